Source: an optimization exercise on an open RTL-to-GDS flow (aim: small area). Production flows keep margins and buffers that such runs may drop.
At most, simulation tests tie the RTL to the original design; equivalence was not proved.
Runs are listed by start time; runs that overlapped did not see each other's results, and the first one shown may already differ from the original design.
Not every run is shown, and edits may drop behaviour that the tests do not exercise.
No functional check of the RTL was part of run 2.
In runs 10 and 12 to 16 the design's own scripts or RTL, not TritonCTS, make the clock network.
The flow treats the clock pin as an ideal source. Dropping or thinning the clock tree relies on that and would not hold on a real chip.
No activity file was given, so power comes from the tool's default toggle rates.

**flow/run.sh**
```bash
#!/bin/bash
# synth_recipe.tcl (not shown) runs the flow's synth.tcl, then flattens the netlist and writes it again
# the make line also repeats each setting of config.mk as NAME=value (left out here)
make -C /OpenROAD-flow-scripts/flow DESIGN_CONFIG=/design/flow/config.mk WORK_HOME=/design/flow/orfs CLKGATE_MAP_FILE= SYNTH_SCRIPT=/design/flow/synth_recipe.tcl finish
```
**flow/constraint.sdc**
```tcl
create_clock -name core_clock -period 60.0 [get_ports {clk}]
set_input_delay 12.0000 -clock core_clock [delete_from_list [all_inputs] [get_ports {clk}]]
set_output_delay 12.0000 -clock core_clock [all_outputs]
set_load 0.01 [all_outputs]
```
**flow/design.v**
```verilog
module sign_reg(key_value, is_op, is_clr, is_eq, is_dig, digit);
	input      [3:0] key_value;
	output           is_op, is_clr, is_eq, is_dig;
	output reg [3:0] digit;
assign is_op  = (key_value[1:0] == 2'b11);
assign is_clr = (key_value == 4'd12);
assign is_eq  = (key_value == 4'd14);
assign is_dig = ~is_op & ~is_clr & ~is_eq;
always @(*) begin
	case (key_value)
		4'd0:  digit = 4'd7;
		4'd1:  digit = 4'd8;
		4'd2:  digit = 4'd9;
		4'd4:  digit = 4'd4;
		4'd5:  digit = 4'd5;
		4'd6:  digit = 4'd6;
		4'd8:  digit = 4'd1;
		4'd9:  digit = 4'd2;
		4'd10: digit = 4'd3;
		default: digit = 4'd0;
	endcase
end
endmodule
module number_reg(bcd, bin);
	input  [11:0] bcd;
	output [9:0]  bin;
assign bin = bcd[11:8] * 7'd100 + bcd[7:4] * 4'd10 + bcd[3:0];
endmodule
module processor(d, o);
	input  [23:0] d;
	output [23:0] o;
	genvar k;
generate
	for (k = 0; k < 5; k = k + 1) begin : g
		assign o[4*k +: 4] = (d[4*k +: 4] >= 4'd5) ? d[4*k +: 4] + 4'd3 : d[4*k +: 4];
	end
endgenerate
assign o[23:20] = d[23:20];
endmodule
module drive_tube(c, sym, ar, op, dsp, nd, seg);
	input         c, sym, ar;
	input  [1:0]  op;
	input  [23:0] dsp;
	input  [11:0] nd;
	output reg [47:0] seg;
	wire   [23:0] v = c ? dsp : {12'd0, nd};
	reg    [5:0]  lit;
	integer       k;
function [7:0] digit_seg;
	input [3:0] d;
	case (d)
		4'd0: digit_seg = 8'h3f;
		4'd1: digit_seg = 8'h06;
		4'd2: digit_seg = 8'h5b;
		4'd3: digit_seg = 8'h4f;
		4'd4: digit_seg = 8'h66;
		4'd5: digit_seg = 8'h6d;
		4'd6: digit_seg = 8'h7d;
		4'd7: digit_seg = 8'h07;
		4'd8: digit_seg = 8'h7f;
		4'd9: digit_seg = 8'h6f;
		default: digit_seg = 8'h00;
	endcase
endfunction
always @(*) begin
	lit[5] = |v[23:20];
	for (k = 4; k >= 1; k = k - 1)
		lit[k] = lit[k+1] | (|v[4*k +: 4]);
	lit[0] = 1'b1;
	seg = 48'd0;
	if (sym) begin
		if (!ar) seg[7:0] = 8'h3f;
		else case (op)
			2'd0: seg[7:0] = 8'h70;
			2'd1: seg[7:0] = 8'h40;
			2'd2: seg[7:0] = 8'h76;
			default: seg[7:0] = 8'h49;
		endcase
	end
	else
		for (k = 0; k < 6; k = k + 1)
			if (lit[k]) seg[8*k +: 8] = digit_seg(v[4*k +: 4]);
end
endmodule
module calc_core(clk, rst, key_valid, key_value, ready, seg);
	input         clk;
	input         rst;
	input         key_valid;
	input  [3:0]  key_value;
	output        ready;
	output [47:0] seg;
	reg    [11:0] nd;     
	reg    [19:0] r;      
	reg    [23:0] dsp;    
	reg    [9:0]  acc;    
	reg           c;      
	reg           sym;    
	reg           ar;     
	reg    [1:0]  op;     
	reg           busy;
	reg           ph;     
	reg           ld;     
	reg    [4:0]  cnt;
	wire          is_op, is_clr, is_eq, is_dig;
	wire   [3:0]  dv;
	wire   [9:0]  nb;
assign ready = ~busy;
wire take = key_valid & ~busy;
sign_reg   u_key (.key_value(key_value), .is_op(is_op), .is_clr(is_clr),
                  .is_eq(is_eq), .is_dig(is_dig), .digit(dv));
number_reg u_nb  (.bcd(nd), .bin(nb));
wire        div  = ~ld & (op == 2'd3);
wire        mul  = ~ld & (op == 2'd2);
wire        sub  = ~ld & (op == 2'd1);
wire        rbit = (r[0] ^ sub) & ~ld;
wire [10:0] a_in = div ? {acc, r[19]} : {1'b0, acc};
wire [10:0] b_in = div ? ~{1'b0, nb} :
                   mul ? (r[0] ? {1'b0, nb} : 11'd0) : {10'd0, rbit};
wire [11:0] sum  = {1'b0, a_in} + {1'b0, b_in} + {11'd0, div};
wire        q    = sum[11];
wire [23:0] dd;
processor u_dd (.d(dsp), .o(dd));
always @(posedge clk) begin
	if (rst) begin
		nd   <= 12'd0;
		r    <= 20'd0;
		c    <= 1'b0;
		sym  <= 1'b0;
		ar   <= 1'b0;
		busy <= 1'b0;
	end
	else if (busy) begin
		cnt <= cnt + 5'd1;
		if (!ph) begin
			if (div) begin
				acc <= q ? sum[9:0] : a_in[9:0];
				r   <= {r[18:0], q};
			end
			else begin
				acc <= sum[10:1];
				r   <= {sum[0] ^ sub, r[19:1]};
			end
			if (cnt == 5'd19) begin
				cnt <= 5'd0;
				if (ld) busy <= 1'b0;
				else    ph   <= 1'b1;
			end
		end
		else begin
			dsp <= {dd[22:0], r[19]};
			r   <= {r[18:0], r[19]};
			if (cnt == 5'd19) busy <= 1'b0;
		end
	end
	else if (take) begin
		if (is_dig) begin
			nd  <= {nd[7:0], dv};
			sym <= 1'b0;
		end
		if (is_op) begin
			ar  <= 1'b1;
			op  <= key_value[3:2];
			sym <= 1'b1;
			nd  <= 12'd0;
			acc <= nb;
			ld  <= 1'b1;
			cnt <= 5'd0;
			ph  <= 1'b0;
			if (!c) busy <= 1'b1;
		end
		if (is_clr) begin
			ar  <= 1'b0;
			c   <= 1'b0;
			r   <= 20'd0;
			nd  <= 12'd0;
			sym <= 1'b1;
		end
		if (is_eq) begin
			sym  <= 1'b0;
			c    <= 1'b1;
			ld   <= 1'b0;
			cnt  <= 5'd0;
			ph   <= ~ar;
			busy <= 1'b1;
			dsp  <= 24'd0;
			acc  <= op[1] ? 10'd0 : nb;
		end
	end
end
drive_tube u_tube (.c(c), .sym(sym), .ar(ar), .op(op), .dsp(dsp), .nd(nd), .seg(seg));
endmodule
```
**flow/config.mk**
```make
export PLATFORM = sky130hd
export DESIGN_NAME = calc_core
export DESIGN_NICKNAME = calc_core
export VERILOG_FILES = /design/flow/design.v
export SDC_FILE = /design/flow/constraint.sdc
export NUM_CORES = 4
export LEC_CHECK = 0
export CAP_MARGIN = 20
export CORE_MARGIN = 2
export CORE_UTILIZATION = 40
export PLACE_DENSITY = 0.6
export SLEW_MARGIN = 20
```
==> results of run 1 <==
## power by group
group	internal, W	switching (W)	leakage [nW]
logic	0.0000122	0.0000148	2.51
clock network	0.0000294	0.0000260	0.147
registers	0.0000583	0.00000160	0.693
## placed cells by master (no fill, tap or decap), types with 4 or more instances in the layout
cell type,n
nand3_1,11
edfxtp_1,43
mux2i_1,27
clkbuf_16,9
or3_1,4
and2_1,6
nor2b_1,11
a31oi_1,12
fa_1,7
a21oi_1,79
inv_1,56
o21ai_0,36
clkdlybuf4s50_1,49
ha_1,78
conb_1,6
nor3_1,13
o21a_1,5
mux2_1,10
nand2b_1,14
xor2_1,8
mux2_2,4
nor2_1,82
buf_4,7
o21ai_1,17
o211ai_1,5
xnor2_1,21
a21o_1,8
a22oi_1,28
and3_1,5
dfxtp_1,35
a211oi_1,7
inv_6,5
mux2_4,9
nand2_1,88
## metal layers
metal / global-route usage [%] / up-vias
met4: 5.61 / 0
met3: 2.41 / 15
met1: 23.6 / 2720
li1: - / 3000
met2: 27.4 / 66
met5: 0 / -
## worst min path at each step
stage	startpoint	endpoint	slack [ns]
final	nd[3]	nd[7]	0.50
after global routing	nd[3]	nd[7]	0.54
after floorplan	nd[3]	nd[7]	0.46
after global placement	nd[3]	nd[7]	0.49
after detailed placement	nd[3]	nd[7]	0.49
after CTS	nd[3]	nd[7]	0.50
## kinds of logic (layout without fill, tap and decap cells)
group / count (synthesis) / after routing
other: 1 / 6
AO/OA/AOI/OAI: 232 / 232
buffers and inverters: 100 / 129
flip-flops: 79 / 79
multiplexers: 54 / 54
adder cells (fa/ha/maj): 85 / 85
XOR/XNOR: 29 / 29
AND/OR/NAND/NOR: 253 / 253
## per-stage QoR
stage	setup WS, ns	utilization [%]	hold slack (ns)
4_1_cts	44.53	46.1	0.501
3_5_place_dp	44.91	44.4	0.491
3_3_place_gp	45.06	44.4	0.491
2_1_floorplan	45.69	-	0.459
6_report	44.53	46.1	0.501
5_1_grt	44.27	46.1	0.540
## worst max-delay path: cells and delay by family, from the launching register on
kind | cells | cell delay [ns]
mux | 1 | 0.45
simple gates | 1 | 0.28
buf+inv | 2 | 0.91
flops | 1 | 0.66
fa+ha+maj | 1 | 0.26
compound gates | 4 | 0.55
## state kept, by name (all words and copies together), names as in the netlist
name / flops
acc: 10
op: 2
nd: 12
c: 1
ar: 1
cnt: 5
sym: 1
ld: 1
ph: 1
dsp: 24
r: 20
busy: 1
## cell type report
type,instances,area [sq um],share of cell area (%)
flip-flops and latches,79,2010,25.3
clock inverters,7,71.3,0.895
multi-input cells,659,4620,58.0
well taps,225,282,3.53
inverters,57,214,2.68
clock buffers,9,225,2.83
repair buffers,56,543,6.81
==> flow_metrics.py, run 1 <==
metrics = {
    "run_status": {
        "status": "timing/DRC/antenna clean",
    },
    "critical_path": {
        "timing.rr.end": "acc[8]",
        "critical_path.max_fanout": 33,
        "critPathCaptureType": "primary output",
        "rr_startpoint": "nd[7]",
        "delay_of_the_slowest_cell_on_the_worst_path_ns": 0.66,
        "reg2reg_path_depth": 17,
        "crit_slowest_cell": "dfxtp_2",
        "ff2ff_setup_slack_ns": 54.87,
        "timing.critical_path.cells": "buf_4 -> mux2i_1 -> ha_1 -> o21ai_1 -> nor3_1 -> a31o_1 -> o21bai_2 -> a21oi_1 -> clkdlybuf4s50_1",
        "critPathCapture": "seg[11]",
        "timing_worst_setup_path_type": "reg -> out",
        "timing.critical_path.arrival_ns": 3.47,
        "cp_data_required_time_ns": 48.00,
        "critPathLaunch": "c",
        "critPathLaunchType": "register",
    },
    "synth": {
        "ys_warn_count": 3,
        "post_synth_fa_ha_maj_area_fraction_pct": 15.8,
        "synth_edf_count": 43,
        "synthDistinctLibCells": 69,
        "yosys-mux-area-fraction_pct": 8.88,
        "synth_compound_gate_area_share_pct": 20.2,
        "combinational_family_with_the_most_area_after_synthesis": "compound AO/OA/AOI/OAI gates",
        "post_synth.cell_area_avg_sq_um": 8.47,
        "yosysTopAreaCellShare_pct": 18.3,
        "synth_xor_area_share_pct": 3.60,
        "synthCells": 833,
        "synth-simple-area-share_pct": 16.6,
        "most_repeated_cell_in_the_gate_level_netlist_after_synthesis": "nand2_1",
        "syn-cell-area_sq_um": 7060,
        "seq_area_frac_synth_pct": 28.5,
        "yosys_register_bits": 79,
        "async_flop_share_pct": 0,
        "dominantRegCellSynth": "edfxtp_1",
        "synth.cells.most_frequent": "nand2_1 (88), nor2_1 (82), a21oi_1 (80)",
        "netlist_top_cells_area": "edfxtp_1 (18%), ha_1 (14%), dfxtp_1 (10%), a21oi_1 (5.7%), nand2_1 (4.7%)",
        "synth_top_cell_by_area": "edfxtp_1",
    },
    "placement": {
        "dp_hpwl_um": 11600,
        "placement.io_buffers": 49,
        "placedCellCount": 1076,
        "routabilityCongestion": 0.839,
        "post_dp_cell_area_sq_um": 7670,
    },
    "cells_and_area": {
        "antenna_cells": 0,
        "fillCellCount": 1715,
        "design_area_sq_um": 7970,
        "final_layout_size_suffix_gt1_share_pct": 6.46,
        "final_cells": 1092,
        "number_of_nets_at_the_end_of_the_flow": 954,
        "area_growth_pct": 12.9,
    },
    "timing": {
        "finalCritPeriodShare_pct": 25.8,
        "clock-skew-final_ns": 0.0106,
        "max_slew_margin_pct": 37.4,
        "grt_setup_unrepaired": "false",
        "setup-tns-final_ns": 0,
        "final-hold-violation-count": 0,
        "timing.final.setup_violations": 0,
        "finalMaxSlewViolations": 0,
        "max_slew.worst_pin.slew_ns": 0.939,
        "fmax_mhz": 64.7,
        "layout_min_cycle_time_ns": 15.47,
    },
    "route": {
        "wl_per_cell_um": 14.3,
        "detail_route.wirelength_um": 15600,
        "met3WireLength_um": 382,
        "drc": 0,
        "route.layer.met1.wl_um": 7770,
        "dr_wl_met2_um": 7200,
        "drt.antenna.violating_nets": 0,
        "detail_route.vias_per_cell": 5.31,
        "highest_layer": "met4",
        "num_vias": 5801,
        "drt_pass1_iterations": 4,
        "initialDrtViolationCount": 281,
    },
    "cts": {
        "cts_num_sinks": 79,
        "cts_tree": "yes",
        "clock_path_buffers": 2,
        "clock_tree.htree_level_count": 3,
        "cts-hold-fix-buffers": 0,
        "cts_root_buffer": "clkbuf_16",
        "cts_inserted_buffers": 9,
        "post_cts_buffers": 0,
        "path_clk_slew_ns": 0.06,
        "clock_latency_ns": 0.35,
        "number_of_gates_given_a_new_drive_strength_after_cts": 0,
    },
    "power_and_ir_drop": {
        "post-layout-total-power_w": 0.000142,
        "power_density_relative_to_cell_area_nw_per_um2": 17.9,
        "p_leak_nw": 3.35,
        "vdd_drop_max_mv": 0.0151,
    },
    "floorplan": {
        "dieHeight_um": 137,
        "dieArea_sq_um": 18700,
        "start_util_pct": 40.8,
        "num_rows": 48,
        "design.core.area_sq_um": 17300,
        "die_w_um": 137,
        "io_pins": 56,
    },
    "worst_hold_path": {
        "hp-class": "reg -> reg",
        "worst_hold_path.num_cells": 2,
    },
    "global_routing": {
        "grt-ovfl-total": 0,
        "vias_in_the_first_global_route": 5343,
        "grt_first_pass_wirelength_um": 25600,
        "grt_antenna_before_repair": 0,
        "track_usage_pct": 17.0,
        "grt_start_max_net_pins": 35,
    },
    "flow_run": {
        "drv_cap": 0,
    },
}
==> run 2, diff against run 1 <==
==> flow/design.v (replaced) <==
module sign_reg(key_value, is_op, is_clr, is_eq, is_dig, digit);
	input      [3:0] key_value;
	output           is_op, is_clr, is_eq, is_dig;
	output reg [3:0] digit;
assign is_op  = (key_value[1:0] == 2'b11);
assign is_clr = (key_value == 4'd12);
assign is_eq  = (key_value == 4'd14);
assign is_dig = ~is_op & ~is_clr & ~is_eq;
always @(*) begin
	case (key_value)
		4'd0:  digit = 4'd7;
		4'd1:  digit = 4'd8;
		4'd2:  digit = 4'd9;
		4'd4:  digit = 4'd4;
		4'd5:  digit = 4'd5;
		4'd6:  digit = 4'd6;
		4'd8:  digit = 4'd1;
		4'd9:  digit = 4'd2;
		4'd10: digit = 4'd3;
		default: digit = 4'd0;
	endcase
end
endmodule
module number_reg(bcd, bin);
	input  [11:0] bcd;
	output [9:0]  bin;
assign bin = bcd[11:8] * 7'd100 + bcd[7:4] * 4'd10 + bcd[3:0];
endmodule
module processor(d, cin, o);
	input  [23:0] d;
	input         cin;
	output [23:0] o;
	wire   [6:0]  cy;
function [4:0] step;       
	input [3:0] x;
	input       ci;
	case (x)
		4'd0: step = {1'b0, 3'd0, ci};
		4'd1: step = {1'b0, 3'd1, ci};
		4'd2: step = {1'b0, 3'd2, ci};
		4'd3: step = {1'b0, 3'd3, ci};
		4'd4: step = {1'b0, 3'd4, ci};
		4'd5: step = {1'b1, 3'd0, ci};
		4'd6: step = {1'b1, 3'd1, ci};
		4'd7: step = {1'b1, 3'd2, ci};
		4'd8: step = {1'b1, 3'd3, ci};
		4'd9: step = {1'b1, 3'd4, ci};
		default: step = ci ? 5'b00001 : 5'b01010;
	endcase
endfunction
assign cy[0] = cin;
genvar k;
generate
	for (k = 0; k < 5; k = k + 1) begin : g
		assign {cy[k+1], o[4*k +: 4]} = step(d[4*k +: 4], cy[k]);
	end
endgenerate
assign o[23:20] = (d[23:20] == 4'ha) ? (cy[5] ? 4'd1 : 4'ha) : {d[22:20], cy[5]};
endmodule
module drive_tube(dsp, seg);
	input  [23:0] dsp;
	output [47:0] seg;
	wire [111:0] t0 = {16'hf37c, 16'h5371, 16'h5145, 16'h836d, 16'h43fb, 16'h439f, 16'h83ed};
	wire [111:0] t1 = {16'h037c, 16'h0371, 16'h0145, 16'h036d, 16'h03fb, 16'h039f, 16'h03ed};
	genvar k, j;
generate
	for (j = 0; j < 7; j = j + 1) begin : s0
		assign seg[j] = t0[16*j + dsp[3:0]];
	end
	for (k = 1; k < 6; k = k + 1) begin : g
		for (j = 0; j < 7; j = j + 1) begin : s
			assign seg[8*k + j] = t1[16*j + dsp[4*k +: 4]];
		end
	end
	for (k = 0; k < 6; k = k + 1) begin : dp
		assign seg[8*k + 7] = 1'b0;
	end
endgenerate
endmodule
module calc_core(clk, rst, key_valid, key_value, ready, seg);
	input         clk;
	input         rst;
	input         key_valid;
	input  [3:0]  key_value;
	output        ready;
	output [47:0] seg;
	reg    [11:0] nd;     
	reg    [19:0] r;      
	reg    [23:0] dsp;    
	reg    [9:0]  acc;    
	reg           c;      
	reg           ar;     
	reg    [1:0]  op;     
	reg           busy;
	reg           ph;     
	reg           ld;     
	reg    [4:0]  cnt;
	wire          is_op, is_clr, is_eq, is_dig;
	wire   [3:0]  dv;
	wire   [9:0]  nb;
localparam [23:0] ZERO = 24'haaaaa0;    
assign ready = ~busy;
wire take = key_valid & ~busy;
sign_reg   u_key (.key_value(key_value), .is_op(is_op), .is_clr(is_clr),
                  .is_eq(is_eq), .is_dig(is_dig), .digit(dv));
number_reg u_nb  (.bcd(nd), .bin(nb));
wire        div  = ~ld & (op == 2'd3);
wire        mul  = ~ld & (op == 2'd2);
wire        sub  = ~ld & (op == 2'd1);
wire        rbit = (r[0] ^ sub) & ~ld;
wire [10:0] a_in = div ? {acc, r[19]} : {1'b0, acc};
wire [10:0] b_in = div ? ~{1'b0, nb} :
                   mul ? (r[0] ? {1'b0, nb} : 11'd0) : {10'd0, rbit};
wire [11:0] sum  = {1'b0, a_in} + {1'b0, b_in} + {11'd0, div};
wire        q    = sum[11];
wire [23:0] dd;
processor u_dd (.d(dsp), .cin(r[19]), .o(dd));
wire [11:0] nn  = {nd[7:0], dv};
wire        l2  = |nn[11:8];
wire        l1  = l2 | (|nn[7:4]);
wire [11:0] nds = {l2 ? nn[11:8] : 4'ha, l1 ? nn[7:4] : 4'ha, nn[3:0]};
always @(posedge clk) begin
	if (rst) begin
		nd   <= 12'd0;
		r    <= 20'd0;
		dsp  <= ZERO;
		c    <= 1'b0;
		ar   <= 1'b0;
		busy <= 1'b0;
	end
	else if (busy) begin
		cnt <= cnt + 5'd1;
		if (!ph) begin
			if (div) begin
				acc <= q ? sum[9:0] : a_in[9:0];
				r   <= {r[18:0], q};
			end
			else begin
				acc <= sum[10:1];
				r   <= {sum[0] ^ sub, r[19:1]};
			end
			if (cnt == 5'd19) begin
				cnt <= 5'd0;
				if (ld) busy <= 1'b0;
				else    ph   <= 1'b1;
			end
		end
		else begin
			dsp <= dd;
			r   <= {r[18:0], r[19]};
			if (cnt == 5'd19) busy <= 1'b0;
		end
	end
	else if (take) begin
		if (is_dig) begin
			nd <= nn;
			if (!c) dsp <= {12'haaa, nds};
			else if (dsp[3:2] == 2'b11) begin
				dsp  <= ZERO;
				busy <= 1'b1;
				ph   <= 1'b1;
				cnt  <= 5'd0;
			end
		end
		if (is_op) begin
			ar  <= 1'b1;
			op  <= key_value[3:2];
			nd  <= 12'd0;
			dsp <= {20'haaaaa, 2'b11, key_value[3:2]};
			acc <= nb;
			ld  <= 1'b1;
			cnt <= 5'd0;
			ph  <= 1'b0;
			if (!c) busy <= 1'b1;
		end
		if (is_clr) begin
			ar  <= 1'b0;
			c   <= 1'b0;
			r   <= 20'd0;
			nd  <= 12'd0;
			dsp <= ZERO;
		end
		if (is_eq) begin
			c    <= 1'b1;
			ld   <= 1'b0;
			cnt  <= 5'd0;
			ph   <= ~ar;
			busy <= 1'b1;
			dsp  <= ZERO;
			acc  <= op[1] ? 10'd0 : nb;
		end
	end
end
drive_tube u_tube (.dsp(dsp), .seg(seg));
endmodule
==> flow/flow/run.sh (new file) <==
#!/bin/bash
# Standard layout, logged.
bash standard.sh > standard.log 2>&1
==> flow/standard.sh (new file) <==
#!/bin/bash
# synth_recipe.tcl (not shown) runs the flow's synth.tcl, then flattens the netlist and writes it again
# the make line also repeats each setting of config.mk as NAME=value (left out here)
make -C /OpenROAD-flow-scripts/flow DESIGN_CONFIG=/design/flow/config.mk WORK_HOME=/design/flow/orfs CLKGATE_MAP_FILE= SYNTH_SCRIPT=/design/flow/synth_recipe.tcl "${@:-finish}"
removed: flow/run.sh
==> run 2 against run 1 <==
Net effect: flip-flop and latch count down 1; critical path type is now in -> reg; combinational power is about 50% higher; sequential power is essentially flat; first-iteration DRC count rose by 68%; die area shrank 0.71%; via count increased by 7.9%; critical endpoint is now dsp[19]; area after synthesis is 0.73% lower; sequential share of layout area down 3.1 points; cell count is 5.2% higher; still clean on timing, DRC and antenna; wire length rose by 6.2%.
==> flow_metrics.py, run 2 <==
metrics = {
    "run_status": {
        "status": "timing/DRC/antenna clean",
    },
    "floorplan": {
        "start_util_pct": 40.6,
        "die_w_um": 136,
        "io_pins": 56,
        "design.core.area_sq_um": 17200,
        "dieArea_sq_um": 18600,
        "dieHeight_um": 136,
        "num_rows": 48,
    },
    "cts": {
        "cts_root_buffer": "clkbuf_16",
        "number_of_gates_given_a_new_drive_strength_after_cts": 0,
        "cts_num_sinks": 78,
        "cts_tree": "yes",
        "cts_inserted_buffers": 9,
        "post_cts_buffers": 0,
        "path_clk_slew_ns": 0.06,
        "clock_path_buffers": 2,
        "clock_latency_ns": 0.35,
        "clock_tree.htree_level_count": 3,
        "cts-hold-fix-buffers": 0,
    },
    "synth": {
        "synthCells": 903,
        "ys_warn_count": 3,
        "most_repeated_cell_in_the_gate_level_netlist_after_synthesis": "a21oi_1",
        "synth_edf_count": 19,
        "synthDistinctLibCells": 69,
        "seq_area_frac_synth_pct": 25.0,
        "synth.cells.most_frequent": "a21oi_1 (90), ha_1 (84), nor2_1 (84)",
        "async_flop_share_pct": 0,
        "synth_top_cell_by_area": "dfxtp_1",
        "netlist_top_cells_area": "dfxtp_1 (17%), ha_1 (15%), edfxtp_1 (8.1%), a21oi_1 (6.4%), o21ai_0 (5.6%)",
        "post_synth.cell_area_avg_sq_um": 7.76,
        "dominantRegCellSynth": "dfxtp_1",
        "yosysTopAreaCellShare_pct": 16.9,
        "syn-cell-area_sq_um": 7000,
        "yosys_register_bits": 78,
    },
    "route": {
        "initialDrtViolationCount": 473,
        "drt.antenna.violating_nets": 0,
        "detail_route.wirelength_um": 16500,
        "drc": 0,
        "wl_per_cell_um": 14.4,
        "detail_route.vias_per_cell": 5.45,
        "drt_pass1_iterations": 7,
        "num_vias": 6258,
    },
    "timing": {
        "layout_min_cycle_time_ns": 14.28,
        "fmax_mhz": 70.0,
        "finalCritPeriodShare_pct": 23.8,
        "grt_setup_unrepaired": "false",
        "clock-skew-final_ns": 0.00901,
        "setup-tns-final_ns": 0,
        "max_slew_margin_pct": 35.3,
        "timing.final.setup_violations": 0,
        "finalHoldWorstSlack_ns": 0.505,
        "finalMaxSlewViolations": 0,
        "final-hold-violation-count": 0,
        "max_slew.worst_pin.slew_ns": 0.963,
    },
    "critical_path": {
        "critical_path.max_fanout": 18,
        "timing.critical_path.cells": "clkdlybuf4s50_1 -> ha_1 -> nor3b_1 -> a21boi_0 -> o21a_1 -> o21ai_0 -> a221o_1",
        "worst-path-buf-inv": 1,
        "timing_worst_setup_path_type": "in -> reg",
        "critPathTopFamily": "compound AO/OA/AOI/OAI gates",
        "cp_data_required_time_ns": 60.23,
        "crit_slowest_cell": "ha_1",
        "critPathLaunchType": "primary input",
        "timing.critical_path.arrival_ns": 14.51,
        "delay_of_the_slowest_cell_on_the_worst_path_ns": 0.53,
        "critPathCaptureType": "register",
    },
    "power_and_ir_drop": {
        "p_leak_nw": 3.23,
        "power_density_relative_to_cell_area_nw_per_um2": 19.7,
        "vdd_drop_max_mv": 0.0128,
        "post-layout-total-power_w": 0.000155,
    },
    "cells_and_area": {
        "flip_flop_count_of_the_largest_register_after_layout": 24,
        "max_flop_register": "dsp",
        "number_of_nets_at_the_end_of_the_flow": 1017,
        "area_growth_pct": 12.7,
        "multiInputGateArea_sq_um": 4780,
        "layout.area.seq_sq_um": 1750,
        "final_layout_size_suffix_gt1_share_pct": 3.90,
        "antenna_cells": 0,
        "mostFrequentLayoutCell": "a21oi_1",
        "layout_common_cells": "a21oi_1 (90), nor2_1 (84), ha_1 (84), nand2_1 (80), o21ai_0 (79)",
        "final_util_pct": 45.8,
        "largestRegisters": "dsp x24, r x20, nd x12",
        "fillCellCount": 1738,
    },
    "global_routing": {
        "track_usage_pct": 18.2,
        "grt_first_pass_wirelength_um": 27800,
        "grt-ovfl-total": 0,
        "grt_antenna_before_repair": 0,
        "vias_in_the_first_global_route": 5778,
        "grt_start_max_net_pins": 64,
    },
    "flow_run": {
        "drv_cap": 0,
    },
    "placement": {
        "placement.io_buffers": 49,
        "dp_hpwl_um": 11600,
        "routabilityCongestion": 0.812,
    },
    "worst_hold_path": {
        "hp-class": "reg -> reg",
    },
}
-- run 2: cell types whose count changed in the layout (fill, tap and decap cells not counted), sizes merged, moves of 11 or more --
cell / change
mux2i: -14
o22ai: +19
edfxtp: -24
o21ai: +28
dfxtp: +23
a22oi: -11
nand2b: +12
mux2: -20
-- run 2: worst paths after layout --
kind / from / endpoint / slack (ns) / depth (start not counted)
worst max-delay path: key_value[1] / dsp[19] / 45.72 / 7
worst min-delay path: r[15] / r[15] / 0.51 / 2
worst max register to register: nd[5] / acc[5] / 54.17 / 18
worst min register to register: r[15] / r[15] / 0.51 / 2
-- run 2: per-layer routing --
metal / wire [um] / GRT usage, % / vias up
met3: 540 / 1.79 / 16
met2: 7230 / 28.3 / 109
met5: 0 / 0 / -
met1: 8560 / 26.2 / 2891
li1: - / - / 3242
met4: 218 / 6.08 / 0
-- run 2: final cells by class --
| type | instances | area share [%] |
|---|---|---|
| Inverter | 62 | 2.95 |
| Clock inverter | 5 | 0.507 |
| Clock buffer | 11 | 3.22 |
| Multi-Input combinational cell | 710 | 60.6 |
| Sequential cell | 78 | 22.2 |
| Tap cell | 225 | 3.57 |
| Timing Repair Buffer | 58 | 7.01 |
-- run 2: kinds of logic (layout without fill, tap and decap cells) --
kind of cell	after synthesis	count (layout)	synth area share, %
xor+xnor	24	24	3.00
buf+inv	120	136	7.04
simple gates	264	264	17.6
fa+ha+maj	91	91	17.0
other cells	1	6	0.0535
mux	20	20	2.91
flops	78	78	25.0
compound gates	305	305	27.3
-- run 2: metrics by stage --
step,instances,worst slack [ns],cell area [sq um]
after floorplan,908,46.27,7020
after global placement,1133,45.46,7600
after detailed placement,1133,45.37,7600
after CTS,1149,45.73,7890
after global routing,1149,45.47,7890
final,1149,45.72,7890
-- run 2: power by group --
part	switching, W	internal, W	total (W)
clock network	0.0000235	0.0000309	0.0000544
registers	0.00000449	0.0000558	0.0000602
logic	0.0000211	0.0000193	0.0000405
-- run 2: tightest hold or removal path, cell delays in order (launching register included) --
cell,delay [ns]
dfxtp_1,0.34
a21oi_1,0.06
nor2_1,0.07
==> run 3, diff against run 2 <==
==> flow/design.v (replaced) <==
module sign_reg(key_value, is_op, is_clr, is_eq, is_dig, dcode);
	input      [3:0] key_value;
	output           is_op, is_clr, is_eq, is_dig;
	output reg [3:0] dcode;
assign is_op  = (key_value[1:0] == 2'b11);
assign is_clr = (key_value == 4'd12);
assign is_eq  = (key_value == 4'd14);
assign is_dig = ~is_op & ~is_clr & ~is_eq;
always @(*) begin
	case (key_value)
		4'd0:  dcode = 4'd7;
		4'd1:  dcode = 4'd8;
		4'd2:  dcode = 4'd9;
		4'd4:  dcode = 4'd4;
		4'd5:  dcode = 4'd5;
		4'd6:  dcode = 4'd6;
		4'd8:  dcode = 4'd1;
		4'd9:  dcode = 4'd2;
		4'd10: dcode = 4'd3;
		default: dcode = 4'ha;
	endcase
end
endmodule
module number_reg(nd, dcode, nn, nb);
	input  [11:0] nd;
	input  [3:0]  dcode;
	output [11:0] nn;
	output [9:0]  nb;
function [3:0] val;
	input [3:0] x;
	val = (x == 4'ha) ? 4'd0 : x;
endfunction
	wire   [3:0]  o1 = nd[7:4];
	wire   [3:0]  o0 = nd[3:0];
	wire   [3:0]  n2 = (o1 == 4'd0 || o1 == 4'ha) ? 4'd0 : o1;
	wire   [3:0]  n1 = (o0 == 4'ha && n2 == 4'd0) ? 4'd0 : o0;
assign nn = {n2, n1, dcode};
assign nb = val(nd[11:8]) * 7'd100 + val(nd[7:4]) * 4'd10 + val(nd[3:0]);
endmodule
module processor(d, cin, o);
	input  [23:0] d;
	input         cin;
	output [23:0] o;
	wire   [5:0]  cy;
function [3:0] val;
	input [3:0] x;
	val = (x == 4'ha) ? 4'd0 : x;
endfunction
function [4:0] step;       
	input [3:0] x;
	input       ci;
	reg   [3:0] e;
	begin
		e = (val(x) >= 4'd5) ? val(x) + 4'd3 : val(x);
		if (x == 4'd0)
			step = {1'b0, 3'd0, ci};
		else if ({e[2:0], ci} == 4'd0)
			step = {e[3], 4'ha};
		else
			step = {e[3], e[2:0], ci};
	end
endfunction
assign cy[0] = cin;
genvar k;
generate
	for (k = 0; k < 5; k = k + 1) begin : g
		assign {cy[k+1], o[4*k +: 4]} = step(d[4*k +: 4], cy[k]);
	end
endgenerate
assign o[23:20] = (d[23:20] == 4'd5 && !cy[5]) ? 4'hb : {d[22:20], cy[5]};
endmodule
module drive_tube(dsp, seg);
	input  [23:0] dsp;
	output [47:0] seg;
	wire [111:0] t0 = {16'hf37c, 16'h5770, 16'h5544, 16'h876c, 16'h47fa, 16'h479e, 16'h87ec};
	wire [111:0] t1 = {16'h037c, 16'h0770, 16'h0544, 16'h076c, 16'h07fa, 16'h079e, 16'h07ec};
	genvar k, j;
generate
	for (j = 0; j < 7; j = j + 1) begin : s0
		assign seg[j] = t0[16*j + dsp[3:0]];
	end
	for (k = 1; k < 6; k = k + 1) begin : g
		for (j = 0; j < 7; j = j + 1) begin : s
			assign seg[8*k + j] = t1[16*j + dsp[4*k +: 4]];
		end
	end
	for (k = 0; k < 6; k = k + 1) begin : dp
		assign seg[8*k + 7] = 1'b0;
	end
endgenerate
endmodule
module calc_core(clk, rst, key_valid, key_value, ready, seg);
	input         clk;
	input         rst;
	input         key_valid;
	input  [3:0]  key_value;
	output        ready;
	output [47:0] seg;
	reg    [11:0] nd;     
	reg    [19:0] r;      
	reg    [23:0] dsp;    
	reg           c;      
	reg           ar;     
	reg    [1:0]  op;     
	reg           busy;
	reg           ph;     
	reg    [4:0]  cnt;
	wire          is_op, is_clr, is_eq, is_dig;
	wire   [3:0]  dcode;
	wire   [9:0]  nb;
	wire   [11:0] nn;
	wire   [3:0]  symc = {2'b11, op};
	wire   [23:0] dd;
assign ready = ~busy;
wire take = key_valid & ~busy;
sign_reg   u_key (.key_value(key_value), .is_op(is_op), .is_clr(is_clr),
                  .is_eq(is_eq), .is_dig(is_dig), .dcode(dcode));
number_reg u_num (.nd(nd), .dcode(dcode), .nn(nn), .nb(nb));
wire [9:0]  acc  = dsp[23:14];
wire        div  = c & (op == 2'd3);
wire        mul  = c & (op == 2'd2);
wire        sub  = c & (op == 2'd1);
wire        rbit = (r[0] ^ sub) & c;
wire        addn = mul ? r[0] : (cnt == 5'd0);
wire [10:0] a_in = div ? {acc, r[19]} : {1'b0, acc};
wire [10:0] b_in = div ? ~{1'b0, nb} : (addn ? {1'b0, nb} : 11'd0);
wire [11:0] sum  = {1'b0, a_in} + {1'b0, b_in} + {11'd0, div | (~mul & rbit)};
wire        q    = sum[11];
wire        last = (cnt == 5'd19);
processor  u_dd  (.d(dsp), .cin(r[19]), .o(dd));
drive_tube u_seg (.dsp(dsp), .seg(seg));
wire [23:0] ZERO = {20'd0, 4'ha};
always @(posedge clk) begin
	if (rst) begin
		nd   <= {8'd0, 4'ha};
		r    <= 20'd0;
		dsp  <= ZERO;
		c    <= 1'b0;
		ar   <= 1'b0;
		busy <= 1'b0;
	end
	else if (busy) begin
		cnt <= cnt + 5'd1;
		if (!ph) begin
			if (div) begin
				dsp[23:14] <= q ? sum[9:0] : a_in[9:0];
				r          <= {r[18:0], q};
			end
			else begin
				dsp[23:14] <= sum[10:1];
				r          <= {sum[0] ^ sub, r[19:1]};
			end
			if (last) begin
				cnt <= 5'd0;
				if (c) begin
					ph  <= 1'b1;
					dsp <= ZERO;
				end
				else begin
					busy <= 1'b0;
					dsp  <= {20'd0, symc};
					nd   <= {8'd0, 4'ha};
				end
			end
		end
		else begin
			dsp <= dd;
			r   <= {r[18:0], r[19]};
			if (last) busy <= 1'b0;
		end
	end
	else if (take) begin
		cnt <= 5'd0;
		if (is_dig) begin
			nd <= nn;
			if (!c) dsp <= {12'd0, nn};
			else if (dsp[3:2] == 2'b11) begin
				dsp  <= ZERO;
				busy <= 1'b1;
				ph   <= 1'b1;
			end
		end
		if (is_op) begin
			ar  <= 1'b1;
			op  <= key_value[3:2];
			dsp <= {20'd0, 2'b11, key_value[3:2]};
			ph  <= 1'b0;
			if (c) nd <= {8'd0, 4'ha};
			else begin
				busy <= 1'b1;
				dsp  <= 24'd0;
			end
		end
		if (is_clr) begin
			ar  <= 1'b0;
			c   <= 1'b0;
			r   <= 20'd0;
			nd  <= {8'd0, 4'ha};
			dsp <= ZERO;
		end
		if (is_eq) begin
			c    <= 1'b1;
			ph   <= ~ar;
			busy <= 1'b1;
			dsp  <= ZERO;
		end
	end
end
endmodule
==> flow/flow/run.sh (replaced) <==
#!/bin/bash
# The standard layout (standard.sh), with area-oriented synthesis and
# buffering: no adder-cell extraction, an area-oriented ABC script (run
# through flow/synth.tcl, which is synth_recipe.tcl with the ABC script
# swapped), one-site port buffers and mid-size clock buffers.
F=$(pwd)/flow
export MY_ABC_SCRIPT=$F/area.abc
bash standard.sh ADDER_MAP_FILE= SYNTH_SCRIPT=$F/synth.tcl \
	"BUFFER_PORTS_ARGS=-buffer_cell sky130_fd_sc_hd__buf_1" \
	"CTS_BUF_LIST=sky130_fd_sc_hd__clkbuf_8" \
	finish > standard.log 2>&1
==> flow/flow/area.abc (new file) <==
strash
&get -n
&fraig -x
&put
scorr
dc2
dretime
strash
&get -n
&dch -f
&nf -R 1000
&put
strash
&get -n
&dch -f
&nf -R 1000
&put
==> flow/flow/synth.tcl (new file) <==
proc synth {args} { yosys synth -nofsm -noshare {*}$args }
proc abc {args} {
  set i [lsearch -exact $args -script]
  if { $i >= 0 && [info exists ::env(MY_ABC_SCRIPT)] } { lset args [expr {$i + 1}] $::env(MY_ABC_SCRIPT) }
  yosys abc {*}$args
}
source $::env(SCRIPTS_DIR)/synth.tcl
# left out here: clear keep_hierarchy, flatten, clean up, hide names made inside functions, write 1_2_yosys.v
==> run 3 against run 2 <==
Net effect: clock skew is 0.00077 ns lower; setup slack got worse by 0.12 ns; area after synthesis shrank 27%; critical path type unchanged; still clean on timing, DRC and antenna; utilization about the same; register-to-register slack lost 1.0 ns; sequential share of layout area increased by 2.6 points.
==> flow_metrics.py, run 3 <==
metrics = {
    "run_status": {
        "status": "timing/DRC/antenna clean",
    },
    "power_and_ir_drop": {
        "power.share.combinational_pct": 29.7,
        "p_leak_nw": 2.07,
        "sw_share_pct": 36.4,
        "seqPwrFrac_pct": 40.4,
        "internal_power_w": 0.0000830,
        "power_density_relative_to_cell_area_nw_per_um2": 22.8,
        "p_sw_w": 0.0000474,
        "vdd_drop_max_mv": 0.0124,
        "p_clk_share_pct": 30.0,
    },
    "timing": {
        "finalHoldWorstSlack_ns": 0.481,
        "clock-skew-final_ns": 0.00824,
        "finalCritPeriodShare_pct": 24.0,
        "final-hold-violation-count": 0,
        "layout_min_cycle_time_ns": 14.40,
        "max_slew.worst_pin.slew_ns": 0.912,
        "finalMaxSlewViolations": 0,
        "setup-tns-final_ns": 0,
        "worst_slack_ns": 45.60,
        "max_slew_margin_pct": 38.7,
        "timing.final.setup_violations": 0,
        "fmax_mhz": 69.5,
        "grt_setup_unrepaired": "false",
    },
    "worst_hold_path": {
        "worst_hold_path.num_cells": 1,
        "hold_start": "ar",
        "worstHoldEndpoint": "ar",
        "hp-class": "reg -> reg",
    },
    "cells_and_area": {
        "flip_flop_count_of_the_largest_register_after_layout": 24,
        "antenna_cells": 0,
        "largestRegisters": "dsp x24, r x20, nd x12",
        "final_layout_size_suffix_gt1_share_pct": 2.76,
        "final_cells": 1004,
        "layout_common_cells": "nor2_1 (166), a21oi_1 (96), nand2_1 (88), o21ai_0 (81), dfxtp_1 (59)",
        "area_growth_pct": 12.2,
        "mostFrequentLayoutCell": "nor2_1",
        "number_of_nets_at_the_end_of_the_flow": 834,
        "max_flop_register": "dsp",
    },
    "floorplan": {
        "num_rows": 41,
        "start_util_pct": 40.8,
        "io_pins": 56,
        "die_w_um": 117,
        "design.core.area_sq_um": 12500,
        "dieHeight_um": 117,
        "dieArea_sq_um": 13700,
    },
    "global_routing": {
        "grt_antenna_before_repair": 0,
        "vias_in_the_first_global_route": 4817,
        "grt_start_max_net_pins": 51,
        "grt_first_pass_wirelength_um": 22300,
        "track_usage_pct": 19.8,
        "grt-ovfl-total": 0,
    },
    "critical_path": {
        "delay_of_the_slowest_cell_on_the_worst_path_ns": 0.58,
        "worst-path-buf-inv": 1,
        "timing.critical_path.depth": 9,
        "cp_data_required_time_ns": 60.19,
        "timing.rr.end": "dsp[23]",
        "timing.critical_path.cells": "buf_1 -> nand2_1 -> nor3_1 -> nor2_1 -> o21ai_0 -> o22ai_2 -> or2_0 -> a2111oi_0 -> a211oi_1",
        "reg2reg_path_depth": 21,
        "crit_slowest_cell": "or2_0",
        "critPathTopFamily": "simple AND/OR/NAND/NOR gates",
        "critPathLaunchType": "primary input",
        "critPathCaptureType": "register",
        "timing_worst_setup_path_type": "in -> reg",
        "critical_path.max_fanout": 15,
        "ff2ff_setup_slack_ns": 53.16,
        "rr_startpoint": "c",
        "timing.critical_path.arrival_ns": 14.59,
    },
    "route": {
        "drt.antenna.violating_nets": 0,
        "num_vias": 5517,
        "wl_per_cell_um": 13.3,
        "drc": 0,
        "detail_route.wirelength_um": 13400,
        "initialDrtViolationCount": 361,
        "detail_route.vias_per_cell": 5.50,
        "drt_pass1_iterations": 5,
    },
    "cts": {
        "clock_latency_ns": 0.34,
        "post_cts_buffers": 0,
        "cts_tree": "yes",
        "cts_root_buffer": "clkbuf_8",
        "cts-hold-fix-buffers": 0,
        "clock_path_buffers": 2,
        "number_of_gates_given_a_new_drive_strength_after_cts": 0,
        "path_clk_slew_ns": 0.08,
        "cts_num_sinks": 67,
        "clock_tree.htree_level_count": 3,
        "cts_inserted_buffers": 9,
    },
    "synth": {
        "post_synth.cell_area_avg_sq_um": 6.69,
        "ys_warn_count": 4,
        "dominantRegCellSynth": "dfxtp_1",
        "syn-cell-area_sq_um": 5110,
        "seq_area_frac_synth_pct": 27.8,
        "yosysTopAreaCellShare_pct": 23.1,
        "synth.cells.most_frequent": "nor2_1 (167), a21oi_1 (96), nand2_1 (88)",
        "most_repeated_cell_in_the_gate_level_netlist_after_synthesis": "nor2_1",
        "synth_edf_count": 8,
        "synthDistinctLibCells": 38,
        "yosys_register_bits": 67,
        "synth_top_cell_by_area": "dfxtp_1",
        "netlist_top_cells_area": "dfxtp_1 (23%), nor2_1 (12%), a21oi_1 (9.4%), o21ai_0 (7.9%), nand2_1 (6.5%)",
        "async_flop_share_pct": 0,
        "synthCells": 763,
    },
    "placement": {
        "placedCellCount": 988,
        "place_ws_ns": 45.04,
        "routabilityCongestion": 0.873,
        "placement.io_buffers": 49,
        "dp_hpwl_um": 9580,
    },
    "flow_run": {
        "drv_cap": 0,
    },
}
-- run 3: cell count changes after synthesis, moves of 14 or more --
cell / before / now
ha_1: 84 / 0
nor2_1: 84 / 167
inv_1: 61 / 0
clkbuf_1: 41 / 0
xnor2_1: 15 / 37
o22ai_1: 21 / 7
-- run 3: routing by layer --
metal	up-vias	track usage, %	share of wire [%]
li1	2868	-	-
met5	-	0	0
met1	2523	26.1	47
met3	15	2.57	3.5
met4	0	4.63	1.0
met2	111	34.6	48
-- run 3: how the worst max path moves through the flow --
stage          slack, ns     end         start
2_1_floorplan      46.06  dsp[2]  key_value[0]
3_3_place_gp       45.16  dsp[2]  key_value[0]
3_5_place_dp       45.04  dsp[2]  key_value[0]
4_1_cts            45.39  dsp[2]  key_value[0]
5_1_grt            45.39  dsp[2]  key_value[2]
6_report           45.60  dsp[2]  key_value[2]
-- run 3: final cells by class --
class | instances | area [sq um]
Tap cell | 172 | 215
Clock inverter | 6 | 65.1
Multi-Input combinational cell | 683 | 3620
Sequential cell | 67 | 1420
Clock buffer | 10 | 138
Timing Repair Buffer | 54 | 223
Fill cell | 1312 | 6790
Inverter | 12 | 45.0
-- run 3: power groups by stage --
stage / combinational (W) / clock [W] / sequential [W]
after floorplan: 0.0000298 / 0 / 0.0000524
after global placement: 0.0000378 / 0 / 0.0000534
after detailed placement: 0.0000385 / 0 / 0.0000536
after CTS: 0.0000386 / 0.0000405 / 0.0000526
after global routing: 0.0000440 / 0.0000419 / 0.0000534
final: 0.0000387 / 0.0000391 / 0.0000526
-- run 3: through the flow --
| stage | area [sq um] | util [%] | total power, W |
|---|---|---|---|
| 6_report | 5730 | 45.8 | 0.000130 |
| 4_1_cts | 5720 | 45.7 | 0.000132 |
| 3_5_place_dp | 5520 | 44.1 | 0.0000921 |
| 2_1_floorplan | 5120 | - | 0.0000822 |
| 5_1_grt | 5730 | 45.8 | 0.000139 |
| 3_3_place_gp | 5520 | 44.1 | 0.0000913 |
-- run 3: kinds of logic after synthesis --
group,Yosys count,synth area share (%)
AND/OR/NAND/NOR,353,29.8
AO/OA/AOI/OAI,267,30.5
flip-flops,67,27.8
XOR/XNOR,46,7.89
buffers and inverters,18,1.76
adder cells (fa/ha/maj),6,1.18
multiplexers,5,0.980
other,1,0.0734
-- run 3: worst register-to-register path: stages (launching register included) --
cell and delay, ns:
dfxtp_1 0.53, and3_1 0.52, a21oi_1 0.74, a21oi_1 0.22
maj3_1 0.44, maj3_1 0.40, maj3_1 0.39, maj3_1 0.38
maj3_1 0.41, o21a_1 0.20, a21oi_1 0.19, nor2_1 0.07
a21oi_1 0.19, a21oi_1 0.14, o21ai_0 0.27, a21oi_1 0.15
nor2b_1 0.30, nor2_1 0.63, clkinv_1 0.16, o221ai_1 0.21
a222oi_1 0.13, nor2_1 0.12
==> run 4, diff against run 3 <==
--- a/flow/flow/run.sh
+++ b/flow/flow/run.sh
@@ -7,5 +7,5 @@
 export MY_ABC_SCRIPT=$F/area.abc
 bash standard.sh ADDER_MAP_FILE= SYNTH_SCRIPT=$F/synth.tcl \
 	"BUFFER_PORTS_ARGS=-buffer_cell sky130_fd_sc_hd__buf_1" \
-	"CTS_BUF_LIST=sky130_fd_sc_hd__clkbuf_8" \
+	"CTS_BUF_LIST=sky130_fd_sc_hd__clkbuf_8" CTS_CLUSTER_SIZE=30 CTS_CLUSTER_DIAMETER=200 \
 	finish > standard.log 2>&1
==> run 4 against run 3 <==
Net effect: critical path depth is the same; total power is the same; critical path type unchanged; still clean on timing, DRC and antenna; synthesized cell count is the same; largest cell class unchanged.
==> flow_metrics.py, run 4 <==
metrics = {
    "synth": {
        "synth_top_cell_by_area": "dfxtp_1",
        "synth_compound_gate_area_share_pct": 30.5,
        "post_synth.cell_area_avg_sq_um": 6.69,
        "yosys-mux-area-fraction_pct": 0.980,
        "synthCells": 763,
        "synth_xor_area_share_pct": 7.89,
        "post_synth_fa_ha_maj_area_fraction_pct": 1.18,
        "async_flop_share_pct": 0,
        "most_repeated_cell_in_the_gate_level_netlist_after_synthesis": "nor2_1",
        "syn-cell-area_sq_um": 5110,
        "synth_edf_count": 8,
        "yosys_register_bits": 67,
        "synth.cells.most_frequent": "nor2_1 (167), a21oi_1 (96), nand2_1 (88)",
        "ys_warn_count": 4,
        "synthDistinctLibCells": 38,
        "combinational_family_with_the_most_area_after_synthesis": "compound AO/OA/AOI/OAI gates",
        "yosysTopAreaCellShare_pct": 23.1,
        "synth-simple-area-share_pct": 29.8,
        "seq_area_frac_synth_pct": 27.8,
        "dominantRegCellSynth": "dfxtp_1",
        "netlist_top_cells_area": "dfxtp_1 (23%), nor2_1 (12%), a21oi_1 (9.4%), o21ai_0 (7.9%), nand2_1 (6.5%)",
    },
    "timing": {
        "final-hold-violation-count": 0,
        "grt_setup_unrepaired": "false",
        "finalMaxSlewViolations": 0,
        "timing.final.setup_violations": 0,
        "setup-tns-final_ns": 0,
        "fmax_mhz": 69.5,
        "max_slew_margin_pct": 38.7,
        "layout_min_cycle_time_ns": 14.40,
        "worst_slack_ns": 45.60,
        "max_slew.worst_pin.slew_ns": 0.912,
        "clock-skew-final_ns": 0.00824,
        "finalCritPeriodShare_pct": 24.0,
    },
    "placement": {
        "routabilityCongestion": 0.873,
        "dp_hpwl_um": 9580,
        "post_dp_cell_area_sq_um": 5520,
        "placedCellCount": 988,
        "placement.io_buffers": 49,
        "place_ws_ns": 45.04,
    },
    "cells_and_area": {
        "fillCellCount": 1312,
        "final_layout_size_suffix_gt1_share_pct": 2.76,
        "number_of_nets_at_the_end_of_the_flow": 834,
        "multiInputGateArea_sq_um": 3620,
        "design_area_sq_um": 5730,
        "largestRegisters": "dsp x24, r x20, nd x12",
        "layout_common_cells": "nor2_1 (166), a21oi_1 (96), nand2_1 (88), o21ai_0 (81), dfxtp_1 (59)",
        "final_cells": 1004,
        "flip_flop_count_of_the_largest_register_after_layout": 24,
        "antenna_cells": 0,
        "layout.area.seq_sq_um": 1420,
        "max_flop_register": "dsp",
        "mostFrequentLayoutCell": "nor2_1",
        "area_growth_pct": 12.2,
    },
    "critical_path": {
        "reg2reg_path_depth": 21,
        "timing_worst_setup_path_type": "in -> reg",
        "critPathLaunchType": "primary input",
        "timing.critical_path.arrival_ns": 14.59,
        "critical_path.max_fanout": 15,
        "rr_startpoint": "c",
        "timing.rr.end": "dsp[23]",
        "critPathCaptureType": "register",
        "cp_data_required_time_ns": 60.19,
        "ff2ff_setup_slack_ns": 53.16,
    },
    "cts": {
        "clock_tree.htree_level_count": 3,
        "cts_tree": "yes",
        "cts_root_buffer": "clkbuf_8",
        "cts_inserted_buffers": 9,
        "cts_num_sinks": 67,
        "cts-hold-fix-buffers": 0,
        "path_clk_slew_ns": 0.08,
        "post_cts_buffers": 0,
        "clock_latency_ns": 0.34,
        "number_of_gates_given_a_new_drive_strength_after_cts": 0,
        "clock_path_buffers": 2,
    },
    "route": {
        "num_vias": 5517,
        "wl_per_cell_um": 13.3,
        "detail_route.wirelength_um": 13400,
        "initialDrtViolationCount": 361,
        "drc": 0,
        "detail_route.vias_per_cell": 5.50,
        "drt_pass1_iterations": 5,
        "drt.antenna.violating_nets": 0,
    },
    "floorplan": {
        "io_pins": 56,
        "dieHeight_um": 117,
        "die_w_um": 117,
        "design.core.area_sq_um": 12500,
        "num_rows": 41,
        "dieArea_sq_um": 13700,
        "start_util_pct": 40.8,
    },
    "power_and_ir_drop": {
        "power_density_relative_to_cell_area_nw_per_um2": 22.8,
        "p_leak_nw": 2.07,
        "post-layout-total-power_w": 0.000130,
        "vdd_drop_max_mv": 0.0124,
    },
    "worst_hold_path": {
        "hold_start": "ar",
        "hp-class": "reg -> reg",
        "worst_hold_path.num_cells": 1,
        "worstHoldEndpoint": "ar",
    },
    "flow_run": {
        "drv_cap": 0,
    },
    "global_routing": {
        "grt_first_pass_wirelength_um": 22300,
        "track_usage_pct": 19.8,
        "grt_start_max_net_pins": 51,
        "grt_antenna_before_repair": 0,
        "vias_in_the_first_global_route": 4817,
        "grt-ovfl-total": 0,
    },
    "run_status": {
        "status": "timing/DRC/antenna clean",
    },
}
-- run 4: critical path, cell delays in order --
cell and delay (ns):
buf_1 0.29, nand2_1 0.13, nor3_1 0.39, nor2_1 0.09
o21ai_0 0.20, o22ai_2 0.33, or2_0 0.58, a2111oi_0 0.47
a211oi_1 0.09
-- run 4: cells by family after synthesis --
kind of cell               count (synthesis)
muxes                                      5
and+or+nand+nor                          353
adders and majority gates                  6
other                                      1
buffers and inverters                     18
xor gates and xnor gates                  46
DFF                                       67
AOI/OAI and AO/OA                        267
-- run 4: through the flow --
step	utilization, %	hold slack, ns
2_1_floorplan	-	0.426
3_3_place_gp	44.1	0.455
3_5_place_dp	44.1	0.467
4_1_cts	45.7	0.486
5_1_grt	45.8	0.510
6_report	45.8	0.481
-- run 4: where the power goes --
group	leakage, nW	switching (W)	internal [W]
clock	0.108	0.0000187	0.0000204
combinational	1.41	0.0000239	0.0000148
sequential	0.556	0.00000491	0.0000477
-- run 4: worst max path at each step --
stage	startpoint	endpoint	slack, ns	cells after the start
2_1_floorplan	key_value[0]	dsp[2]	46.06	7
3_3_place_gp	key_value[0]	dsp[2]	45.16	8
3_5_place_dp	key_value[0]	dsp[2]	45.04	8
4_1_cts	key_value[0]	dsp[2]	45.39	8
5_1_grt	key_value[2]	dsp[2]	45.39	9
6_report	key_value[2]	dsp[2]	45.60	9
-- run 4: final cells by class --
cell class	instances	area share, %
multi-input cells	683	63.2
flip-flops and latches	67	24.8
repair buffers	54	3.89
well taps	172	3.76
clock buffers	10	2.40
clock inverters	6	1.14
inverters	12	0.786
-- run 4: layer usage --
metal  vias up  share of wire [%]  global-route usage, %  wire (um)
met5         -                  0                      0          0
met4         0                1.0                   4.63        137
met3        15                3.5                   2.57        467
met2       111                 48                   34.6       6430
met1      2523                 47                   26.1       6360
li1       2868                  -                      -          -
==> run 5, diff against run 4 <==
==> flow/design.v (replaced) <==
module sign_reg(key_value, is_op, is_clr, is_eq, is_dig, dcode);
	input  [3:0] key_value;
	output       is_op, is_clr, is_eq, is_dig;
	output [3:0] dcode;
	wire   [63:0] dt = {4'd10, 4'd10, 4'd10, 4'd10, 4'd10, 4'd3, 4'd2, 4'd1, 4'd10, 4'd6, 4'd5, 4'd4, 4'd10, 4'd9, 4'd8, 4'd7};
assign is_op  = (key_value[1:0] == 2'b11);
assign is_clr = (key_value == 4'd12);
assign is_eq  = (key_value == 4'd14);
assign is_dig = ~is_op & ~is_clr & ~is_eq;
assign dcode  = dt[4*key_value +: 4];
endmodule
module number_reg(nd, dcode, nn, nb);
	input  [11:0] nd;
	input  [3:0]  dcode;
	output [11:0] nn;
	output [9:0]  nb;
	wire   [63:0] vt = {4'bx, 4'bx, 4'bx, 4'bx, 4'bx, 4'd0, 4'd9, 4'd8, 4'd7, 4'd6, 4'd5, 4'd4, 4'd3, 4'd2, 4'd1, 4'd0};
	wire   [3:0]  a = vt[4*nd[11:8] +: 4];
	wire   [3:0]  b = vt[4*nd[7:4] +: 4];
	wire   [3:0]  c = vt[4*nd[3:0] +: 4];
	wire   [3:0]  n2 = (b == 4'd0) ? 4'd0 : nd[7:4];
	wire   [3:0]  n1 = (c == 4'd0 && n2 == 4'd0) ? 4'd0 : nd[3:0];
assign nn = {n2, n1, dcode};
assign nb = a * 7'd100 + b * 4'd10 + c;
endmodule
module processor(d, cin, o);
	input  [23:0] d;
	input         cin;
	output [23:0] o;
	wire   [5:0]  cy;
function [4:0] step;
	input [4:0] i;
	case (i)
		5'd0: step = 5'd0;
		5'd1: step = 5'd1;
		5'd2: step = 5'd2;
		5'd3: step = 5'd3;
		5'd4: step = 5'd4;
		5'd5: step = 5'd5;
		5'd6: step = 5'd6;
		5'd7: step = 5'd7;
		5'd8: step = 5'd8;
		5'd9: step = 5'd9;
		5'd10: step = 5'd26;
		5'd11: step = 5'd17;
		5'd12: step = 5'd18;
		5'd13: step = 5'd19;
		5'd14: step = 5'd20;
		5'd15: step = 5'd21;
		5'd16: step = 5'd22;
		5'd17: step = 5'd23;
		5'd18: step = 5'd24;
		5'd19: step = 5'd25;
		5'd20: step = 5'd10;
		5'd21: step = 5'd1;
		default: step = 5'bx;
	endcase
endfunction
function [3:0] step5;
	input [4:0] i;
	case (i)
		5'd0: step5 = 4'd0;
		5'd1: step5 = 4'd1;
		5'd2: step5 = 4'd2;
		5'd3: step5 = 4'd3;
		5'd4: step5 = 4'd4;
		5'd5: step5 = 4'd5;
		5'd6: step5 = 4'd6;
		5'd7: step5 = 4'd7;
		5'd8: step5 = 4'd8;
		5'd9: step5 = 4'd9;
		5'd10: step5 = 4'd11;
		5'd20: step5 = 4'd10;
		5'd21: step5 = 4'd1;
		default: step5 = 4'bx;
	endcase
endfunction
assign cy[0] = cin;
genvar k;
generate
	for (k = 0; k < 5; k = k + 1) begin : g
		assign {cy[k+1], o[4*k +: 4]} = step({d[4*k +: 4], cy[k]});
	end
endgenerate
assign o[23:20] = step5({d[23:20], cy[5]});
endmodule
module drive_tube(dsp, seg);
	input  [23:0] dsp;
	output [47:0] seg;
	wire [111:0] d0_t = {16'b1111x01101111100, 16'b0101x11101110000, 16'b0101x10101000100, 16'b1000x11101101100, 16'b0100x11111111010, 16'b0100x11110011110, 16'b1000x11111101100};
	wire [111:0] d1_t = {16'bxxxx001101111100, 16'bxxxx011101110000, 16'bxxxx010101000100, 16'bxxxx011101101100, 16'bxxxx011111111010, 16'bxxxx011110011110, 16'bxxxx011111101100};
	genvar k, j;
generate
	for (j = 0; j < 7; j = j + 1) begin : s0
		assign seg[j] = d0_t[16*j + dsp[3:0]];
	end
	for (k = 1; k < 6; k = k + 1) begin : g
		for (j = 0; j < 7; j = j + 1) begin : s
			assign seg[8*k + j] = d1_t[16*j + dsp[4*k +: 4]];
		end
	end
	for (k = 0; k < 6; k = k + 1) begin : dp
		assign seg[8*k + 7] = 1'b0;
	end
endgenerate
endmodule
module calc_core(clk, rst, key_valid, key_value, ready, seg);
	input         clk;
	input         rst;
	input         key_valid;
	input  [3:0]  key_value;
	output        ready;
	output [47:0] seg;
	reg    [11:0] nd;     
	reg    [19:0] r;      
	reg    [23:0] dsp;    
	reg           c;      
	reg           ar;     
	reg    [1:0]  op;     
	reg           busy;
	reg           ph;     
	reg    [4:0]  cnt;
	wire          is_op, is_clr, is_eq, is_dig;
	wire   [3:0]  dcode;
	wire   [9:0]  nb;
	wire   [11:0] nn;
	wire   [15:0] opc   = {4'd15, 4'd14, 4'd13, 4'd12};
	wire   [15:0] issym = 16'b1111x0000000000x;
	wire   [23:0] dd;
assign ready = ~busy;
wire take = key_valid & ~busy;
sign_reg   u_key (.key_value(key_value), .is_op(is_op), .is_clr(is_clr),
                  .is_eq(is_eq), .is_dig(is_dig), .dcode(dcode));
number_reg u_num (.nd(nd), .dcode(dcode), .nn(nn), .nb(nb));
wire [10:0] acc  = dsp[23:13];
wire        div  = c & (op == 2'd3);
wire        mul  = c & (op == 2'd2);
wire        sub  = c & (op == 2'd1);
wire        rbit = (r[0] ^ sub) & c;
wire        addn = mul ? r[0] : (cnt == 5'd0);
wire [10:0] b_in = div ? ~{1'b0, nb} : (addn ? {1'b0, nb} : 11'd0);
wire [11:0] sum  = {1'b0, acc} + {1'b0, b_in} + {11'd0, div | (~mul & rbit)};
wire        q    = sum[11];
wire        last = (ph | ~div) ? (cnt == 5'd19) : (cnt == 5'd20);
processor  u_dd  (.d(dsp), .cin(r[19]), .o(dd));
drive_tube u_seg (.dsp(dsp), .seg(seg));
wire [23:0] ZERO = {20'd0, 4'd10};
always @(posedge clk) begin
	if (rst) begin
		nd   <= {8'd0, 4'd10};
		r    <= 20'd0;
		dsp  <= ZERO;
		c    <= 1'b0;
		ar   <= 1'b0;
		busy <= 1'b0;
	end
	else if (busy) begin
		cnt <= cnt + 5'd1;
		if (!ph) begin
			if (div) begin
				dsp[23:13] <= {q ? sum[9:0] : acc[9:0], r[19]};
				r          <= {r[18:0], q};
			end
			else begin
				dsp[23:13] <= {1'b0, sum[10:1]};
				r          <= {sum[0] ^ sub, r[19:1]};
			end
			if (last) begin
				cnt <= 5'd0;
				if (c) begin
					ph  <= 1'b1;
					dsp <= ZERO;
				end
				else begin
					busy       <= 1'b0;
					dsp[23:13] <= 11'd0;
					nd         <= {8'd0, 4'd10};
				end
			end
		end
		else begin
			dsp <= dd;
			r   <= {r[18:0], r[19]};
			if (last) busy <= 1'b0;
		end
	end
	else if (take) begin
		cnt <= 5'd0;
		if (is_dig) begin
			nd <= nn;
			if (!c) dsp <= {12'd0, nn};
			else if (issym[dsp[3:0]]) begin
				dsp  <= ZERO;
				busy <= 1'b1;
				ph   <= 1'b1;
			end
		end
		if (is_op) begin
			ar  <= 1'b1;
			op  <= key_value[3:2];
			dsp <= {20'd0, opc[4*key_value[3:2] +: 4]};
			ph  <= 1'b0;
			if (c) nd <= {8'd0, 4'd10};
			else   busy <= 1'b1;
		end
		if (is_clr) begin
			ar  <= 1'b0;
			c   <= 1'b0;
			r   <= 20'd0;
			nd  <= {8'd0, 4'd10};
			dsp <= ZERO;
		end
		if (is_eq) begin
			c    <= 1'b1;
			ph   <= ~ar;
			busy <= 1'b1;
			dsp  <= ZERO;
		end
	end
end
endmodule
--- a/flow/flow/run.sh
+++ b/flow/flow/run.sh
@@ -7,5 +7,5 @@
 export MY_ABC_SCRIPT=$F/area.abc
 bash standard.sh ADDER_MAP_FILE= SYNTH_SCRIPT=$F/synth.tcl \
 	"BUFFER_PORTS_ARGS=-buffer_cell sky130_fd_sc_hd__buf_1" \
-	"CTS_BUF_LIST=sky130_fd_sc_hd__clkbuf_8" CTS_CLUSTER_SIZE=30 CTS_CLUSTER_DIAMETER=200 \
+	"CTS_BUF_LIST=sky130_fd_sc_hd__clkbuf_8" \
 	finish > standard.log 2>&1
==> run 5 against run 4 <==
Net effect: highest routed layer unchanged; clock power grew 12%; clock skew grew 0.0012 ns; still clean on timing, DRC and antenna; critical path depth shrank 4; first-iteration DRC count grew 12%; maximum frequency grew 3.3%; total power grew 1.6%; non-clock buffer count is the same; synthesized cell count shrank 0.66%; combinational power shrank 6.7%; hold slack lost 0.016 ns.
==> flow_metrics.py, run 5 <==
metrics = {
    "run_status": {
        "status": "timing/DRC/antenna clean",
    },
    "cts": {
        "cts_root_buffer": "clkbuf_8",
        "clock_tree.htree_level_count": 3,
        "cts_tree": "yes",
        "path_clk_slew_ns": 0.08,
        "cts-hold-fix-buffers": 0,
        "clock_path_buffers": 2,
        "cts_inserted_buffers": 9,
        "number_of_gates_given_a_new_drive_strength_after_cts": 0,
        "post_cts_buffers": 0,
        "clock_latency_ns": 0.36,
        "cts_num_sinks": 67,
    },
    "timing": {
        "finalHoldWorstSlack_ns": 0.465,
        "clock-skew-final_ns": 0.00939,
        "max_slew_margin_pct": 36.2,
        "fmax_mhz": 71.7,
        "layout_min_cycle_time_ns": 13.94,
        "grt_setup_unrepaired": "false",
        "setup-tns-final_ns": 0,
        "max_slew.worst_pin.slew_ns": 0.954,
        "finalMaxSlewViolations": 0,
        "final-hold-violation-count": 0,
        "finalCritPeriodShare_pct": 23.2,
        "timing.final.setup_violations": 0,
    },
    "synth": {
        "most_repeated_cell_in_the_gate_level_netlist_after_synthesis": "nor2_1",
        "syn-cell-area_sq_um": 5010,
        "synth_edf_count": 8,
        "async_flop_share_pct": 0,
        "yosys_register_bits": 67,
        "synth.cells.most_frequent": "nor2_1 (156), nand2_1 (110), a21oi_1 (103)",
        "post_synth.cell_area_avg_sq_um": 6.61,
        "netlist_top_cells_area": "dfxtp_1 (24%), nor2_1 (12%), a21oi_1 (10%), o21ai_0 (8.8%), nand2_1 (8.2%)",
        "dominantRegCellSynth": "dfxtp_1",
        "synth_top_cell_by_area": "dfxtp_1",
        "synthCells": 758,
        "yosysTopAreaCellShare_pct": 23.6,
        "ys_warn_count": 2,
        "seq_area_frac_synth_pct": 28.4,
        "synthDistinctLibCells": 43,
    },
    "critical_path": {
        "critical_path.max_fanout": 13,
        "delay_of_the_slowest_cell_on_the_worst_path_ns": 0.59,
        "crit_slowest_cell": "dfxtp_1",
        "critPathLaunchType": "register",
        "cp_data_required_time_ns": 48.00,
        "worst-path-buf-inv": 1,
        "critPathCaptureType": "primary output",
        "timing_worst_setup_path_type": "reg -> out",
        "timing.critical_path.arrival_ns": 1.94,
        "timing.critical_path.cells": "nor2b_1 -> o21ai_0 -> nand2b_1 -> o211ai_1 -> buf_1",
        "critPathTopFamily": "flip-flops",
    },
    "floorplan": {
        "start_util_pct": 41.4,
        "die_w_um": 116,
        "num_rows": 40,
        "dieArea_sq_um": 13400,
        "io_pins": 56,
        "design.core.area_sq_um": 12100,
        "dieHeight_um": 116,
    },
    "route": {
        "drc": 0,
        "initialDrtViolationCount": 405,
        "drt_pass1_iterations": 5,
        "detail_route.vias_per_cell": 5.61,
        "drt.antenna.violating_nets": 0,
        "num_vias": 5577,
        "wl_per_cell_um": 14.2,
        "detail_route.wirelength_um": 14100,
    },
    "placement": {
        "placement.io_buffers": 49,
        "post_dp_cell_area_sq_um": 5420,
        "routabilityCongestion": 0.938,
        "dp_hpwl_um": 9970,
    },
    "cells_and_area": {
        "design_area_sq_um": 5650,
        "max_flop_register": "dsp",
        "flip_flop_count_of_the_largest_register_after_layout": 24,
        "mostFrequentLayoutCell": "nor2_1",
        "largestRegisters": "dsp x24, r x20, nd x12",
        "antenna_cells": 0,
        "area_growth_pct": 12.6,
        "number_of_nets_at_the_end_of_the_flow": 829,
        "layout_common_cells": "nor2_1 (155), nand2_1 (110), a21oi_1 (103), o21ai_0 (88), dfxtp_1 (59)",
        "final_layout_size_suffix_gt1_share_pct": 2.78,
    },
    "global_routing": {
        "grt_antenna_before_repair": 0,
        "vias_in_the_first_global_route": 4799,
        "grt_start_max_net_pins": 50,
        "grt_first_pass_wirelength_um": 23300,
        "grt-ovfl-total": 0,
        "track_usage_pct": 21.3,
    },
    "power_and_ir_drop": {
        "p_leak_nw": 2.02,
        "power_density_relative_to_cell_area_nw_per_um2": 23.5,
        "post-layout-total-power_w": 0.000132,
        "vdd_drop_max_mv": 0.0139,
    },
    "worst_hold_path": {
        "hp-class": "reg -> reg",
    },
    "flow_run": {
        "drv_cap": 0,
    },
}
[run 5: cell count changes after synthesis, moves of 5 or more]
cell      previous run  this run
o31ai_1              6         0
o21ai_0             81        88
or2_0               11         5
maj3_1               6        11
nand2_1             88       110
nor2_1             167       156
a21oi_1             96       103
o21bai_1             7         2
nor3_1              23        13
a22oi_1             10         2
[run 5: metrics by stage]
stage	utilization (%)	setup WS [ns]	std cells
2_1_floorplan	-	46.28	763
3_3_place_gp	44.8	46.01	979
3_5_place_dp	44.8	45.93	979
4_1_cts	46.6	46.11	995
5_1_grt	46.6	45.91	995
6_report	46.6	46.06	995
[run 5: per-layer routing]
metal | global-route usage [%] | routed length, um | vias up
met4 | 5.87 | 167 | 0
met1 | 29.6 | 6650 | 2564
met2 | 34.4 | 6580 | 164
met5 | 0 | 0 | -
li1 | - | - | 2834
met3 | 3.29 | 688 | 15
[run 5: logic make-up (layout without fill, tap and decap cells)]
logic type | after synthesis | after routing | share of synthesized area [%]
AO/OA/AOI/OAI | 264 | 264 | 30.0
XOR/XNOR | 41 | 41 | 7.16
adder cells (fa/ha/maj) | 11 | 11 | 2.20
buffers and inverters | 21 | 85 | 2.02
flip-flops | 67 | 67 | 28.4
multiplexers | 2 | 2 | 0.399
other | 1 | 6 | 0.0748
AND/OR/NAND/NOR | 351 | 351 | 29.8
[run 5: worst paths after layout]
| path | slack, ns | cells after the start | endpoint | startpoint |
|---|---|---|---|---|
| max reg2reg | 53.17 | 26 | dsp[15] | c |
| min reg2reg | 0.47 | 1 | ar | ar |
| min | 0.47 | 1 | ar | ar |
| max | 46.06 | 5 | seg[27] | dsp[14] |
[run 5: cell type report]
class                   count  area (sq um)
clock buffers               9           124
clock inverters             7          98.8
fillers                  1328          6470
inverters                  15          56.3
multi-input cells         675          3510
flip-flops and latches     67          1420
well taps                 168           210
repair buffers             54           223
[run 5: power by group]
| part | internal (W) | switching [W] | leakage [nW] | total [W] |
|---|---|---|---|---|
| clock network | 0.0000237 | 0.0000201 | 0.110 | 0.0000438 |
| logic | 0.0000134 | 0.0000227 | 1.35 | 0.0000361 |
| registers | 0.0000478 | 0.00000475 | 0.556 | 0.0000526 |
| total | 0.0000849 | 0.0000476 | 2.02 | 0.000132 |
==> run 6, diff against run 5 <==
--- a/flow/design.v
+++ b/flow/design.v
@@ -152,10 +152,13 @@
 		dsp  <= ZERO;
 		c    <= 1'b0;
 		ar   <= 1'b0;
+		op   <= 2'd0;
+		ph   <= 1'b0;
 		busy <= 1'b0;
+		cnt  <= 5'd0;
 	end
 	else if (busy) begin
-		cnt <= cnt + 5'd1;
+		cnt <= last ? 5'd0 : cnt + 5'd1;
 		if (!ph) begin
 			if (div) begin
 				dsp[23:13] <= {q ? sum[9:0] : acc[9:0], r[19]};
@@ -166,7 +169,6 @@
 				r          <= {sum[0] ^ sub, r[19:1]};
 			end
 			if (last) begin
-				cnt <= 5'd0;
 				if (c) begin
 					ph  <= 1'b1;
 					dsp <= ZERO;
@@ -185,7 +187,6 @@
 		end
 	end
 	else if (take) begin
-		cnt <= 5'd0;
 		if (is_dig) begin
 			nd <= nn;
 			if (!c) dsp <= {12'd0, nn};
--- a/flow/flow/run.sh
+++ b/flow/flow/run.sh
@@ -7,5 +7,5 @@
 export MY_ABC_SCRIPT=$F/area.abc
 bash standard.sh ADDER_MAP_FILE= SYNTH_SCRIPT=$F/synth.tcl \
 	"BUFFER_PORTS_ARGS=-buffer_cell sky130_fd_sc_hd__buf_1" \
-	"CTS_BUF_LIST=sky130_fd_sc_hd__clkbuf_8" \
+	"CTS_ARGS=-sink_clustering_enable -repair_clock_nets -buf_list sky130_fd_sc_hd__clkbuf_8 -dont_use_dummy_load" SLEW_MARGIN=0 CAP_MARGIN=0 \
 	finish > standard.log 2>&1
==> run 6 against run 5 <==
Net effect: setup slack got worse by 0.23 ns; clock power is 34% lower; critical path depth grew 4; clock-buffer cell count stayed put; register-to-register slack worse by 0.20 ns; still clean on timing, DRC and antenna; design area fell by 2.3%; non-clock buffer count unchanged; die area decreased by 0.55%; clock skew grew 0.017 ns; total power grew 18%; via count decreased by 0.68%.
==> flow_metrics.py, run 6 <==
metrics = {
    "run_status": {
        "status": "timing/DRC/antenna clean",
    },
    "global_routing": {
        "grt_start_max_net_pins": 56,
        "grt_util_met3_pct": 3.03,
        "grt-ovfl-total": 0,
        "grt_antenna_before_repair": 0,
        "busiest_layer": "met2",
        "gr-usage-met2_pct": 31.9,
        "vias_in_the_first_global_route": 4794,
        "grt_first_pass_wirelength_um": 22900,
        "grt_use_met1_pct": 30.5,
        "track_usage_pct": 20.7,
    },
    "placement": {
        "routabilityCongestion": 0.859,
        "place_ws_ns": 45.51,
        "dp_hpwl_um": 9840,
        "post_dp_cell_area_sq_um": 5390,
        "placement.io_buffers": 49,
    },
    "floorplan": {
        "io_pins": 56,
        "num_rows": 40,
        "design.core.area_sq_um": 12100,
        "start_util_pct": 41.2,
        "dieArea_sq_um": 13400,
        "die_w_um": 116,
        "dieHeight_um": 116,
    },
    "timing": {
        "fmax_mhz": 70.6,
        "timing.final.setup_violations": 0,
        "finalCritPeriodShare_pct": 23.6,
        "grt_setup_unrepaired": "false",
        "layout_min_cycle_time_ns": 14.17,
        "finalMaxSlewViolations": 0,
        "max_slew_margin_pct": 23.8,
        "setup-tns-final_ns": 0,
        "max_slew.worst_pin.slew_ns": 1.14,
        "clock-skew-final_ns": 0.0263,
        "worst_slack_ns": 45.83,
        "final-hold-violation-count": 0,
    },
    "synth": {
        "netlist_top_cells_area": "dfxtp_1 (27%), nor2_1 (11%), o21ai_0 (9.6%), a21oi_1 (9.1%), nand2_1 (8.2%)",
        "yosys-mux-area-fraction_pct": 0.402,
        "synthCells": 754,
        "seq_area_frac_synth_pct": 26.9,
        "post_synth_fa_ha_maj_area_fraction_pct": 1.81,
        "synth_top_cell_by_area": "dfxtp_1",
        "most_repeated_cell_in_the_gate_level_netlist_after_synthesis": "nor2_1",
        "synthDistinctLibCells": 49,
        "synth-simple-area-share_pct": 28.7,
        "synth_edf_count": 0,
        "yosysTopAreaCellShare_pct": 26.9,
        "dominantRegCellSynth": "dfxtp_1",
        "ys_warn_count": 2,
        "synth_compound_gate_area_share_pct": 32.9,
        "synth.cells.most_frequent": "nor2_1 (148), nand2_1 (109), o21ai_0 (96)",
        "syn-cell-area_sq_um": 4980,
        "synth_xor_area_share_pct": 7.38,
        "yosys_register_bits": 67,
        "async_flop_share_pct": 0,
        "combinational_family_with_the_most_area_after_synthesis": "compound AO/OA/AOI/OAI gates",
        "post_synth.cell_area_avg_sq_um": 6.61,
    },
    "worst_hold_path": {
        "hp-class": "reg -> reg",
        "hold_start": "ar",
    },
    "power_and_ir_drop": {
        "vdd_drop_max_mv": 0.0129,
        "post-layout-total-power_w": 0.000156,
        "power_density_relative_to_cell_area_nw_per_um2": 28.3,
        "p_leak_nw": 1.84,
    },
    "route": {
        "detail_route.wirelength_um": 13700,
        "wl_per_cell_um": 13.9,
        "drt.antenna.violating_nets": 0,
        "detail_route.vias_per_cell": 5.63,
        "num_vias": 5539,
        "drt_pass1_iterations": 7,
        "drc": 0,
        "initialDrtViolationCount": 398,
    },
    "critical_path": {
        "critical_path.max_fanout": 15,
        "rr_startpoint": "c",
        "cp_data_required_time_ns": 60.20,
        "timing.critical_path.arrival_ns": 14.37,
        "critPathCaptureType": "register",
        "timing_worst_setup_path_type": "in -> reg",
        "critPathLaunch": "key_value[2]",
        "critPathLaunchType": "primary input",
    },
    "flow_run": {
        "drv_cap": 0,
    },
    "cells_and_area": {
        "design_area_sq_um": 5520,
        "layout_common_cells": "nor2_1 (148), nand2_1 (109), o21ai_0 (96), a21oi_1 (91), dfxtp_1 (67)",
        "antenna_cells": 0,
        "mostFrequentLayoutCell": "nor2_1",
        "largestRegisters": "dsp x24, r x20, nd x12",
        "area_growth_pct": 10.6,
        "final_layout_size_suffix_gt1_share_pct": 1.84,
        "max_flop_register": "dsp",
        "number_of_nets_at_the_end_of_the_flow": 825,
        "flip_flop_count_of_the_largest_register_after_layout": 24,
    },
    "cts": {
        "clock_tree.htree_level_count": 3,
        "cts_inserted_buffers": 9,
        "path_clk_slew_ns": 0.07,
        "post_cts_buffers": 0,
        "cts-hold-fix-buffers": 0,
        "cts_tree": "yes",
        "clock_latency_ns": 0.35,
        "cts_root_buffer": "clkbuf_8",
        "number_of_gates_given_a_new_drive_strength_after_cts": 0,
        "clock_path_buffers": 2,
        "cts_num_sinks": 67,
    },
}
[run 6: cell count changes in the layout (fill, tap and decap cells not counted), moves of 3 or more]
cell,previous run,this run
edfxtp_1,8,0
a211oi_1,11,18
and3_1,7,4
nor3_1,13,18
nand2b_1,17,22
nor2_1,155,148
nand3_1,21,14
a211o_1,0,4
dfxtp_1,59,67
a21oi_1,103,91
o21ai_0,88,96
and2_0,9,3
a31oi_1,16,12
[run 6: layout make-up]
cell class / count / area, sq um
multi-input combinational: 673 / 3570
fill: 1292 / 6600
tap: 168 / 210
inverter: 13 / 48.8
clock buffer: 9 / 124
timing repair buffer: 54 / 223
sequential: 67 / 1340
[run 6: stage by stage]
stage / utilization (%) / std cells / hold slack, ns
final: 45.5 / 984 / 0.465
after global routing: 45.5 / 984 / 0.480
after CTS: 45.5 / 984 / 0.470
after detailed placement: 44.5 / 975 / 0.460
after global placement: 44.5 / 975 / 0.453
after floorplan: - / 759 / 0.427
[run 6: path summary, 6_finish.rpt]
path	endpoint	slack, ns	depth (start not counted)
setup / recovery	dsp[4]	45.83	9
hold / removal	ar	0.46	2
setup reg to reg	dsp[18]	52.97	25
hold reg to reg	ar	0.46	2
[run 6: cell families after synthesis]
family                   count (synthesis)
other                                    1
multiplexers                             2
AO/OA/AOI/OAI                          277
buffers and inverters                   19
XOR/XNOR                                42
flip-flops                              67
adder cells (fa/ha/maj)                  9
AND/OR/NAND/NOR                        337
[run 6: routing by layer]
layer,up-vias,wire length (um)
met5,-,0
met4,0,149
met3,11,628
met2,139,6060
met1,2559,6860
li1,2830,-
[run 6: critical path, stage by stage]
cell,delay (ns)
buf_1,0.21
nand2_1,0.10
nor2_1,0.23
a21oi_1,0.15
a31o_1,0.45
nor2_1,0.79
o21ai_0,0.22
a21oi_1,0.16
a211oi_1,0.06
[run 6: power breakdown]
part            total, W  switching [W]  internal (W)
sequential     0.0000579     0.00000920     0.0000487
clock          0.0000290      0.0000156     0.0000134
combinational  0.0000695      0.0000431     0.0000264
==> run 7, diff against run 6 <==
--- a/flow/flow/run.sh
+++ b/flow/flow/run.sh
@@ -7,5 +7,5 @@
 export MY_ABC_SCRIPT=$F/area.abc
 bash standard.sh ADDER_MAP_FILE= SYNTH_SCRIPT=$F/synth.tcl \
 	"BUFFER_PORTS_ARGS=-buffer_cell sky130_fd_sc_hd__buf_1" \
-	"CTS_ARGS=-sink_clustering_enable -repair_clock_nets -buf_list sky130_fd_sc_hd__clkbuf_8 -dont_use_dummy_load" SLEW_MARGIN=0 CAP_MARGIN=0 \
+	"CTS_ARGS=-sink_clustering_enable -repair_clock_nets -buf_list sky130_fd_sc_hd__clkbuf_8 -dont_use_dummy_load" \
 	finish > standard.log 2>&1
==> run 7 against run 6 <==
Net effect: register-to-register slack hardly changed; still clean; clock power about the same; critical path type unchanged; wire length decreased by 0.23%; flip-flop and latch count did not move; critical path depth is the same; via count grew 0.22%.
==> flow_metrics.py, run 7 <==
metrics = {
    "placement": {
        "dp_hpwl_um": 9840,
        "routabilityCongestion": 0.859,
        "place_ws_ns": 45.51,
        "placement.io_buffers": 49,
    },
    "cts": {
        "cts_num_sinks": 67,
        "clock_tree.htree_level_count": 3,
        "cts_inserted_buffers": 9,
        "clock_latency_ns": 0.35,
        "cts-hold-fix-buffers": 0,
        "clock_path_buffers": 2,
        "cts_root_buffer": "clkbuf_8",
        "number_of_gates_given_a_new_drive_strength_after_cts": 0,
        "path_clk_slew_ns": 0.07,
        "post_cts_buffers": 0,
        "cts_tree": "yes",
    },
    "power_and_ir_drop": {
        "vdd_drop_max_mv": 0.0129,
        "internal_power_w": 0.0000884,
        "sw_share_pct": 43.5,
        "power.share.combinational_pct": 44.5,
        "power_density_relative_to_cell_area_nw_per_um2": 28.3,
        "seqPwrFrac_pct": 37.0,
        "p_sw_w": 0.0000679,
        "p_leak_nw": 1.84,
        "p_clk_share_pct": 18.5,
    },
    "timing": {
        "layout_min_cycle_time_ns": 14.14,
        "final-hold-violation-count": 0,
        "setup-tns-final_ns": 0,
        "max_slew.worst_pin.slew_ns": 0.935,
        "finalHoldWorstSlack_ns": 0.463,
        "max_slew_margin_pct": 37.5,
        "finalCritPeriodShare_pct": 23.6,
        "fmax_mhz": 70.7,
        "clock-skew-final_ns": 0.0266,
        "finalMaxSlewViolations": 0,
        "grt_setup_unrepaired": "false",
        "worst_slack_ns": 45.86,
        "timing.final.setup_violations": 0,
    },
    "critical_path": {
        "timing_worst_setup_path_type": "in -> reg",
        "critPathLaunchType": "primary input",
        "cp_data_required_time_ns": 60.20,
        "timing.critical_path.cells": "buf_1 -> nand2_1 -> nor2_1 -> a21oi_1 -> a31o_1 -> nor2_1 -> o21ai_0 -> a21oi_1 -> a211oi_1",
        "critical_path.max_fanout": 15,
        "critPathCaptureType": "register",
        "timing.critical_path.arrival_ns": 14.34,
        "crit_slowest_cell": "nor2_1",
        "delay_of_the_slowest_cell_on_the_worst_path_ns": 0.78,
    },
    "route": {
        "met3WireLength_um": 711,
        "detail_route.wirelength_um": 13700,
        "highest_layer": "met4",
        "drt.antenna.violating_nets": 0,
        "dr_wl_met2_um": 6050,
        "wl_per_cell_um": 13.9,
        "route.layer.met1.wl_um": 6750,
        "num_vias": 5551,
        "drc": 0,
        "initialDrtViolationCount": 388,
        "drt_pass1_iterations": 5,
        "detail_route.vias_per_cell": 5.64,
    },
    "synth": {
        "synth_top_cell_by_area": "dfxtp_1",
        "post_synth.cell_area_avg_sq_um": 6.61,
        "synthDistinctLibCells": 49,
        "async_flop_share_pct": 0,
        "synth.cells.most_frequent": "nor2_1 (148), nand2_1 (109), o21ai_0 (96)",
        "synth_edf_count": 0,
        "yosys_register_bits": 67,
        "yosysTopAreaCellShare_pct": 26.9,
        "synthCells": 754,
        "seq_area_frac_synth_pct": 26.9,
        "ys_warn_count": 2,
        "netlist_top_cells_area": "dfxtp_1 (27%), nor2_1 (11%), o21ai_0 (9.6%), a21oi_1 (9.1%), nand2_1 (8.2%)",
        "most_repeated_cell_in_the_gate_level_netlist_after_synthesis": "nor2_1",
        "dominantRegCellSynth": "dfxtp_1",
        "syn-cell-area_sq_um": 4980,
    },
    "cells_and_area": {
        "largestRegisters": "dsp x24, r x20, nd x12",
        "max_flop_register": "dsp",
        "fillCellCount": 1292,
        "mostFrequentLayoutCell": "nor2_1",
        "layout_common_cells": "nor2_1 (148), nand2_1 (109), o21ai_0 (96), a21oi_1 (91), dfxtp_1 (67)",
        "flip_flop_count_of_the_largest_register_after_layout": 24,
        "area_growth_pct": 10.7,
        "antenna_cells": 0,
        "final_util_pct": 45.6,
        "final_layout_size_suffix_gt1_share_pct": 1.96,
        "number_of_nets_at_the_end_of_the_flow": 825,
    },
    "global_routing": {
        "grt_start_max_net_pins": 56,
        "grt_first_pass_wirelength_um": 22900,
        "vias_in_the_first_global_route": 4794,
        "track_usage_pct": 20.7,
        "grt-ovfl-total": 0,
        "grt_antenna_before_repair": 0,
    },
    "floorplan": {
        "design.core.area_sq_um": 12100,
        "io_pins": 56,
        "start_util_pct": 41.2,
        "dieArea_sq_um": 13400,
        "num_rows": 40,
        "dieHeight_um": 116,
        "die_w_um": 116,
    },
    "run_status": {
        "status": "timing/DRC/antenna clean",
    },
    "worst_hold_path": {
        "hp-class": "reg -> reg",
    },
    "flow_run": {
        "drv_cap": 0,
    },
}
run 7: cell counts after synthesis:
Identical to the previous run, type by type.
run 7: area by class of cell:
type	instances	area [sq um]	area share [%]
Sequential cell	67	1340	24.3
Multi-Input combinational cell	673	3570	64.7
Inverter	13	48.8	0.884
Timing Repair Buffer	54	223	4.04
Clock buffer	9	124	2.24
Tap cell	168	210	3.81
run 7: worst paths after layout:
check        cells past startpoint    startpoint  slack, ns  endpoint
max                              9  key_value[3]      45.86    dsp[4]
min reg2reg                      2            ar       0.46        ar
min                              2            ar       0.46        ar
max reg2reg                     25             c      52.97   dsp[18]
run 7: cell families (layout without fill, tap and decap cells):
group                    count (synthesis)  in the layout  share of synthesized area, %
buffers and inverters                   19             76                          1.88
AND/OR/NAND/NOR                        337            337                          28.7
other                                    1              6                        0.0752
AO/OA/AOI/OAI                          277            277                          32.9
XOR/XNOR                                42             42                          7.38
flip-flops                              67             67                          26.9
adder cells (fa/ha/maj)                  9              9                          1.81
multiplexers                             2              2                         0.402
run 7: critical path, delay by kind of cell:
| kind | cells | cell delay [ns] |
|---|---|---|
| buffers and inverters | 1 | 0.20 |
| AND/OR/NAND/NOR | 3 | 1.10 |
| AO/OA/AOI/OAI | 5 | 1.02 |
run 7: through the flow:
step,total power (W),instance area (sq um),std cells
5_1_grt,0.000170,5520,984
2_1_floorplan,0.000108,5000,759
3_3_place_gp,0.000126,5390,975
6_report,0.000156,5520,984
3_5_place_dp,0.000128,5390,975
4_1_cts,0.000157,5520,984
run 7: layer usage:
layer | global-route usage [%] | vias to the layer above
met5 | 0 | -
met4 | 5.24 | 0
li1 | - | 2832
met2 | 31.9 | 148
met3 | 3.03 | 13
met1 | 30.5 | 2558
run 7: power groups by stage:
stage	sequential (W)	clock [W]	combinational, W
after floorplan	0.0000566	0	0.0000519
after global placement	0.0000583	0	0.0000677
after detailed placement	0.0000586	0	0.0000691
after CTS	0.0000577	0.0000298	0.0000695
after global routing	0.0000591	0.0000315	0.0000790
final	0.0000579	0.0000289	0.0000695
==> run 8, diff against run 7 <==
==> flow/flow/run.sh (replaced) <==
#!/bin/bash
# The standard layout (standard.sh) with area-oriented settings:
# - synthesis through flow/synth.tcl (synth_recipe.tcl with the ABC script
#   swapped for flow/area.abc, an area-oriented script), and no adder-cell
#   extraction (ADDER_MAP_FILE empty); registers are mapped as in the
#   standard synthesis;
# - one-site port buffers;
# - clock tree from clkbuf_8 only, without dummy loads.
F=$(pwd)/flow
export MY_ABC_SCRIPT=$F/area.abc
bash standard.sh ADDER_MAP_FILE= SYNTH_SCRIPT=$F/synth.tcl \
	"BUFFER_PORTS_ARGS=-buffer_cell sky130_fd_sc_hd__buf_1" \
	"CTS_ARGS=-sink_clustering_enable -repair_clock_nets -buf_list sky130_fd_sc_hd__clkbuf_8 -dont_use_dummy_load" \
	finish > standard.log 2>&1
==> flow/flow/area.abc (replaced) <==
strash
&get -n
&fraig -x
&put
scorr
dc2
dretime
strash
&get -n
&deepsyn -T 240
&dch -f
&nf -R 1000
&put
==> run 8 against run 7 <==
Net effect: sequential share of layout area up 3.0 points; clock skew decreased by 0.0049 ns; design area down 11%; synthesized cell count decreased by 19%; wire length decreased by 15%; utilization decreased by 0.091 points; total power shrank 31%; global-route usage decreased by 0.72 points; register-to-register slack better by 0.46 ns; setup slack got worse by 0.53 ns; non-clock buffer count down 1; critical path type unchanged; critical endpoint is now dsp[0]; largest power group is now sequential cells; highest routed layer unchanged.
==> flow_metrics.py, run 8 <==
metrics = {
    "run_status": {
        "status": "timing/DRC/antenna clean",
    },
    "timing": {
        "timing.final.setup_violations": 0,
        "fmax_mhz": 68.2,
        "max_slew.worst_pin.slew_ns": 0.856,
        "clock-skew-final_ns": 0.0218,
        "finalCritPeriodShare_pct": 24.4,
        "finalMaxSlewViolations": 0,
        "setup-tns-final_ns": 0,
        "layout_min_cycle_time_ns": 14.66,
        "grt_setup_unrepaired": "false",
        "max_slew_margin_pct": 42.9,
        "final-hold-violation-count": 0,
    },
    "route": {
        "detail_route.vias_per_cell": 5.74,
        "drt.antenna.violating_nets": 0,
        "num_vias": 4677,
        "initialDrtViolationCount": 396,
        "met3WireLength_um": 654,
        "drc": 0,
        "dr_wl_met2_um": 5310,
        "wl_per_cell_um": 14.2,
        "route.layer.met1.wl_um": 5440,
        "drt_pass1_iterations": 8,
        "highest_layer": "met4",
        "detail_route.wirelength_um": 11600,
    },
    "global_routing": {
        "grt-ovfl-total": 0,
        "grt_antenna_before_repair": 0,
        "vias_in_the_first_global_route": 4094,
        "grt_first_pass_wirelength_um": 19200,
        "track_usage_pct": 20.0,
        "grt_start_max_net_pins": 21,
    },
    "cells_and_area": {
        "antenna_cells": 0,
        "flip_flop_count_of_the_largest_register_after_layout": 24,
        "final_cells": 815,
        "area_growth_pct": 11.2,
        "largestRegisters": "dsp x24, r x20, nd x12",
        "mostFrequentLayoutCell": "nand2_1",
        "final_util_pct": 45.5,
        "max_flop_register": "dsp",
        "final_layout_size_suffix_gt1_share_pct": 2.07,
        "number_of_nets_at_the_end_of_the_flow": 684,
        "layout_common_cells": "nand2_1 (97), nor2_1 (75), dfxtp_1 (67), a21oi_1 (56)",
    },
    "synth": {
        "ys_warn_count": 2,
        "synth_top_cell_by_area": "dfxtp_1",
        "synthDistinctLibCells": 49,
        "async_flop_share_pct": 0,
        "seq_area_frac_synth_pct": 30.4,
        "synth.cells.most_frequent": "nand2_1 (97), nor2_1 (75), dfxtp_1 (67)",
        "most_repeated_cell_in_the_gate_level_netlist_after_synthesis": "nand2_1",
        "netlist_top_cells_area": "dfxtp_1 (30%), nand2_1 (8.2%), nor2_1 (6.4%), a21oi_1 (6.3%), o21ai_0 (5.7%)",
        "yosys_register_bits": 67,
        "synth_edf_count": 0,
        "synthCells": 614,
        "yosysTopAreaCellShare_pct": 30.4,
        "syn-cell-area_sq_um": 4410,
        "post_synth.cell_area_avg_sq_um": 7.19,
        "dominantRegCellSynth": "dfxtp_1",
    },
    "critical_path": {
        "worst-path-buf-inv": 1,
        "timing.critical_path.arrival_ns": 14.92,
        "delay_of_the_slowest_cell_on_the_worst_path_ns": 0.60,
        "critPathCaptureType": "register",
        "timing.critical_path.cells": "buf_1 -> nor2_1 -> nand2_1 -> a21oi_1 -> o21ai_1 -> o22ai_2 -> nor2b_1 -> o21ai_0 -> a21o_1 -> a222oi_1 -> o21ai_0",
        "critPathTopFamily": "compound AO/OA/AOI/OAI gates",
        "most_common_cell_type_on_the_critical_path": "o21ai_0",
        "crit_slowest_cell": "o22ai_2",
        "timing_worst_setup_path_type": "in -> reg",
        "critPathLaunchType": "primary input",
        "critical_path.max_fanout": 13,
        "cp_data_required_time_ns": 60.26,
    },
    "placement": {
        "dp_hpwl_um": 8550,
        "placedCellCount": 806,
        "routabilityCongestion": 0.876,
        "placement.io_buffers": 49,
    },
    "floorplan": {
        "dieHeight_um": 109,
        "dieArea_sq_um": 11900,
        "die_w_um": 109,
        "design.core.area_sq_um": 10800,
        "io_pins": 56,
        "start_util_pct": 40.9,
        "num_rows": 38,
    },
    "cts": {
        "cts_inserted_buffers": 9,
        "number_of_gates_given_a_new_drive_strength_after_cts": 0,
        "cts_tree": "yes",
        "clock_latency_ns": 0.35,
        "clock_tree.htree_level_count": 3,
        "path_clk_slew_ns": 0.06,
        "cts-hold-fix-buffers": 0,
        "cts_root_buffer": "clkbuf_8",
        "cts_num_sinks": 67,
        "clock_path_buffers": 2,
        "post_cts_buffers": 0,
    },
    "power_and_ir_drop": {
        "vdd_drop_max_mv": 0.0107,
        "post-layout-total-power_w": 0.000108,
        "p_leak_nw": 1.84,
        "power_density_relative_to_cell_area_nw_per_um2": 22.0,
    },
    "flow_run": {
        "drv_cap": 0,
    },
    "worst_hold_path": {
        "hp-class": "reg -> reg",
    },
}
==> run 8: changes by cell type in the layout (fill, tap and decap cells not counted), sizes merged, moves of 10 or more <==
| cell | before | now |
|---|---|---|
| a222oi | 0 | 23 |
| nor2 | 148 | 75 |
| o21ai | 96 | 50 |
| a211oi | 18 | 3 |
| nand2b | 22 | 12 |
| xnor2 | 36 | 19 |
| a21o | 2 | 13 |
| nand2 | 109 | 97 |
| a21oi | 91 | 56 |
| clkinv | 13 | 42 |
| xor2 | 6 | 16 |
==> run 8: kinds of logic (layout without fill, tap and decap cells) <==
group | Yosys count | after routing | synth area share (%)
buffers and inverters | 48 | 104 | 4.59
muxes | 4 | 4 | 0.907
DFF | 67 | 67 | 30.4
AOI/OAI and AO/OA | 203 | 203 | 30.4
xor gates and xnor gates | 35 | 35 | 6.94
adders and majority gates | 8 | 8 | 1.81
and+or+nand+nor | 248 | 248 | 24.9
other | 1 | 6 | 0.0850
==> run 8: area by class of cell <==
type | instances | area (sq um)
Clock buffer | 9 | 124
Fill cell | 1122 | 5890
Inverter | 42 | 158
Multi-Input combinational cell | 504 | 2900
Sequential cell | 67 | 1340
Tap cell | 140 | 175
Timing Repair Buffer | 53 | 214
==> run 8: worst paths after layout <==
| check | slack [ns] | endpoint | depth (start not counted) | from |
|---|---|---|---|---|
| hold reg to reg | 0.45 | ar | 1 | ar |
| hold / removal | 0.45 | ar | 1 | ar |
| setup / recovery | 45.34 | dsp[0] | 11 | rst |
| setup reg to reg | 53.43 | dsp[16] | 21 | c |
==> run 8: where the power goes <==
group | switching, W | leakage (nW) | total [W] | internal (W)
Sequential | 0.00000374 | 0.543 | 0.0000503 | 0.0000466
Clock | 0.0000150 | 0.0647 | 0.0000284 | 0.0000134
Combinational | 0.0000186 | 1.24 | 0.0000292 | 0.0000106
Total | 0.0000374 | 1.84 | 0.000108 | 0.0000706
==> run 8: stage by stage <==
stage | instance area, sq um | setup slack, ns | hold slack (ns)
after detailed placement | 4780 | 44.40 | 0.435
after floorplan | 4430 | 45.63 | 0.418
after global routing | 4910 | 45.01 | 0.472
after CTS | 4900 | 44.73 | 0.452
final | 4910 | 45.34 | 0.449
after global placement | 4780 | 44.51 | 0.430
==> run 8: per-layer routing <==
| layer | up-vias | GRT usage, % |
|---|---|---|
| li1 | 2353 | - |
| met1 | 2167 | 27.3 |
| met2 | 143 | 32.6 |
| met3 | 14 | 2.99 |
| met4 | 0 | 5.95 |
| met5 | - | 0 |
==> run 9, diff against run 8 <==
==> flow/flow/run.sh (replaced) <==
#!/bin/bash
# The standard layout (standard.sh), with area-oriented synthesis and
# buffering: no adder-cell extraction, an area-oriented ABC script (run
# through flow/synth.tcl, which is synth_recipe.tcl with the ABC script
# swapped), one-site port buffers and mid-size clock buffers.
F=$(pwd)/flow
export MY_ABC_SCRIPT=$F/area.abc
bash standard.sh ADDER_MAP_FILE= SYNTH_SCRIPT=$F/synth.tcl \
	"BUFFER_PORTS_ARGS=-buffer_cell sky130_fd_sc_hd__buf_1" \
	"CTS_ARGS=-sink_clustering_enable -repair_clock_nets -buf_list sky130_fd_sc_hd__clkbuf_16 -dont_use_dummy_load -sink_clustering_size 40 -sink_clustering_max_diameter 400" \
	finish > standard.log 2>&1
==> flow/flow/area.abc (replaced) <==
strash
&get -n
&fraig -x
&put
scorr
dc2
dretime
strash
&get -n
&dch -f
&nf -R 1000
&put
strash
&get -n
&dch -f
&nf -R 1000
&put
==> run 9 against run 8 <==
Net effect: still clean; wire length increased by 19%; clock-buffer cell count did not move; maximum frequency grew 3.3%; non-clock buffer count grew 1; clock power grew 54%; flip-flop and latch count is the same; die area up 12%; design area is 15% higher; utilization grew 0.93 points; highest routed layer unchanged.
==> flow_metrics.py, run 9 <==
metrics = {
    "synth": {
        "synthDistinctLibCells": 49,
        "post_synth_fa_ha_maj_area_fraction_pct": 1.81,
        "netlist_top_cells_area": "dfxtp_1 (27%), nor2_1 (11%), o21ai_0 (9.6%), a21oi_1 (9.1%), nand2_1 (8.2%)",
        "synth.cells.most_frequent": "nor2_1 (148), nand2_1 (109), o21ai_0 (96)",
        "synth_edf_count": 0,
        "syn-cell-area_sq_um": 4980,
        "post_synth.cell_area_avg_sq_um": 6.61,
        "synth_top_cell_by_area": "dfxtp_1",
        "yosys-mux-area-fraction_pct": 0.402,
        "yosys_register_bits": 67,
        "yosysTopAreaCellShare_pct": 26.9,
        "most_repeated_cell_in_the_gate_level_netlist_after_synthesis": "nor2_1",
        "synthCells": 754,
        "async_flop_share_pct": 0,
        "dominantRegCellSynth": "dfxtp_1",
        "synth-simple-area-share_pct": 28.7,
        "seq_area_frac_synth_pct": 26.9,
        "combinational_family_with_the_most_area_after_synthesis": "compound AO/OA/AOI/OAI gates",
        "synth_xor_area_share_pct": 7.38,
        "synth_compound_gate_area_share_pct": 32.9,
        "ys_warn_count": 2,
    },
    "global_routing": {
        "grt-ovfl-total": 0,
        "track_usage_pct": 20.8,
        "grt_first_pass_wirelength_um": 22900,
        "grt_antenna_before_repair": 0,
        "vias_in_the_first_global_route": 4787,
        "grt_start_max_net_pins": 56,
    },
    "flow_run": {
        "drv_cap": 0,
    },
    "timing": {
        "clock-skew-final_ns": 0.0188,
        "max_slew.worst_pin.slew_ns": 0.952,
        "setup-tns-final_ns": 0,
        "layout_min_cycle_time_ns": 14.20,
        "finalMaxSlewViolations": 0,
        "grt_setup_unrepaired": "false",
        "final-hold-violation-count": 0,
        "fmax_mhz": 70.4,
        "timing.final.setup_violations": 0,
        "max_slew_margin_pct": 36.3,
        "finalCritPeriodShare_pct": 23.7,
    },
    "cells_and_area": {
        "antenna_cells": 0,
        "max_flop_register": "dsp",
        "largestRegisters": "dsp x24, r x20, nd x12",
        "area_growth_pct": 12.7,
        "layout_common_cells": "nor2_1 (148), nand2_1 (109), o21ai_0 (96), a21oi_1 (91), dfxtp_1 (67)",
        "final_layout_size_suffix_gt1_share_pct": 1.96,
        "number_of_nets_at_the_end_of_the_flow": 825,
        "mostFrequentLayoutCell": "nor2_1",
        "flip_flop_count_of_the_largest_register_after_layout": 24,
    },
    "floorplan": {
        "dieArea_sq_um": 13400,
        "num_rows": 40,
        "design.core.area_sq_um": 12100,
        "die_w_um": 116,
        "io_pins": 56,
        "dieHeight_um": 116,
        "start_util_pct": 41.2,
    },
    "critical_path": {
        "ff2ff_setup_slack_ns": 52.98,
        "cp_data_required_time_ns": 60.18,
        "timing_worst_setup_path_type": "in -> reg",
        "timing.critical_path.arrival_ns": 14.38,
        "critical_path.max_fanout": 15,
        "critPathCaptureType": "register",
        "critPathLaunchType": "primary input",
    },
    "power_and_ir_drop": {
        "post-layout-total-power_w": 0.000171,
        "vdd_drop_max_mv": 0.0149,
        "p_leak_nw": 1.88,
        "power_density_relative_to_cell_area_nw_per_um2": 30.5,
    },
    "route": {
        "detail_route.vias_per_cell": 5.63,
        "drt_pass1_iterations": 5,
        "wl_per_cell_um": 14.0,
        "initialDrtViolationCount": 367,
        "drt.antenna.violating_nets": 0,
        "drc": 0,
        "num_vias": 5542,
        "detail_route.wirelength_um": 13800,
    },
    "run_status": {
        "status": "timing/DRC/antenna clean",
    },
    "cts": {
        "cts-hold-fix-buffers": 0,
        "clock_path_buffers": 2,
        "path_clk_slew_ns": 0.05,
        "clock_tree.htree_level_count": 3,
        "cts_num_sinks": 67,
        "clock_latency_ns": 0.33,
        "number_of_gates_given_a_new_drive_strength_after_cts": 0,
        "cts_tree": "yes",
        "cts_inserted_buffers": 9,
        "post_cts_buffers": 0,
        "cts_root_buffer": "clkbuf_16",
    },
    "placement": {
        "dp_hpwl_um": 9840,
        "placement.io_buffers": 49,
        "routabilityCongestion": 0.859,
    },
    "worst_hold_path": {
        "hp-class": "reg -> reg",
    },
}
## run 9: cell type report
class                      instances  area, sq um
multi-input combinational        673         3570
sequential                        67         1340
tap                              168          210
fill                            1286         6490
clock buffer                       9          225
timing repair buffer              54          223
inverter                          13         48.8
## run 9: through the flow
stage	utilization [%]	hold slack, ns	setup slack [ns]	area (sq um)	std cells
floorplan	-	0.427	46.36	5000	759
global placement	44.5	0.453	45.63	5390	975
detailed placement	44.5	0.460	45.51	5390	975
CTS	46.4	0.468	45.84	5620	984
global route	46.4	0.478	45.60	5620	984
finish	46.4	0.461	45.80	5620	984
## run 9: final timing paths
check	start	endpoint	cells after the start
setup / recovery	key_value[3]	dsp[4]	9
hold reg to reg	ar	ar	2
setup reg to reg	c	dsp[18]	25
hold / removal	ar	ar	2
## run 9: power breakdown
part | internal [W] | switching, W | total (W)
combinational | 0.0000264 | 0.0000432 | 0.0000695
sequential | 0.0000488 | 0.00000922 | 0.0000580
clock | 0.0000262 | 0.0000174 | 0.0000436
total | 0.000101 | 0.0000698 | 0.000171
## run 9: critical path, stage by stage
cell and delay [ns]:
buf_1 0.20, nand2_1 0.10, nor2_1 0.22, a21oi_1 0.14
a31o_1 0.44, nor2_1 0.81, o21ai_0 0.23, a21oi_1 0.17
a211oi_1 0.06
## run 9: logic make-up after synthesis
logic type,after synthesis
XOR/XNOR,42
adder cells (fa/ha/maj),9
flip-flops,67
AO/OA/AOI/OAI,277
other,1
multiplexers,2
buffers and inverters,19
AND/OR/NAND/NOR,337
## run 9: metal layers
metal	GRT usage [%]	wire length, um	part of all wire, %
met1	30.4	6910	50
met5	0	0	0
met4	5.16	122	0.89
met2	32.2	6110	44
met3	2.98	624	4.5
==> run 10, diff against run 9 <==
==> flow/flow/run.sh (replaced) <==
#!/bin/bash
# The standard layout (standard.sh) with area-oriented settings:
# - synthesis through flow/synth.tcl (synth_recipe.tcl with the ABC script
#   swapped for flow/area.abc, an area-oriented script), and no adder-cell
#   extraction (ADDER_MAP_FILE empty); registers are mapped as in the
#   standard synthesis;
# - one-site port buffers;
# - clock tree from clkbuf_8 only, without dummy loads.
F=$(pwd)/flow
export MY_ABC_SCRIPT=$F/area.abc
bash standard.sh ADDER_MAP_FILE= SYNTH_SCRIPT=$F/synth.tcl \
	"BUFFER_PORTS_ARGS=-buffer_cell sky130_fd_sc_hd__buf_1" \
	PRE_CTS_TCL=$F/cts.tcl \
	finish > standard.log 2>&1
==> flow/flow/area.abc (replaced) <==
strash
&get -n
&fraig -x
&put
scorr
dc2
dretime
strash
&get -n
&deepsyn -T 20
&dch -f
&nf -R 1000
&put
==> flow/flow/cts.tcl (new file) <==
# Sourced before ORFS's CTS step (PRE_CTS_TCL): a two-level clock tree.
# The registers are split into four groups by the median of their x and y
# positions; each group's clock pins are driven by one leaf clock buffer at
# the group's centre, and one root buffer drives the leaf buffers.
rename clock_tree_synthesis __orfs_clock_tree_synthesis
proc clock_tree_synthesis { args } {
  set block [ord::get_db_block]
  set dbu [$block getDbUnitsPerMicron]
  set regs {}
  foreach inst [$block getInsts] {
    if { [[$inst getMaster] isSequential] } {
      set box [$inst getBBox]
      lappend regs [list $inst [expr { ([$box xMin] + [$box xMax]) / 2.0 }] \
        [expr { ([$box yMin] + [$box yMax]) / 2.0 }]]
    }
  }
  set xs [lsort -real [lmap r $regs { lindex $r 1 }]]
  set xm [lindex $xs [expr { [llength $xs] / 2 }]]
  set groups [dict create]
  foreach r $regs {
    set g [expr { [lindex $r 1] < $xm ? 0 : 2 }]
    dict lappend groups $g $r
  }
  set final [dict create]
  foreach g [dict keys $groups] {
    set rs [dict get $groups $g]
    set ys [lsort -real [lmap r $rs { lindex $r 2 }]]
    set ym [lindex $ys [expr { [llength $ys] / 2 }]]
    foreach r $rs {
      dict lappend final [expr { $g + ([lindex $r 2] < $ym ? 0 : 1) }] $r
    }
  }
  set k 0
  foreach g [lsort [dict keys $final]] {
    set rs [dict get $final $g]
    set sx 0.0
    set sy 0.0
    set pins {}
    foreach r $rs {
      set sx [expr { $sx + [lindex $r 1] }]
      set sy [expr { $sy + [lindex $r 2] }]
      set inst [lindex $r 0]
      foreach it [$inst getITerms] {
        if { [[$it getMTerm] getSigType] eq "CLOCK" || [[$it getMTerm] getName] eq "CLK" } {
          lappend pins [get_pins [$inst getName]/[[$it getMTerm] getName]]
        }
      }
    }
    set n [llength $rs]
    set x [expr { $sx / $n / $dbu }]
    set y [expr { $sy / $n / $dbu }]
    puts "leaf clock buffer $k at ($x, $y) for $n registers"
    insert_buffer -buffer_cell sky130_fd_sc_hd__clkbuf_8 -net clk -load_pins $pins \
      -location [list $x $y] -buffer_name clkbuf_leaf_$k -net_name clknet_leaf_$k
    incr k
  }
  set die [$block getCoreArea]
  set x [expr { ([$die xMin] + [$die xMax]) / 2.0 / $dbu }]
  set y [expr { ([$die yMin] + [$die yMax]) / 2.0 / $dbu }]
  insert_buffer -buffer_cell sky130_fd_sc_hd__clkbuf_8 -net clk \
    -location [list $x $y] -buffer_name clkbuf_root -net_name clknet_root
  set_propagated_clock [all_clocks]
}
==> run 10 against run 9 <==
Net effect: largest cell class unchanged; sequential share of layout area is 3.5 points higher; flip-flop and latch count stayed put; first-iteration DRC count is 19% lower; clock skew is 0.0052 ns higher; critical endpoint is now dsp[11]; synthesized cell count is 17% lower.
==> flow_metrics.py, run 10 <==
metrics = {
    "synth": {
        "synthCells": 628,
        "async_flop_share_pct": 0,
        "synth.cells.most_frequent": "nand2_1 (103), nor2_1 (90), dfxtp_1 (67)",
        "ys_warn_count": 2,
        "synth_edf_count": 0,
        "dominantRegCellSynth": "dfxtp_1",
        "synthDistinctLibCells": 51,
        "syn-cell-area_sq_um": 4500,
        "seq_area_frac_synth_pct": 29.8,
        "yosysTopAreaCellShare_pct": 29.8,
        "synth_top_cell_by_area": "dfxtp_1",
        "netlist_top_cells_area": "dfxtp_1 (30%), nand2_1 (8.6%), nor2_1 (7.5%), o21ai_0 (5.7%), a21oi_1 (4.9%)",
        "yosys_register_bits": 67,
        "post_synth.cell_area_avg_sq_um": 7.17,
        "most_repeated_cell_in_the_gate_level_netlist_after_synthesis": "nand2_1",
    },
    "timing": {
        "max_slew.worst_pin.slew_ns": 1.13,
        "finalCritPeriodShare_pct": 23.5,
        "fmax_mhz": 71.1,
        "clock-skew-final_ns": 0.0240,
        "max_slew_margin_pct": 24.7,
        "finalMaxSlewViolations": 0,
        "grt_setup_unrepaired": "false",
        "setup-tns-final_ns": 0,
        "timing.final.setup_violations": 0,
        "final-hold-violation-count": 0,
        "layout_min_cycle_time_ns": 14.07,
    },
    "global_routing": {
        "track_usage_pct": 18.5,
        "grt_antenna_before_repair": 0,
        "grt-ovfl-total": 0,
        "grt_first_pass_wirelength_um": 19000,
        "grt_start_max_net_pins": 24,
        "vias_in_the_first_global_route": 4047,
    },
    "route": {
        "initialDrtViolationCount": 296,
        "wl_per_cell_um": 14.0,
        "drc": 0,
        "num_vias": 4682,
        "drt.antenna.violating_nets": 0,
        "drt_pass1_iterations": 7,
        "detail_route.wirelength_um": 11500,
        "detail_route.vias_per_cell": 5.70,
    },
    "flow_run": {
        "drv_cap": 0,
    },
    "critical_path": {
        "critPathLaunchType": "primary input",
        "timing.critical_path.arrival_ns": 14.31,
        "cp_data_required_time_ns": 60.24,
        "critical_path.max_fanout": 13,
        "timing_worst_setup_path_type": "in -> reg",
        "critPathCaptureType": "register",
    },
    "cells_and_area": {
        "max_flop_register": "dsp",
        "fillCellCount": 1115,
        "layout_common_cells": "nand2_1 (103), nor2_1 (88), dfxtp_1 (67), o21ai_0 (51), buf_1 (49)",
        "number_of_nets_at_the_end_of_the_flow": 690,
        "largestRegisters": "dsp x24, r x20, nd x12",
        "flip_flop_count_of_the_largest_register_after_layout": 24,
        "final_cells": 821,
        "area_growth_pct": 9.03,
        "antenna_cells": 0,
        "mostFrequentLayoutCell": "nand2_1",
        "final_layout_size_suffix_gt1_share_pct": 1.03,
        "design_area_sq_um": 4910,
    },
    "floorplan": {
        "design.core.area_sq_um": 10900,
        "dieHeight_um": 110,
        "io_pins": 56,
        "start_util_pct": 41.3,
        "dieArea_sq_um": 12100,
        "num_rows": 38,
        "die_w_um": 110,
    },
    "worst_hold_path": {
        "hp-class": "reg -> reg",
    },
    "cts": {
        "post_cts_buffers": 0,
        "clock_latency_ns": 0.34,
        "path_clk_slew_ns": 0.12,
        "number_of_gates_given_a_new_drive_strength_after_cts": 0,
        "cts-hold-fix-buffers": 0,
    },
    "power_and_ir_drop": {
        "power_density_relative_to_cell_area_nw_per_um2": 19.6,
        "p_leak_nw": 1.75,
        "vdd_drop_max_mv": 0.0144,
    },
    "placement": {
        "placement.io_buffers": 49,
        "placedCellCount": 816,
        "post_dp_cell_area_sq_um": 4830,
        "dp_hpwl_um": 8570,
        "routabilityCongestion": 0.867,
    },
    "run_status": {
        "status": "timing/DRC/antenna clean",
    },
}
==> run 10: cell types whose count changed in the layout (fill, tap and decap cells not counted), sizes merged, moves of 12 or more <==
cell,previous run,this run
clkinv,13,35
a222oi,0,20
o21ai,96,51
a21oi,91,44
xnor2,36,22
nor2,148,90
a211oi,18,6
==> run 10: per-layer routing <==
| layer | wire length (um) | vias up | share of wire [%] | GRT usage [%] |
|---|---|---|---|---|
| li1 | - | 2391 | - | - |
| met1 | 5600 | 2166 | 49 | 26.7 |
| met2 | 5260 | 116 | 46 | 31.7 |
| met3 | 457 | 9 | 4.0 | 0.764 |
| met4 | 140 | 0 | 1.2 | 1.99 |
| met5 | 0 | - | 0 | 0 |
==> run 10: kinds of logic after synthesis <==
kind of cell             synth area share, %
AND/OR/NAND/NOR                         28.3
AO/OA/AOI/OAI                           27.4
flip-flops                              29.8
buffers and inverters                   3.92
XOR/XNOR                                6.92
adder cells (fa/ha/maj)                 2.67
multiplexers                           0.889
other                                 0.0833
==> run 10: final timing paths <==
path | end | start | cells after the start | slack [ns]
worst max-delay path | dsp[11] | key_value[3] | 7 | 45.93
worst min-delay path | r[4] | r[3] | 2 | 0.49
worst max register to register | dsp[15] | c | 20 | 53.00
worst min register to register | r[4] | r[3] | 2 | 0.49
==> run 10: report_power, final <==
part	switching [W]	total (W)	leakage (nW)	internal [W]
registers	0.00000343	0.0000497	0.543	0.0000463
clock network	0.0000141	0.0000218	0.0359	0.00000764
logic	0.0000157	0.0000245	1.17	0.00000877
total	0.0000333	0.0000960	1.75	0.0000627
==> run 10: worst max-delay path: stages <==
cell	delay, ns
buf_1	0.18
nand3b_1	0.24
nand4_1	0.15
a21oi_1	0.94
or3_1	0.52
o21ai_0	0.16
o311ai_0	0.11
==> run 10: area by class of cell, clock buffers not listed <==
cell class / instances / area (sq um) / area share, %
multi-input combinational: 525 / 3010 / 61.3
sequential: 67 / 1340 / 27.3
timing repair buffer: 49 / 184 / 3.75
tap: 140 / 175 / 3.57
inverter: 35 / 131 / 2.68
==> run 10: metrics by stage <==
| stage | util [%] | setup slack [ns] | total power, W | hold WS, ns |
|---|---|---|---|---|
| 6_report | 45.1 | 45.93 | 0.0000960 | 0.487 |
| 4_1_cts | 45.0 | 45.94 | 0.0000968 | 0.495 |
| 5_1_grt | 45.1 | 45.68 | 0.000102 | 0.521 |
| 3_3_place_gp | 44.4 | 45.71 | 0.0000747 | 0.466 |
| 3_5_place_dp | 44.4 | 45.62 | 0.0000751 | 0.477 |
| 2_1_floorplan | - | 46.35 | 0.0000684 | 0.444 |
==> run 11, diff against run 10 <==
--- a/flow/flow/run.sh
+++ b/flow/flow/run.sh
@@ -10,5 +10,5 @@
 export MY_ABC_SCRIPT=$F/area.abc
 bash standard.sh ADDER_MAP_FILE= SYNTH_SCRIPT=$F/synth.tcl \
 	"BUFFER_PORTS_ARGS=-buffer_cell sky130_fd_sc_hd__buf_1" \
-	PRE_CTS_TCL=$F/cts.tcl \
+	"CTS_ARGS=-sink_clustering_enable -repair_clock_nets -buf_list sky130_fd_sc_hd__clkbuf_8 -dont_use_dummy_load" \
 	finish > standard.log 2>&1
==> flow/flow/area.abc (replaced) <==
strash
&get -n
&fraig -x
&put
scorr
dc2
dretime
strash
&get -n
&deepsyn -T 240
&put
amap
removed: flow/flow/cts.tcl
==> run 11 against run 10 <==
Net effect: first-iteration DRC count is 53% higher; cell count is 2.8% higher; global-route usage increased by 2.4 points; largest cell class unchanged; design area fell by 1.7%; critical endpoint is now dsp[1]; maximum frequency is 6.7% lower; flip-flop and latch count did not move; still clean; register-to-register slack better by 1.2 ns; sequential power fell by 2%; combinational power grew 35%; critical path depth is 5 higher; area after synthesis shrank 3.4%; highest routed layer unchanged; via count is 5.7% higher.
==> flow_metrics.py, run 11 <==
metrics = {
    "run_status": {
        "status": "timing/DRC/antenna clean",
    },
    "synth": {
        "yosys-mux-area-fraction_pct": 0,
        "ys_warn_count": 2,
        "post_synth_fa_ha_maj_area_fraction_pct": 0,
        "post_synth.cell_area_avg_sq_um": 6.73,
        "yosys_register_bits": 67,
        "synth_top_cell_by_area": "dfxtp_1",
        "seq_area_frac_synth_pct": 30.8,
        "synth.cells.most_frequent": "nor2_1 (116), clkinv_1 (115), o21ai_0 (81)",
        "yosysTopAreaCellShare_pct": 30.8,
        "netlist_top_cells_area": "dfxtp_1 (31%), nor2_1 (10%), clkinv_1 (9.9%), o21ai_0 (9.3%), a222oi_1 (5.8%)",
        "synth-simple-area-share_pct": 19.5,
        "synth_edf_count": 0,
        "synth_compound_gate_area_share_pct": 38.6,
        "syn-cell-area_sq_um": 4350,
        "combinational_family_with_the_most_area_after_synthesis": "compound AO/OA/AOI/OAI gates",
        "synthDistinctLibCells": 38,
        "async_flop_share_pct": 0,
        "most_repeated_cell_in_the_gate_level_netlist_after_synthesis": "nor2_1",
        "synth_xor_area_share_pct": 0,
        "synthCells": 646,
        "dominantRegCellSynth": "dfxtp_1",
    },
    "global_routing": {
        "vias_in_the_first_global_route": 4298,
        "grt_first_pass_wirelength_um": 20000,
        "track_usage_pct": 20.9,
        "grt-ovfl-total": 0,
        "grt_antenna_before_repair": 0,
        "grt_start_max_net_pins": 21,
    },
    "route": {
        "detail_route.vias_per_cell": 5.86,
        "drt.antenna.violating_nets": 0,
        "drt_pass1_iterations": 5,
        "detail_route.wirelength_um": 12100,
        "initialDrtViolationCount": 454,
        "num_vias": 4947,
        "drc": 0,
        "wl_per_cell_um": 14.3,
    },
    "cts": {
        "cts_root_buffer": "clkbuf_8",
        "cts_num_sinks": 67,
        "clock_tree.htree_level_count": 3,
        "post_cts_buffers": 0,
        "clock_latency_ns": 0.35,
        "cts-hold-fix-buffers": 0,
        "cts_inserted_buffers": 9,
        "path_clk_slew_ns": 0.07,
        "clock_path_buffers": 2,
        "cts_tree": "yes",
        "number_of_gates_given_a_new_drive_strength_after_cts": 0,
    },
    "timing": {
        "worst_slack_ns": 44.92,
        "setup-tns-final_ns": 0,
        "max_slew_margin_pct": 47.2,
        "final-hold-violation-count": 0,
        "timing.final.setup_violations": 0,
        "grt_setup_unrepaired": "false",
        "finalCritPeriodShare_pct": 25.1,
        "max_slew.worst_pin.slew_ns": 0.784,
        "fmax_mhz": 66.3,
        "clock-skew-final_ns": 0.0293,
        "finalMaxSlewViolations": 0,
        "layout_min_cycle_time_ns": 15.08,
    },
    "critical_path": {
        "timing_worst_setup_path_type": "in -> reg",
        "delay_of_the_slowest_cell_on_the_worst_path_ns": 0.46,
        "crit_slowest_cell": "o32ai_1",
        "timing.critical_path.arrival_ns": 15.31,
        "cp_data_required_time_ns": 60.23,
        "critical_path.max_fanout": 12,
        "critPathCaptureType": "register",
        "critPathLaunchType": "primary input",
        "timing.critical_path.cells": "buf_1 -> nor2_1 -> nand2_1 -> a21oi_1 -> nand2b_1 -> o32ai_1 -> clkinv_1 -> nand2_1 -> o21ai_0 -> o21ai_0 -> clkinv_1 -> o21a_1",
    },
    "placement": {
        "routabilityCongestion": 0.921,
        "place_ws_ns": 44.62,
        "dp_hpwl_um": 9320,
        "placement.io_buffers": 49,
        "post_dp_cell_area_sq_um": 4690,
    },
    "floorplan": {
        "dieArea_sq_um": 11700,
        "start_util_pct": 40.5,
        "io_pins": 56,
        "dieHeight_um": 108,
        "design.core.area_sq_um": 10700,
        "die_w_um": 108,
        "num_rows": 38,
    },
    "cells_and_area": {
        "area_growth_pct": 10.9,
        "flip_flop_count_of_the_largest_register_after_layout": 24,
        "final_layout_size_suffix_gt1_share_pct": 1.99,
        "final_util_pct": 44.9,
        "largestRegisters": "dsp x24, r x20, nd x12",
        "mostFrequentLayoutCell": "clkinv_1",
        "max_flop_register": "dsp",
        "layout_common_cells": "clkinv_1 (115), nor2_1 (112), o21ai_0 (81), dfxtp_1 (67)",
        "antenna_cells": 0,
        "design_area_sq_um": 4820,
        "number_of_nets_at_the_end_of_the_flow": 713,
    },
    "worst_hold_path": {
        "hp-class": "reg -> reg",
    },
    "power_and_ir_drop": {
        "p_leak_nw": 1.62,
        "vdd_drop_max_mv": 0.0122,
        "power_density_relative_to_cell_area_nw_per_um2": 23.0,
    },
    "flow_run": {
        "drv_cap": 0,
    },
}
[run 11: metrics by stage]
| step | cells | hold WS [ns] | power (W) |
|---|---|---|---|
| 3_3_place_gp | 835 | 0.453 | 0.0000816 |
| 5_1_grt | 844 | 0.520 | 0.000117 |
| 3_5_place_dp | 835 | 0.455 | 0.0000822 |
| 2_1_floorplan | 651 | 0.428 | 0.0000738 |
| 4_1_cts | 844 | 0.477 | 0.000111 |
| 6_report | 844 | 0.479 | 0.000111 |
[run 11: final cells by class]
| class | instances | area (sq um) |
|---|---|---|
| well taps | 140 | 175 |
| inverters | 115 | 432 |
| clock buffers | 9 | 124 |
| fillers | 1146 | 5920 |
| flip-flops and latches | 67 | 1340 |
| multi-input cells | 463 | 2560 |
| repair buffers | 50 | 191 |
[run 11: worst max-delay path, delay by kind of cell]
| family | cells | cell delay (ns) |
|---|---|---|
| and+or+nand+nor | 4 | 0.87 |
| buffers and inverters | 3 | 0.97 |
| AOI/OAI and AO/OA | 5 | 1.46 |
[run 11: path summary, 6_finish.rpt]
kind | start | slack [ns] | cells after the start | end
setup / recovery | rst | 44.92 | 12 | dsp[1]
hold / removal | ar | 0.48 | 2 | ar
setup reg to reg | c | 54.16 | 29 | dsp[22]
hold reg to reg | ar | 0.48 | 2 | ar
[run 11: kinds of logic after synthesis]
logic type,count (synthesis)
buf+inv,121
flops,67
other cells,1
simple gates,203
compound gates,254
[run 11: per-layer routing]
layer	vias up	GRT usage [%]	share of wire, %
met5	-	0	0
met4	0	7.78	2.6
met3	25	3.07	5.1
met2	158	33.9	46
met1	2295	28.1	47
li1	2469	-	-
[run 11: where the power goes]
group	internal (W)	leakage (nW)	switching (W)
logic	0.0000106	1.01	0.0000224
registers	0.0000466	0.542	0.00000219
clock network	0.0000134	0.0647	0.0000156
==> run 12, diff against run 11 <==
--- a/flow/flow/run.sh
+++ b/flow/flow/run.sh
@@ -10,5 +10,5 @@
 export MY_ABC_SCRIPT=$F/area.abc
 bash standard.sh ADDER_MAP_FILE= SYNTH_SCRIPT=$F/synth.tcl \
 	"BUFFER_PORTS_ARGS=-buffer_cell sky130_fd_sc_hd__buf_1" \
-	"CTS_ARGS=-sink_clustering_enable -repair_clock_nets -buf_list sky130_fd_sc_hd__clkbuf_8 -dont_use_dummy_load" \
+	PRE_CTS_TCL=$F/cts.tcl SKIP_REPAIR_TIE_FANOUT=1 \
 	finish > standard.log 2>&1
==> flow/flow/area.abc (replaced) <==
strash
&get -n
&fraig -x
&put
scorr
dc2
dretime
strash
&get -n
&deepsyn -T 40
&put
amap
==> flow/flow/cts.tcl (new file) <==
# Sourced before ORFS's CTS step (PRE_CTS_TCL): a two-level clock tree.
# The registers are split into six groups: three columns by x position,
# each halved by y position; each group's clock pins are driven by one leaf clock buffer at
# the group's centre, and one root buffer drives the leaf buffers.
rename clock_tree_synthesis __orfs_clock_tree_synthesis
proc clock_tree_synthesis { args } {
  set block [ord::get_db_block]
  set dbu [$block getDbUnitsPerMicron]
  set regs {}
  foreach inst [$block getInsts] {
    if { [[$inst getMaster] isSequential] } {
      set box [$inst getBBox]
      lappend regs [list $inst [expr { ([$box xMin] + [$box xMax]) / 2.0 }] \
        [expr { ([$box yMin] + [$box yMax]) / 2.0 }]]
    }
  }
  set xs [lsort -real [lmap r $regs { lindex $r 1 }]]
  set n3 [expr { [llength $xs] / 3 }]
  set x1 [lindex $xs $n3]
  set x2 [lindex $xs [expr { 2 * $n3 }]]
  set groups [dict create]
  foreach r $regs {
    set x [lindex $r 1]
    set g [expr { $x < $x1 ? 0 : ($x < $x2 ? 2 : 4) }]
    dict lappend groups $g $r
  }
  set final [dict create]
  foreach g [dict keys $groups] {
    set rs [dict get $groups $g]
    set ys [lsort -real [lmap r $rs { lindex $r 2 }]]
    set ym [lindex $ys [expr { [llength $ys] / 2 }]]
    foreach r $rs {
      dict lappend final [expr { $g + ([lindex $r 2] < $ym ? 0 : 1) }] $r
    }
  }
  set k 0
  foreach g [lsort [dict keys $final]] {
    set rs [dict get $final $g]
    set sx 0.0
    set sy 0.0
    set pins {}
    foreach r $rs {
      set sx [expr { $sx + [lindex $r 1] }]
      set sy [expr { $sy + [lindex $r 2] }]
      set inst [lindex $r 0]
      foreach it [$inst getITerms] {
        if { [[$it getMTerm] getSigType] eq "CLOCK" || [[$it getMTerm] getName] eq "CLK" } {
          lappend pins [get_pins [$inst getName]/[[$it getMTerm] getName]]
        }
      }
    }
    set n [llength $rs]
    set x [expr { $sx / $n / $dbu }]
    set y [expr { $sy / $n / $dbu }]
    puts "leaf clock buffer $k at ($x, $y) for $n registers"
    insert_buffer -buffer_cell sky130_fd_sc_hd__clkbuf_8 -net clk -load_pins $pins \
      -location [list $x $y] -buffer_name clkbuf_leaf_$k -net_name clknet_leaf_$k
    incr k
  }
  set die [$block getCoreArea]
  set x [expr { ([$die xMin] + [$die xMax]) / 2.0 / $dbu }]
  set y [expr { ([$die yMin] + [$die yMax]) / 2.0 / $dbu }]
  insert_buffer -buffer_cell sky130_fd_sc_hd__clkbuf_8 -net clk \
    -location [list $x $y] -buffer_name clkbuf_root -net_name clknet_root
  set_propagated_clock [all_clocks]
}
==> run 12 against run 11 <==
Net effect: clock skew shrank 0.013 ns; flip-flop and latch count is the same; cell count grew 1.1%; global-route usage grew 0.25 points; critical path type unchanged; largest power group unchanged; highest routed layer unchanged.
==> flow_metrics.py, run 12 <==
metrics = {
    "placement": {
        "placement.io_buffers": 49,
        "place_ws_ns": 45.13,
        "routabilityCongestion": 0.901,
        "dp_hpwl_um": 9800,
        "post_dp_cell_area_sq_um": 4760,
    },
    "cts": {
        "path_clk_slew_ns": 0.07,
        "cts-hold-fix-buffers": 0,
        "clock_latency_ns": 0.34,
        "number_of_gates_given_a_new_drive_strength_after_cts": 0,
        "post_cts_buffers": 0,
    },
    "floorplan": {
        "io_pins": 56,
        "dieArea_sq_um": 11900,
        "design.core.area_sq_um": 10800,
        "start_util_pct": 40.9,
        "die_w_um": 109,
        "dieHeight_um": 109,
        "num_rows": 38,
    },
    "route": {
        "detail_route.wirelength_um": 12600,
        "drt_pass1_iterations": 6,
        "met3WireLength_um": 757,
        "dr_wl_met2_um": 5640,
        "route.layer.met1.wl_um": 5990,
        "highest_layer": "met4",
        "num_vias": 4934,
        "detail_route.vias_per_cell": 5.78,
        "wl_per_cell_um": 14.8,
        "drt.antenna.violating_nets": 0,
        "drc": 0,
        "initialDrtViolationCount": 467,
    },
    "synth": {
        "seq_area_frac_synth_pct": 30.4,
        "most_repeated_cell_in_the_gate_level_netlist_after_synthesis": "nor2_1",
        "yosys_register_bits": 67,
        "synthCells": 658,
        "async_flop_share_pct": 0,
        "synth.cells.most_frequent": "nor2_1 (131), clkinv_1 (107), o21ai_0 (75)",
        "synth_edf_count": 0,
        "netlist_top_cells_area": "dfxtp_1 (30%), nor2_1 (11%), clkinv_1 (9.1%), o21ai_0 (8.5%), a222oi_1 (5.2%)",
        "post_synth.cell_area_avg_sq_um": 6.70,
        "synth_top_cell_by_area": "dfxtp_1",
        "yosysTopAreaCellShare_pct": 30.4,
        "synthDistinctLibCells": 43,
        "syn-cell-area_sq_um": 4410,
        "ys_warn_count": 2,
        "dominantRegCellSynth": "dfxtp_1",
    },
    "cells_and_area": {
        "largestRegisters": "dsp x24, r x20, nd x12",
        "flip_flop_count_of_the_largest_register_after_layout": 24,
        "max_flop_register": "dsp",
        "mostFrequentLayoutCell": "nor2_1",
        "area_growth_pct": 10.3,
        "layout_common_cells": "nor2_1 (129), clkinv_1 (107), o21ai_0 (75), dfxtp_1 (67), nand2_1 (51)",
        "number_of_nets_at_the_end_of_the_flow": 722,
        "design_area_sq_um": 4860,
        "antenna_cells": 0,
        "final_layout_size_suffix_gt1_share_pct": 1.96,
    },
    "power_and_ir_drop": {
        "power_density_relative_to_cell_area_nw_per_um2": 22.7,
        "p_leak_nw": 1.61,
        "vdd_drop_max_mv": 0.0139,
    },
    "timing": {
        "finalMaxSlewViolations": 0,
        "max_slew_margin_pct": 47.1,
        "setup-tns-final_ns": 0,
        "worst_slack_ns": 45.39,
        "final-hold-violation-count": 0,
        "grt_setup_unrepaired": "false",
        "finalCritPeriodShare_pct": 24.4,
        "finalHoldWorstSlack_ns": 0.479,
        "max_slew.worst_pin.slew_ns": 0.784,
        "layout_min_cycle_time_ns": 14.61,
        "clock-skew-final_ns": 0.0164,
        "timing.final.setup_violations": 0,
        "fmax_mhz": 68.4,
    },
    "global_routing": {
        "grt_start_max_net_pins": 21,
        "grt-ovfl-total": 0,
        "track_usage_pct": 21.2,
        "grt_first_pass_wirelength_um": 20800,
        "vias_in_the_first_global_route": 4292,
        "grt_antenna_before_repair": 0,
    },
    "worst_hold_path": {
        "hp-class": "reg -> reg",
        "worst_hold_path.num_cells": 2,
    },
    "critical_path": {
        "timing.critical_path.arrival_ns": 14.83,
        "critPathCaptureType": "register",
        "cp_data_required_time_ns": 60.21,
        "reg2reg_path_depth": 31,
        "critPathLaunchType": "primary input",
        "critical_path.max_fanout": 12,
        "timing_worst_setup_path_type": "in -> reg",
    },
    "flow_run": {
        "drv_cap": 0,
    },
    "run_status": {
        "status": "timing/DRC/antenna clean",
    },
}
==> run 12: changes by cell type in the layout (fill, tap and decap cells not counted), moves of 5 or more <==
| cell | before | now |
|---|---|---|
| conb_1 | 6 | 1 |
| a211oi_1 | 2 | 7 |
| o211ai_1 | 5 | 0 |
| o21ai_0 | 81 | 75 |
| nand2_1 | 46 | 51 |
| o221ai_1 | 21 | 14 |
| clkinv_1 | 115 | 107 |
| o22ai_1 | 19 | 25 |
| nor2_1 | 112 | 129 |
| a21oi_1 | 49 | 40 |
==> run 12: critical path, stage by stage <==
cell	delay [ns]
buf_1	0.16
nor2_1	0.16
clkinv_1	0.17
nor2_1	0.22
clkinv_1	0.12
nor3_1	0.36
clkinv_1	0.32
nand4_1	0.13
o21ai_0	0.12
a21o_1	0.21
o21ai_0	0.26
clkinv_1	0.36
nor2_1	0.17
a311oi_1	0.05
==> run 12: cells by family (layout without fill, tap and decap cells) <==
family | after synthesis | in the layout | synth area share, %
DFF | 67 | 67 | 30.4
buffers and inverters | 113 | 168 | 10.1
and+or+nand+nor | 227 | 227 | 21.2
other | 1 | 1 | 0.0850
AOI/OAI and AO/OA | 250 | 250 | 38.1
==> run 12: stage by stage <==
step / total power, W / util [%] / std cells
2_1_floorplan: 0.0000748 / - / 658
3_3_place_gp: 0.0000851 / 44.1 / 846
3_5_place_dp: 0.0000854 / 44.1 / 846
4_1_cts: 0.000111 / 45.0 / 853
5_1_grt: 0.000117 / 45.1 / 853
6_report: 0.000110 / 45.1 / 853
==> run 12: final cells by class, clock buffers not listed <==
cell class                      count  area, sq um
Fill cell                        1108         5930
Multi-Input combinational cell    478         2630
Sequential cell                    67         1340
Inverter                          107          402
Timing Repair Buffer               54          221
Tap cell                          140          175
==> run 12: power breakdown <==
part           internal [W]  switching [W]
clock network     0.0000105      0.0000147
registers         0.0000464     0.00000271
logic             0.0000116      0.0000243
==> run 12: path summary, 6_finish.rpt <==
kind              startpoint  endpoint  slack (ns)
setup reg to reg           c   dsp[17]       53.60
hold reg to reg           ar        ar        0.48
hold / removal            ar        ar        0.48
setup / recovery         rst    dsp[1]       45.39
==> run 12: routing by layer <==
layer,vias to the layer above,track usage [%]
li1,2527,-
met1,2236,30.6
met2,151,35.0
met3,20,1.43
met4,0,3.66
met5,-,0
==> run 13, diff against run 12 <==
--- a/flow/flow/run.sh
+++ b/flow/flow/run.sh
@@ -10,5 +10,5 @@
 export MY_ABC_SCRIPT=$F/area.abc
 bash standard.sh ADDER_MAP_FILE= SYNTH_SCRIPT=$F/synth.tcl \
 	"BUFFER_PORTS_ARGS=-buffer_cell sky130_fd_sc_hd__buf_1" \
-	PRE_CTS_TCL=$F/cts.tcl SKIP_REPAIR_TIE_FANOUT=1 \
+	PRE_CTS_TCL=$F/cts.tcl GPL_TIMING_DRIVEN=0 REMOVE_ABC_BUFFERS=1 \
 	finish > standard.log 2>&1
==> run 13 against run 12 <==
Net effect: global-route usage down 0.66 points; synthesized cell count did not move; cell count is 0.12% higher; total power barely moved; wire length is 0.93% lower; first-iteration DRC count increased by 3.2%; combinational power fell by 2%; register-to-register slack got worse by 0.04 ns; critical path depth decreased by 6; design area grew 0.18%; highest routed layer unchanged.
==> flow_metrics.py, run 13 <==
metrics = {
    "cells_and_area": {
        "flip_flop_count_of_the_largest_register_after_layout": 24,
        "area_growth_pct": 10.5,
        "final_layout_size_suffix_gt1_share_pct": 1.96,
        "largestRegisters": "dsp x24, r x20, nd x12",
        "layout_common_cells": "nor2_1 (128), clkinv_1 (107), o21ai_0 (74), dfxtp_1 (67), nand2_1 (51)",
        "antenna_cells": 0,
        "design_area_sq_um": 4870,
        "mostFrequentLayoutCell": "nor2_1",
        "fillCellCount": 1114,
        "number_of_nets_at_the_end_of_the_flow": 723,
        "max_flop_register": "dsp",
    },
    "timing": {
        "setup-tns-final_ns": 0,
        "finalCritPeriodShare_pct": 24.9,
        "timing.final.setup_violations": 0,
        "max_slew_margin_pct": 43.4,
        "clock-skew-final_ns": 0.0172,
        "final-hold-violation-count": 0,
        "layout_min_cycle_time_ns": 14.95,
        "max_slew.worst_pin.slew_ns": 0.848,
        "grt_setup_unrepaired": "false",
        "fmax_mhz": 66.9,
        "finalMaxSlewViolations": 0,
    },
    "global_routing": {
        "grt-ovfl-total": 0,
        "vias_in_the_first_global_route": 4281,
        "grt_start_max_net_pins": 22,
        "track_usage_pct": 20.5,
        "grt_antenna_before_repair": 0,
        "grt_first_pass_wirelength_um": 20400,
    },
    "critical_path": {
        "timing.critical_path.arrival_ns": 15.14,
        "critPathTopFamily": "buffers and inverters",
        "cp_data_required_time_ns": 60.19,
        "critPathLaunchType": "primary input",
        "crit_slowest_cell": "a211oi_2",
        "critical_path.max_fanout": 13,
        "worst-path-buf-inv": 3,
        "critPathCaptureType": "register",
        "delay_of_the_slowest_cell_on_the_worst_path_ns": 0.69,
        "timing_worst_setup_path_type": "in -> reg",
        "timing.critical_path.cells": "buf_1 -> nor2_1 -> nand2_1 -> clkinv_1 -> nor2_1 -> clkinv_1 -> a211oi_2 -> o22ai_1",
    },
    "power_and_ir_drop": {
        "power_density_relative_to_cell_area_nw_per_um2": 22.6,
        "internal_power_w": 0.0000683,
        "seqPwrFrac_pct": 44.6,
        "p_leak_nw": 1.61,
        "p_clk_share_pct": 23.4,
        "power.share.combinational_pct": 32.0,
        "vdd_drop_max_mv": 0.0153,
        "p_sw_w": 0.0000421,
        "sw_share_pct": 38.1,
    },
    "route": {
        "drc": 0,
        "detail_route.wirelength_um": 12500,
        "detail_route.vias_per_cell": 5.91,
        "drt_pass1_iterations": 7,
        "initialDrtViolationCount": 482,
        "drt.antenna.violating_nets": 0,
        "num_vias": 5051,
        "wl_per_cell_um": 14.6,
    },
    "synth": {
        "synth_edf_count": 0,
        "async_flop_share_pct": 0,
        "synthCells": 658,
        "post_synth.cell_area_avg_sq_um": 6.70,
        "ys_warn_count": 2,
        "netlist_top_cells_area": "dfxtp_1 (30%), nor2_1 (11%), clkinv_1 (9.1%), o21ai_0 (8.5%), a222oi_1 (5.2%)",
        "syn-cell-area_sq_um": 4410,
        "synth.cells.most_frequent": "nor2_1 (131), clkinv_1 (107), o21ai_0 (75)",
        "synth_top_cell_by_area": "dfxtp_1",
        "most_repeated_cell_in_the_gate_level_netlist_after_synthesis": "nor2_1",
        "seq_area_frac_synth_pct": 30.4,
        "yosysTopAreaCellShare_pct": 30.4,
        "dominantRegCellSynth": "dfxtp_1",
        "yosys_register_bits": 67,
        "synthDistinctLibCells": 43,
    },
    "floorplan": {
        "start_util_pct": 40.9,
        "dieArea_sq_um": 11900,
        "num_rows": 38,
        "die_w_um": 109,
        "io_pins": 56,
        "dieHeight_um": 109,
        "design.core.area_sq_um": 10800,
    },
    "placement": {
        "post_dp_cell_area_sq_um": 4770,
        "routabilityCongestion": 0.926,
        "dp_hpwl_um": 9560,
        "placement.io_buffers": 49,
    },
    "cts": {
        "cts-hold-fix-buffers": 0,
        "number_of_gates_given_a_new_drive_strength_after_cts": 0,
        "path_clk_slew_ns": 0.09,
        "clock_latency_ns": 0.35,
        "post_cts_buffers": 0,
    },
    "worst_hold_path": {
        "hp-class": "reg -> reg",
    },
    "flow_run": {
        "drv_cap": 0,
    },
    "run_status": {
        "status": "timing/DRC/antenna clean",
    },
}
[run 13: cell counts after synthesis]
Identical to the previous run, type by type.
[run 13: final cells by class, clock buffers not listed]
type	count	area [sq um]	area share [%]
flip-flops and latches	67	1340	27.5
multi-input cells	483	2670	54.8
repair buffers	50	189	3.88
inverters	107	402	8.24
well taps	140	175	3.59
[run 13: power groups by stage]
stage	registers, W	clock network [W]	logic, W
global route	0.0000495	0.0000283	0.0000397
finish	0.0000492	0.0000258	0.0000353
global placement	0.0000500	0	0.0000341
CTS	0.0000491	0.0000265	0.0000350
floorplan	0.0000494	0	0.0000252
detailed placement	0.0000501	0	0.0000348
[run 13: layer usage]
| metal | up-vias | track usage (%) | part of all wire, % |
|---|---|---|---|
| met5 | - | 0 | 0 |
| met4 | 0 | 5.31 | 2.6 |
| li1 | 2506 | - | - |
| met1 | 2316 | 28.8 | 47 |
| met3 | 29 | 1.79 | 6.4 |
| met2 | 200 | 33.7 | 44 |
[run 13: worst min-delay path: cells and delay by family, from the launching register on]
family | cells | cell delay [ns]
flip-flops | 1 | 0.31
AND/OR/NAND/NOR | 2 | 0.12
[run 13: final timing paths]
kind	startpoint	endpoint	depth (start not counted)	slack [ns]
max	rst	nd[10]	8	45.05
min	ar	ar	2	0.46
max reg2reg	c	dsp[20]	29	53.56
min reg2reg	ar	ar	2	0.46
[run 13: cell families (layout without fill, tap and decap cells)]
| logic type | after synthesis | in the layout | synth area share, % |
|---|---|---|---|
| other cells | 1 | 6 | 0.0850 |
| compound gates | 250 | 250 | 38.1 |
| simple gates | 227 | 227 | 21.2 |
| flops | 67 | 67 | 30.4 |
| buf+inv | 113 | 164 | 10.1 |
[run 13: stage by stage]
step	total power (W)	worst slack, ns	hold slack (ns)	utilization, %	cells
2_1_floorplan	0.0000745	45.84	0.428	-	657
3_3_place_gp	0.0000841	44.41	0.442	44.0	846
3_5_place_dp	0.0000850	44.81	0.452	44.2	847
4_1_cts	0.000111	45.16	0.470	45.1	854
5_1_grt	0.000118	44.82	0.497	45.2	854
6_report	0.000110	45.05	0.463	45.2	854
==> run 14, diff against run 13 <==
==> flow/flow/run.sh (replaced) <==
#!/bin/bash
# The standard layout (standard.sh) with area-oriented settings:
# - synthesis through flow/synth.tcl, which is synth_recipe.tcl with the ABC
#   script swapped for flow/area.abc (deep AIG optimisation, then area
#   mapping); no adder-cell extraction (ADDER_MAP_FILE empty). Registers are
#   mapped exactly as in the standard synthesis.
# - one-site port buffers (every input and output port is buffered).
# - a two-level clock tree built by flow/cts.tcl (six leaf clock buffers
#   at the centres of six register groups, one root buffer on the clock
#   port) in place of ORFS's clock_tree_synthesis.
# All tool output goes to standard.log and ORFS's own logs under orfs/.
F=$(pwd)/flow
export MY_ABC_SCRIPT=$F/area.abc
bash standard.sh ADDER_MAP_FILE= SYNTH_SCRIPT=$F/synth.tcl \
	"BUFFER_PORTS_ARGS=-buffer_cell sky130_fd_sc_hd__buf_1" \
	PRE_CTS_TCL=$F/cts.tcl \
	finish > standard.log 2>&1
==> flow/flow/area.abc (replaced) <==
strash
&get -n
&fraig -x
&put
scorr
dc2
dretime
strash
&get -n
&deepsyn -I 4 -T 240
&put
amap
--- a/flow/flow/cts.tcl
+++ b/flow/flow/cts.tcl
@@ -1,4 +1,5 @@
-# Sourced before ORFS's CTS step (PRE_CTS_TCL): a two-level clock tree.
+# Sourced before ORFS's CTS step (PRE_CTS_TCL): a two-level clock tree in
+# place of clock_tree_synthesis.
 # The registers are split into six groups: three columns by x position,
 # each halved by y position; each group's clock pins are driven by one leaf clock buffer at
 # the group's centre, and one root buffer drives the leaf buffers.
==> run 14 against run 13 <==
Net effect: still clean; register-to-register slack worse by 0.80 ns; hold slack better by 0.022 ns; design area is 2.0% lower; critical endpoint is now dsp[15]; largest cell class unchanged.
==> flow_metrics.py, run 14 <==
metrics = {
    "run_status": {
        "status": "timing/DRC/antenna clean",
    },
    "route": {
        "met3WireLength_um": 498,
        "drc": 0,
        "detail_route.wirelength_um": 11900,
        "highest_layer": "met4",
        "wl_per_cell_um": 14.0,
        "drt.antenna.violating_nets": 0,
        "drt_pass1_iterations": 6,
        "route.layer.met1.wl_um": 5880,
        "num_vias": 4857,
        "detail_route.vias_per_cell": 5.72,
        "initialDrtViolationCount": 365,
        "dr_wl_met2_um": 5270,
    },
    "timing": {
        "fmax_mhz": 68.4,
        "setup-tns-final_ns": 0,
        "max_slew_margin_pct": 33.2,
        "grt_setup_unrepaired": "false",
        "max_slew.worst_pin.slew_ns": 1.00,
        "final-hold-violation-count": 0,
        "clock-skew-final_ns": 0.0242,
        "timing.final.setup_violations": 0,
        "finalCritPeriodShare_pct": 24.4,
        "finalMaxSlewViolations": 0,
        "layout_min_cycle_time_ns": 14.62,
    },
    "synth": {
        "netlist_top_cells_area": "dfxtp_1 (31%), nor2_1 (11%), o21ai_0 (9.6%), clkinv_1 (9.4%), a21oi_1 (6.1%)",
        "synthCells": 656,
        "most_repeated_cell_in_the_gate_level_netlist_after_synthesis": "nor2_1",
        "post_synth.cell_area_avg_sq_um": 6.60,
        "yosys_register_bits": 67,
        "ys_warn_count": 2,
        "dominantRegCellSynth": "dfxtp_1",
        "synth.cells.most_frequent": "nor2_1 (127), clkinv_1 (108), o21ai_0 (83)",
        "synth_edf_count": 0,
        "async_flop_share_pct": 0,
        "yosysTopAreaCellShare_pct": 31.0,
        "synthDistinctLibCells": 37,
        "syn-cell-area_sq_um": 4330,
        "seq_area_frac_synth_pct": 31.0,
        "synth_top_cell_by_area": "dfxtp_1",
    },
    "power_and_ir_drop": {
        "p_leak_nw": 1.65,
        "power_density_relative_to_cell_area_nw_per_um2": 19.4,
        "vdd_drop_max_mv": 0.0157,
        "post-layout-total-power_w": 0.0000926,
    },
    "placement": {
        "placement.io_buffers": 49,
        "post_dp_cell_area_sq_um": 4670,
        "dp_hpwl_um": 9330,
        "routabilityCongestion": 0.879,
    },
    "cells_and_area": {
        "mostFrequentLayoutCell": "nor2_1",
        "layout_common_cells": "nor2_1 (125), clkinv_1 (108), o21ai_0 (83), dfxtp_1 (67), nand2_1 (55)",
        "largestRegisters": "dsp x24, r x20, nd x12",
        "design_area_sq_um": 4770,
        "multiInputGateArea_sq_um": 2560,
        "max_flop_register": "dsp",
        "antenna_cells": 0,
        "number_of_nets_at_the_end_of_the_flow": 722,
        "flip_flop_count_of_the_largest_register_after_layout": 24,
        "area_growth_pct": 10.3,
        "final_layout_size_suffix_gt1_share_pct": 1.54,
        "fillCellCount": 1116,
        "layout.area.seq_sq_um": 1340,
    },
    "cts": {
        "path_clk_slew_ns": 0.09,
        "number_of_gates_given_a_new_drive_strength_after_cts": 0,
        "post_cts_buffers": 0,
        "cts-hold-fix-buffers": 0,
        "clock_latency_ns": 0.34,
    },
    "floorplan": {
        "die_w_um": 108,
        "dieArea_sq_um": 11700,
        "num_rows": 37,
        "dieHeight_um": 108,
        "start_util_pct": 41.6,
        "design.core.area_sq_um": 10400,
        "io_pins": 56,
    },
    "critical_path": {
        "delay_of_the_slowest_cell_on_the_worst_path_ns": 0.70,
        "critPathCaptureType": "register",
        "critPathLaunchType": "primary input",
        "timing.critical_path.arrival_ns": 14.90,
        "crit_slowest_cell": "nor2_2",
        "cp_data_required_time_ns": 60.28,
        "critical_path.max_fanout": 21,
        "timing.critical_path.cells": "buf_1 -> clkinv_1 -> nand2_1 -> nor2_1 -> clkinv_1 -> nand2_1 -> nor2_2 -> nand2_1 -> o21ai_0 -> nor3_1 -> o22ai_1",
        "timing_worst_setup_path_type": "in -> reg",
        "most_common_cell_type_on_the_critical_path": "nand2_1",
    },
    "flow_run": {
        "drv_cap": 0,
    },
    "global_routing": {
        "vias_in_the_first_global_route": 4255,
        "grt_start_max_net_pins": 22,
        "grt-ovfl-total": 0,
        "grt_first_pass_wirelength_um": 20000,
        "track_usage_pct": 20.1,
        "grt_antenna_before_repair": 0,
    },
    "worst_hold_path": {
        "hp-class": "reg -> reg",
    },
}
==> run 14: cell families after synthesis <==
logic type | share of synthesized area [%]
simple gates | 22.1
compound gates | 36.3
buf+inv | 10.4
other cells | 0.0866
flops | 31.0
xor+xnor | 0.202
==> run 14: routing by layer <==
layer | GRT usage [%] | vias to the layer above
met4 | 4.21 | 0
met1 | 29.3 | 2229
met5 | 0 | -
li1 | - | 2470
met3 | 1.33 | 18
met2 | 32.7 | 140
==> run 14: critical path, delay by kind of cell <==
kind,cells,cell delay (ns)
AO/OA/AOI/OAI,2,0.35
AND/OR/NAND/NOR,6,1.82
buffers and inverters,3,0.72
==> run 14: final timing paths <==
kind                            startpoint  endpoint  slack [ns]  cells after the start
worst max-delay path                   rst   dsp[15]       45.38                     11
worst min-delay path                    ar        ar        0.48                      2
worst max register to register       nd[7]   dsp[21]       52.76                     39
worst min register to register          ar        ar        0.48                      2
==> run 14: metrics by stage <==
stage	setup WS, ns	utilization [%]	cells	hold slack (ns)
final	45.38	45.8	849	0.485
after floorplan	45.35	-	661	0.428
after detailed placement	44.70	44.9	842	0.463
after CTS	45.09	45.8	849	0.481
after global placement	44.87	44.9	842	0.467
after global routing	44.99	45.8	849	0.513
==> run 14: where the power goes <==
part | internal [W] | leakage (nW) | switching, W | total (W)
clock | 0.0000105 | 0.0503 | 0.0000144 | 0.0000249
sequential | 0.0000456 | 0.542 | 0.00000147 | 0.0000471
combinational | 0.00000644 | 1.06 | 0.0000141 | 0.0000206
total | 0.0000626 | 1.65 | 0.0000300 | 0.0000926
==> run 14: final cells by class, clock buffers not listed <==
| class | count | share of cell area (%) |
|---|---|---|
| inverters | 108 | 8.49 |
| multi-input cells | 480 | 53.7 |
| flip-flops and latches | 67 | 28.1 |
| well taps | 136 | 3.56 |
| repair buffers | 51 | 4.17 |
==> run 15, diff against run 14 <==
==> flow/flow/area.abc (replaced) <==
strash
&get -n
&fraig -x
&put
scorr
dc2
dretime
strash
&get -n
&deepsyn -I 8 -T 240
&put
amap
==> run 15 against run 14 <==
Net effect: maximum frequency did not move; flip-flop and latch count unchanged; setup slack stayed put; critical path depth did not move; total power did not move; critical endpoint unchanged; largest power group unchanged.
==> flow_metrics.py, run 15 <==
metrics = {
    "run_status": {
        "status": "timing/DRC/antenna clean",
    },
    "placement": {
        "placement.io_buffers": 49,
        "post_dp_cell_area_sq_um": 4670,
        "placedCellCount": 842,
        "dp_hpwl_um": 9330,
        "routabilityCongestion": 0.879,
    },
    "cells_and_area": {
        "layout_common_cells": "nor2_1 (125), clkinv_1 (108), o21ai_0 (83), dfxtp_1 (67), nand2_1 (55)",
        "design_area_sq_um": 4770,
        "area_growth_pct": 10.3,
        "antenna_cells": 0,
        "number_of_nets_at_the_end_of_the_flow": 722,
        "multiInputGateArea_sq_um": 2560,
        "mostFrequentLayoutCell": "nor2_1",
        "fillCellCount": 1116,
        "final_layout_size_suffix_gt1_share_pct": 1.54,
        "final_cells": 849,
        "flip_flop_count_of_the_largest_register_after_layout": 24,
        "layout.area.seq_sq_um": 1340,
        "max_flop_register": "dsp",
        "largestRegisters": "dsp x24, r x20, nd x12",
    },
    "floorplan": {
        "design.core.area_sq_um": 10400,
        "num_rows": 37,
        "dieArea_sq_um": 11700,
        "io_pins": 56,
        "die_w_um": 108,
        "start_util_pct": 41.6,
        "dieHeight_um": 108,
    },
    "synth": {
        "synth_edf_count": 0,
        "ys_warn_count": 2,
        "netlist_top_cells_area": "dfxtp_1 (31%), nor2_1 (11%), o21ai_0 (9.6%), clkinv_1 (9.4%), a21oi_1 (6.1%)",
        "synthCells": 656,
        "dominantRegCellSynth": "dfxtp_1",
        "yosys_register_bits": 67,
        "yosysTopAreaCellShare_pct": 31.0,
        "seq_area_frac_synth_pct": 31.0,
        "synthDistinctLibCells": 37,
        "syn-cell-area_sq_um": 4330,
        "synth_top_cell_by_area": "dfxtp_1",
        "async_flop_share_pct": 0,
        "synth.cells.most_frequent": "nor2_1 (127), clkinv_1 (108), o21ai_0 (83)",
        "most_repeated_cell_in_the_gate_level_netlist_after_synthesis": "nor2_1",
        "post_synth.cell_area_avg_sq_um": 6.60,
    },
    "global_routing": {
        "gr-usage-met2_pct": 32.7,
        "grt-ovfl-total": 0,
        "track_usage_pct": 20.1,
        "grt_use_met1_pct": 29.3,
        "grt_start_max_net_pins": 22,
        "grt_util_met3_pct": 1.33,
        "vias_in_the_first_global_route": 4255,
        "busiest_layer": "met2",
        "grt_antenna_before_repair": 0,
        "grt_first_pass_wirelength_um": 20000,
    },
    "route": {
        "detail_route.vias_per_cell": 5.72,
        "drc": 0,
        "detail_route.wirelength_um": 11900,
        "drt_pass1_iterations": 6,
        "drt.antenna.violating_nets": 0,
        "wl_per_cell_um": 14.0,
        "num_vias": 4857,
        "initialDrtViolationCount": 365,
    },
    "cts": {
        "path_clk_slew_ns": 0.09,
        "post_cts_buffers": 0,
        "clock_latency_ns": 0.34,
        "number_of_gates_given_a_new_drive_strength_after_cts": 0,
        "cts-hold-fix-buffers": 0,
    },
    "power_and_ir_drop": {
        "internal_power_w": 0.0000626,
        "power_density_relative_to_cell_area_nw_per_um2": 19.4,
        "vdd_drop_max_mv": 0.0157,
        "p_clk_share_pct": 26.9,
        "p_leak_nw": 1.65,
        "sw_share_pct": 32.4,
        "p_sw_w": 0.0000300,
        "seqPwrFrac_pct": 50.9,
        "power.share.combinational_pct": 22.2,
    },
    "timing": {
        "fmax_mhz": 68.4,
        "timing.final.setup_violations": 0,
        "max_slew.worst_pin.slew_ns": 1.00,
        "grt_setup_unrepaired": "false",
        "finalCritPeriodShare_pct": 24.4,
        "max_slew_margin_pct": 33.2,
        "finalMaxSlewViolations": 0,
        "final-hold-violation-count": 0,
        "setup-tns-final_ns": 0,
        "layout_min_cycle_time_ns": 14.62,
        "clock-skew-final_ns": 0.0242,
    },
    "critical_path": {
        "critPathCaptureType": "register",
        "critical_path.max_fanout": 21,
        "cp_data_required_time_ns": 60.28,
        "timing.critical_path.arrival_ns": 14.90,
        "timing.critical_path.cells": "buf_1 -> clkinv_1 -> nand2_1 -> nor2_1 -> clkinv_1 -> nand2_1 -> nor2_2 -> nand2_1 -> o21ai_0 -> nor3_1 -> o22ai_1",
        "most_common_cell_type_on_the_critical_path": "nand2_1",
        "critPathLaunchType": "primary input",
        "timing_worst_setup_path_type": "in -> reg",
        "crit_slowest_cell": "nor2_2",
        "delay_of_the_slowest_cell_on_the_worst_path_ns": 0.70,
    },
    "flow_run": {
        "drv_cap": 0,
    },
    "worst_hold_path": {
        "hp-class": "reg -> reg",
    },
}
-- run 15: logic make-up (layout without fill, tap and decap cells) --
kind of cell              Yosys count  after routing  share of synthesized area, %
AOI/OAI and AO/OA                 243            243                          36.3
and+or+nand+nor                   230            230                          22.1
buffers and inverters             114            166                          10.4
DFF                                67             67                          31.0
other                               1              6                        0.0866
xor gates and xnor gates            1              1                         0.202
-- run 15: path summary, 6_finish.rpt --
check	cells past startpoint	from	end	slack, ns
setup / recovery	11	rst	dsp[15]	45.38
hold / removal	2	ar	ar	0.48
setup reg to reg	39	nd[7]	dsp[21]	52.76
hold reg to reg	2	ar	ar	0.48
-- run 15: routing by layer --
metal,part of all wire [%],vias to the layer above
li1,-,2470
met1,50,2229
met2,44,140
met3,4.2,18
met4,1.9,0
met5,0,-
-- run 15: final cells by class, clock buffers not listed --
cell class / count / area share [%]
inverters: 108 / 8.49
multi-input cells: 480 / 53.7
flip-flops and latches: 67 / 28.1
well taps: 136 / 3.56
repair buffers: 51 / 4.17
-- run 15: worst max-delay path: cells and delay by family --
family / cells / cell delay [ns]
AOI/OAI and AO/OA: 2 / 0.35
and+or+nand+nor: 6 / 1.82
buffers and inverters: 3 / 0.72
-- run 15: power groups by stage --
stage | logic (W) | clock network, W | registers [W]
floorplan | 0.0000152 | 0 | 0.0000477
global placement | 0.0000202 | 0 | 0.0000480
detailed placement | 0.0000203 | 0 | 0.0000481
CTS | 0.0000204 | 0.0000260 | 0.0000470
global route | 0.0000234 | 0.0000273 | 0.0000473
finish | 0.0000206 | 0.0000249 | 0.0000471
-- run 15: per-stage QoR --
step | worst slack (ns) | utilization [%] | hold slack (ns) | total power (W)
6_report | 45.38 | 45.8 | 0.485 | 0.0000926
5_1_grt | 44.99 | 45.8 | 0.513 | 0.0000979
4_1_cts | 45.09 | 45.8 | 0.481 | 0.0000934
3_5_place_dp | 44.70 | 44.9 | 0.463 | 0.0000684
3_3_place_gp | 44.87 | 44.9 | 0.467 | 0.0000682
2_1_floorplan | 45.35 | - | 0.428 | 0.0000629
==> run 16, diff against run 15 <==
--- a/flow/design.v
+++ b/flow/design.v
@@ -119,7 +119,7 @@
 	reg    [1:0]  op;     
 	reg           busy;
 	reg           ph;     
-	reg    [4:0]  cnt;
+	reg    [4:0]  cnt;    
 	wire          is_op, is_clr, is_eq, is_dig;
 	wire   [3:0]  dcode;
 	wire   [9:0]  nb;
@@ -137,11 +137,11 @@
 wire        mul  = c & (op == 2'd2);
 wire        sub  = c & (op == 2'd1);
 wire        rbit = (r[0] ^ sub) & c;
-wire        addn = mul ? r[0] : (cnt == 5'd0);
+wire        addn = mul ? r[0] : (cnt == 5'd1);
 wire [10:0] b_in = div ? ~{1'b0, nb} : (addn ? {1'b0, nb} : 11'd0);
 wire [11:0] sum  = {1'b0, acc} + {1'b0, b_in} + {11'd0, div | (~mul & rbit)};
 wire        q    = sum[11];
-wire        last = (ph | ~div) ? (cnt == 5'd19) : (cnt == 5'd20);
+wire        last = (ph | ~div) ? (cnt == 5'd6) : (cnt == 5'd13);
 processor  u_dd  (.d(dsp), .cin(r[19]), .o(dd));
 drive_tube u_seg (.dsp(dsp), .seg(seg));
 wire [23:0] ZERO = {20'd0, 4'd10};
@@ -155,10 +155,10 @@
 		op   <= 2'd0;
 		ph   <= 1'b0;
 		busy <= 1'b0;
-		cnt  <= 5'd0;
+		cnt  <= 5'd1;
 	end
 	else if (busy) begin
-		cnt <= last ? 5'd0 : cnt + 5'd1;
+		cnt <= last ? 5'd1 : {cnt[3:0], cnt[4] ^ cnt[2]};
 		if (!ph) begin
 			if (div) begin
 				dsp[23:13] <= {q ? sum[9:0] : acc[9:0], r[19]};
==> flow/flow/area.abc (replaced) <==
strash
&get -n
&fraig -x
&put
scorr
dc2
dretime
strash
&get -n
&deepsyn -I 4 -T 240
&put
amap
==> run 16 against run 15 <==
Net effect: largest cell class unchanged; register-to-register slack got worse by 0.04 ns; die area about the same; synthesized cell count fell by 2.1%; critical path type is now reg -> out; critical endpoint is now seg[8]; clock power hardly changed; sequential power grew 4%.
==> flow_metrics.py, run 16 <==
metrics = {
    "run_status": {
        "status": "timing/DRC/antenna clean",
    },
    "cts": {
        "post_cts_buffers": 0,
        "cts-hold-fix-buffers": 0,
        "path_clk_slew_ns": 0.07,
        "number_of_gates_given_a_new_drive_strength_after_cts": 0,
        "clock_latency_ns": 0.35,
    },
    "power_and_ir_drop": {
        "p_leak_nw": 1.62,
        "seqPwrFrac_pct": 45.8,
        "internal_power_w": 0.0000672,
        "sw_share_pct": 37.1,
        "p_clk_share_pct": 23.3,
        "power_density_relative_to_cell_area_nw_per_um2": 22.3,
        "p_sw_w": 0.0000396,
        "power.share.combinational_pct": 30.9,
        "vdd_drop_max_mv": 0.0162,
    },
    "synth": {
        "synthCells": 642,
        "synth.cells.most_frequent": "nor2_1 (124), clkinv_1 (108), dfxtp_1 (67), o21ai_0 (67), nand2_1 (51)",
        "post_synth.cell_area_avg_sq_um": 6.74,
        "synth_edf_count": 0,
        "most_repeated_cell_in_the_gate_level_netlist_after_synthesis": "nor2_1",
        "syn-cell-area_sq_um": 4330,
        "combinational_family_with_the_most_area_after_synthesis": "compound AO/OA/AOI/OAI gates",
        "synth_xor_area_share_pct": 0.202,
        "synth_compound_gate_area_share_pct": 37.2,
        "yosys_register_bits": 67,
        "netlist_top_cells_area": "dfxtp_1 (31%), nor2_1 (11%), clkinv_1 (9.4%), o21ai_0 (7.7%), a222oi_1 (5.6%)",
        "yosys-mux-area-fraction_pct": 0,
        "synth_top_cell_by_area": "dfxtp_1",
        "post_synth_fa_ha_maj_area_fraction_pct": 0,
        "ys_warn_count": 2,
        "synth-simple-area-share_pct": 21.1,
        "synthDistinctLibCells": 43,
        "dominantRegCellSynth": "dfxtp_1",
        "async_flop_share_pct": 0,
        "seq_area_frac_synth_pct": 31.0,
        "yosysTopAreaCellShare_pct": 31.0,
    },
    "route": {
        "initialDrtViolationCount": 384,
        "drc": 0,
        "num_vias": 4891,
        "detail_route.wirelength_um": 12400,
        "drt.antenna.violating_nets": 0,
        "detail_route.vias_per_cell": 5.84,
        "wl_per_cell_um": 14.8,
        "drt_pass1_iterations": 9,
    },
    "timing": {
        "final-hold-violation-count": 0,
        "timing.final.setup_violations": 0,
        "finalMaxSlewViolations": 0,
        "setup-tns-final_ns": 0,
        "fmax_mhz": 70.6,
        "max_slew.worst_pin.slew_ns": 0.878,
        "layout_min_cycle_time_ns": 14.17,
        "grt_setup_unrepaired": "false",
        "finalHoldWorstSlack_ns": 0.477,
        "clock-skew-final_ns": 0.0228,
        "finalCritPeriodShare_pct": 23.6,
        "max_slew_margin_pct": 41.2,
    },
    "critical_path": {
        "timing_worst_setup_path_type": "reg -> out",
        "critPathLaunchType": "register",
        "timing.critical_path.arrival_ns": 2.17,
        "reg2reg_path_depth": 33,
        "critPathCaptureType": "primary output",
        "cp_data_required_time_ns": 48.00,
        "critical_path.max_fanout": 5,
    },
    "cells_and_area": {
        "final_cells": 838,
        "area_growth_pct": 10.7,
        "largestRegisters": "dsp x24, r x20, nd x12",
        "max_flop_register": "dsp",
        "antenna_cells": 0,
        "mostFrequentLayoutCell": "nor2_1",
        "final_layout_size_suffix_gt1_share_pct": 1.85,
        "number_of_nets_at_the_end_of_the_flow": 711,
        "design_area_sq_um": 4790,
        "fillCellCount": 1100,
        "flip_flop_count_of_the_largest_register_after_layout": 24,
        "layout.area.seq_sq_um": 1340,
        "multiInputGateArea_sq_um": 2560,
        "layout_common_cells": "nor2_1 (123), clkinv_1 (108), o21ai_0 (67), dfxtp_1 (67), nand2_1 (51)",
    },
    "floorplan": {
        "design.core.area_sq_um": 10400,
        "num_rows": 37,
        "die_w_um": 108,
        "start_util_pct": 41.5,
        "dieArea_sq_um": 11700,
        "dieHeight_um": 108,
        "io_pins": 56,
    },
    "worst_hold_path": {
        "hp-class": "reg -> reg",
        "worst_hold_path.num_cells": 2,
    },
    "placement": {
        "placedCellCount": 831,
        "post_dp_cell_area_sq_um": 4700,
        "dp_hpwl_um": 9540,
        "placement.io_buffers": 49,
        "routabilityCongestion": 0.918,
    },
    "global_routing": {
        "grt_antenna_before_repair": 0,
        "grt_start_max_net_pins": 21,
        "grt_first_pass_wirelength_um": 20700,
        "grt-ovfl-total": 0,
        "track_usage_pct": 21.0,
        "vias_in_the_first_global_route": 4328,
    },
    "flow_run": {
        "drv_cap": 0,
    },
}
## run 16: cell count changes in the layout (fill, tap and decap cells not counted), moves of 4 or more
cell	before	now
o32ai_1	4	0
o21ai_0	83	67
o22ai_1	17	21
nand2_1	55	51
a31oi_1	3	7
o221a_1	0	6
a21oi_1	53	45
o211ai_1	5	1
o221ai_1	16	21
## run 16: power groups by stage
stage	sequential, W	clock, W	combinational (W)
6_report	0.0000490	0.0000248	0.0000330
5_1_grt	0.0000492	0.0000276	0.0000371
4_1_cts	0.0000489	0.0000259	0.0000326
3_5_place_dp	0.0000499	0	0.0000324
3_3_place_gp	0.0000499	0	0.0000319
2_1_floorplan	0.0000492	0	0.0000238
## run 16: per-layer routing
layer / global-route usage, % / vias up / part of all wire, %
li1: - / 2463 / -
met5: 0 / - / 0
met1: 31.0 / 2246 / 48
met3: 2.17 / 11 / 6.8
met4: 3.21 / 0 / 1.0
met2: 33.9 / 171 / 44
## run 16: layout make-up, clock buffers not listed
| class | instances | area share (%) |
|---|---|---|
| Inverter | 108 | 8.46 |
| Multi-Input combinational cell | 466 | 53.4 |
| Sequential cell | 67 | 28.0 |
| Tap cell | 136 | 3.55 |
| Timing Repair Buffer | 54 | 4.62 |
## run 16: cells by family after synthesis
group,after synthesis
AOI/OAI and AO/OA,239
and+or+nand+nor,220
buffers and inverters,114
DFF,67
xor gates and xnor gates,1
other,1
## run 16: stage by stage
stage / util (%) / total power, W / setup WS, ns
after floorplan: - / 0.0000730 / 45.51
after global placement: 45.1 / 0.0000817 / 45.80
after detailed placement: 45.1 / 0.0000823 / 45.72
after CTS: 46.0 / 0.000107 / 45.86
after global routing: 46.0 / 0.000114 / 45.65
final: 46.0 / 0.000107 / 45.83
## run 16: final timing paths
check	startpoint	endpoint	slack [ns]
max	dsp[5]	seg[8]	45.83
min	nd[0]	nd[0]	0.48
max reg2reg	c	dsp[19]	52.72
min reg2reg	nd[0]	nd[0]	0.48
## run 16: critical path, stage by stage, from the launching register on
cell      delay [ns]
dfxtp_1         0.39
clkinv_1        0.16
nor2_1          0.24
a21oi_1         0.10
o21ai_0         0.12
nor2_1          0.09
nor3_1          0.33
a21o_1          0.14
or2_0           0.11
buf_1           0.15

afterwards: timing with drivers on the ports:
The results above use ideal ports. As a check the final layouts listed here were re-extracted and re-timed, cells and wires unchanged. Step 1, drivers: a clkbuf_16 drives clk and a buf_2 each remaining input, both assumed. Step 2 times the ports against the registers' clock, not the clock port: input delays grow and output delays shrink by t, the midpoint of the rising clock arrivals with the driver on. a / b / c = ideal ports / drivers / drivers and shift; a / b = the first two.
run	t, ns	setup WS [ns]	clock arrival spread, ns	cell pins on the clock port's net
run 1	0.390	44.533 / 44.492 / 44.882	0.011 / 0.012	1
run 2	0.383	45.718 / 45.715 / 45.345	0.009 / 0.010	1
run 3	0.365	45.603 / 45.611 / 45.245	0.009 / 0.009	1
run 4	0.365	45.603 / 45.611 / 45.245	0.009 / 0.009	1
run 5	0.393	46.062 / 46.030 / 45.873	0.010 / 0.010	1
run 6	0.370	45.832 / 45.838 / 45.468	0.026 / 0.026	1
run 7	0.369	45.861 / 45.871 / 45.502	0.027 / 0.026	1
run 8	0.367	45.336 / 45.346 / 44.979	0.023 / 0.022	1
run 9	0.356	45.800 / 45.815 / 45.458	0.019 / 0.019	1
run 10	0.365	45.929 / 45.898 / 45.575	0.025 / 0.025	1
run 11	0.369	44.924 / 44.939 / 44.569	0.031 / 0.031	1
run 12	0.367	45.387 / 45.390 / 45.023	0.016 / 0.017	1
run 13	0.371	45.049 / 45.059 / 44.688	0.018 / 0.017	1
run 14	0.364	45.381 / 45.393 / 45.029	0.025 / 0.024	1
run 15	0.364	45.381 / 45.393 / 45.029	0.025 / 0.024	1
run 16	0.372	45.834 / 45.802 / 45.661	0.023 / 0.023	1
After both steps setup and hold are still met in every run listed. The setup slack of run 2, which loses most, moves by -0.003 ns with the drivers and by -0.373 ns with both steps.
